Source: an optimization exercise on an open RTL-to-GDS flow (aim: small area, a short achievable clock period and few clock cycles). Production flows keep margins and buffers that such runs may drop. Where RTL was checked, it was by simulation tests only, not by an equivalence proof against the original. Order is by start time. A run may have started before the one above it ended, and the first run may already hold edits. Some runs may be left out. An edit can pass the tests and still lose a function that they never use. Function not checked in runs 2 and 3: the RTL went through the layout flow alone. Power and IR drop assume default switching activity.

### flow/config.mk
export PLATFORM = sky130hd
export DESIGN_NAME = mvm
export DESIGN_NICKNAME = mvm
export VERILOG_FILES = /design/flow/design.v
export SDC_FILE = /design/flow/constraint.sdc
export NUM_CORES = 4
export LEC_CHECK = 0
export CAP_MARGIN = 20
export CORE_MARGIN = 2
export CORE_UTILIZATION = 40
export SLEW_MARGIN = 20
### flow/constraint.sdc
create_clock -name core_clock -period 5.5 [get_ports {clk}]
set_input_delay 1.1000 -clock core_clock [delete_from_list [all_inputs] [get_ports {clk}]]
set_output_delay 1.1000 -clock core_clock [all_outputs]
set_load 0.01 [all_outputs]
### flow/design.v
module mem # (
    parameter DATAW = 8,
    parameter DEPTH = 512,
    parameter ADDRW = $clog2(DEPTH)
)(
    input  clk,
    input  [DATAW-1:0] wdata,
    input  [ADDRW-1:0] waddr,
    input  wen,
    input  [ADDRW-1:0] raddr,
    output [DATAW-1:0] rdata
);
logic [DATAW-1:0] r_rdata;
logic [DATAW-1:0] mem_array [0:DEPTH-1];
always_ff @ (posedge clk) begin
    if (wen) begin
        mem_array[waddr] <= wdata;
    end
    r_rdata <= mem_array[raddr];
end
assign rdata = r_rdata;
endmodule
module ctrl # (
  parameter VEC_ADDRW  = 8,
  parameter MAT_ADDRW  = 9,
  parameter VEC_SIZEW  = VEC_ADDRW + 1,
  parameter MAT_SIZEW  = MAT_ADDRW + 1
)(
  input  logic                    clk,
  input  logic                    rst,
  input  logic                    start,
  input  logic [VEC_ADDRW-1:0]    vec_start_addr,
  input  logic [VEC_SIZEW-1:0]    vec_num_words,
  input  logic [MAT_ADDRW-1:0]    mat_start_addr,
  input  logic [MAT_SIZEW-1:0]    mat_num_rows_per_olane,
  output logic [VEC_ADDRW-1:0]    vec_raddr,
  output logic [MAT_ADDRW-1:0]    mat_raddr,
  output logic                    accum_first,
  output logic                    accum_last,
  output logic                    ovalid,
  output logic                    busy
);
typedef enum logic [1:0] {
 IDLE, COMPUTE 
} state_t;
state_t curr_state, next_state;
logic [VEC_SIZEW-1:0] chunk_counter;
logic [MAT_SIZEW-1:0] row_counter;
logic start_d;
    always_ff @(posedge clk) begin
        if (rst) begin                
            start_d <= 1'b0;
        end else begin                    
            start_d <= start;
        end
    end
wire start_pulse = start & ~start_d;
    logic [VEC_ADDRW-1:0]    r_vec_start_addr;
    logic [VEC_SIZEW-1:0]    r_vec_num_words;
    logic [MAT_ADDRW-1:0]    r_mat_start_addr;
    logic [MAT_SIZEW-1:0]    r_mat_num_rows_per_olane;
    always_ff @(posedge clk) begin
        if (rst) begin
            curr_state    <= IDLE;
            chunk_counter <= '0;
            row_counter   <= '0;
        end else begin
            curr_state <= next_state;            
            if (curr_state == IDLE && start_pulse) begin
                chunk_counter <= '0;
                row_counter   <= '0;                                                             
                r_vec_start_addr <= vec_start_addr;                
                r_vec_num_words <= vec_num_words;                  
                r_mat_start_addr <= mat_start_addr;                
                r_mat_num_rows_per_olane <= mat_num_rows_per_olane;
            end else if (curr_state == COMPUTE) begin
                if (chunk_counter < r_vec_num_words - 1) begin
                    chunk_counter <= chunk_counter + 1;
                end else begin
                    chunk_counter <= '0;
                    if (row_counter < r_mat_num_rows_per_olane - 1) begin
                        row_counter <= row_counter + 1;
                    end else begin
                        row_counter <= '0;
                    end
                end
            end
        end
    end
    always_comb begin
        case (curr_state)
            IDLE:
            next_state = start_pulse ? COMPUTE : IDLE;
            COMPUTE:
            next_state = (row_counter == r_mat_num_rows_per_olane - 1 && chunk_counter == r_vec_num_words   - 1) ? IDLE : COMPUTE;
            default: next_state = IDLE;
        endcase
    end
    always_comb begin
        busy        = (curr_state == COMPUTE);
        accum_first = (curr_state == COMPUTE && chunk_counter == 0);
        accum_last  = (curr_state == COMPUTE && chunk_counter == r_vec_num_words - 1);
        ovalid      = (chunk_counter == r_vec_num_words - 1 && row_counter   == r_mat_num_rows_per_olane - 1);
        vec_raddr   = (curr_state == COMPUTE) ? r_vec_start_addr + chunk_counter : '0;
        mat_raddr   = (curr_state == COMPUTE) ? r_mat_start_addr + row_counter * r_vec_num_words + chunk_counter : '0;
    end
endmodule
module dot8 # (
    parameter IWIDTH = 8,
    parameter OWIDTH = 32
)(
    input clk,
    input rst,
    input logic signed [8*IWIDTH-1:0] vec0,
    input signed [8*IWIDTH-1:0] vec1,
    input ivalid,
    output logic signed [OWIDTH-1:0] result,
    output logic ovalid
);
logic signed [IWIDTH-1:0] input_reg_a0, input_reg_a1, input_reg_a2, input_reg_a3, input_reg_a4, input_reg_a5, input_reg_a6, input_reg_a7;
logic signed [IWIDTH-1:0] input_reg_b0, input_reg_b1, input_reg_b2, input_reg_b3, input_reg_b4, input_reg_b5, input_reg_b6, input_reg_b7;
logic signed [(2*IWIDTH) - 1:0] mult_reg_0, mult_reg_1, mult_reg_2, mult_reg_3, mult_reg_4, mult_reg_5, mult_reg_6, mult_reg_7;
logic signed [(2*IWIDTH):0] add1_reg_0, add1_reg_1, add1_reg_2, add1_reg_3;
logic signed [(2*IWIDTH) + 1:0] add2_reg_0, add2_reg_1;
logic valid_0, valid_1, valid_2, valid_3;
always_ff @(posedge clk) begin
    if (rst) begin
        input_reg_a0 <= 0; input_reg_a1 <= 0; input_reg_a2 <= 0; input_reg_a3 <= 0; input_reg_a4 <= 0; input_reg_a5 <= 0; input_reg_a6 <= 0; input_reg_a7 <= 0;
        input_reg_b0 <= 0; input_reg_b1 <= 0; input_reg_b2 <= 0; input_reg_b3 <= 0; input_reg_b4 <= 0; input_reg_b5 <= 0; input_reg_b6 <= 0; input_reg_b7 <= 0;
        mult_reg_0 <= 0; mult_reg_1 <= 0; mult_reg_2 <= 0; mult_reg_3 <= 0;
        mult_reg_4 <= 0; mult_reg_5 <= 0; mult_reg_6 <= 0; mult_reg_7 <= 0;
        add1_reg_0 <= 0; add1_reg_1 <= 0; add1_reg_2 <= 0; add1_reg_3 <= 0;
        add2_reg_0 <= 0; add2_reg_1 <= 0;
        valid_0 <= 0; valid_1 <= 0; valid_2 <= 0; valid_3 <= 0;
        result <= 0;
        ovalid <= 1;
    end else begin
        input_reg_a0 <= vec0[IWIDTH-1:0]; input_reg_a1 <= vec0[(2*IWIDTH)-1:IWIDTH]; input_reg_a2 <= vec0[(3*IWIDTH)-1:2*IWIDTH]; input_reg_a3 <= vec0[(4*IWIDTH)-1:3*IWIDTH];
        input_reg_a4 <= vec0[(5*IWIDTH)-1:4*IWIDTH]; input_reg_a5 <= vec0[(6*IWIDTH)-1:5*IWIDTH]; input_reg_a6 <= vec0[(7*IWIDTH)-1:6*IWIDTH]; input_reg_a7 <= vec0[(8*IWIDTH)-1:7*IWIDTH];
        input_reg_b0 <= vec1[IWIDTH-1:0]; input_reg_b1 <= vec1[(2*IWIDTH)-1:IWIDTH]; input_reg_b2 <= vec1[(3*IWIDTH)-1:2*IWIDTH]; input_reg_b3 <= vec1[(4*IWIDTH)-1:3*IWIDTH];
        input_reg_b4 <= vec1[(5*IWIDTH)-1:4*IWIDTH]; input_reg_b5 <= vec1[(6*IWIDTH)-1:5*IWIDTH]; input_reg_b6 <= vec1[(7*IWIDTH)-1:6*IWIDTH]; input_reg_b7 <= vec1[(8*IWIDTH)-1:7*IWIDTH];
        valid_0 <= ivalid;                     
        mult_reg_0 <= input_reg_a0 * input_reg_b0; mult_reg_1 <= input_reg_a1 * input_reg_b1; mult_reg_2 <= input_reg_a2 * input_reg_b2; mult_reg_3 <= input_reg_a3 * input_reg_b3;
        mult_reg_4 <= input_reg_a4 * input_reg_b4; mult_reg_5 <= input_reg_a5 * input_reg_b5; mult_reg_6 <= input_reg_a6 * input_reg_b6; mult_reg_7 <= input_reg_a7 * input_reg_b7;        
        valid_1 <= valid_0;
        add1_reg_0 <= mult_reg_0 + mult_reg_1; add1_reg_1 <= mult_reg_2 + mult_reg_3; add1_reg_2 <= mult_reg_4 + mult_reg_5; add1_reg_3 <= mult_reg_6 + mult_reg_7;
        valid_2 <= valid_1;
        add2_reg_0 <= add1_reg_0 + add1_reg_1; add2_reg_1 <= add1_reg_2 + add1_reg_3;    
        valid_3 <= valid_2;
        result <= add2_reg_0 + add2_reg_1;
        ovalid <= valid_3;
   end
end
endmodule
module accum # (
    parameter DATAW = 32,
    parameter ACCUMW = 32
)(
    input  clk,
    input  rst,
    input  logic signed [DATAW-1:0] data,
    input  logic ivalid,
    input  logic first,
    input  logic last,
    output logic signed [ACCUMW-1:0] result,
    output logic ovalid
);
logic signed [ACCUMW-1:0] acc;
always_ff @(posedge clk) begin
    if (rst) begin
        ovalid <= 1'b0;
    end else begin
        if (ivalid) begin
            if (first) acc <= data;
            else       acc <= acc + data;
        end
        ovalid <= ivalid & last;
    end
end
assign result = acc;
endmodule
module mvm # (
    parameter IWIDTH = 8,
    parameter OWIDTH = 32,
    parameter MEM_DATAW = IWIDTH * 8,
    parameter VEC_MEM_DEPTH = 4,
    parameter VEC_ADDRW = $clog2(VEC_MEM_DEPTH),
    parameter MAT_MEM_DEPTH = 8,
    parameter MAT_ADDRW = $clog2(MAT_MEM_DEPTH),
    parameter NUM_OLANES = 4
)(
    input  logic                   clk,
    input  logic                   rst,
    input  logic [MEM_DATAW-1:0]   i_vec_wdata,
    input  logic [VEC_ADDRW-1:0]   i_vec_waddr,
    input  logic                   i_vec_wen,
    input  logic [MEM_DATAW-1:0]   i_mat_wdata,
    input  logic [MAT_ADDRW-1:0]   i_mat_waddr,
    input  logic [NUM_OLANES-1:0]  i_mat_wen,
    input  logic                   i_start,
    input  logic [VEC_ADDRW-1:0]   i_vec_start_addr,
    input  logic [VEC_ADDRW:0]     i_vec_num_words,
    input  logic [MAT_ADDRW-1:0]   i_mat_start_addr,
    input  logic [MAT_ADDRW:0]     i_mat_num_rows_per_olane,
    output logic                   o_busy,
    output logic [NUM_OLANES*OWIDTH-1:0] o_result,
    output logic                   o_valid
);
  logic [VEC_ADDRW-1:0]  cntrl_vec_raddr;
  logic [MEM_DATAW-1:0]  r_vec_data;
  mem #(
    .DATAW(MEM_DATAW),
    .DEPTH(VEC_MEM_DEPTH),
    .ADDRW(VEC_ADDRW)
  ) vec_mem_inst (
    .clk   (clk),
    .wdata (i_vec_wdata),
    .waddr (i_vec_waddr),
    .wen   (i_vec_wen),
    .raddr (cntrl_vec_raddr),
    .rdata (r_vec_data)
  );
  logic [MAT_ADDRW-1:0] cntrl_mat_raddr;
  logic                  cntrl_accum_first, cntrl_accum_last;
  logic                  cntrl_busy;
  logic                  cntrl_ovalid;
  ctrl #(
    .VEC_ADDRW(VEC_ADDRW),
    .MAT_ADDRW(MAT_ADDRW)
  ) ctrl_inst (
    .clk                    (clk),
    .rst                    (rst),
    .start                  (i_start),
    .vec_start_addr         (i_vec_start_addr),
    .vec_num_words          (i_vec_num_words),
    .mat_start_addr         (i_mat_start_addr),
    .mat_num_rows_per_olane (i_mat_num_rows_per_olane),
    .vec_raddr              (cntrl_vec_raddr),
    .mat_raddr              (cntrl_mat_raddr),
    .accum_first            (cntrl_accum_first),
    .accum_last             (cntrl_accum_last),
    .ovalid                 (cntrl_ovalid),
    .busy                   (cntrl_busy)
  );
  logic [6:1] busy_r;
  logic [6:1] first_r;
  logic [6:1] last_r;
  always_ff @(posedge clk) begin
    if (rst) begin
      busy_r <= 6'b0;
      first_r <= 6'b0;
      last_r <= 6'b0;
    end else begin
        busy_r[1]  <= cntrl_busy;
        first_r[1] <= cntrl_accum_first;
        last_r[1] <= cntrl_accum_last;
        busy_r[2]  <= busy_r[1];
        first_r[2] <= first_r[1];
        last_r [2] <= last_r [1];
        busy_r[3]  <= busy_r[2];
        first_r[3] <= first_r[2];
        last_r [3] <= last_r [2];
        busy_r[4]  <= busy_r[3];
        first_r[4] <= first_r[3];
        last_r [4] <= last_r [3];
        busy_r[5]  <= busy_r[4];
        first_r[5] <= first_r[4];
        last_r [5] <= last_r [4];
        busy_r[6]  <= busy_r[5];
        first_r[6] <= first_r[5];
        last_r [6] <= last_r [5];
    end
  end
  logic [MEM_DATAW-1:0] r_mat_data       [NUM_OLANES];
  logic [OWIDTH-1:0]    r_dot_result     [NUM_OLANES];
  logic                 r_dot_res_valid  [NUM_OLANES];
  logic [NUM_OLANES-1:0] r_accum_res_valid;
  genvar computation_num;
  generate
    for (computation_num = 0; computation_num < NUM_OLANES; computation_num = computation_num + 1) begin : OLANE
      mem #(
        .DATAW(MEM_DATAW),
        .DEPTH(MAT_MEM_DEPTH),
        .ADDRW(MAT_ADDRW)
      ) mat_mem_inst (
        .clk   (clk),
        .wdata (i_mat_wdata),
        .waddr (i_mat_waddr),
        .wen   (i_mat_wen[computation_num]),
        .raddr (cntrl_mat_raddr),
        .rdata (r_mat_data[computation_num])
      );
      dot8 #(
        .IWIDTH(IWIDTH),
        .OWIDTH(OWIDTH)
      ) dot8_inst (
        .clk    (clk),
        .rst    (rst),
        .vec0   (r_vec_data),
        .vec1   (r_mat_data[computation_num]),
        .ivalid (busy_r[1]),
        .result (r_dot_result[computation_num]),
        .ovalid (r_dot_res_valid[computation_num])
      );
      accum #(
        .DATAW(OWIDTH),
        .ACCUMW(OWIDTH)
      ) accum_inst (
        .clk    (clk),
        .rst    (rst),
        .data   (r_dot_result[computation_num]),
        .ivalid (r_dot_res_valid[computation_num]),
        .first  (first_r[6]),
        .last   (last_r[6]),
        .result (o_result[computation_num*OWIDTH +: OWIDTH]),
        .ovalid (r_accum_res_valid[computation_num])
      );
    end
  endgenerate
  assign o_busy  = cntrl_busy;
  assign o_valid  = &r_accum_res_valid;
endmodule
### flow/run.sh
#!/bin/bash
# synth_recipe.tcl (not shown) runs the flow's synth.tcl, then flattens the netlist and writes it again
# the make line also repeats each setting of config.mk as NAME=value (left out here)
make -C /OpenROAD-flow-scripts/flow DESIGN_CONFIG=/design/flow/config.mk WORK_HOME=/design/flow/orfs CLKGATE_MAP_FILE= SYNTH_SCRIPT=/design/flow/synth_recipe.tcl finish
==> qor.yml, run 1 <==
yosysWarnings: 9
synth_nets: 23411
synth-compound-area-share_pct: 8.23
ios: 283
start_kind: "register"
dp_cells: 27685
route.detailed.wl_per_inst_um: 22.1
fmax_mhz: 190
cts_resized: 0
clockBufferDepth: 4
synthCells: 19931
irDropWorstVdd_uv: 329
worst-setup-path-type: "register to register"
tritoncts: "done"
drt-pass1-iter-count: 6
grt_max_degree: 157
comb_power_share_pct: 32.6
ys_top_cells_by_area: "edfxtp_1 (31%), fa_1 (15%), dfxtp_1 (14%)"
synth_commonest_cells: "inv_1 (3012), edfxtp_1 (2444), fa_1 (1793)"
finalClockSkew_ns: 0.161
seq_area_frac_synth_pct: 45.5
final_nets: 23823
final_area_mm2: 0.265
cts-htree-levels: 5
multi_input_comb_area_mm2: 0.114
end_kind: "register"
tightest_slew_ns: 1.19
final_cells: 28540
synth_edf_count: 2444
drt-vias-per-instance: 5.18
power_density_mw_per_mm2: 398
crit_top_cell: "inv_1"
crit_path_max_fanout: 26
rows: 281
relSlewSlack_pct: 19.7
synthMuxAreaShare_pct: 3.36
initial_core_util_pct: 40.1
p_clk_share_pct: 29.2
setup_violations: 0
die_area_mm2: 0.593
yosys.area_share.simple_pct: 10.9
path_cells: "buf_12 > and2_1 > fa_1 > inv_1 > fa_1 > inv_1 > fa_1 > inv_1 > fa_1 > inv_1 > ha_1 > inv_1 > o21ai_0 > a21oi_1 > o21ai_0 > a21oi_1 > o21ai_0 > a2111oi_0 > o21ai_0 > a21oi_1"
wirelength_um: 630000
cp.arrival_ns: 6.13
cts_setup_buffers: 0
sequentialPowerShare_pct: 38.2
cts_hold_buf: 0
grt_first_pass_wirelength_um: 947000
grt_pass1_vias: 147758
synth_area_mm2: 0.235
holdCritPathClass: "register to register"
synthXorXnorAreaFrac_pct: 2.67
tns_ns: 0
critPathMaxStageDelay_ns: 0.55
cap_violations: 0
worstPathRequired_ns: 6.37
leakage_nw: 111
cp_top_family: "adder cells"
p_sw_share_pct: 34.5
synth_top_family_by_area: "adder cells"
vias: 147757
drc: 0
die_h_um: 770
path_buf_inv: 6
slowest_stage: "a2111oi_0"
numCtsBuffers: 438
synthFlopType: "edfxtp_1"
ant_nets: 0
insertion_delay_ns: 1.11
synth-async-reset-ratio_pct: 0
ys_seq_elements: 4116
cts.sinks: 4116
yosysTopAreaCellShare_pct: 31.2
synth_fa_ha_area_share_pct: 23.4
grt-ovfl-total: 0
antenna_found_initial: 99
utilization_pct: 45.2
gp_congestion: 0.877
track_usage_pct: 21.0
cts_root_buffer: "clkbuf_16"
status: "timing/DRC/antenna clean"
maxSlewViolCount: 0
power_switching_mw: 36.4
yosysUniqueCellTypes: 89
yosysMostFrequentCell: "inv_1"
dpl_cell_area_mm2: 0.250
min_period_over_period_pct: 95.7
portBuffers: 282
seq_area_mm2: 0.107
intPower_mw: 69.0
fill_cells: 53211
die_w_um: 770
postSynthAreaPerCell_um2: 11.8
areaGrowthSynthToFinish_pct: 12.7
hpwl_um: 458000
coreArea_mm2: 0.585
drt_iter0_drc: 11432
fin_crit_ns: 5.26
yosys.area.top_type: "edfxtp_1"
drive_gt1_share_pct: 7.80
path_clk_slew_ns: 0.07
finalHoldViolations: 0
==> final timing paths <==
kind | start | endpoint | slack (ns) | cells after the start
max | OLANE[3].dot8_inst.input_reg_a7[5] | OLANE[0].dot8_inst.mult_reg_7[15] | 0.24 | 20
max reg2reg | OLANE[3].dot8_inst.input_reg_a7[5] | OLANE[0].dot8_inst.mult_reg_7[15] | 0.24 | 20
min | OLANE[3].mat_mem_inst.r_rdata[4] | OLANE[3].dot8_inst.input_reg_b0[4] | 0.43 | 1
min reg2reg | OLANE[3].mat_mem_inst.r_rdata[4] | OLANE[3].dot8_inst.input_reg_b0[4] | 0.43 | 1
==> metal layers <==
metal	GRT usage [%]	wire [µm]	vias up
met5	0	297	-
met4	4.84	15400	50
met3	3.01	39300	717
met2	32.9	285000	3971
met1	30.8	290000	74909
li1	-	-	68110
==> flip-flops by register name, summed over array words and instances, names as in the netlist, 68 cells and up <==
signal / cells
OLANE.mat_mem_inst.r_rdata: 256
OLANE.dot8_inst.result: 76
OLANE.dot8_inst.add2_reg_1: 72
OLANE.dot8_inst.add1_reg_1: 68
OLANE.dot8_inst.add2_reg_0: 72
OLANE.mat_mem_inst.mem_array: 2048
OLANE.accum_inst.acc: 128
vec_mem_inst.mem_array: 256
OLANE.dot8_inst.add1_reg_0: 68
OLANE.dot8_inst.add1_reg_2: 68
OLANE.dot8_inst.add1_reg_3: 68
==> area by class of cell <==
type | count | share of cell area [%]
multi-input cells | 12118 | 43.2
flip-flops and latches | 4116 | 40.4
clock buffers | 594 | 4.64
inverters | 3012 | 4.27
well taps | 7782 | 3.68
repair buffers | 657 | 2.66
clock inverters | 231 | 1.09
diodes | 30 | 0.0284
==> cell usage in the layout, fill, tap and decap left out, types with 33 or more instances in the layout <==
cell                n
nor3_1            371
buf_2              37
nand2_1           811
clkinv_1           34
mux2_2             51
clkbuf_16         448
nand2b_1          122
clkbuf_1           93
a21o_1            407
o21bai_1           62
dfxtp_1          1651
and2_1           1375
o21ai_0           563
mux4_2            320
and3_1             75
xnor2_1           487
nor2_4             33
buf_4             248
or3_1              87
nand3_1           111
clkbuf_8           52
ha_1             1533
a21oi_1           750
clkdlybuf4s50_1   244
edfxtp_1         2444
inv_1            3011
nor3b_1            64
o21a_1             47
a2111oi_0          40
a21boi_0          147
o21ai_1            33
bufinv_16          43
nor2b_1           831
xor2_1            229
fa_1             1793
o221ai_1          513
nor2_1            796
buf_12            126
a211oi_1           45
clkinv_2           71
==> metrics by stage <==
| step | worst slack [ns] | total power, mW | hold slack [ns] |
|---|---|---|---|
| floorplan | 0.201 | 62.8 | 0.389 |
| global placement | 0.201 | 74.7 | 0.415 |
| detailed placement | 0.149 | 75.1 | 0.418 |
| CTS | 0.107 | 106 | 0.428 |
| global route | -0.0151 | 112 | 0.444 |
| finish | 0.239 | 105 | 0.427 |
==> cell families after synthesis <==
logic type,after synthesis
simple gates,4807
buf+inv,3697
fa+ha+maj,3327
mux,383
xor+xnor,716
flops,4116
compound gates,2885
==> power groups by stage <==
stage	registers, mW	clock network, mW	logic, mW
finish	40.3	30.8	34.4
global route	40.6	32.5	38.6
CTS	40.3	31.3	34.4
detailed placement	41.0	0	34.1
global placement	40.9	0	33.8
floorplan	38.9	0	24.0
Testbench counts, summed over its fixed seeds: cycles 6,463.
## Run 2: large edit since run 1, in outline
flow/design.v: 322 -> 3448 lines; modules unchanged: 0
  mem: edited, 22 -> 18 lines
  ctrl: edited, 85 -> 70 lines
  dot8: edited, 47 -> 3274 lines, shown in part
  accum: edited, 27 -> 15 lines
  mvm: edited, 141 -> 71 lines
==> module mem as of run 2 <==
module mem #(
  parameter DATAW = 64,
  parameter DEPTH = 8,
  parameter ADDRW = $clog2(DEPTH)
)(
  input  logic             clk,
  input  logic [DATAW-1:0] wdata,
  input  logic [ADDRW-1:0] waddr,
  input  logic             wen,
  input  logic [ADDRW-1:0] raddr,
  output logic [DATAW-1:0] rdata
);
  logic [DATAW-1:0] mem_array [0:DEPTH-1];
  always_ff @(posedge clk) begin
    if (wen) mem_array[waddr] <= wdata;
    rdata <= mem_array[raddr];
  end
endmodule
==> module ctrl as of run 2 <==
module ctrl (
  input  logic       clk,
  input  logic       rst,
  input  logic       start,
  input  logic [1:0] vec_start_addr,
  input  logic [2:0] vec_num_words,
  input  logic [2:0] mat_start_addr,
  input  logic [3:0] mat_num_rows_per_olane,
  output logic [1:0] vec_raddr,
  output logic [2:0] mat_raddr,
  output logic       issue,
  output logic       first,
  output logic       last,
  output logic       busy
);
  logic [1:0] vs;       
  logic [2:0] wm1;      
  logic [2:0] col;      
  logic [3:0] rows;     
  logic       act;
  wire accept  = start & ~busy;
  wire row_end = (col == wm1);
  wire job_end = row_end & (rows == 4'd0);
  logic       act_n;
  logic [2:0] col_n, wm1_n;
  logic [3:0] rows_n;
  always_comb begin
    act_n  = act;
    col_n  = col;
    rows_n = rows;
    wm1_n  = wm1;
    if (accept) begin
      act_n  = 1'b1;
      col_n  = 3'd0;
      rows_n = mat_num_rows_per_olane - 4'd1;
      wm1_n  = vec_num_words - 3'd1;
    end else if (act) begin
      if (row_end) begin
        col_n  = 3'd0;
        rows_n = rows - 4'd1;
        act_n  = ~job_end;
      end else begin
        col_n  = col + 3'd1;
      end
    end
  end
  always_ff @(posedge clk) begin
    if (rst) begin
      act  <= 1'b0;
      busy <= 1'b0;
    end else begin
      act  <= act_n;
      busy <= accept | (act_n & ~((col_n == wm1_n) & (rows_n == 4'd0)));
    end
    col  <= col_n;
    rows <= rows_n;
    wm1  <= wm1_n;
    if (accept) begin
      vs        <= vec_start_addr;
      vec_raddr <= vec_start_addr;
      mat_raddr <= mat_start_addr;
    end else if (act) begin
      mat_raddr <= mat_raddr + 3'd1;
      vec_raddr <= row_end ? vs : vec_raddr + 2'd1;
    end
  end
  assign issue = act;
  assign first = (col == 3'd0);
  assign last  = row_end;
endmodule
==> module dot8, changes in run 2, first 36 of 3320 lines <==
@@ -1,47 +1,3274 @@
-module dot8 # (
-    parameter IWIDTH = 8,
-    parameter OWIDTH = 32
-)(
-    input clk,
-    input rst,
-    input logic signed [8*IWIDTH-1:0] vec0,
-    input signed [8*IWIDTH-1:0] vec1,
-    input ivalid,
-    output logic signed [OWIDTH-1:0] result,
-    output logic ovalid
+module dot8 (
+  input  logic        clk,
+  input  logic [63:0] a,
+  input  logic [63:0] b,
+  output logic [31:0] x,
+  output logic [31:0] y
 );
-logic signed [IWIDTH-1:0] input_reg_a0, input_reg_a1, input_reg_a2, input_reg_a3, input_reg_a4, input_reg_a5, input_reg_a6, input_reg_a7;
-logic signed [IWIDTH-1:0] input_reg_b0, input_reg_b1, input_reg_b2, input_reg_b3, input_reg_b4, input_reg_b5, input_reg_b6, input_reg_b7;
-logic signed [(2*IWIDTH) - 1:0] mult_reg_0, mult_reg_1, mult_reg_2, mult_reg_3, mult_reg_4, mult_reg_5, mult_reg_6, mult_reg_7;
-logic signed [(2*IWIDTH):0] add1_reg_0, add1_reg_1, add1_reg_2, add1_reg_3;
-logic signed [(2*IWIDTH) + 1:0] add2_reg_0, add2_reg_1;
-logic valid_0, valid_1, valid_2, valid_3;
-always_ff @(posedge clk) begin
-    if (rst) begin
-        input_reg_a0 <= 0; input_reg_a1 <= 0; input_reg_a2 <= 0; input_reg_a3 <= 0; input_reg_a4 <= 0; input_reg_a5 <= 0; input_reg_a6 <= 0; input_reg_a7 <= 0;
-        input_reg_b0 <= 0; input_reg_b1 <= 0; input_reg_b2 <= 0; input_reg_b3 <= 0; input_reg_b4 <= 0; input_reg_b5 <= 0; input_reg_b6 <= 0; input_reg_b7 <= 0;
-        mult_reg_0 <= 0; mult_reg_1 <= 0; mult_reg_2 <= 0; mult_reg_3 <= 0;
-        mult_reg_4 <= 0; mult_reg_5 <= 0; mult_reg_6 <= 0; mult_reg_7 <= 0;
-        add1_reg_0 <= 0; add1_reg_1 <= 0; add1_reg_2 <= 0; add1_reg_3 <= 0;
-        add2_reg_0 <= 0; add2_reg_1 <= 0;
-        valid_0 <= 0; valid_1 <= 0; valid_2 <= 0; valid_3 <= 0;
-        result <= 0;
-        ovalid <= 1;
==> module accum as of run 2 <==
module accum (
  input  logic        clk,
  input  logic        first,
  input  logic [31:0] x,
  input  logic [31:0] y,
  output logic [31:0] result
);
  logic [31:0] acc;
  wire  [31:0] a = first ? 32'd0 : acc;
  wire  [31:0] s = a ^ x ^ y;
  wire  [31:0] c = (a & x) | (a & y) | (x & y);
  always_ff @(posedge clk)
    acc <= s + {c[30:0], 1'b0};
  assign result = acc;
endmodule
==> module mvm as of run 2 <==
module mvm #(
  parameter IWIDTH = 8,
  parameter OWIDTH = 32,
  parameter MEM_DATAW = IWIDTH * 8,
  parameter VEC_MEM_DEPTH = 4,
  parameter VEC_ADDRW = $clog2(VEC_MEM_DEPTH),
  parameter MAT_MEM_DEPTH = 8,
  parameter MAT_ADDRW = $clog2(MAT_MEM_DEPTH),
  parameter NUM_OLANES = 4
)(
  input  logic                   clk,
  input  logic                   rst,
  input  logic [MEM_DATAW-1:0]   i_vec_wdata,
  input  logic [VEC_ADDRW-1:0]   i_vec_waddr,
  input  logic                   i_vec_wen,
  input  logic [MEM_DATAW-1:0]   i_mat_wdata,
  input  logic [MAT_ADDRW-1:0]   i_mat_waddr,
  input  logic [NUM_OLANES-1:0]  i_mat_wen,
  input  logic                   i_start,
  input  logic [VEC_ADDRW-1:0]   i_vec_start_addr,
  input  logic [VEC_ADDRW:0]     i_vec_num_words,
  input  logic [MAT_ADDRW-1:0]   i_mat_start_addr,
  input  logic [MAT_ADDRW:0]     i_mat_num_rows_per_olane,
  output logic                   o_busy,
  output logic [NUM_OLANES*OWIDTH-1:0] o_result,
  output logic                   o_valid
);
  logic [VEC_ADDRW-1:0] vec_raddr;
  logic [MAT_ADDRW-1:0] mat_raddr;
  logic issue, first, last;
  ctrl ctrl_inst (
    .clk(clk), .rst(rst), .start(i_start),
    .vec_start_addr(i_vec_start_addr), .vec_num_words(i_vec_num_words),
    .mat_start_addr(i_mat_start_addr), .mat_num_rows_per_olane(i_mat_num_rows_per_olane),
    .vec_raddr(vec_raddr), .mat_raddr(mat_raddr),
    .issue(issue), .first(first), .last(last), .busy(o_busy)
  );
  logic [3:1] v_r, first_r, last_r;
  always_ff @(posedge clk) begin
    if (rst) begin
      v_r     <= '0;
      o_valid <= 1'b0;
    end else begin
      v_r     <= {v_r[2:1], issue};
      o_valid <= v_r[3] & last_r[3];
    end
    first_r <= {first_r[2:1], first};
    last_r  <= {last_r[2:1], last};
  end
  logic [MEM_DATAW-1:0] vec_data;
  mem #(.DATAW(MEM_DATAW), .DEPTH(VEC_MEM_DEPTH)) vec_mem_inst (
    .clk(clk), .wdata(i_vec_wdata), .waddr(i_vec_waddr), .wen(i_vec_wen),
    .raddr(vec_raddr), .rdata(vec_data)
  );
  genvar k;
  generate
    for (k = 0; k < NUM_OLANES; k = k + 1) begin : OLANE
      logic [MEM_DATAW-1:0] mat_data;
      logic [31:0] x, y;
      mem #(.DATAW(MEM_DATAW), .DEPTH(MAT_MEM_DEPTH)) mat_mem_inst (
        .clk(clk), .wdata(i_mat_wdata), .waddr(i_mat_waddr), .wen(i_mat_wen[k]),
        .raddr(mat_raddr), .rdata(mat_data)
      );
      dot8 dot8_inst (.clk(clk), .a(vec_data), .b(mat_data), .x(x), .y(y));
      accum accum_inst (
        .clk(clk), .first(first_r[3]), .x(x), .y(y),
        .result(o_result[k*OWIDTH +: OWIDTH])
      );
    end
  endgenerate
endmodule
==> qor.yml, run 2 <==
status: "timing/DRC/antenna clean"  # unchanged
cts_root_buffer: "clkbuf_16"  # unchanged
die_h_um: 663  # was 770 µm
synth_area_mm2: 0.174  # was 0.235 mm²
synthCells: 11875  # was 19.9k
ant_nets: 0  # unchanged
final_nets: 14654  # was 23.8k
track_usage_pct: 22.8  # was 21.0%
rows: 242  # was 281
largest_reg_flops: 2048  # unchanged
die_w_um: 663  # was 770 µm
insertion_delay_ns: 0.99  # was 1.11 ns
cts_setup_buffers: 0  # unchanged
finalHoldViolations: 0  # unchanged
setup_violations: 0  # unchanged
areaGrowthSynthToFinish_pct: 13.4  # was 12.7%
tightest_slew_ns: 1.15  # was 1.19 ns
yosys.area.top_type: "edfxtp_1"  # unchanged
crit_path_max_fanout: 37  # was 26
ios: 283  # unchanged
yosysTopAreaCellShare_pct: 39.9  # was 31.2%
min_period_over_period_pct: 78.3  # was 95.7%
synth_edf_count: 2311  # was 2444
cts-htree-levels: 5  # unchanged
drc: 0  # unchanged
synth_commonest_cells: "edfxtp_1 (2311), inv_1 (2185), fa_1 (1980)"  # was inv_1 (3012), edfxtp_1 (2444), fa_1 (1793)
fin_crit_ns: 4.31  # was 5.26 ns
drt_iter0_drc: 9519  # was 11.4k
fmax_mhz: 232  # was 190 MHz
end_kind: "register"  # unchanged
yosysWarnings: 6  # was 9
synthFlopType: "edfxtp_1"  # unchanged
yosysUniqueCellTypes: 71  # was 89
cts_hold_buf: 0  # unchanged
relSlewSlack_pct: 23.6  # was 19.7%
yosysMostFrequentCell: "edfxtp_1"  # was inv_1
cts_resized: 0  # unchanged
vias: 95505  # was 148k
holdCritPathClass: "register to register"  # unchanged
grt_pass1_vias: 99679  # was 148k
portBuffers: 282  # unchanged
route.detailed.wl_per_inst_um: 27.3  # was 22.1 µm
r2r_start: "first_r[3]"  # was OLANE[3].dot8_inst.input_reg_a7[5]
finalClockSkew_ns: 0.0774  # was 0.161 ns
path_clk_slew_ns: 0.06  # was 0.07 ns
tns_ns: 0  # unchanged
drive_gt1_share_pct: 13.3  # was 7.80%
grt_max_degree: 92  # was 157
postSynthAreaPerCell_um2: 14.6  # was 11.8 µm²
start_kind: "register"  # unchanged
grt-ovfl-total: 0  # unchanged
ys_top_cells_by_area: "edfxtp_1 (40%), fa_1 (23%), dfxtp_1 (12%)"  # was edfxtp_1 (31%), fa_1 (15%), dfxtp_1 (14%)
ys_seq_elements: 3369  # was 4116
numCtsBuffers: 358  # was 438
die_area_mm2: 0.440  # was 0.593 mm²
synth_nets: 14175  # was 23.4k
tritoncts: "done"  # unchanged
cts.sinks: 3369  # was 4116
worstPathRequired_ns: 6.31  # was 6.37 ns
reg_top3: "OLANE.mat_mem_inst.mem_array: 2048 flops, OLANE.mat_mem_inst.rdata: 256 flops, vec_mem_inst.mem_array: 256 flops"  # was OLANE.mat_mem_inst.mem_array: 2048 flops, OLANE.mat_mem_inst.r_rdata: 256 flops, vec_mem_inst.mem_array: 256 flops
min_from: "OLANE[0].dot8_inst.r1312"  # was OLANE[3].mat_mem_inst.r_rdata[4]
critPathLaunch: "first_r[3]"  # was OLANE[3].dot8_inst.input_reg_a7[5]
cp.arrival_ns: 5.12  # was 6.13 ns
initial_core_util_pct: 40.1  # about the same
clockBufferDepth: 4  # unchanged
grt_first_pass_wirelength_um: 718000  # was 947000 µm
maxSlewViolCount: 0  # unchanged
drt-vias-per-instance: 5.18  # about the same
wirelength_um: 502000  # was 630000 µm
seq_area_frac_synth_pct: 52.1  # was 45.5%
worst-setup-path-type: "register to register"  # unchanged
drt-pass1-iter-count: 5  # was 6
gp_congestion: 0.903  # was 0.877
synth-async-reset-ratio_pct: 0  # unchanged
rsz0062_at_grt: "false"
final_common_cell: "edfxtp_1"  # was inv_1
mostFrequentLayoutCells: "edfxtp_1 (2311), inv_1 (2185), fa_1 (1980)"  # was inv_1 (3011), edfxtp_1 (2444), fa_1 (1793)
coreArea_mm2: 0.433  # was 0.585 mm²
cap_violations: 0  # unchanged
hpwl_um: 356000  # was 458000 µm
regMostFlops: "OLANE.mat_mem_inst.mem_array"  # unchanged
antenna_found_initial: 83  # was 99
run 2: changes by cell type after synthesis, sizes merged, moves of 614 or more:
| cell | delta |
|---|---|
| ha | -1367 |
| inv | -827 |
| nor2b | -801 |
| nor2 | -735 |
| a21oi | -648 |
| dfxtp | -614 |
run 2: path summary, 6_finish.rpt:
check                                              endpoint  cells after the start  slack [ns]
worst max-delay path            OLANE[1].accum_inst.acc[30]                     14        1.19
worst min-delay path               OLANE[0].dot8_inst.r1600                      0        0.30
worst max register to register  OLANE[1].accum_inst.acc[30]                     14        1.19
worst min register to register     OLANE[0].dot8_inst.r1600                      0        0.30
run 2: critical path, cell delays in order, from the launching register on:
cell	delay (ns)
dfxtp_4	0.70
buf_4	0.43
nand2b_1	0.17
fa_1	0.40
inv_1	0.07
ha_1	0.30
a21o_1	0.19
a21o_1	0.18
a21oi_1	0.23
nand2b_1	0.08
o31ai_1	0.45
o21ai_0	0.25
a31oi_1	0.32
mux2i_1	0.24
nand3_1	0.09
run 2: layout make-up:
class	instances	area (µm²)
clock inverters	157	1910
flip-flops and latches	3369	90600
fillers	38068	236000
clock buffers	514	10100
well taps	5734	7170
repair buffers	513	5220
multi-input cells	5926	73700
diodes	32	80.1
inverters	2186	8210
run 2: cell families after synthesis:
family | count (synthesis) | synth area share, %
DFF | 3369 | 52.1
buffers and inverters | 2580 | 5.58
adders and majority gates | 2147 | 24.0
muxes | 834 | 9.14
AOI/OAI and AO/OA | 338 | 1.27
xor gates and xnor gates | 126 | 0.635
and+or+nand+nor | 2481 | 7.22
run 2: layer usage:
layer,track usage (%),share of wire (%),up-vias
li1,-,-,39690
met1,31.7,41,50454
met2,35.3,45,4395
met3,5.67,9.8,908
met4,7.27,3.5,58
met5,0.109,0.082,-
run 2: per-stage QoR:
step	setup slack [ns]	hold WS [ns]	utilization, %	cells	cell area [µm²]
floorplan	0.756	0.310	-	11875	174000
global placement	1.14	0.312	42.7	17728	185000
detailed placement	1.14	0.312	42.7	17728	185000
CTS	0.975	0.303	45.4	18399	197000
global route	0.760	0.322	45.4	18402	197000
finish	1.19	0.301	45.5	18431	197000
Power of run 2 is left out: the tool's default activity adds up to more than one toggle a clock period on the data nets, which glitch-free logic cannot reach.
==> run 3, diff against run 2 <==
==> flow/design.v (replaced) <==
module mem #(
  parameter DATAW = 64,
  parameter DEPTH = 8,
  parameter ADDRW = $clog2(DEPTH)
)(
  input  logic             clk,
  input  logic [DATAW-1:0] wdata,
  input  logic [ADDRW-1:0] waddr,
  input  logic             wen,
  input  logic [DEPTH-1:0] rsel,
  output logic [DATAW-1:0] rdata
);
  logic [DATAW-1:0] mem_array [0:DEPTH-1];
  always_ff @(posedge clk)
    if (wen) mem_array[waddr] <= wdata;
  always_comb begin
    rdata = '0;
    for (int i = 0; i < DEPTH; i++)
      rdata = rdata | (mem_array[i] & {DATAW{rsel[i]}});
  end
endmodule
module ctrl (
  input  logic       clk,
  input  logic       rst,
  input  logic       start,
  input  logic [1:0] vec_start_addr,
  input  logic [2:0] vec_num_words,
  input  logic [2:0] mat_start_addr,
  input  logic [3:0] mat_num_rows_per_olane,
  output logic [3:0] vec_rsel,    
  output logic [7:0] mat_rsel,    
  output logic       issue,
  output logic       first,
  output logic       last,
  output logic       busy
);
  logic [3:0] vs;       
  logic [2:0] wm1;      
  logic [2:0] col;      
  logic [3:0] rows;     
  logic       act;
  wire accept  = start & ~busy;
  wire row_end = (col == wm1);
  wire job_end = row_end & (rows == 4'd0);
  logic       act_n;
  logic [2:0] col_n, wm1_n;
  logic [3:0] rows_n;
  always_comb begin
    act_n  = act;
    col_n  = col;
    rows_n = rows;
    wm1_n  = wm1;
    if (accept) begin
      act_n  = 1'b1;
      col_n  = 3'd0;
      rows_n = mat_num_rows_per_olane - 4'd1;
      wm1_n  = vec_num_words - 3'd1;
    end else if (act) begin
      if (row_end) begin
        col_n  = 3'd0;
        rows_n = rows - 4'd1;
        act_n  = ~job_end;
      end else begin
        col_n  = col + 3'd1;
      end
    end
  end
  always_ff @(posedge clk) begin
    if (rst) begin
      act  <= 1'b0;
      busy <= 1'b0;
    end else begin
      act  <= act_n;
      busy <= accept | (act_n & ~((col_n == wm1_n) & (rows_n == 4'd0)));
    end
    col  <= col_n;
    rows <= rows_n;
    wm1  <= wm1_n;
    if (accept) begin
      vs       <= 4'd1 << vec_start_addr;
      vec_rsel <= 4'd1 << vec_start_addr;
      mat_rsel <= 8'd1 << mat_start_addr;
    end else if (act) begin
      mat_rsel <= {mat_rsel[6:0], mat_rsel[7]};
      vec_rsel <= row_end ? vs : {vec_rsel[2:0], vec_rsel[3]};
    end
  end
  assign issue = act;
  assign first = (col == 3'd0);
  assign last  = row_end;
endmodule
module dot8 (
  input  logic        clk,
  input  logic        first,    
  input  logic [95:0] a,    
  input  logic [63:0] b,
  output logic [31:0] result
);
  logic [18:0] xn, yn, dot;
  logic [31:0] acc;
  logic first_q;
  logic p1;
  logic p2;
  logic p3;
  logic p4;
  logic p5;
  logic p6;
  logic p7;
  logic p8;
  logic p9;
  logic p10;
  logic p11;
  logic p12;
  logic p13;
  logic p14;
  logic p15;
  logic p16;
  logic p17;
  logic p18;
  logic p19;
  logic p20;
  logic p21;
  logic p22;
  logic p23;
  logic p24;
  logic p25;
  logic p26;
  logic p27;
  logic p28;
  logic p29;
  logic p30;
  logic p31;
  logic p32;
  logic p33;
  logic p34;
  logic p35;
  logic p36;
  logic p37;
  logic p38;
  logic p39;
  logic p40;
  logic p41;
  logic p42;
  logic p43;
  logic p44;
  logic p45;
  logic p46;
  logic p47;
  logic p48;
  logic p49;
  logic p50;
  logic p51;
  logic p52;
  logic p53;
  logic p54;
  logic p55;
  logic p56;
  logic p57;
  logic p58;
  logic p59;
  logic p60;
  logic p61;
  logic p62;
  logic p63;
  logic p64;
  logic p65;
  logic p66;
  logic p67;
  logic p68;
  logic p69;
  logic p70;
  logic p71;
  logic p72;
  logic p73;
  logic p74;
  logic p75;
  logic p76;
  logic p77;
  logic p78;
  logic p79;
  logic p80;
  logic p81;
  logic p82;
  logic p83;
  logic p84;
  logic p85;
  logic p86;
  logic p87;
  logic p88;
  logic p89;
  logic p90;
  logic p91;
  logic p92;
  logic p93;
  logic p94;
  logic p95;
  logic p96;
  logic p97;
  logic p98;
  logic p99;
  logic p100;
  logic p101;
  logic p102;
  logic p103;
  logic p104;
  logic p105;
  logic p106;
  logic p107;
  logic p108;
  logic p109;
  logic p110;
  logic p111;
  logic p112;
  logic p113;
  logic p114;
  logic p115;
  logic p116;
  logic p117;
  logic p118;
  logic p119;
  logic p120;
  logic p121;
  logic p122;
  logic p123;
  logic p124;
  logic p125;
  logic p126;
  logic p127;
  logic p128;
  logic p129;
  logic p130;
  logic p131;
  logic p132;
  logic p133;
  logic p134;
  logic p135;
  logic p136;
  logic p137;
  logic p138;
  logic p139;
  logic p140;
  logic p141;
  logic p142;
  logic p143;
  logic p144;
  logic p145;
  logic p146;
  logic p147;
  logic p148;
  logic p149;
  logic p150;
  logic p151;
  logic p152;
  logic p153;
  logic p154;
  logic p155;
  logic p156;
  logic p157;
  logic p158;
  logic p159;
  logic p160;
  logic p161;
  logic p162;
  logic p163;
  logic p164;
  logic p165;
  logic p166;
  logic p167;
  logic p168;
  logic p169;
  logic p170;
  logic p171;
  logic p172;
  logic p173;
  logic p174;
  logic p175;
  logic p176;
  logic p177;
  logic p178;
  logic p179;
  logic p180;
  logic p181;
  logic p182;
  logic p183;
  logic p184;
  logic p185;
  logic p186;
  logic p187;
  logic p188;
  logic p189;
  logic p190;
  logic p191;
  logic p192;
  logic p193;
  logic p194;
  logic p195;
  logic p196;
  logic p197;
  logic p198;
  logic p199;
  logic p200;
  logic p201;
  logic p202;
  logic p203;
  logic p204;
  logic p205;
  logic p206;
  logic p207;
  logic p208;
  logic p209;
  logic p210;
  logic p211;
  logic p212;
  logic p213;
  logic p214;
  logic p215;
  logic p216;
  logic p217;
  logic p218;
  logic p219;
  logic p220;
  logic p221;
  logic p222;
  logic p223;
  logic p224;
  logic p225;
  logic p226;
  logic p227;
  logic p228;
  logic p229;
  logic p230;
  logic p231;
  logic p232;
  logic p233;
  logic p234;
  logic p235;
  logic p236;
  logic p237;
  logic p238;
  logic p239;
  logic p240;
  logic p241;
  logic p242;
  logic p243;
  logic p244;
  logic p245;
  logic p246;
  logic p247;
  logic p248;
  logic p249;
  logic p250;
  logic p251;
  logic p252;
  logic p253;
  logic p254;
  logic p255;
  logic p256;
  logic p257;
  logic p258;
  logic p259;
  logic p260;
  logic p261;
  logic p262;
  logic p263;
  logic p264;
  logic p265;
  logic p266;
  logic p267;
  logic p268;
  logic p269;
  logic p270;
  logic p271;
  logic p272;
  logic p273;
  logic p274;
  logic p275;
  logic p276;
  logic p277;
  logic p278;
  logic p279;
  logic p280;
  logic p281;
  logic p282;
  logic p283;
  logic p284;
  logic p285;
  logic p286;
  logic p287;
  logic p288;
  logic p289;
  logic p290;
  logic p291;
  logic p292;
  logic p293;
  logic p294;
  logic p295;
  logic p296;
  logic p297;
  logic p298;
  logic p299;
  logic p300;
  logic p301;
  logic p302;
  logic p303;
  logic p304;
  logic p305;
  logic p306;
  logic p307;
  logic p308;
  logic p309;
  logic p310;
  logic p311;
  logic p312;
  logic p313;
  logic p314;
  logic p315;
  logic p316;
  logic p317;
  logic p318;
  logic p319;
  logic p320;
  logic s321;
  logic c322;
  logic s323;
  logic c324;
  logic s325;
  logic c326;
  logic s327;
  logic c328;
  logic s329;
  logic c330;
  logic s331;
  logic c332;
  logic s333;
  logic c334;
  logic s335;
  logic c336;
  logic s337;
  logic c338;
  logic s339;
  logic c340;
  logic s341;
  logic c342;
  logic s343;
  logic c344;
  logic s345;
  logic c346;
  logic s347;
  logic c348;
  logic s349;
  logic c350;
  logic s351;
  logic c352;
  logic s353;
  logic c354;
  logic s355;
  logic c356;
  logic s357;
  logic c358;
  logic s359;
  logic c360;
  logic s361;
  logic c362;
  logic s363;
  logic c364;
  logic s365;
  logic c366;
  logic s367;
  logic c368;
  logic s369;
  logic c370;
  logic s371;
  logic c372;
  logic s373;
  logic c374;
  logic s375;
  logic c376;
  logic s377;
  logic c378;
  logic s379;
  logic c380;
  logic s381;
  logic c382;
  logic s383;
  logic c384;
  logic s385;
  logic c386;
  logic s387;
  logic c388;
  logic s389;
  logic c390;
  logic s391;
  logic c392;
  logic s393;
  logic c394;
  logic s395;
  logic c396;
  logic s397;
  logic c398;
  logic s399;
  logic c400;
  logic s401;
  logic c402;
  logic s403;
  logic c404;
  logic s405;
  logic c406;
  logic s407;
  logic c408;
  logic s409;
  logic c410;
  logic s411;
  logic c412;
  logic s413;
  logic c414;
  logic s415;
  logic c416;
  logic s417;
  logic c418;
  logic s419;
  logic c420;
  logic s421;
  logic c422;
  logic s423;
  logic c424;
  logic s425;
  logic c426;
  logic s427;
  logic c428;
  logic s429;
  logic c430;
  logic s431;
  logic c432;
  logic s433;
  logic c434;
  logic s435;
  logic c436;
  logic s437;
  logic c438;
  logic s439;
  logic c440;
  logic s441;
  logic c442;
  logic s443;
  logic c444;
  logic s445;
  logic c446;
  logic s447;
  logic c448;
  logic s449;
  logic c450;
  logic s451;
  logic c452;
  logic s453;
  logic c454;
  logic s455;
  logic c456;
  logic s457;
  logic c458;
  logic s459;
  logic c460;
  logic s461;
  logic c462;
  logic s463;
  logic c464;
  logic s465;
  logic c466;
  logic s467;
  logic c468;
  logic s469;
  logic c470;
  logic s471;
  logic c472;
  logic s473;
  logic c474;
  logic s475;
  logic c476;
  logic s477;
  logic c478;
  logic s479;
  logic c480;
  logic s481;
  logic c482;
  logic s483;
  logic c484;
  logic s485;
  logic c486;
  logic s487;
  logic c488;
  logic s489;
  logic c490;
  logic s491;
  logic c492;
  logic s493;
  logic c494;
  logic s495;
  logic c496;
  logic s497;
  logic c498;
  logic s499;
  logic c500;
  logic s501;
  logic c502;
  logic s503;
  logic c504;
  logic s505;
  logic c506;
  logic s507;
  logic c508;
  logic s509;
  logic c510;
  logic s511;
  logic c512;
  logic s513;
  logic c514;
  logic s515;
  logic c516;
  logic s517;
  logic c518;
  logic s519;
  logic c520;
  logic s521;
  logic c522;
  logic s523;
  logic c524;
  logic s525;
  logic c526;
  logic s527;
  logic c528;
  logic s529;
  logic c530;
  logic s531;
  logic c532;
  logic s533;
  logic c534;
  logic s535;
  logic c536;
  logic s537;
  logic c538;
  logic s539;
  logic c540;
  logic s541;
  logic c542;
  logic s543;
  logic c544;
  logic s545;
  logic c546;
  logic s547;
  logic c548;
  logic s549;
  logic c550;
  logic s551;
  logic c552;
  logic s553;
  logic c554;
  logic s555;
  logic c556;
  logic s557;
  logic c558;
  logic s559;
  logic c560;
  logic s561;
  logic c562;
  logic s563;
  logic c564;
  logic s565;
  logic c566;
  logic s567;
  logic c568;
  logic s569;
  logic c570;
  logic s571;
  logic c572;
  logic s573;
  logic c574;
  logic s575;
  logic c576;
  logic s577;
  logic c578;
  logic s579;
  logic c580;
  logic s581;
  logic c582;
  logic s583;
  logic c584;
  logic s585;
  logic c586;
  logic s587;
  logic c588;
  logic s589;
  logic c590;
  logic s591;
  logic c592;
  logic s593;
  logic c594;
  logic s595;
  logic c596;
  logic s597;
  logic c598;
  logic s599;
  logic c600;
  logic s601;
  logic c602;
  logic s603;
  logic c604;
  logic s605;
  logic c606;
  logic s607;
  logic c608;
  logic s609;
  logic c610;
  logic s611;
  logic c612;
  logic s613;
  logic c614;
  logic s615;
  logic c616;
  logic s617;
  logic c618;
  logic s619;
  logic c620;
  logic s621;
  logic c622;
  logic s623;
  logic c624;
  logic s625;
  logic c626;
  logic s627;
  logic c628;
  logic s629;
  logic c630;
  logic s631;
  logic c632;
  logic s633;
  logic c634;
  logic s635;
  logic c636;
  logic s637;
  logic c638;
  logic s639;
  logic c640;
  logic s641;
  logic c642;
  logic s643;
  logic c644;
  logic s645;
  logic c646;
  logic s647;
  logic c648;
  logic s649;
  logic c650;
  logic s651;
  logic c652;
  logic s653;
  logic c654;
  logic s655;
  logic c656;
  logic s657;
  logic c658;
  logic s659;
  logic c660;
  logic s661;
  logic c662;
  logic s663;
  logic c664;
  logic s665;
  logic c666;
  logic s667;
  logic c668;
  logic s669;
  logic c670;
  logic s671;
  logic c672;
  logic s673;
  logic c674;
  logic s675;
  logic c676;
  logic s677;
  logic c678;
  logic s679;
  logic c680;
  logic s681;
  logic c682;
  logic s683;
  logic c684;
  logic s685;
  logic c686;
  logic s687;
  logic c688;
  logic s689;
  logic c690;
  logic s691;
  logic c692;
  logic s693;
  logic c694;
  logic s695;
  logic c696;
  logic s697;
  logic c698;
  logic s699;
  logic c700;
  logic s701;
  logic c702;
  logic s703;
  logic c704;
  logic s705;
  logic c706;
  logic s707;
  logic c708;
  logic s709;
  logic c710;
  logic s711;
  logic c712;
  logic s713;
  logic c714;
  logic s715;
  logic c716;
  logic s717;
  logic c718;
  logic s719;
  logic c720;
  logic s721;
  logic c722;
  logic s723;
  logic c724;
  logic s725;
  logic c726;
  logic s727;
  logic c728;
  logic s729;
  logic c730;
  logic s731;
  logic c732;
  logic s733;
  logic c734;
  logic s735;
  logic c736;
  logic s737;
  logic c738;
  logic s739;
  logic c740;
  logic s741;
  logic c742;
  logic s743;
  logic c744;
  logic s745;
  logic c746;
  logic s747;
  logic c748;
  logic s749;
  logic c750;
  logic s751;
  logic c752;
  logic r753;
  logic r754;
  logic r755;
  logic r756;
  logic r757;
  logic r758;
  logic r759;
  logic r760;
  logic r761;
  logic r762;
  logic r763;
  logic r764;
  logic r765;
  logic r766;
  logic r767;
  logic r768;
  logic r769;
  logic r770;
  logic r771;
  logic r772;
  logic r773;
  logic r774;
  logic r775;
  logic r776;
  logic r777;
  logic r778;
  logic r779;
  logic r780;
  logic r781;
  logic r782;
  logic r783;
  logic r784;
  logic r785;
  logic r786;
  logic r787;
  logic r788;
  logic r789;
  logic r790;
  logic r791;
  logic r792;
  logic r793;
  logic r794;
  logic r795;
  logic r796;
  logic r797;
  logic r798;
  logic r799;
  logic r800;
  logic r801;
  logic r802;
  logic r803;
  logic r804;
  logic r805;
  logic r806;
  logic r807;
  logic r808;
  logic r809;
  logic r810;
  logic r811;
  logic r812;
  logic r813;
  logic r814;
  logic r815;
  logic r816;
  logic r817;
  logic r818;
  logic r819;
  logic r820;
  logic r821;
  logic r822;
  logic r823;
  logic r824;
  logic r825;
  logic r826;
  logic r827;
  logic r828;
  logic r829;
  logic r830;
  logic r831;
  logic r832;
  logic r833;
  logic r834;
  logic r835;
  logic r836;
  logic r837;
  logic r838;
  logic r839;
  logic r840;
  logic r841;
  logic r842;
  logic r843;
  logic r844;
  logic r845;
  logic r846;
  logic r847;
  logic r848;
  logic r849;
  logic r850;
  logic r851;
  logic r852;
  logic r853;
  logic r854;
  logic r855;
  logic r856;
  logic r857;
  logic r858;
  logic r859;
  logic s860;
  logic c861;
  logic s862;
  logic c863;
  logic s864;
  logic c865;
  logic s866;
  logic c867;
  logic s868;
  logic c869;
  logic s870;
  logic c871;
  logic s872;
  logic c873;
  logic s874;
  logic c875;
  logic s876;
  logic c877;
  logic s878;
  logic c879;
  logic s880;
  logic c881;
  logic s882;
  logic c883;
  logic s884;
  logic c885;
  logic s886;
  logic c887;
  logic s888;
  logic c889;
  logic s890;
  logic c891;
  logic s892;
  logic c893;
  logic s894;
  logic c895;
  logic s896;
  logic c897;
  logic s898;
  logic c899;
  logic s900;
  logic c901;
  logic s902;
  logic c903;
  logic s904;
  logic c905;
  logic s906;
  logic c907;
  logic s908;
  logic c909;
  logic s910;
  logic c911;
  logic s912;
  logic c913;
  logic s914;
  logic c915;
  logic s916;
  logic c917;
  logic s918;
  logic c919;
  logic s920;
  logic c921;
  logic s922;
  logic c923;
  logic s924;
  logic c925;
  logic s926;
  logic c927;
  logic s928;
  logic c929;
  logic s930;
  logic c931;
  logic s932;
  logic c933;
  logic s934;
  logic c935;
  logic s936;
  logic c937;
  logic s938;
  logic c939;
  logic s940;
  logic c941;
  logic s942;
  logic c943;
  logic s944;
  logic c945;
  logic s946;
  logic c947;
  logic s948;
  logic c949;
  logic s950;
  logic c951;
  logic s952;
  logic c953;
  logic s954;
  logic c955;
  logic s956;
  logic c957;
  logic s958;
  logic c959;
  logic s960;
  logic c961;
  logic s962;
  logic c963;
  logic s964;
  logic c965;
  logic s966;
  logic c967;
  logic s968;
  logic c969;
  logic s970;
  logic c971;
  logic s972;
  logic c973;
  logic s974;
  logic c975;
  logic s976;
  logic c977;
  logic s978;
  logic c979;
  logic s980;
  logic c981;
  logic s982;
  logic c983;
  logic s984;
  logic c985;
  logic s986;
  logic c987;
  logic s988;
  logic c989;
  logic s990;
  logic c991;
  logic s992;
  logic c993;
  logic s994;
  logic c995;
  logic s996;
  logic c997;
  logic s998;
  logic c999;
  logic s1000;
  logic c1001;
  logic r1002;
  logic r1003;
  logic r1004;
  logic r1005;
  logic r1006;
  logic r1007;
  logic r1008;
  logic r1009;
  logic r1010;
  logic r1011;
  logic r1012;
  logic r1013;
  logic r1014;
  logic r1015;
  logic r1016;
  logic r1017;
  logic r1018;
  logic r1019;
  logic r1020;
  logic r1021;
  logic r1022;
  logic r1023;
  logic r1024;
  logic r1025;
  logic r1026;
  logic r1027;
  logic r1028;
  logic r1029;
  logic r1030;
  logic r1031;
  logic r1032;
  logic r1033;
  logic r1034;
  logic r1035;
  logic r1036;
  logic r1037;
  logic r1038;
  logic r1039;
  logic r1040;
  logic r1041;
  logic r1042;
  logic r1043;
  logic r1044;
  logic r1045;
  logic r1046;
  logic r1047;
  logic s1048;
  logic c1049;
  logic s1050;
  logic c1051;
  logic s1052;
  logic c1053;
  logic s1054;
  logic c1055;
  logic s1056;
  logic c1057;
  logic s1058;
  logic c1059;
  logic s1060;
  logic c1061;
  logic s1062;
  logic c1063;
  logic s1064;
  logic c1065;
  logic s1066;
  logic c1067;
  logic s1068;
  logic c1069;
  logic s1070;
  logic c1071;
  logic s1072;
  logic c1073;
  logic s1074;
  logic c1075;
  assign p1 = ~((a[0] & b[0]) ^ a[2]);
  assign p2 = ~(((a[0] & b[1]) | (a[1] & b[0])) ^ a[2]);
  assign p3 = ~(((a[0] & b[2]) | (a[1] & b[1])) ^ a[2]);
  assign p4 = ~(((a[0] & b[3]) | (a[1] & b[2])) ^ a[2]);
  assign p5 = ~(((a[0] & b[4]) | (a[1] & b[3])) ^ a[2]);
  assign p6 = ~(((a[0] & b[5]) | (a[1] & b[4])) ^ a[2]);
  assign p7 = ~(((a[0] & b[6]) | (a[1] & b[5])) ^ a[2]);
  assign p8 = ~(((a[0] & b[7]) | (a[1] & b[6])) ^ a[2]);
  assign p9 = ((a[0] & b[7]) | (a[1] & b[7])) ^ a[2];
  assign p10 = ~a[2];
  assign p11 = ~((a[3] & b[0]) ^ a[5]);
  assign p12 = ~(((a[3] & b[1]) | (a[4] & b[0])) ^ a[5]);
  assign p13 = ~(((a[3] & b[2]) | (a[4] & b[1])) ^ a[5]);
  assign p14 = ~(((a[3] & b[3]) | (a[4] & b[2])) ^ a[5]);
  assign p15 = ~(((a[3] & b[4]) | (a[4] & b[3])) ^ a[5]);
  assign p16 = ~(((a[3] & b[5]) | (a[4] & b[4])) ^ a[5]);
  assign p17 = ~(((a[3] & b[6]) | (a[4] & b[5])) ^ a[5]);
  assign p18 = ~(((a[3] & b[7]) | (a[4] & b[6])) ^ a[5]);
  assign p19 = ((a[3] & b[7]) | (a[4] & b[7])) ^ a[5];
  assign p20 = ~a[5];
  assign p21 = ~((a[6] & b[0]) ^ a[8]);
  assign p22 = ~(((a[6] & b[1]) | (a[7] & b[0])) ^ a[8]);
  assign p23 = ~(((a[6] & b[2]) | (a[7] & b[1])) ^ a[8]);
  assign p24 = ~(((a[6] & b[3]) | (a[7] & b[2])) ^ a[8]);
  assign p25 = ~(((a[6] & b[4]) | (a[7] & b[3])) ^ a[8]);
  assign p26 = ~(((a[6] & b[5]) | (a[7] & b[4])) ^ a[8]);
  assign p27 = ~(((a[6] & b[6]) | (a[7] & b[5])) ^ a[8]);
  assign p28 = ~(((a[6] & b[7]) | (a[7] & b[6])) ^ a[8]);
  assign p29 = ((a[6] & b[7]) | (a[7] & b[7])) ^ a[8];
  assign p30 = ~a[8];
  assign p31 = ~((a[9] & b[0]) ^ a[11]);
  assign p32 = ~(((a[9] & b[1]) | (a[10] & b[0])) ^ a[11]);
  assign p33 = ~(((a[9] & b[2]) | (a[10] & b[1])) ^ a[11]);
  assign p34 = ~(((a[9] & b[3]) | (a[10] & b[2])) ^ a[11]);
  assign p35 = ~(((a[9] & b[4]) | (a[10] & b[3])) ^ a[11]);
  assign p36 = ~(((a[9] & b[5]) | (a[10] & b[4])) ^ a[11]);
  assign p37 = ~(((a[9] & b[6]) | (a[10] & b[5])) ^ a[11]);
  assign p38 = ~(((a[9] & b[7]) | (a[10] & b[6])) ^ a[11]);
  assign p39 = ((a[9] & b[7]) | (a[10] & b[7])) ^ a[11];
  assign p40 = ~a[11];
  assign p41 = ~((a[12] & b[8]) ^ a[14]);
  assign p42 = ~(((a[12] & b[9]) | (a[13] & b[8])) ^ a[14]);
  assign p43 = ~(((a[12] & b[10]) | (a[13] & b[9])) ^ a[14]);
  assign p44 = ~(((a[12] & b[11]) | (a[13] & b[10])) ^ a[14]);
  assign p45 = ~(((a[12] & b[12]) | (a[13] & b[11])) ^ a[14]);
  assign p46 = ~(((a[12] & b[13]) | (a[13] & b[12])) ^ a[14]);
  assign p47 = ~(((a[12] & b[14]) | (a[13] & b[13])) ^ a[14]);
  assign p48 = ~(((a[12] & b[15]) | (a[13] & b[14])) ^ a[14]);
  assign p49 = ((a[12] & b[15]) | (a[13] & b[15])) ^ a[14];
  assign p50 = ~a[14];
  assign p51 = ~((a[15] & b[8]) ^ a[17]);
  assign p52 = ~(((a[15] & b[9]) | (a[16] & b[8])) ^ a[17]);
  assign p53 = ~(((a[15] & b[10]) | (a[16] & b[9])) ^ a[17]);
  assign p54 = ~(((a[15] & b[11]) | (a[16] & b[10])) ^ a[17]);
  assign p55 = ~(((a[15] & b[12]) | (a[16] & b[11])) ^ a[17]);
  assign p56 = ~(((a[15] & b[13]) | (a[16] & b[12])) ^ a[17]);
  assign p57 = ~(((a[15] & b[14]) | (a[16] & b[13])) ^ a[17]);
  assign p58 = ~(((a[15] & b[15]) | (a[16] & b[14])) ^ a[17]);
  assign p59 = ((a[15] & b[15]) | (a[16] & b[15])) ^ a[17];
  assign p60 = ~a[17];
  assign p61 = ~((a[18] & b[8]) ^ a[20]);
  assign p62 = ~(((a[18] & b[9]) | (a[19] & b[8])) ^ a[20]);
  assign p63 = ~(((a[18] & b[10]) | (a[19] & b[9])) ^ a[20]);
  assign p64 = ~(((a[18] & b[11]) | (a[19] & b[10])) ^ a[20]);
  assign p65 = ~(((a[18] & b[12]) | (a[19] & b[11])) ^ a[20]);
  assign p66 = ~(((a[18] & b[13]) | (a[19] & b[12])) ^ a[20]);
  assign p67 = ~(((a[18] & b[14]) | (a[19] & b[13])) ^ a[20]);
  assign p68 = ~(((a[18] & b[15]) | (a[19] & b[14])) ^ a[20]);
  assign p69 = ((a[18] & b[15]) | (a[19] & b[15])) ^ a[20];
  assign p70 = ~a[20];
  assign p71 = ~((a[21] & b[8]) ^ a[23]);
  assign p72 = ~(((a[21] & b[9]) | (a[22] & b[8])) ^ a[23]);
  assign p73 = ~(((a[21] & b[10]) | (a[22] & b[9])) ^ a[23]);
  assign p74 = ~(((a[21] & b[11]) | (a[22] & b[10])) ^ a[23]);
  assign p75 = ~(((a[21] & b[12]) | (a[22] & b[11])) ^ a[23]);
  assign p76 = ~(((a[21] & b[13]) | (a[22] & b[12])) ^ a[23]);
  assign p77 = ~(((a[21] & b[14]) | (a[22] & b[13])) ^ a[23]);
  assign p78 = ~(((a[21] & b[15]) | (a[22] & b[14])) ^ a[23]);
  assign p79 = ((a[21] & b[15]) | (a[22] & b[15])) ^ a[23];
  assign p80 = ~a[23];
  assign p81 = ~((a[24] & b[16]) ^ a[26]);
  assign p82 = ~(((a[24] & b[17]) | (a[25] & b[16])) ^ a[26]);
  assign p83 = ~(((a[24] & b[18]) | (a[25] & b[17])) ^ a[26]);
  assign p84 = ~(((a[24] & b[19]) | (a[25] & b[18])) ^ a[26]);
  assign p85 = ~(((a[24] & b[20]) | (a[25] & b[19])) ^ a[26]);
  assign p86 = ~(((a[24] & b[21]) | (a[25] & b[20])) ^ a[26]);
  assign p87 = ~(((a[24] & b[22]) | (a[25] & b[21])) ^ a[26]);
  assign p88 = ~(((a[24] & b[23]) | (a[25] & b[22])) ^ a[26]);
  assign p89 = ((a[24] & b[23]) | (a[25] & b[23])) ^ a[26];
  assign p90 = ~a[26];
  assign p91 = ~((a[27] & b[16]) ^ a[29]);
  assign p92 = ~(((a[27] & b[17]) | (a[28] & b[16])) ^ a[29]);
  assign p93 = ~(((a[27] & b[18]) | (a[28] & b[17])) ^ a[29]);
  assign p94 = ~(((a[27] & b[19]) | (a[28] & b[18])) ^ a[29]);
  assign p95 = ~(((a[27] & b[20]) | (a[28] & b[19])) ^ a[29]);
  assign p96 = ~(((a[27] & b[21]) | (a[28] & b[20])) ^ a[29]);
  assign p97 = ~(((a[27] & b[22]) | (a[28] & b[21])) ^ a[29]);
  assign p98 = ~(((a[27] & b[23]) | (a[28] & b[22])) ^ a[29]);
  assign p99 = ((a[27] & b[23]) | (a[28] & b[23])) ^ a[29];
  assign p100 = ~a[29];
  assign p101 = ~((a[30] & b[16]) ^ a[32]);
  assign p102 = ~(((a[30] & b[17]) | (a[31] & b[16])) ^ a[32]);
  assign p103 = ~(((a[30] & b[18]) | (a[31] & b[17])) ^ a[32]);
  assign p104 = ~(((a[30] & b[19]) | (a[31] & b[18])) ^ a[32]);
  assign p105 = ~(((a[30] & b[20]) | (a[31] & b[19])) ^ a[32]);
  assign p106 = ~(((a[30] & b[21]) | (a[31] & b[20])) ^ a[32]);
  assign p107 = ~(((a[30] & b[22]) | (a[31] & b[21])) ^ a[32]);
  assign p108 = ~(((a[30] & b[23]) | (a[31] & b[22])) ^ a[32]);
  assign p109 = ((a[30] & b[23]) | (a[31] & b[23])) ^ a[32];
  assign p110 = ~a[32];
  assign p111 = ~((a[33] & b[16]) ^ a[35]);
  assign p112 = ~(((a[33] & b[17]) | (a[34] & b[16])) ^ a[35]);
  assign p113 = ~(((a[33] & b[18]) | (a[34] & b[17])) ^ a[35]);
  assign p114 = ~(((a[33] & b[19]) | (a[34] & b[18])) ^ a[35]);
  assign p115 = ~(((a[33] & b[20]) | (a[34] & b[19])) ^ a[35]);
  assign p116 = ~(((a[33] & b[21]) | (a[34] & b[20])) ^ a[35]);
  assign p117 = ~(((a[33] & b[22]) | (a[34] & b[21])) ^ a[35]);
  assign p118 = ~(((a[33] & b[23]) | (a[34] & b[22])) ^ a[35]);
  assign p119 = ((a[33] & b[23]) | (a[34] & b[23])) ^ a[35];
  assign p120 = ~a[35];
  assign p121 = ~((a[36] & b[24]) ^ a[38]);
  assign p122 = ~(((a[36] & b[25]) | (a[37] & b[24])) ^ a[38]);
  assign p123 = ~(((a[36] & b[26]) | (a[37] & b[25])) ^ a[38]);
  assign p124 = ~(((a[36] & b[27]) | (a[37] & b[26])) ^ a[38]);
  assign p125 = ~(((a[36] & b[28]) | (a[37] & b[27])) ^ a[38]);
  assign p126 = ~(((a[36] & b[29]) | (a[37] & b[28])) ^ a[38]);
  assign p127 = ~(((a[36] & b[30]) | (a[37] & b[29])) ^ a[38]);
  assign p128 = ~(((a[36] & b[31]) | (a[37] & b[30])) ^ a[38]);
  assign p129 = ((a[36] & b[31]) | (a[37] & b[31])) ^ a[38];
  assign p130 = ~a[38];
  assign p131 = ~((a[39] & b[24]) ^ a[41]);
  assign p132 = ~(((a[39] & b[25]) | (a[40] & b[24])) ^ a[41]);
  assign p133 = ~(((a[39] & b[26]) | (a[40] & b[25])) ^ a[41]);
  assign p134 = ~(((a[39] & b[27]) | (a[40] & b[26])) ^ a[41]);
  assign p135 = ~(((a[39] & b[28]) | (a[40] & b[27])) ^ a[41]);
  assign p136 = ~(((a[39] & b[29]) | (a[40] & b[28])) ^ a[41]);
  assign p137 = ~(((a[39] & b[30]) | (a[40] & b[29])) ^ a[41]);
  assign p138 = ~(((a[39] & b[31]) | (a[40] & b[30])) ^ a[41]);
  assign p139 = ((a[39] & b[31]) | (a[40] & b[31])) ^ a[41];
  assign p140 = ~a[41];
  assign p141 = ~((a[42] & b[24]) ^ a[44]);
  assign p142 = ~(((a[42] & b[25]) | (a[43] & b[24])) ^ a[44]);
  assign p143 = ~(((a[42] & b[26]) | (a[43] & b[25])) ^ a[44]);
  assign p144 = ~(((a[42] & b[27]) | (a[43] & b[26])) ^ a[44]);
  assign p145 = ~(((a[42] & b[28]) | (a[43] & b[27])) ^ a[44]);
  assign p146 = ~(((a[42] & b[29]) | (a[43] & b[28])) ^ a[44]);
  assign p147 = ~(((a[42] & b[30]) | (a[43] & b[29])) ^ a[44]);
  assign p148 = ~(((a[42] & b[31]) | (a[43] & b[30])) ^ a[44]);
  assign p149 = ((a[42] & b[31]) | (a[43] & b[31])) ^ a[44];
  assign p150 = ~a[44];
  assign p151 = ~((a[45] & b[24]) ^ a[47]);
  assign p152 = ~(((a[45] & b[25]) | (a[46] & b[24])) ^ a[47]);
  assign p153 = ~(((a[45] & b[26]) | (a[46] & b[25])) ^ a[47]);
  assign p154 = ~(((a[45] & b[27]) | (a[46] & b[26])) ^ a[47]);
  assign p155 = ~(((a[45] & b[28]) | (a[46] & b[27])) ^ a[47]);
  assign p156 = ~(((a[45] & b[29]) | (a[46] & b[28])) ^ a[47]);
  assign p157 = ~(((a[45] & b[30]) | (a[46] & b[29])) ^ a[47]);
  assign p158 = ~(((a[45] & b[31]) | (a[46] & b[30])) ^ a[47]);
  assign p159 = ((a[45] & b[31]) | (a[46] & b[31])) ^ a[47];
  assign p160 = ~a[47];
  assign p161 = ~((a[48] & b[32]) ^ a[50]);
  assign p162 = ~(((a[48] & b[33]) | (a[49] & b[32])) ^ a[50]);
  assign p163 = ~(((a[48] & b[34]) | (a[49] & b[33])) ^ a[50]);
  assign p164 = ~(((a[48] & b[35]) | (a[49] & b[34])) ^ a[50]);
  assign p165 = ~(((a[48] & b[36]) | (a[49] & b[35])) ^ a[50]);
  assign p166 = ~(((a[48] & b[37]) | (a[49] & b[36])) ^ a[50]);
  assign p167 = ~(((a[48] & b[38]) | (a[49] & b[37])) ^ a[50]);
  assign p168 = ~(((a[48] & b[39]) | (a[49] & b[38])) ^ a[50]);
  assign p169 = ((a[48] & b[39]) | (a[49] & b[39])) ^ a[50];
  assign p170 = ~a[50];
  assign p171 = ~((a[51] & b[32]) ^ a[53]);
  assign p172 = ~(((a[51] & b[33]) | (a[52] & b[32])) ^ a[53]);
  assign p173 = ~(((a[51] & b[34]) | (a[52] & b[33])) ^ a[53]);
  assign p174 = ~(((a[51] & b[35]) | (a[52] & b[34])) ^ a[53]);
  assign p175 = ~(((a[51] & b[36]) | (a[52] & b[35])) ^ a[53]);
  assign p176 = ~(((a[51] & b[37]) | (a[52] & b[36])) ^ a[53]);
  assign p177 = ~(((a[51] & b[38]) | (a[52] & b[37])) ^ a[53]);
  assign p178 = ~(((a[51] & b[39]) | (a[52] & b[38])) ^ a[53]);
  assign p179 = ((a[51] & b[39]) | (a[52] & b[39])) ^ a[53];
  assign p180 = ~a[53];
  assign p181 = ~((a[54] & b[32]) ^ a[56]);
  assign p182 = ~(((a[54] & b[33]) | (a[55] & b[32])) ^ a[56]);
  assign p183 = ~(((a[54] & b[34]) | (a[55] & b[33])) ^ a[56]);
  assign p184 = ~(((a[54] & b[35]) | (a[55] & b[34])) ^ a[56]);
  assign p185 = ~(((a[54] & b[36]) | (a[55] & b[35])) ^ a[56]);
  assign p186 = ~(((a[54] & b[37]) | (a[55] & b[36])) ^ a[56]);
  assign p187 = ~(((a[54] & b[38]) | (a[55] & b[37])) ^ a[56]);
  assign p188 = ~(((a[54] & b[39]) | (a[55] & b[38])) ^ a[56]);
  assign p189 = ((a[54] & b[39]) | (a[55] & b[39])) ^ a[56];
  assign p190 = ~a[56];
  assign p191 = ~((a[57] & b[32]) ^ a[59]);
  assign p192 = ~(((a[57] & b[33]) | (a[58] & b[32])) ^ a[59]);
  assign p193 = ~(((a[57] & b[34]) | (a[58] & b[33])) ^ a[59]);
  assign p194 = ~(((a[57] & b[35]) | (a[58] & b[34])) ^ a[59]);
  assign p195 = ~(((a[57] & b[36]) | (a[58] & b[35])) ^ a[59]);
  assign p196 = ~(((a[57] & b[37]) | (a[58] & b[36])) ^ a[59]);
  assign p197 = ~(((a[57] & b[38]) | (a[58] & b[37])) ^ a[59]);
  assign p198 = ~(((a[57] & b[39]) | (a[58] & b[38])) ^ a[59]);
  assign p199 = ((a[57] & b[39]) | (a[58] & b[39])) ^ a[59];
  assign p200 = ~a[59];
  assign p201 = ~((a[60] & b[40]) ^ a[62]);
  assign p202 = ~(((a[60] & b[41]) | (a[61] & b[40])) ^ a[62]);
  assign p203 = ~(((a[60] & b[42]) | (a[61] & b[41])) ^ a[62]);
  assign p204 = ~(((a[60] & b[43]) | (a[61] & b[42])) ^ a[62]);
  assign p205 = ~(((a[60] & b[44]) | (a[61] & b[43])) ^ a[62]);
  assign p206 = ~(((a[60] & b[45]) | (a[61] & b[44])) ^ a[62]);
  assign p207 = ~(((a[60] & b[46]) | (a[61] & b[45])) ^ a[62]);
  assign p208 = ~(((a[60] & b[47]) | (a[61] & b[46])) ^ a[62]);
  assign p209 = ((a[60] & b[47]) | (a[61] & b[47])) ^ a[62];
  assign p210 = ~a[62];
  assign p211 = ~((a[63] & b[40]) ^ a[65]);
  assign p212 = ~(((a[63] & b[41]) | (a[64] & b[40])) ^ a[65]);
  assign p213 = ~(((a[63] & b[42]) | (a[64] & b[41])) ^ a[65]);
  assign p214 = ~(((a[63] & b[43]) | (a[64] & b[42])) ^ a[65]);
  assign p215 = ~(((a[63] & b[44]) | (a[64] & b[43])) ^ a[65]);
  assign p216 = ~(((a[63] & b[45]) | (a[64] & b[44])) ^ a[65]);
  assign p217 = ~(((a[63] & b[46]) | (a[64] & b[45])) ^ a[65]);
  assign p218 = ~(((a[63] & b[47]) | (a[64] & b[46])) ^ a[65]);
  assign p219 = ((a[63] & b[47]) | (a[64] & b[47])) ^ a[65];
  assign p220 = ~a[65];
  assign p221 = ~((a[66] & b[40]) ^ a[68]);
  assign p222 = ~(((a[66] & b[41]) | (a[67] & b[40])) ^ a[68]);
  assign p223 = ~(((a[66] & b[42]) | (a[67] & b[41])) ^ a[68]);
  assign p224 = ~(((a[66] & b[43]) | (a[67] & b[42])) ^ a[68]);
  assign p225 = ~(((a[66] & b[44]) | (a[67] & b[43])) ^ a[68]);
  assign p226 = ~(((a[66] & b[45]) | (a[67] & b[44])) ^ a[68]);
  assign p227 = ~(((a[66] & b[46]) | (a[67] & b[45])) ^ a[68]);
  assign p228 = ~(((a[66] & b[47]) | (a[67] & b[46])) ^ a[68]);
  assign p229 = ((a[66] & b[47]) | (a[67] & b[47])) ^ a[68];
  assign p230 = ~a[68];
  assign p231 = ~((a[69] & b[40]) ^ a[71]);
  assign p232 = ~(((a[69] & b[41]) | (a[70] & b[40])) ^ a[71]);
  assign p233 = ~(((a[69] & b[42]) | (a[70] & b[41])) ^ a[71]);
  assign p234 = ~(((a[69] & b[43]) | (a[70] & b[42])) ^ a[71]);
  assign p235 = ~(((a[69] & b[44]) | (a[70] & b[43])) ^ a[71]);
  assign p236 = ~(((a[69] & b[45]) | (a[70] & b[44])) ^ a[71]);
  assign p237 = ~(((a[69] & b[46]) | (a[70] & b[45])) ^ a[71]);
  assign p238 = ~(((a[69] & b[47]) | (a[70] & b[46])) ^ a[71]);
  assign p239 = ((a[69] & b[47]) | (a[70] & b[47])) ^ a[71];
  assign p240 = ~a[71];
  assign p241 = ~((a[72] & b[48]) ^ a[74]);
  assign p242 = ~(((a[72] & b[49]) | (a[73] & b[48])) ^ a[74]);
  assign p243 = ~(((a[72] & b[50]) | (a[73] & b[49])) ^ a[74]);
  assign p244 = ~(((a[72] & b[51]) | (a[73] & b[50])) ^ a[74]);
  assign p245 = ~(((a[72] & b[52]) | (a[73] & b[51])) ^ a[74]);
  assign p246 = ~(((a[72] & b[53]) | (a[73] & b[52])) ^ a[74]);
  assign p247 = ~(((a[72] & b[54]) | (a[73] & b[53])) ^ a[74]);
  assign p248 = ~(((a[72] & b[55]) | (a[73] & b[54])) ^ a[74]);
  assign p249 = ((a[72] & b[55]) | (a[73] & b[55])) ^ a[74];
  assign p250 = ~a[74];
  assign p251 = ~((a[75] & b[48]) ^ a[77]);
  assign p252 = ~(((a[75] & b[49]) | (a[76] & b[48])) ^ a[77]);
  assign p253 = ~(((a[75] & b[50]) | (a[76] & b[49])) ^ a[77]);
  assign p254 = ~(((a[75] & b[51]) | (a[76] & b[50])) ^ a[77]);
  assign p255 = ~(((a[75] & b[52]) | (a[76] & b[51])) ^ a[77]);
  assign p256 = ~(((a[75] & b[53]) | (a[76] & b[52])) ^ a[77]);
  assign p257 = ~(((a[75] & b[54]) | (a[76] & b[53])) ^ a[77]);
  assign p258 = ~(((a[75] & b[55]) | (a[76] & b[54])) ^ a[77]);
  assign p259 = ((a[75] & b[55]) | (a[76] & b[55])) ^ a[77];
  assign p260 = ~a[77];
  assign p261 = ~((a[78] & b[48]) ^ a[80]);
  assign p262 = ~(((a[78] & b[49]) | (a[79] & b[48])) ^ a[80]);
  assign p263 = ~(((a[78] & b[50]) | (a[79] & b[49])) ^ a[80]);
  assign p264 = ~(((a[78] & b[51]) | (a[79] & b[50])) ^ a[80]);
  assign p265 = ~(((a[78] & b[52]) | (a[79] & b[51])) ^ a[80]);
  assign p266 = ~(((a[78] & b[53]) | (a[79] & b[52])) ^ a[80]);
  assign p267 = ~(((a[78] & b[54]) | (a[79] & b[53])) ^ a[80]);
  assign p268 = ~(((a[78] & b[55]) | (a[79] & b[54])) ^ a[80]);
  assign p269 = ((a[78] & b[55]) | (a[79] & b[55])) ^ a[80];
  assign p270 = ~a[80];
  assign p271 = ~((a[81] & b[48]) ^ a[83]);
  assign p272 = ~(((a[81] & b[49]) | (a[82] & b[48])) ^ a[83]);
  assign p273 = ~(((a[81] & b[50]) | (a[82] & b[49])) ^ a[83]);
  assign p274 = ~(((a[81] & b[51]) | (a[82] & b[50])) ^ a[83]);
  assign p275 = ~(((a[81] & b[52]) | (a[82] & b[51])) ^ a[83]);
  assign p276 = ~(((a[81] & b[53]) | (a[82] & b[52])) ^ a[83]);
  assign p277 = ~(((a[81] & b[54]) | (a[82] & b[53])) ^ a[83]);
  assign p278 = ~(((a[81] & b[55]) | (a[82] & b[54])) ^ a[83]);
  assign p279 = ((a[81] & b[55]) | (a[82] & b[55])) ^ a[83];
  assign p280 = ~a[83];
  assign p281 = ~((a[84] & b[56]) ^ a[86]);
  assign p282 = ~(((a[84] & b[57]) | (a[85] & b[56])) ^ a[86]);
  assign p283 = ~(((a[84] & b[58]) | (a[85] & b[57])) ^ a[86]);
  assign p284 = ~(((a[84] & b[59]) | (a[85] & b[58])) ^ a[86]);
  assign p285 = ~(((a[84] & b[60]) | (a[85] & b[59])) ^ a[86]);
  assign p286 = ~(((a[84] & b[61]) | (a[85] & b[60])) ^ a[86]);
  assign p287 = ~(((a[84] & b[62]) | (a[85] & b[61])) ^ a[86]);
  assign p288 = ~(((a[84] & b[63]) | (a[85] & b[62])) ^ a[86]);
  assign p289 = ((a[84] & b[63]) | (a[85] & b[63])) ^ a[86];
  assign p290 = ~a[86];
  assign p291 = ~((a[87] & b[56]) ^ a[89]);
  assign p292 = ~(((a[87] & b[57]) | (a[88] & b[56])) ^ a[89]);
  assign p293 = ~(((a[87] & b[58]) | (a[88] & b[57])) ^ a[89]);
  assign p294 = ~(((a[87] & b[59]) | (a[88] & b[58])) ^ a[89]);
  assign p295 = ~(((a[87] & b[60]) | (a[88] & b[59])) ^ a[89]);
  assign p296 = ~(((a[87] & b[61]) | (a[88] & b[60])) ^ a[89]);
  assign p297 = ~(((a[87] & b[62]) | (a[88] & b[61])) ^ a[89]);
  assign p298 = ~(((a[87] & b[63]) | (a[88] & b[62])) ^ a[89]);
  assign p299 = ((a[87] & b[63]) | (a[88] & b[63])) ^ a[89];
  assign p300 = ~a[89];
  assign p301 = ~((a[90] & b[56]) ^ a[92]);
  assign p302 = ~(((a[90] & b[57]) | (a[91] & b[56])) ^ a[92]);
  assign p303 = ~(((a[90] & b[58]) | (a[91] & b[57])) ^ a[92]);
  assign p304 = ~(((a[90] & b[59]) | (a[91] & b[58])) ^ a[92]);
  assign p305 = ~(((a[90] & b[60]) | (a[91] & b[59])) ^ a[92]);
  assign p306 = ~(((a[90] & b[61]) | (a[91] & b[60])) ^ a[92]);
  assign p307 = ~(((a[90] & b[62]) | (a[91] & b[61])) ^ a[92]);
  assign p308 = ~(((a[90] & b[63]) | (a[91] & b[62])) ^ a[92]);
  assign p309 = ((a[90] & b[63]) | (a[91] & b[63])) ^ a[92];
  assign p310 = ~a[92];
  assign p311 = ~((a[93] & b[56]) ^ a[95]);
  assign p312 = ~(((a[93] & b[57]) | (a[94] & b[56])) ^ a[95]);
  assign p313 = ~(((a[93] & b[58]) | (a[94] & b[57])) ^ a[95]);
  assign p314 = ~(((a[93] & b[59]) | (a[94] & b[58])) ^ a[95]);
  assign p315 = ~(((a[93] & b[60]) | (a[94] & b[59])) ^ a[95]);
  assign p316 = ~(((a[93] & b[61]) | (a[94] & b[60])) ^ a[95]);
  assign p317 = ~(((a[93] & b[62]) | (a[94] & b[61])) ^ a[95]);
  assign p318 = ~(((a[93] & b[63]) | (a[94] & b[62])) ^ a[95]);
  assign p319 = ((a[93] & b[63]) | (a[94] & b[63])) ^ a[95];
  assign p320 = ~a[95];
  fa u_s321 (.a(p1), .b(p10), .c(p41), .s(s321), .co(c322));
  fa u_s323 (.a(p50), .b(p81), .c(p90), .s(s323), .co(c324));
  fa u_s325 (.a(p121), .b(p130), .c(p161), .s(s325), .co(c326));
  fa u_s327 (.a(p170), .b(p201), .c(p210), .s(s327), .co(c328));
  fa u_s329 (.a(p241), .b(p250), .c(p281), .s(s329), .co(c330));
  fa u_s331 (.a(p2), .b(p42), .c(p82), .s(s331), .co(c332));
  fa u_s333 (.a(p122), .b(p162), .c(p202), .s(s333), .co(c334));
  fa u_s335 (.a(p3), .b(p11), .c(p20), .s(s335), .co(c336));
  fa u_s337 (.a(p43), .b(p51), .c(p60), .s(s337), .co(c338));
  fa u_s339 (.a(p83), .b(p91), .c(p100), .s(s339), .co(c340));
  fa u_s341 (.a(p123), .b(p131), .c(p140), .s(s341), .co(c342));
  fa u_s343 (.a(p163), .b(p171), .c(p180), .s(s343), .co(c344));
  fa u_s345 (.a(p203), .b(p211), .c(p220), .s(s345), .co(c346));
  fa u_s347 (.a(p243), .b(p251), .c(p260), .s(s347), .co(c348));
  fa u_s349 (.a(p283), .b(p291), .c(p300), .s(s349), .co(c350));
  fa u_s351 (.a(p4), .b(p12), .c(p44), .s(s351), .co(c352));
  fa u_s353 (.a(p52), .b(p84), .c(p92), .s(s353), .co(c354));
  fa u_s355 (.a(p124), .b(p132), .c(p164), .s(s355), .co(c356));
  fa u_s357 (.a(p172), .b(p204), .c(p212), .s(s357), .co(c358));
  fa u_s359 (.a(p244), .b(p252), .c(p284), .s(s359), .co(c360));
  fa u_s361 (.a(p5), .b(p13), .c(p21), .s(s361), .co(c362));
  fa u_s363 (.a(p30), .b(p45), .c(p53), .s(s363), .co(c364));
  fa u_s365 (.a(p61), .b(p70), .c(p85), .s(s365), .co(c366));
  fa u_s367 (.a(p93), .b(p101), .c(p110), .s(s367), .co(c368));
  fa u_s369 (.a(p125), .b(p133), .c(p141), .s(s369), .co(c370));
  fa u_s371 (.a(p150), .b(p165), .c(p173), .s(s371), .co(c372));
  fa u_s373 (.a(p181), .b(p190), .c(p205), .s(s373), .co(c374));
  fa u_s375 (.a(p213), .b(p221), .c(p230), .s(s375), .co(c376));
  fa u_s377 (.a(p245), .b(p253), .c(p261), .s(s377), .co(c378));
  fa u_s379 (.a(p270), .b(p285), .c(p293), .s(s379), .co(c380));
  fa u_s381 (.a(p6), .b(p14), .c(p22), .s(s381), .co(c382));
  fa u_s383 (.a(p46), .b(p54), .c(p62), .s(s383), .co(c384));
  fa u_s385 (.a(p86), .b(p94), .c(p102), .s(s385), .co(c386));
  fa u_s387 (.a(p126), .b(p134), .c(p142), .s(s387), .co(c388));
  fa u_s389 (.a(p166), .b(p174), .c(p182), .s(s389), .co(c390));
  fa u_s391 (.a(p206), .b(p214), .c(p222), .s(s391), .co(c392));
  fa u_s393 (.a(p246), .b(p254), .c(p262), .s(s393), .co(c394));
  fa u_s395 (.a(p286), .b(p294), .c(p302), .s(s395), .co(c396));
  fa u_s397 (.a(p7), .b(p15), .c(p23), .s(s397), .co(c398));
  fa u_s399 (.a(p31), .b(p40), .c(p47), .s(s399), .co(c400));
  fa u_s401 (.a(p55), .b(p63), .c(p71), .s(s401), .co(c402));
  fa u_s403 (.a(p80), .b(p87), .c(p95), .s(s403), .co(c404));
  fa u_s405 (.a(p103), .b(p111), .c(p120), .s(s405), .co(c406));
  fa u_s407 (.a(p127), .b(p135), .c(p143), .s(s407), .co(c408));
  fa u_s409 (.a(p151), .b(p160), .c(p167), .s(s409), .co(c410));
  fa u_s411 (.a(p175), .b(p183), .c(p191), .s(s411), .co(c412));
  fa u_s413 (.a(p200), .b(p207), .c(p215), .s(s413), .co(c414));
  fa u_s415 (.a(p223), .b(p231), .c(p240), .s(s415), .co(c416));
  fa u_s417 (.a(p247), .b(p255), .c(p263), .s(s417), .co(c418));
  fa u_s419 (.a(p271), .b(p280), .c(p287), .s(s419), .co(c420));
  fa u_s421 (.a(p295), .b(p303), .c(p311), .s(s421), .co(c422));
  fa u_s423 (.a(p8), .b(p16), .c(p24), .s(s423), .co(c424));
  fa u_s425 (.a(p32), .b(p48), .c(p56), .s(s425), .co(c426));
  fa u_s427 (.a(p64), .b(p72), .c(p88), .s(s427), .co(c428));
  fa u_s429 (.a(p96), .b(p104), .c(p112), .s(s429), .co(c430));
  fa u_s431 (.a(p128), .b(p136), .c(p144), .s(s431), .co(c432));
  fa u_s433 (.a(p152), .b(p168), .c(p176), .s(s433), .co(c434));
  fa u_s435 (.a(p184), .b(p192), .c(p208), .s(s435), .co(c436));
  fa u_s437 (.a(p216), .b(p224), .c(p232), .s(s437), .co(c438));
  fa u_s439 (.a(p248), .b(p256), .c(p264), .s(s439), .co(c440));
  fa u_s441 (.a(p272), .b(p288), .c(p296), .s(s441), .co(c442));
  fa u_s443 (.a(p9), .b(p17), .c(p25), .s(s443), .co(c444));
  fa u_s445 (.a(p33), .b(p49), .c(p57), .s(s445), .co(c446));
  fa u_s447 (.a(p65), .b(p73), .c(p89), .s(s447), .co(c448));
  fa u_s449 (.a(p97), .b(p105), .c(p113), .s(s449), .co(c450));
  fa u_s451 (.a(p129), .b(p137), .c(p145), .s(s451), .co(c452));
  fa u_s453 (.a(p153), .b(p169), .c(p177), .s(s453), .co(c454));
  fa u_s455 (.a(p185), .b(p193), .c(p209), .s(s455), .co(c456));
  fa u_s457 (.a(p217), .b(p225), .c(p233), .s(s457), .co(c458));
  fa u_s459 (.a(p249), .b(p257), .c(p265), .s(s459), .co(c460));
  fa u_s461 (.a(p273), .b(p289), .c(p297), .s(s461), .co(c462));
  fa u_s463 (.a(p18), .b(p26), .c(p34), .s(s463), .co(c464));
  fa u_s465 (.a(p58), .b(p66), .c(p74), .s(s465), .co(c466));
  fa u_s467 (.a(p98), .b(p106), .c(p114), .s(s467), .co(c468));
  fa u_s469 (.a(p138), .b(p146), .c(p154), .s(s469), .co(c470));
  fa u_s471 (.a(p178), .b(p186), .c(p194), .s(s471), .co(c472));
  fa u_s473 (.a(p218), .b(p226), .c(p234), .s(s473), .co(c474));
  fa u_s475 (.a(p258), .b(p266), .c(p274), .s(s475), .co(c476));
  fa u_s477 (.a(p298), .b(p306), .c(p314), .s(s477), .co(c478));
  fa u_s479 (.a(p19), .b(p27), .c(p35), .s(s479), .co(c480));
  fa u_s481 (.a(p59), .b(p67), .c(p75), .s(s481), .co(c482));
  fa u_s483 (.a(p99), .b(p107), .c(p115), .s(s483), .co(c484));
  fa u_s485 (.a(p139), .b(p147), .c(p155), .s(s485), .co(c486));
  fa u_s487 (.a(p179), .b(p187), .c(p195), .s(s487), .co(c488));
  fa u_s489 (.a(p219), .b(p227), .c(p235), .s(s489), .co(c490));
  fa u_s491 (.a(p259), .b(p267), .c(p275), .s(s491), .co(c492));
  fa u_s493 (.a(p299), .b(p307), .c(p315), .s(s493), .co(c494));
  fa u_s495 (.a(p28), .b(p36), .c(p68), .s(s495), .co(c496));
  fa u_s497 (.a(p76), .b(p108), .c(p116), .s(s497), .co(c498));
  fa u_s499 (.a(p148), .b(p156), .c(p188), .s(s499), .co(c500));
  fa u_s501 (.a(p196), .b(p228), .c(p236), .s(s501), .co(c502));
  fa u_s503 (.a(p268), .b(p276), .c(p308), .s(s503), .co(c504));
  fa u_s505 (.a(p29), .b(p37), .c(p69), .s(s505), .co(c506));
  fa u_s507 (.a(p77), .b(p109), .c(p117), .s(s507), .co(c508));
  fa u_s509 (.a(p149), .b(p157), .c(p189), .s(s509), .co(c510));
  fa u_s511 (.a(p197), .b(p229), .c(p237), .s(s511), .co(c512));
  fa u_s513 (.a(p269), .b(p277), .c(p309), .s(s513), .co(c514));
  fa u_s515 (.a(p38), .b(p78), .c(p118), .s(s515), .co(c516));
  fa u_s517 (.a(p158), .b(p198), .c(p238), .s(s517), .co(c518));
  fa u_s519 (.a(p39), .b(p79), .c(p119), .s(s519), .co(c520));
  fa u_s521 (.a(p159), .b(p199), .c(p239), .s(s521), .co(c522));
  assign s523 = p279 ^ p319 ^ 1'b0;
  assign c524 = (p279 & p319) | (p279 & 1'b0) | (p319 & 1'b0);
  fa u_s525 (.a(p290), .b(s321), .c(s323), .s(s525), .co(c526));
  fa u_s527 (.a(s325), .b(s327), .c(s329), .s(s527), .co(c528));
  fa u_s529 (.a(p242), .b(p282), .c(s331), .s(s529), .co(c530));
  fa u_s531 (.a(s333), .b(c322), .c(c324), .s(s531), .co(c532));
  fa u_s533 (.a(c326), .b(c328), .c(c330), .s(s533), .co(c534));
  fa u_s535 (.a(s335), .b(s337), .c(s339), .s(s535), .co(c536));
  fa u_s537 (.a(s341), .b(s343), .c(s345), .s(s537), .co(c538));
  fa u_s539 (.a(s347), .b(s349), .c(c332), .s(s539), .co(c540));
  fa u_s541 (.a(p292), .b(s351), .c(s353), .s(s541), .co(c542));
  fa u_s543 (.a(s355), .b(s357), .c(s359), .s(s543), .co(c544));
  fa u_s545 (.a(c336), .b(c338), .c(c340), .s(s545), .co(c546));
  fa u_s547 (.a(c342), .b(c344), .c(c346), .s(s547), .co(c548));
  fa u_s549 (.a(p301), .b(p310), .c(s361), .s(s549), .co(c550));
  fa u_s551 (.a(s363), .b(s365), .c(s367), .s(s551), .co(c552));
  fa u_s553 (.a(s369), .b(s371), .c(s373), .s(s553), .co(c554));
  fa u_s555 (.a(s375), .b(s377), .c(s379), .s(s555), .co(c556));
  fa u_s557 (.a(c352), .b(c354), .c(c356), .s(s557), .co(c558));
  fa u_s559 (.a(s381), .b(s383), .c(s385), .s(s559), .co(c560));
  fa u_s561 (.a(s387), .b(s389), .c(s391), .s(s561), .co(c562));
  fa u_s563 (.a(s393), .b(s395), .c(c362), .s(s563), .co(c564));
  fa u_s565 (.a(c364), .b(c366), .c(c368), .s(s565), .co(c566));
  fa u_s567 (.a(c370), .b(c372), .c(c374), .s(s567), .co(c568));
  fa u_s569 (.a(c376), .b(c378), .c(c380), .s(s569), .co(c570));
  fa u_s571 (.a(p320), .b(s397), .c(s399), .s(s571), .co(c572));
  fa u_s573 (.a(s401), .b(s403), .c(s405), .s(s573), .co(c574));
  fa u_s575 (.a(s407), .b(s409), .c(s411), .s(s575), .co(c576));
  fa u_s577 (.a(s413), .b(s415), .c(s417), .s(s577), .co(c578));
  fa u_s579 (.a(s419), .b(s421), .c(c382), .s(s579), .co(c580));
  fa u_s581 (.a(c384), .b(c386), .c(c388), .s(s581), .co(c582));
  fa u_s583 (.a(c390), .b(c392), .c(c394), .s(s583), .co(c584));
  fa u_s585 (.a(p304), .b(p312), .c(s423), .s(s585), .co(c586));
  fa u_s587 (.a(s425), .b(s427), .c(s429), .s(s587), .co(c588));
  fa u_s589 (.a(s431), .b(s433), .c(s435), .s(s589), .co(c590));
  fa u_s591 (.a(s437), .b(s439), .c(s441), .s(s591), .co(c592));
  fa u_s593 (.a(c398), .b(c400), .c(c402), .s(s593), .co(c594));
  fa u_s595 (.a(c404), .b(c406), .c(c408), .s(s595), .co(c596));
  fa u_s597 (.a(c410), .b(c412), .c(c414), .s(s597), .co(c598));
  fa u_s599 (.a(c416), .b(c418), .c(c420), .s(s599), .co(c600));
  fa u_s601 (.a(p305), .b(p313), .c(s443), .s(s601), .co(c602));
  fa u_s603 (.a(s445), .b(s447), .c(s449), .s(s603), .co(c604));
  fa u_s605 (.a(s451), .b(s453), .c(s455), .s(s605), .co(c606));
  fa u_s607 (.a(s457), .b(s459), .c(s461), .s(s607), .co(c608));
  fa u_s609 (.a(c424), .b(c426), .c(c428), .s(s609), .co(c610));
  fa u_s611 (.a(c430), .b(c432), .c(c434), .s(s611), .co(c612));
  fa u_s613 (.a(c436), .b(c438), .c(c440), .s(s613), .co(c614));
  fa u_s615 (.a(s463), .b(s465), .c(s467), .s(s615), .co(c616));
  fa u_s617 (.a(s469), .b(s471), .c(s473), .s(s617), .co(c618));
  fa u_s619 (.a(s475), .b(s477), .c(c444), .s(s619), .co(c620));
  fa u_s621 (.a(c446), .b(c448), .c(c450), .s(s621), .co(c622));
  fa u_s623 (.a(c452), .b(c454), .c(c456), .s(s623), .co(c624));
  fa u_s625 (.a(c458), .b(c460), .c(c462), .s(s625), .co(c626));
  fa u_s627 (.a(s479), .b(s481), .c(s483), .s(s627), .co(c628));
  fa u_s629 (.a(s485), .b(s487), .c(s489), .s(s629), .co(c630));
  fa u_s631 (.a(s491), .b(s493), .c(c464), .s(s631), .co(c632));
  fa u_s633 (.a(c466), .b(c468), .c(c470), .s(s633), .co(c634));
  fa u_s635 (.a(c472), .b(c474), .c(c476), .s(s635), .co(c636));
  assign s637 = p316 ^ 1'b0 ^ s495;
  assign c638 = (p316 & 1'b0) | (p316 & s495) | (1'b0 & s495);
  fa u_s639 (.a(s497), .b(s499), .c(s501), .s(s639), .co(c640));
  fa u_s641 (.a(s503), .b(c480), .c(c482), .s(s641), .co(c642));
  fa u_s643 (.a(c484), .b(c486), .c(c488), .s(s643), .co(c644));
  fa u_s645 (.a(c490), .b(c492), .c(c494), .s(s645), .co(c646));
  assign s647 = p317 ^ 1'b0 ^ s505;
  assign c648 = (p317 & 1'b0) | (p317 & s505) | (1'b0 & s505);
  fa u_s649 (.a(s507), .b(s509), .c(s511), .s(s649), .co(c650));
  fa u_s651 (.a(s513), .b(c496), .c(c498), .s(s651), .co(c652));
  fa u_s653 (.a(c500), .b(c502), .c(c504), .s(s653), .co(c654));
  fa u_s655 (.a(p278), .b(p318), .c(s515), .s(s655), .co(c656));
  fa u_s657 (.a(s517), .b(c506), .c(c508), .s(s657), .co(c658));
  fa u_s659 (.a(c510), .b(c512), .c(c514), .s(s659), .co(c660));
  fa u_s661 (.a(s519), .b(s521), .c(s523), .s(s661), .co(c662));
  fa u_s663 (.a(c520), .b(c522), .c(c524), .s(s663), .co(c664));
  fa u_s665 (.a(s529), .b(s531), .c(s533), .s(s665), .co(c666));
  fa u_s667 (.a(c334), .b(s535), .c(s537), .s(s667), .co(c668));
  fa u_s669 (.a(s539), .b(c530), .c(c532), .s(s669), .co(c670));
  fa u_s671 (.a(c348), .b(c350), .c(s541), .s(s671), .co(c672));
  fa u_s673 (.a(s543), .b(s545), .c(s547), .s(s673), .co(c674));
  fa u_s675 (.a(c536), .b(c538), .c(c540), .s(s675), .co(c676));
  fa u_s677 (.a(c358), .b(c360), .c(s549), .s(s677), .co(c678));
  fa u_s679 (.a(s551), .b(s553), .c(s555), .s(s679), .co(c680));
  fa u_s681 (.a(s557), .b(c542), .c(c544), .s(s681), .co(c682));
  fa u_s683 (.a(s559), .b(s561), .c(s563), .s(s683), .co(c684));
  fa u_s685 (.a(s565), .b(s567), .c(s569), .s(s685), .co(c686));
  fa u_s687 (.a(c550), .b(c552), .c(c554), .s(s687), .co(c688));
  fa u_s689 (.a(c396), .b(s571), .c(s573), .s(s689), .co(c690));
  fa u_s691 (.a(s575), .b(s577), .c(s579), .s(s691), .co(c692));
  fa u_s693 (.a(s581), .b(s583), .c(c560), .s(s693), .co(c694));
  fa u_s695 (.a(c562), .b(c564), .c(c566), .s(s695), .co(c696));
  fa u_s697 (.a(c422), .b(s585), .c(s587), .s(s697), .co(c698));
  fa u_s699 (.a(s589), .b(s591), .c(s593), .s(s699), .co(c700));
  fa u_s701 (.a(s595), .b(s597), .c(s599), .s(s701), .co(c702));
  fa u_s703 (.a(c572), .b(c574), .c(c576), .s(s703), .co(c704));
  fa u_s705 (.a(c578), .b(c580), .c(c582), .s(s705), .co(c706));
  fa u_s707 (.a(c442), .b(s601), .c(s603), .s(s707), .co(c708));
  fa u_s709 (.a(s605), .b(s607), .c(s609), .s(s709), .co(c710));
  fa u_s711 (.a(s611), .b(s613), .c(c586), .s(s711), .co(c712));
  fa u_s713 (.a(c588), .b(c590), .c(c592), .s(s713), .co(c714));
  fa u_s715 (.a(c594), .b(c596), .c(c598), .s(s715), .co(c716));
  fa u_s717 (.a(s615), .b(s617), .c(s619), .s(s717), .co(c718));
  fa u_s719 (.a(s621), .b(s623), .c(s625), .s(s719), .co(c720));
  fa u_s721 (.a(c602), .b(c604), .c(c606), .s(s721), .co(c722));
  fa u_s723 (.a(c608), .b(c610), .c(c612), .s(s723), .co(c724));
  fa u_s725 (.a(c478), .b(s627), .c(s629), .s(s725), .co(c726));
  fa u_s727 (.a(s631), .b(s633), .c(s635), .s(s727), .co(c728));
  fa u_s729 (.a(c616), .b(c618), .c(c620), .s(s729), .co(c730));
  fa u_s731 (.a(c622), .b(c624), .c(c626), .s(s731), .co(c732));
  fa u_s733 (.a(s637), .b(s639), .c(s641), .s(s733), .co(c734));
  fa u_s735 (.a(s643), .b(s645), .c(c628), .s(s735), .co(c736));
  fa u_s737 (.a(c630), .b(c632), .c(c634), .s(s737), .co(c738));
  fa u_s739 (.a(s647), .b(s649), .c(s651), .s(s739), .co(c740));
  fa u_s741 (.a(s653), .b(c638), .c(c640), .s(s741), .co(c742));
  fa u_s743 (.a(c642), .b(c644), .c(c646), .s(s743), .co(c744));
  fa u_s745 (.a(s655), .b(s657), .c(s659), .s(s745), .co(c746));
  fa u_s747 (.a(c648), .b(c650), .c(c652), .s(s747), .co(c748));
  fa u_s749 (.a(c516), .b(c518), .c(s661), .s(s749), .co(c750));
  fa u_s751 (.a(c656), .b(c658), .c(c660), .s(s751), .co(c752));
  fa u_s860 (.a(r755), .b(r756), .c(r757), .s(s860), .co(c861));
  fa u_s862 (.a(r758), .b(r759), .c(r760), .s(s862), .co(c863));
  fa u_s864 (.a(r762), .b(r763), .c(r764), .s(s864), .co(c865));
  fa u_s866 (.a(r767), .b(r768), .c(r769), .s(s866), .co(c867));
  fa u_s868 (.a(r770), .b(r771), .c(r772), .s(s868), .co(c869));
  fa u_s870 (.a(r775), .b(r776), .c(r777), .s(s870), .co(c871));
  fa u_s872 (.a(r778), .b(r779), .c(r780), .s(s872), .co(c873));
  fa u_s874 (.a(r783), .b(r784), .c(r785), .s(s874), .co(c875));
  fa u_s876 (.a(r786), .b(r787), .c(r788), .s(s876), .co(c877));
  fa u_s878 (.a(r789), .b(r790), .c(r791), .s(s878), .co(c879));
  fa u_s880 (.a(r792), .b(r793), .c(r794), .s(s880), .co(c881));
  fa u_s882 (.a(r795), .b(r796), .c(r797), .s(s882), .co(c883));
  fa u_s884 (.a(r798), .b(r799), .c(r800), .s(s884), .co(c885));
  fa u_s886 (.a(r802), .b(r803), .c(r804), .s(s886), .co(c887));
  fa u_s888 (.a(r805), .b(r806), .c(r807), .s(s888), .co(c889));
  fa u_s890 (.a(r808), .b(r809), .c(r810), .s(s890), .co(c891));
  fa u_s892 (.a(r813), .b(r814), .c(r815), .s(s892), .co(c893));
  fa u_s894 (.a(r816), .b(r817), .c(r818), .s(s894), .co(c895));
  fa u_s896 (.a(r819), .b(r820), .c(r821), .s(s896), .co(c897));
  fa u_s898 (.a(r823), .b(r824), .c(r825), .s(s898), .co(c899));
  fa u_s900 (.a(r826), .b(r827), .c(r828), .s(s900), .co(c901));
  fa u_s902 (.a(r831), .b(r832), .c(r833), .s(s902), .co(c903));
  fa u_s904 (.a(r834), .b(r835), .c(r836), .s(s904), .co(c905));
  fa u_s906 (.a(r839), .b(r840), .c(r841), .s(s906), .co(c907));
  fa u_s908 (.a(r842), .b(r843), .c(r844), .s(s908), .co(c909));
  fa u_s910 (.a(r845), .b(r846), .c(r847), .s(s910), .co(c911));
  fa u_s912 (.a(r848), .b(r849), .c(r850), .s(s912), .co(c913));
  fa u_s914 (.a(r851), .b(r852), .c(r853), .s(s914), .co(c915));
  fa u_s916 (.a(r855), .b(r856), .c(r857), .s(s916), .co(c917));
  fa u_s918 (.a(r761), .b(s862), .c(c861), .s(s918), .co(c919));
  fa u_s920 (.a(r765), .b(r766), .c(s864), .s(s920), .co(c921));
  fa u_s922 (.a(r773), .b(r774), .c(s866), .s(s922), .co(c923));
  fa u_s924 (.a(r781), .b(r782), .c(s870), .s(s924), .co(c925));
  fa u_s926 (.a(s872), .b(c867), .c(c869), .s(s926), .co(c927));
  fa u_s928 (.a(s874), .b(s876), .c(s878), .s(s928), .co(c929));
  fa u_s930 (.a(r801), .b(s880), .c(s882), .s(s930), .co(c931));
  fa u_s932 (.a(s884), .b(c875), .c(c877), .s(s932), .co(c933));
  fa u_s934 (.a(r811), .b(r812), .c(s886), .s(s934), .co(c935));
  fa u_s936 (.a(s888), .b(s890), .c(c881), .s(s936), .co(c937));
  fa u_s938 (.a(r822), .b(s892), .c(s894), .s(s938), .co(c939));
  fa u_s940 (.a(s896), .b(c887), .c(c889), .s(s940), .co(c941));
  fa u_s942 (.a(r829), .b(r830), .c(s898), .s(s942), .co(c943));
  fa u_s944 (.a(s900), .b(c893), .c(c895), .s(s944), .co(c945));
  fa u_s946 (.a(r837), .b(r838), .c(s902), .s(s946), .co(c947));
  fa u_s948 (.a(s904), .b(c899), .c(c901), .s(s948), .co(c949));
  fa u_s950 (.a(s906), .b(s908), .c(c903), .s(s950), .co(c951));
  fa u_s952 (.a(s910), .b(s912), .c(c907), .s(s952), .co(c953));
  fa u_s954 (.a(r854), .b(s914), .c(c911), .s(s954), .co(c955));
  fa u_s956 (.a(r858), .b(s916), .c(c915), .s(s956), .co(c957));
  assign s958 = 1'b0 ^ r859 ^ c917;
  assign c959 = (1'b0 & r859) | (1'b0 & c917) | (r859 & c917);
  assign s960 = ~(c871 ^ c873);
  assign c961 = c871 | c873;
  assign s962 = ~(c879 ^ s930);
  assign c963 = c879 | s930;
  fa u_s964 (.a(c883), .b(c885), .c(s934), .s(s964), .co(c965));
  assign s966 = ~(s936 ^ c931);
  assign c967 = s936 | c931;
  fa u_s968 (.a(c891), .b(s938), .c(s940), .s(s968), .co(c969));
  assign s970 = ~(c935 ^ c937);
  assign c971 = c935 | c937;
  fa u_s972 (.a(c897), .b(s942), .c(s944), .s(s972), .co(c973));
  assign s974 = ~(c939 ^ c941);
  assign c975 = c939 | c941;
  fa u_s976 (.a(s946), .b(s948), .c(c943), .s(s976), .co(c977));
  assign s978 = ~(c905 ^ s950);
  assign c979 = c905 | s950;
  assign s980 = ~(s868 ^ c865);
  assign c981 = s868 | c865;
  assign s982 = ~(s924 ^ s926);
  assign c983 = s924 | s926;
  fa u_s984 (.a(s928), .b(c925), .c(c927), .s(s984), .co(c985));
  fa u_s986 (.a(s932), .b(c929), .c(s962), .s(s986), .co(c987));
  fa u_s988 (.a(c933), .b(s964), .c(s966), .s(s988), .co(c989));
  fa u_s990 (.a(s968), .b(s970), .c(c965), .s(s990), .co(c991));
  fa u_s992 (.a(s972), .b(s974), .c(c969), .s(s992), .co(c993));
  fa u_s994 (.a(c945), .b(s976), .c(c973), .s(s994), .co(c995));
  fa u_s996 (.a(c947), .b(c949), .c(s978), .s(s996), .co(c997));
  fa u_s998 (.a(c909), .b(s952), .c(c951), .s(s998), .co(c999));
  assign s1000 = ~(c913 ^ s954);
  assign c1001 = c913 | s954;
  assign s1048 = ~(r1006 ^ r1007);
  assign c1049 = r1006 | r1007;
  fa u_s1050 (.a(r1009), .b(r1010), .c(r1011), .s(s1050), .co(c1051));
  fa u_s1052 (.a(r1012), .b(r1013), .c(r1014), .s(s1052), .co(c1053));
  fa u_s1054 (.a(r1015), .b(r1016), .c(r1017), .s(s1054), .co(c1055));
  fa u_s1056 (.a(r1018), .b(r1019), .c(r1020), .s(s1056), .co(c1057));
  fa u_s1058 (.a(r1021), .b(r1022), .c(r1023), .s(s1058), .co(c1059));
  fa u_s1060 (.a(r1024), .b(r1025), .c(r1026), .s(s1060), .co(c1061));
  fa u_s1062 (.a(r1027), .b(r1028), .c(r1029), .s(s1062), .co(c1063));
  fa u_s1064 (.a(r1030), .b(r1031), .c(r1032), .s(s1064), .co(c1065));
  fa u_s1066 (.a(r1033), .b(r1034), .c(r1035), .s(s1066), .co(c1067));
  fa u_s1068 (.a(r1036), .b(r1037), .c(r1038), .s(s1068), .co(c1069));
  fa u_s1070 (.a(r1039), .b(r1040), .c(r1041), .s(s1070), .co(c1071));
  fa u_s1072 (.a(r1042), .b(r1043), .c(r1044), .s(s1072), .co(c1073));
  assign s1074 = ~(r1045 ^ r1046);
  assign c1075 = r1045 | r1046;
  always_ff @(posedge clk) begin
    r753 <= s525;
    r754 <= s527;
    r755 <= c526;
    r756 <= c528;
    r757 <= s665;
    r758 <= c534;
    r759 <= s667;
    r760 <= s669;
    r761 <= c666;
    r762 <= s671;
    r763 <= s673;
    r764 <= s675;
    r765 <= c668;
    r766 <= c670;
    r767 <= c546;
    r768 <= c548;
    r769 <= s677;
    r770 <= s679;
    r771 <= s681;
    r772 <= c672;
    r773 <= c674;
    r774 <= c676;
    r775 <= c556;
    r776 <= c558;
    r777 <= s683;
    r778 <= s685;
    r779 <= s687;
    r780 <= c678;
    r781 <= c680;
    r782 <= c682;
    r783 <= c568;
    r784 <= c570;
    r785 <= s689;
    r786 <= s691;
    r787 <= s693;
    r788 <= s695;
    r789 <= c684;
    r790 <= c686;
    r791 <= c688;
    r792 <= c584;
    r793 <= s697;
    r794 <= s699;
    r795 <= s701;
    r796 <= s703;
    r797 <= s705;
    r798 <= c690;
    r799 <= c692;
    r800 <= c694;
    r801 <= c696;
    r802 <= c600;
    r803 <= s707;
    r804 <= s709;
    r805 <= s711;
    r806 <= s713;
    r807 <= s715;
    r808 <= c698;
    r809 <= c700;
    r810 <= c702;
    r811 <= c704;
    r812 <= c706;
    r813 <= c614;
    r814 <= s717;
    r815 <= s719;
    r816 <= s721;
    r817 <= s723;
    r818 <= c708;
    r819 <= c710;
    r820 <= c712;
    r821 <= c714;
    r822 <= c716;
    r823 <= s725;
    r824 <= s727;
    r825 <= s729;
    r826 <= s731;
    r827 <= c718;
    r828 <= c720;
    r829 <= c722;
    r830 <= c724;
    r831 <= c636;
    r832 <= s733;
    r833 <= s735;
    r834 <= s737;
    r835 <= c726;
    r836 <= c728;
    r837 <= c730;
    r838 <= c732;
    r839 <= s739;
    r840 <= s741;
    r841 <= s743;
    r842 <= c734;
    r843 <= c736;
    r844 <= c738;
    r845 <= c654;
    r846 <= s745;
    r847 <= s747;
    r848 <= c740;
    r849 <= c742;
    r850 <= c744;
    r851 <= s749;
    r852 <= s751;
    r853 <= c746;
    r854 <= c748;
    r855 <= s663;
    r856 <= c662;
    r857 <= c750;
    r858 <= c752;
    r859 <= c664;
    r1002 <= r753;
    r1003 <= r754;
    r1004 <= s860;
    r1005 <= s918;
    r1006 <= c863;
    r1007 <= s920;
    r1008 <= c919;
    r1009 <= s922;
    r1010 <= c921;
    r1011 <= s980;
    r1012 <= c923;
    r1013 <= s982;
    r1014 <= c981;
    r1015 <= s960;
    r1016 <= s984;
    r1017 <= c983;
    r1018 <= c961;
    r1019 <= s986;
    r1020 <= c985;
    r1021 <= c963;
    r1022 <= s988;
    r1023 <= c987;
    r1024 <= c967;
    r1025 <= s990;
    r1026 <= c989;
    r1027 <= c971;
    r1028 <= s992;
    r1029 <= c991;
    r1030 <= c975;
    r1031 <= s994;
    r1032 <= c993;
    r1033 <= c977;
    r1034 <= s996;
    r1035 <= c995;
    r1036 <= c979;
    r1037 <= s998;
    r1038 <= c997;
    r1039 <= c953;
    r1040 <= s1000;
    r1041 <= c999;
    r1042 <= s956;
    r1043 <= c955;
    r1044 <= c1001;
    r1045 <= s958;
    r1046 <= c957;
    r1047 <= c959;
  end
  assign xn = {1'b0, r1047, s1074, s1072, s1070, s1068, s1066, s1064, s1062, s1060, s1058, s1056, s1054, s1052, s1050, r1008, r1005, r1004, r1002};
  assign yn = {1'b1, c1075, c1073, c1071, c1069, c1067, c1065, c1063, c1061, c1059, c1057, c1055, c1053, c1051, c1049, s1048, 1'b1, 1'b1, r1003};
  always_ff @(posedge clk) begin
    dot     <= ~xn + ~yn;
    first_q <= first;
    acc     <= (first_q ? 32'd0 : acc) + {{13{dot[18]}}, dot};
  end
  assign result = acc;
endmodule
module fa (
  input  logic a,
  input  logic b,
  input  logic c,
  output logic s,
  output logic co
);
  assign s  = a ^ b ^ c;
  assign co = (a & b) | (a & c) | (b & c);
endmodule
module ha (
  input  logic a,
  input  logic b,
  output logic s,
  output logic co
);
  assign s  = a ^ b;
  assign co = a & b;
endmodule
module mvm #(
  parameter IWIDTH = 8,
  parameter OWIDTH = 32,
  parameter MEM_DATAW = IWIDTH * 8,
  parameter VEC_MEM_DEPTH = 4,
  parameter VEC_ADDRW = $clog2(VEC_MEM_DEPTH),
  parameter MAT_MEM_DEPTH = 8,
  parameter MAT_ADDRW = $clog2(MAT_MEM_DEPTH),
  parameter NUM_OLANES = 4
)(
  input  logic                   clk,
  input  logic                   rst,
  input  logic [MEM_DATAW-1:0]   i_vec_wdata,
  input  logic [VEC_ADDRW-1:0]   i_vec_waddr,
  input  logic                   i_vec_wen,
  input  logic [MEM_DATAW-1:0]   i_mat_wdata,
  input  logic [MAT_ADDRW-1:0]   i_mat_waddr,
  input  logic [NUM_OLANES-1:0]  i_mat_wen,
  input  logic                   i_start,
  input  logic [VEC_ADDRW-1:0]   i_vec_start_addr,
  input  logic [VEC_ADDRW:0]     i_vec_num_words,
  input  logic [MAT_ADDRW-1:0]   i_mat_start_addr,
  input  logic [MAT_ADDRW:0]     i_mat_num_rows_per_olane,
  output logic                   o_busy,
  output logic [NUM_OLANES*OWIDTH-1:0] o_result,
  output logic                   o_valid
);
  logic [VEC_MEM_DEPTH-1:0] vec_rsel;
  logic [MAT_MEM_DEPTH-1:0] mat_rsel;
  logic issue, first, last;
  ctrl ctrl_inst (
    .clk(clk), .rst(rst), .start(i_start),
    .vec_start_addr(i_vec_start_addr), .vec_num_words(i_vec_num_words),
    .mat_start_addr(i_mat_start_addr), .mat_num_rows_per_olane(i_mat_num_rows_per_olane),
    .vec_rsel(vec_rsel), .mat_rsel(mat_rsel),
    .issue(issue), .first(first), .last(last), .busy(o_busy)
  );
  logic [4:1] v_r, first_r, last_r;
  always_ff @(posedge clk) begin
    if (rst) begin
      v_r     <= '0;
      o_valid <= 1'b0;
    end else begin
      v_r     <= {v_r[3:1], issue};
      o_valid <= v_r[4] & last_r[4];
    end
    first_r <= {first_r[3:1], first};
    last_r  <= {last_r[3:1], last};
  end
  logic [MEM_DATAW-1:0] vec_rd;
  logic [95:0]          vec_booth;
  mem #(.DATAW(MEM_DATAW), .DEPTH(VEC_MEM_DEPTH)) vec_mem_inst (
    .clk(clk), .wdata(i_vec_wdata), .waddr(i_vec_waddr), .wen(i_vec_wen),
    .rsel(vec_rsel), .rdata(vec_rd)
  );
  always_ff @(posedge clk) begin
    for (int e = 0; e < 8; e++) begin
      for (int d = 0; d < 4; d++) begin
        logic hi, mid, lo;
        hi  = vec_rd[8*e + 2*d + 1];
        mid = vec_rd[8*e + 2*d];
        lo  = (d == 0) ? 1'b0 : vec_rd[8*e + 2*d - 1];
        vec_booth[3*(4*e+d)]     <= mid ^ lo;
        vec_booth[3*(4*e+d) + 1] <= (hi & ~mid & ~lo) | (~hi & mid & lo);
        vec_booth[3*(4*e+d) + 2] <= hi;
      end
    end
  end
  genvar k;
  generate
    for (k = 0; k < NUM_OLANES; k = k + 1) begin : OLANE
      logic [MEM_DATAW-1:0] mat_rd, mat_data;
      mem #(.DATAW(MEM_DATAW), .DEPTH(MAT_MEM_DEPTH)) mat_mem_inst (
        .clk(clk), .wdata(i_mat_wdata), .waddr(i_mat_waddr), .wen(i_mat_wen[k]),
        .rsel(mat_rsel), .rdata(mat_rd)
      );
      always_ff @(posedge clk) mat_data <= mat_rd;
      dot8 dot8_inst (
        .clk(clk), .first(first_r[3]), .a(vec_booth), .b(mat_data),
        .result(o_result[k*OWIDTH +: OWIDTH])
      );
    end
  endgenerate
endmodule
--- a/flow/config.mk
+++ b/flow/config.mk
@@ -6,6 +6,11 @@
 export NUM_CORES = 4
 export LEC_CHECK = 0
+export ABC_CLOCK_PERIOD_IN_PS = 2800
 export CAP_MARGIN = 20
 export CORE_MARGIN = 2
-export CORE_UTILIZATION = 40
+export CORE_UTILIZATION = 50
+export SETUP_SLACK_MARGIN = 2.6
 export SLEW_MARGIN = 20
+export SYNTH_HIERARCHICAL = 1
+export SYNTH_MINIMUM_KEEP_SIZE = 0
+export TNS_END_PERCENT = 10
==> qor.yml, run 3 <==
hpwl_um: 367000  # was 356000 µm
synth_commonest_cells: "edfxtp_1 (2320), a22oi_1 (2042), xnor2_1 (1263)"  # was edfxtp_1 (2311), inv_1 (2185), fa_1 (1980)
fmax_mhz: 320  # was 232 MHz
track_usage_pct: 30.9  # was 22.8%
die_h_um: 578  # was 663 µm
grt_pass1_vias: 100024  # was 99.7k
antenna_found_initial: 57  # was 83
status: "timing/DRC/antenna clean"  # unchanged
cap_violations: 0  # unchanged
maxSlewViolCount: 0  # unchanged
insertion_delay_ns: 0.97  # was 0.99 ns
vias: 101067  # was 95.5k
tns_ns: 0  # unchanged
die_w_um: 578  # was 663 µm
cts.sinks: 3516  # was 3369
synth-async-reset-ratio_pct: 0  # unchanged
drc: 0  # unchanged
cts-htree-levels: 5  # unchanged
cp.arrival_ns: 3.92  # was 5.12 ns
die_area_mm2: 0.334  # was 0.440 mm²
tightest_slew_ns: 1.34  # was 1.15 ns
synth_nets: 13058  # was 14.2k
mostFrequentLayoutCells: "edfxtp_1 (2320), a22oi_1 (2041), xnor2_1 (1257)"  # was edfxtp_1 (2311), inv_1 (2185), fa_1 (1980)
synthCells: 11499  # was 11.9k
rsz0062_at_grt: "true"  # was false
yosysMostFrequentCell: "edfxtp_1"  # unchanged
largest_reg_flops: 2048  # unchanged
final_nets: 13155  # was 14.7k
wirelength_um: 524000  # was 502000 µm
synth_area_mm2: 0.165  # was 0.174 mm²
tritoncts: "done"  # unchanged
setup_violations: 0  # unchanged
gp_congestion: 0.973  # was 0.903
postSynthAreaPerCell_um2: 14.3  # was 14.6 µm²
grt_first_pass_wirelength_um: 738000  # was 718000 µm
ys_seq_elements: 3516  # was 3369
clockBufferDepth: 4  # unchanged
yosys.area.top_type: "edfxtp_1"  # unchanged
path_clk_slew_ns: 0.06  # about the same
synth_edf_count: 2320  # was 2311
fin_crit_ns: 3.12  # was 4.31 ns
synthFlopType: "edfxtp_1"  # unchanged
ios: 283  # unchanged
areaGrowthSynthToFinish_pct: 11.2  # was 13.4%
ant_nets: 0  # unchanged
utilization_pct: 56.0  # was 45.5%
drive_gt1_share_pct: 9.69  # was 13.3%
drt-vias-per-instance: 6.21  # was 5.18
crit_path_max_fanout: 9  # was 37
seq_area_frac_synth_pct: 56.8  # was 52.1%
final_common_cell: "edfxtp_1"  # unchanged
reg_top3: "OLANE.mat_mem_inst.mem_array: 2048 flops, OLANE.mat_data: 256 flops, vec_mem_inst.mem_array: 256 flops"  # was OLANE.mat_mem_inst.mem_array: 2048 flops, OLANE.mat_mem_inst.rdata: 256 flops, vec_mem_inst.mem_array: 256 flops
finalClockSkew_ns: 0.0521  # was 0.0774 ns
route.detailed.wl_per_inst_um: 32.2  # was 27.3 µm
initial_core_util_pct: 50.3  # was 40.1%
ys_top_cells_by_area: "edfxtp_1 (42%), dfxtp_1 (15%), fa_1 (14%)"  # was edfxtp_1 (40%), fa_1 (23%), dfxtp_1 (12%)
regMostFlops: "OLANE.mat_mem_inst.mem_array"  # unchanged
worst-setup-path-type: "register to register"  # unchanged
finalHoldViolations: 0  # unchanged
min_period_over_period_pct: 56.8  # was 78.3%
rows: 210  # was 242
grt-ovfl-total: 0  # unchanged
coreArea_mm2: 0.328  # was 0.433 mm²
holdCritPathClass: "register to register"  # unchanged
worstPathRequired_ns: 6.30  # was 6.31 ns
start_kind: "register"  # unchanged
end_kind: "register"  # unchanged
yosysUniqueCellTypes: 76  # was 71
drt_iter0_drc: 13317  # was 9519
numCtsBuffers: 362  # was 358
portBuffers: 282  # unchanged
drt-pass1-iter-count: 10  # was 5
relSlewSlack_pct: 10.5  # was 23.6%
grt_max_degree: 142  # was 92
cts_root_buffer: "clkbuf_16"  # unchanged
yosysTopAreaCellShare_pct: 42.2  # was 39.9%
yosysWarnings: 11  # was 6
run 3: kinds of logic after synthesis:
group	synth area share [%]
buffers and inverters	3.90
AO/OA/AOI/OAI	12.4
multiplexers	0.0486
XOR/XNOR	7.19
AND/OR/NAND/NOR	3.75
adder cells (fa/ha/maj)	15.9
flip-flops	56.8
run 3: modules after synthesis (local to each module, per instance), a selection:
| module | flops+latches | cells inside | area (µm²) |
|---|---|---|---|
| dot8 | 205 | 1414 | 12400 |
| ctrl | 28 | 140 | 1450 |
| mvm | 364 | 474 | 8030 |
| fa | 0 | 1 | 20.0 |
run 3: worst max-delay path, stage by stage (launching register included):
cell and delay (ns):
dfxtp_1 0.31, buf_4 0.29, inv_2 0.24, xnor2_1 0.55, fa_1 0.61, fa_1 0.55
fa_1 0.41
run 3: per-stage QoR:
stage,setup WS [ns],area [µm²],hold WS [ns],cells
after floorplan,2.03,165000,0.310,11499
after global placement,1.30,170000,0.313,15550
after detailed placement,1.38,170000,0.313,15550
after CTS,2.40,183000,0.327,16232
after global routing,2.38,183000,0.333,16248
final,2.38,183000,0.326,16262
run 3: area by class of cell:
| cell class | instances | area, µm² |
|---|---|---|
| fill | 26037 | 144000 |
| sequential | 3516 | 93800 |
| multi-input combinational | 6758 | 65300 |
| clock buffer | 497 | 10200 |
| tap | 4346 | 5440 |
| timing repair buffer | 499 | 5110 |
| clock inverter | 168 | 1770 |
| inverter | 459 | 1720 |
| antenna | 19 | 47.5 |
run 3: final timing paths:
path                                 from                  endpoint  slack (ns)  cells past startpoint
setup / recovery            vec_booth[71]   OLANE[3].dot8_inst.r839        2.38                      6
hold reg to reg   OLANE[1].dot8_inst.r753  OLANE[1].dot8_inst.r1002        0.33                      0
setup reg to reg            vec_booth[71]   OLANE[3].dot8_inst.r839        2.38                      6
hold / removal    OLANE[1].dot8_inst.r753  OLANE[1].dot8_inst.r1002        0.33                      0
run 3: timing repair:
action	CTS	global route
hold buffers	0	0
buffers inserted	17	7
endpoints found under the setup margin	1065	1323
cloned	0	3
pin swaps	2	5
gates resized for setup	169	32
run 3: metal layers:
metal	vias to the layer above	part of all wire, %	GRT usage [%]
li1	42576	-	-
met1	51932	41	44.2
met2	5654	43	45.3
met3	893	12	9.08
met4	12	3.7	9.92
met5	-	0.016	0
Power of run 3 is not shown: the default activity estimate is doubtful for this run.
==> run 4, diff against run 3 <==
--- a/flow/design.v
+++ b/flow/design.v
@@ -66,4 +66,6 @@
     end
   end
+  wire next_final = row_end ? ((wm1 == 3'd0) & (rows == 4'd1))
+                            : ((col + 3'd1 == wm1) & (rows == 4'd0));
   always_ff @(posedge clk) begin
     if (rst) begin
@@ -72,5 +74,5 @@
     end else begin
       act  <= act_n;
-      busy <= accept | (act_n & ~((col_n == wm1_n) & (rows_n == 4'd0)));
+      busy <= accept | (act & ~job_end & ~next_final);
     end
     col  <= col_n;
@@ -2021,4 +2023,17 @@
   output logic                   o_valid
 );
+  logic [MEM_DATAW-1:0]  vec_wdata, mat_wdata;
+  logic [VEC_ADDRW-1:0]  vec_waddr;
+  logic [MAT_ADDRW-1:0]  mat_waddr;
+  logic                  vec_wen;
+  logic [NUM_OLANES-1:0] mat_wen;
+  always_ff @(posedge clk) begin
+    vec_wdata <= i_vec_wdata;
+    vec_waddr <= i_vec_waddr;
+    vec_wen   <= i_vec_wen;
+    mat_wdata <= i_mat_wdata;
+    mat_waddr <= i_mat_waddr;
+    mat_wen   <= i_mat_wen;
+  end
   logic [VEC_MEM_DEPTH-1:0] vec_rsel;
   logic [MAT_MEM_DEPTH-1:0] mat_rsel;
@@ -2046,5 +2061,5 @@
   logic [95:0]          vec_booth;
   mem #(.DATAW(MEM_DATAW), .DEPTH(VEC_MEM_DEPTH)) vec_mem_inst (
-    .clk(clk), .wdata(i_vec_wdata), .waddr(i_vec_waddr), .wen(i_vec_wen),
+    .clk(clk), .wdata(vec_wdata), .waddr(vec_waddr), .wen(vec_wen),
     .rsel(vec_rsel), .rdata(vec_rd)
   );
@@ -2067,5 +2082,5 @@
       logic [MEM_DATAW-1:0] mat_rd, mat_data;
       mem #(.DATAW(MEM_DATAW), .DEPTH(MAT_MEM_DEPTH)) mat_mem_inst (
-        .clk(clk), .wdata(i_mat_wdata), .waddr(i_mat_waddr), .wen(i_mat_wen[k]),
+        .clk(clk), .wdata(mat_wdata), .waddr(mat_waddr), .wen(mat_wen[k]),
         .rsel(mat_rsel), .rdata(mat_rd)
       );
--- a/flow/config.mk
+++ b/flow/config.mk
@@ -10,7 +10,7 @@
 export CORE_MARGIN = 2
 export CORE_UTILIZATION = 50
-export SETUP_SLACK_MARGIN = 2.6
+export SETUP_SLACK_MARGIN = 2.75
 export SLEW_MARGIN = 20
 export SYNTH_HIERARCHICAL = 1
 export SYNTH_MINIMUM_KEEP_SIZE = 0
-export TNS_END_PERCENT = 10
+export TNS_END_PERCENT = 100
==> qor.yml, run 4 <==
finalClockSkew_ns: 0.0829  # was 0.0521 ns
mostFrequentLayoutCells: "edfxtp_1 (2327), a22oi_1 (1770), xnor2_1 (1078)"  # was edfxtp_1 (2320), a22oi_1 (2041), xnor2_1 (1257)
final_common_cell: "edfxtp_1"  # unchanged
dpl_cell_area_mm2: 0.174  # was 0.170 mm²
drive_gt1_share_pct: 21.6  # was 9.69%
synth_area_mm2: 0.168  # was 0.165 mm²
yosys.area.top_type: "edfxtp_1"  # unchanged
coreArea_mm2: 0.334  # was 0.328 mm²
synthXorXnorAreaFrac_pct: 7.06  # was 7.19%
start_kind: "register"  # unchanged
track_usage_pct: 36.2  # was 30.9%
fill_cells: 25490  # was 26.0k
synth_top_family_by_area: "adder cells"  # unchanged
ant_nets: 0  # unchanged
areaGrowthSynthToFinish_pct: 18.8  # was 11.2%
grt_max_degree: 116  # was 142
synthCells: 11620  # was 11.5k
final_nets: 13753  # was 13.2k
synth_nets: 13179  # was 13.1k
grt_first_pass_wirelength_um: 853000  # was 738000 µm
final_area_mm2: 0.199  # was 0.183 mm²
tritoncts: "done"  # unchanged
clockBufferDepth: 4  # unchanged
ys_top_cells_by_area: "edfxtp_1 (42%), dfxtp_1 (16%), fa_1 (14%)"  # was edfxtp_1 (42%), dfxtp_1 (15%), fa_1 (14%)
gp_congestion: 1.02  # was 0.973
yosysTopAreaCellShare_pct: 41.7  # was 42.2%
ys_seq_elements: 3654  # was 3516
postSynthAreaPerCell_um2: 14.4  # was 14.3 µm²
finalHoldViolations: 0  # unchanged
yosysWarnings: 11  # unchanged
antenna_found_initial: 102  # was 57
vias: 110701  # was 101k
cts.sinks: 3654  # was 3516
worstPathRequired_ns: 6.38  # was 6.30 ns
portBuffers: 282  # unchanged
path_clk_slew_ns: 0.06  # about the same
min_period_over_period_pct: 53.9  # was 56.8%
initial_core_util_pct: 50.2  # was 50.3%
die_area_mm2: 0.340  # was 0.334 mm²
die_h_um: 583  # was 578 µm
synth-async-reset-ratio_pct: 0  # unchanged
synth_fa_ha_area_share_pct: 15.6  # was 15.9%
fin_crit_ns: 2.96  # was 3.12 ns
rsz0062_at_grt: "true"  # unchanged
drc: 0  # unchanged
grt_pass1_vias: 106807  # was 100k
status: "timing/DRC/antenna clean"  # unchanged
insertion_delay_ns: 1.05  # was 0.97 ns
maxSlewViolCount: 0  # unchanged
rows: 212  # was 210
fmax_mhz: 337  # was 320 MHz
worst-setup-path-type: "register to register"  # unchanged
cap_violations: 0  # unchanged
synth_edf_count: 2327  # was 2320
drt_iter0_drc: 14994  # was 13.3k
yosysUniqueCellTypes: 73  # was 76
synth_commonest_cells: "edfxtp_1 (2327), a22oi_1 (2042), dfxtp_1 (1327)"  # was edfxtp_1 (2320), a22oi_1 (2042), xnor2_1 (1263)
cts_root_buffer: "clkbuf_16"  # unchanged
tightest_slew_ns: 1.12  # was 1.34 ns
drt-vias-per-instance: 6.52  # was 6.21
die_w_um: 583  # was 578 µm
utilization_pct: 59.7  # was 56.0%
cts-htree-levels: 5  # unchanged
numCtsBuffers: 374  # was 362
tns_ns: 0  # unchanged
wirelength_um: 651000  # was 524000 µm
largest_reg_flops: 2048  # unchanged
yosysMostFrequentCell: "edfxtp_1"  # unchanged
route.detailed.wl_per_inst_um: 38.3  # was 32.2 µm
drt-pass1-iter-count: 10  # unchanged
seq_area_frac_synth_pct: 57.5  # was 56.8%
setup_violations: 0  # unchanged
synthFlopType: "edfxtp_1"  # unchanged
grt-ovfl-total: 0  # unchanged
end_kind: "register"  # unchanged
regMostFlops: "OLANE.mat_mem_inst.mem_array"  # unchanged
ios: 283  # unchanged
synth-compound-area-share_pct: 12.2  # was 12.4%
reg_top3: "OLANE.mat_mem_inst.mem_array: 2048 flops, OLANE.mat_data: 256 flops, vec_mem_inst.mem_array: 256 flops"  # unchanged
crit_path_max_fanout: 9  # unchanged
cp.arrival_ns: 3.85  # was 3.92 ns
relSlewSlack_pct: 25.4  # was 10.5%
hpwl_um: 399000  # was 367000 µm
synthMuxAreaShare_pct: 0.0537  # was 0.0486%
holdCritPathClass: "register to register"  # unchanged
yosys.area_share.simple_pct: 3.68  # was 3.75%
run 4: logic make-up (layout without fill, tap and decap cells):
group,count (synthesis),count (layout)
AND/OR/NAND/NOR,1165,1167
buffers and inverters,1227,2126
AO/OA/AOI/OAI,2808,2808
XOR/XNOR,1351,1351
flip-flops,3654,3654
other,0,81
multiplexers,9,9
adder cells (fa/ha/maj),1406,1406
run 4: per-stage QoR:
step | hold WS, ns | worst slack [ns] | cells
floorplan | 0.310 | 1.96 | 11620
global placement | 0.312 | 1.87 | 15745
detailed placement | 0.312 | 1.87 | 15748
CTS | 0.325 | 2.57 | 16726
global route | 0.325 | 2.53 | 16929
finish | 0.325 | 2.54 | 16989
run 4: critical path, stage by stage (launching register included):
cell and delay (ns):
dfxtp_4 0.61, inv_2 0.29, xnor2_1 0.36, fa_1 0.50, fa_2 0.61, fa_2 0.45
run 4: Yosys stat by module (local to each module, per instance), excerpt:
module,cells,cell area [µm²],flops+latches,times used
dot8,1414,12400,205,4
fa,1,20.0,0,1144
ctrl,123,1410,28,1
mvm,612,10800,502,1
run 4: routing by layer:
layer | GRT usage (%) | part of all wire (%)
met1 | 46.7 | 36
met4 | 21.2 | 8.3
met3 | 12.8 | 13
met2 | 52.8 | 42
met5 | 0.128 | 0.15
run 4: final cells by class:
class	instances	area [µm²]	area share, %
antenna	81	203	0.102
clock buffer	532	10600	5.30
clock inverter	171	2090	1.05
inverter	460	1760	0.886
multi-input combinational	6741	69300	34.8
sequential	3654	97200	48.8
tap	4387	5490	2.76
timing repair buffer	963	12500	6.27
run 4: timing repair:
action	in CTS	in global routing
setup endpoints to repair	796	503
setup buffers	233	139
gates resized for setup	932	937
pin swaps	291	605
gates cloned	42	41
hold buffers	0	0
run 4: worst paths after layout:
path	start	slack (ns)	cells after the start	end
max	vec_booth[5]	2.54	5	OLANE[0].dot8_inst.r785
min	first_r[1]	0.32	0	first_r[2]
max reg2reg	vec_booth[5]	2.54	5	OLANE[0].dot8_inst.r785
min reg2reg	first_r[1]	0.32	0	first_r[2]
Testbench counts for the RTL of run 4, summed over its fixed seeds: cycles 5,436.
Power of run 4 is not shown: the default activity estimate is doubtful for this run.
==> run 5, diff against run 4 <==
--- a/flow/design.v
+++ b/flow/design.v
@@ -2059,10 +2059,10 @@
   end
   logic [MEM_DATAW-1:0] vec_rd;
-  logic [95:0]          vec_booth;
   mem #(.DATAW(MEM_DATAW), .DEPTH(VEC_MEM_DEPTH)) vec_mem_inst (
     .clk(clk), .wdata(vec_wdata), .waddr(vec_waddr), .wen(vec_wen),
     .rsel(vec_rsel), .rdata(vec_rd)
   );
-  always_ff @(posedge clk) begin
+  logic [95:0] vec_enc;
+  always_comb begin
     for (int e = 0; e < 8; e++) begin
       for (int d = 0; d < 4; d++) begin
@@ -2071,10 +2071,17 @@
         mid = vec_rd[8*e + 2*d];
         lo  = (d == 0) ? 1'b0 : vec_rd[8*e + 2*d - 1];
-        vec_booth[3*(4*e+d)]     <= mid ^ lo;
-        vec_booth[3*(4*e+d) + 1] <= (hi & ~mid & ~lo) | (~hi & mid & lo);
-        vec_booth[3*(4*e+d) + 2] <= hi;
+        vec_enc[3*(4*e+d)]     = mid ^ lo;
+        vec_enc[3*(4*e+d) + 1] = (hi & ~mid & ~lo) | (~hi & mid & lo);
+        vec_enc[3*(4*e+d) + 2] = hi;
       end
     end
   end
+  logic [95:0] vec_booth [2];
+  genvar p;
+  generate
+    for (p = 0; p < 2; p = p + 1) begin : VPAIR
+      vreg #(.W(96)) booth_reg_inst (.clk(clk), .d(vec_enc), .q(vec_booth[p]));
+    end
+  endgenerate
   genvar k;
   generate
@@ -2087,5 +2094,5 @@
       always_ff @(posedge clk) mat_data <= mat_rd;
       dot8 dot8_inst (
-        .clk(clk), .first(first_r[3]), .a(vec_booth), .b(mat_data),
+        .clk(clk), .first(first_r[3]), .a(vec_booth[k/2]), .b(mat_data),
         .result(o_result[k*OWIDTH +: OWIDTH])
       );
@@ -2093,2 +2100,11 @@
   endgenerate
 endmodule
+module vreg #(
+  parameter W = 1
+)(
+  input  logic         clk,
+  input  logic [W-1:0] d,
+  output logic [W-1:0] q
+);
+  always_ff @(posedge clk) q <= d;
+endmodule
==> flow/flow/run.sh (new file) <==
#!/bin/bash
# The standard layout, with plain buffers (sky130_fd_sc_hd__buf_4, which the
# resizer may resize) on the ports instead of the resizer's default pick,
# a delay cell. Everything else is standard.sh unchanged.
set -euo pipefail
bash standard.sh "BUFFER_PORTS_ARGS=-buffer_cell sky130_fd_sc_hd__buf_4" finish > standard.log 2>&1
==> flow/standard.sh (new file) <==
#!/bin/bash
# synth_recipe.tcl (not shown) runs the flow's synth.tcl, then flattens the netlist and writes it again
# the make line also repeats each setting of config.mk as NAME=value (left out here)
make -C /OpenROAD-flow-scripts/flow DESIGN_CONFIG=/design/flow/config.mk WORK_HOME=/design/flow/orfs CLKGATE_MAP_FILE= SYNTH_SCRIPT=/design/flow/synth_recipe.tcl "${@:-finish}"
removed: flow/run.sh
==> qor.yml, run 5 <==
fin_crit_ns: 2.82  # was 2.96 ns
r2r_slack_ns: 2.68  # was 2.54 ns
synth_commonest_cells: "edfxtp_1 (2327), a22oi_1 (2042), dfxtp_1 (1423)"  # was edfxtp_1 (2327), a22oi_1 (2042), dfxtp_1 (1327)
end_kind: "register"  # unchanged
critPathMaxStageDelay_ns: 0.67  # was 0.61 ns
route.detailed.wl_per_inst_um: 34.0  # was 38.3 µm
rows: 213  # was 212
areaGrowthSynthToFinish_pct: 12.8  # was 18.8%
drt-pass1-iter-count: 7  # was 10
synth-async-reset-ratio_pct: 0  # unchanged
reg_top3: "OLANE.mat_mem_inst.mem_array: 2048 flops, OLANE.mat_data: 256 flops, vec_mem_inst.mem_array: 256 flops"  # unchanged
ys_top_cells_by_area: "edfxtp_1 (41%), dfxtp_1 (17%), fa_1 (14%)"  # was edfxtp_1 (42%), dfxtp_1 (16%), fa_1 (14%)
hold-path-endpoint: "mat_wdata[35]"  # was first_r[2]
largest_reg_flops: 2048  # unchanged
die_area_mm2: 0.344  # was 0.340 mm²
tightest_slew_ns: 1.17  # was 1.12 ns
grt_max_degree: 103  # was 116
gp_congestion: 1.02  # about the same
wirelength_um: 573000  # was 651000 µm
yosysWarnings: 13  # was 11
seq_area_frac_synth_pct: 58.0  # was 57.5%
path_clk_slew_ns: 0.06  # about the same
relSlewSlack_pct: 21.6  # was 25.4%
r2r_start: "VPAIR[0].booth_reg_inst.q[8]"  # was vec_booth[5]
worst-setup-path-type: "register to register"  # unchanged
grt_pass1_vias: 102313  # was 107k
holdCritPathClass: "primary input to register"  # was register to register
postSynthAreaPerCell_um2: 14.5  # was 14.4 µm²
die_h_um: 586  # was 583 µm
finalHoldViolations: 0  # unchanged
worstPathRequired_ns: 6.31  # was 6.38 ns
final_nets: 13464  # was 13.8k
tritoncts: "done"  # unchanged
yosysMostFrequentCell: "edfxtp_1"  # unchanged
crit_top_cell: "fa_1"  # was fa_2
yosysUniqueCellTypes: 73  # unchanged
cp.arrival_ns: 3.64  # was 3.85 ns
min_period_over_period_pct: 51.3  # was 53.9%
antenna_found_initial: 91  # was 102
utilization_pct: 56.7  # was 59.7%
coreArea_mm2: 0.337  # was 0.334 mm²
slowest_stage: "fa_1"  # was dfxtp_4
fmax_mhz: 354  # was 337 MHz
start_kind: "register"  # unchanged
cts_root_buffer: "clkbuf_16"  # unchanged
synth_nets: 13275  # was 13.2k
cts.sinks: 3750  # was 3654
numCtsBuffers: 390  # was 374
rr_endpoint: "OLANE[1].dot8_inst.r785"  # was OLANE[0].dot8_inst.r785
synth_edf_count: 2327  # unchanged
drt-vias-per-instance: 6.16  # was 6.52
synthCells: 11716  # was 11.6k
min_path_cells: 1  # was 0
ios: 283  # unchanged
rsz0062_at_grt: "true"  # unchanged
initial_core_util_pct: 50.3  # was 50.2%
tns_ns: 0  # unchanged
die_w_um: 586  # was 583 µm
hpwl_um: 414000  # was 399000 µm
track_usage_pct: 32.9  # was 36.2%
setup_violations: 0  # unchanged
yosysTopAreaCellShare_pct: 41.2  # was 41.7%
rr_worst_depth: 5  # unchanged
grt-ovfl-total: 0  # unchanged
maxSlewViolCount: 0  # unchanged
cts-htree-levels: 5  # unchanged
finalClockSkew_ns: 0.0715  # was 0.0829 ns
synth_area_mm2: 0.170  # was 0.168 mm²
drt_iter0_drc: 12476  # was 15.0k
vias: 103958  # was 111k
final_area_mm2: 0.191  # was 0.199 mm²
mostFrequentLayoutCells: "edfxtp_1 (2327), a22oi_1 (2036), xnor2_1 (1227)"  # was edfxtp_1 (2327), a22oi_1 (1770), xnor2_1 (1078)
crit_path_max_fanout: 9  # unchanged
path_cells: "inv_2 > xnor2_1 > fa_1 > fa_1 > fa_1"  # was inv_2 > xnor2_1 > fa_1 > fa_2 > fa_2
status: "timing/DRC/antenna clean"  # unchanged
clockBufferDepth: 4  # unchanged
portBuffers: 282  # unchanged
ant_nets: 0  # unchanged
ys_seq_elements: 3750  # was 3654
synthFlopType: "edfxtp_1"  # unchanged
min_from: "i_mat_wdata[35]"  # was first_r[1]
final_common_cell: "edfxtp_1"  # unchanged
insertion_delay_ns: 1.00  # was 1.05 ns
drc: 0  # unchanged
cap_violations: 0  # unchanged
yosys.area.top_type: "edfxtp_1"  # unchanged
dpl_cell_area_mm2: 0.175  # was 0.174 mm²
drive_gt1_share_pct: 16.4  # was 21.6%
regMostFlops: "OLANE.mat_mem_inst.mem_array"  # unchanged
grt_first_pass_wirelength_um: 791000  # was 853000 µm
## run 5: changes by cell type after synthesis
cell	change
dfxtp_1	+96
## run 5: cell type report
class | instances | area [µm²]
Sequential cell | 3750 | 99300
Fill cell | 26778 | 146000
Antenna cell | 110 | 275
Inverter | 460 | 1740
Tap cell | 4515 | 5650
Clock inverter | 207 | 2150
Timing Repair Buffer | 564 | 5030
Multi-Input combinational cell | 6739 | 66200
Clock buffer | 519 | 10900
## run 5: metrics by stage
stage                     instances  worst slack, ns  hold slack (ns)
after global placement        15928             2.00            0.313
after global routing          16814             2.56            0.175
after floorplan               11716             1.96            0.310
after detailed placement      15931             2.05            0.312
final                         16864             2.68            0.213
after CTS                     16688             2.66            0.146
## run 5: cells by family (layout without fill, tap and decap cells)
family                     Yosys count  count (layout)  synth area share, %
xor gates and xnor gates          1351            1351                 6.98
DFF                               3750            3750                 58.0
other                                0             110                    0
muxes                                9               9               0.0531
adders and majority gates         1406            1406                 15.5
AOI/OAI and AO/OA                 2808            2808                 12.1
buffers and inverters             1227            1750                 3.79
and+or+nand+nor                   1165            1165                 3.64
## run 5: per-module statistics from Yosys (local to each module, per instance), excerpt
module  copies in the design  cells inside
ctrl                       1           123
dot8                       4          1414
mvm                        1           516
fa                      1144             1
## run 5: critical path, delay by kind of cell, from the launching register on
kind       cells  cell delay, ns
xor+xnor       1            0.37
flops          1            0.44
buf+inv        1            0.21
fa+ha+maj      3            1.66
## run 5: what timing repair did
action,CTS,global route
hold buffers,0,0
gates cloned,1,1
gates resized for setup,458,355
pin swaps,16,77
endpoints found under the setup margin,832,313
buffers inserted,30,64
## run 5: worst max-delay path by stage
stage | startpoint | to | slack (ns)
6_report | VPAIR[0].booth_reg_inst.q[8] | OLANE[1].dot8_inst.r785 | 2.68
5_1_grt | OLANE[1].dot8_inst.r1030 | OLANE[1].dot8_inst.dot[17] | 2.56
4_1_cts | OLANE[1].dot8_inst.r1009 | OLANE[1].dot8_inst.dot[16] | 2.66
3_5_place_dp | VPAIR[1].booth_reg_inst.q[36] | OLANE[3].dot8_inst.r757 | 2.05
3_3_place_gp | ctrl_inst.vec_rsel[1] | VPAIR[1].booth_reg_inst.q[76] | 2.00
2_1_floorplan | mat_waddr[0] | OLANE[0].mat_mem_inst.mem_array[0][0] | 1.96
## run 5: routing by layer
layer  global-route usage (%)  vias up  wire, µm
li1                         -    43543         -
met1                     45.7    53746    230000
met2                     50.4     5592    260000
met3                     6.67     1049     55300
met4                     14.4       28     27700
met5                        0        -       190
Testbench counts for the RTL of run 5, summed over its fixed seeds: cycles 5,436.
Power of run 5 is not shown: the default activity estimate is doubtful for this run.
==> run 6, diff against run 5 <==
--- a/flow/design.v
+++ b/flow/design.v
@@ -36,4 +36,6 @@
 );
   logic [3:0] vs;       
+  logic [3:0] vsel;     
+  logic [7:0] msel;     
   logic [2:0] wm1;      
   logic [2:0] col;      
@@ -43,7 +45,28 @@
   wire row_end = (col == wm1);
   wire job_end = row_end & (rows == 4'd0);
+  wire [3:0] s_vsel = 4'd1 << vec_start_addr;
+  wire [7:0] s_msel = 8'd1 << mat_start_addr;
+  wire [2:0] s_wm1  = vec_num_words - 3'd1;
+  wire [3:0] s_rm1  = mat_num_rows_per_olane - 4'd1;
+  wire       s_rend = (s_wm1 == 3'd0);
+  always_comb begin
+    if (accept) begin
+      issue    = 1'b1;
+      vec_rsel = s_vsel;
+      mat_rsel = s_msel;
+      first    = 1'b1;
+      last     = s_rend;
+    end else begin
+      issue    = act;
+      vec_rsel = vsel;
+      mat_rsel = msel;
+      first    = (col == 3'd0);
+      last     = row_end;
+    end
+  end
   logic       act_n;
   logic [2:0] col_n, wm1_n;
-  logic [3:0] rows_n;
+  logic [3:0] rows_n, vs_n, vsel_n;
+  logic [7:0] msel_n;
   always_comb begin
     act_n  = act;
@@ -51,21 +74,35 @@
     rows_n = rows;
     wm1_n  = wm1;
+    vs_n   = vs;
+    vsel_n = vsel;
+    msel_n = msel;
     if (accept) begin
-      act_n  = 1'b1;
-      col_n  = 3'd0;
-      rows_n = mat_num_rows_per_olane - 4'd1;
-      wm1_n  = vec_num_words - 3'd1;
+      wm1_n  = s_wm1;
+      vs_n   = s_vsel;
+      msel_n = {s_msel[6:0], s_msel[7]};
+      if (s_rend) begin
+        col_n  = 3'd0;
+        rows_n = s_rm1 - 4'd1;
+        act_n  = (s_rm1 != 4'd0);
+        vsel_n = s_vsel;
+      end else begin
+        col_n  = 3'd1;
+        rows_n = s_rm1;
+        act_n  = 1'b1;
+        vsel_n = {s_vsel[2:0], s_vsel[3]};
+      end
     end else if (act) begin
+      msel_n = {msel[6:0], msel[7]};
       if (row_end) begin
         col_n  = 3'd0;
         rows_n = rows - 4'd1;
         act_n  = ~job_end;
+        vsel_n = vs;
       end else begin
         col_n  = col + 3'd1;
+        vsel_n = {vsel[2:0], vsel[3]};
       end
     end
   end
-  wire next_final = row_end ? ((wm1 == 3'd0) & (rows == 4'd1))
-                            : ((col + 3'd1 == wm1) & (rows == 4'd0));
   always_ff @(posedge clk) begin
     if (rst) begin
@@ -74,21 +111,13 @@
     end else begin
       act  <= act_n;
-      busy <= accept | (act & ~job_end & ~next_final);
+      busy <= accept | act_n;
     end
     col  <= col_n;
     rows <= rows_n;
     wm1  <= wm1_n;
-    if (accept) begin
-      vs       <= 4'd1 << vec_start_addr;
-      vec_rsel <= 4'd1 << vec_start_addr;
-      mat_rsel <= 8'd1 << mat_start_addr;
-    end else if (act) begin
-      mat_rsel <= {mat_rsel[6:0], mat_rsel[7]};
-      vec_rsel <= row_end ? vs : {vec_rsel[2:0], vec_rsel[3]};
-    end
+    vs   <= vs_n;
+    vsel <= vsel_n;
+    msel <= msel_n;
   end
-  assign issue = act;
-  assign first = (col == 3'd0);
-  assign last  = row_end;
 endmodule
 module dot8 (
@@ -2023,17 +2052,4 @@
   output logic                   o_valid
 );
-  logic [MEM_DATAW-1:0]  vec_wdata, mat_wdata;
-  logic [VEC_ADDRW-1:0]  vec_waddr;
-  logic [MAT_ADDRW-1:0]  mat_waddr;
-  logic                  vec_wen;
-  logic [NUM_OLANES-1:0] mat_wen;
-  always_ff @(posedge clk) begin
-    vec_wdata <= i_vec_wdata;
-    vec_waddr <= i_vec_waddr;
-    vec_wen   <= i_vec_wen;
-    mat_wdata <= i_mat_wdata;
-    mat_waddr <= i_mat_waddr;
-    mat_wen   <= i_mat_wen;
-  end
   logic [VEC_MEM_DEPTH-1:0] vec_rsel;
   logic [MAT_MEM_DEPTH-1:0] mat_rsel;
@@ -2060,5 +2076,5 @@
   logic [MEM_DATAW-1:0] vec_rd;
   mem #(.DATAW(MEM_DATAW), .DEPTH(VEC_MEM_DEPTH)) vec_mem_inst (
-    .clk(clk), .wdata(vec_wdata), .waddr(vec_waddr), .wen(vec_wen),
+    .clk(clk), .wdata(i_vec_wdata), .waddr(i_vec_waddr), .wen(i_vec_wen),
     .rsel(vec_rsel), .rdata(vec_rd)
   );
@@ -2089,5 +2105,5 @@
       logic [MEM_DATAW-1:0] mat_rd, mat_data;
       mem #(.DATAW(MEM_DATAW), .DEPTH(MAT_MEM_DEPTH)) mat_mem_inst (
-        .clk(clk), .wdata(mat_wdata), .waddr(mat_waddr), .wen(mat_wen[k]),
+        .clk(clk), .wdata(i_mat_wdata), .waddr(i_mat_waddr), .wen(i_mat_wen[k]),
         .rsel(mat_rsel), .rdata(mat_rd)
       );
--- a/flow/config.mk
+++ b/flow/config.mk
@@ -10,4 +10,6 @@
 export CORE_MARGIN = 2
 export CORE_UTILIZATION = 50
+export CTS_CLUSTER_DIAMETER = 60
+export CTS_CLUSTER_SIZE = 30
 export SETUP_SLACK_MARGIN = 2.75
 export SLEW_MARGIN = 20
==> qor.yml, run 6 <==
rr_endpoint: "OLANE[0].dot8_inst.r823"  # was OLANE[1].dot8_inst.r785
path_clk_slew_ns: 0.09  # was 0.06 ns
cts_hold_buf: 0  # unchanged
endpoint: "OLANE[0].dot8_inst.r823"  # was OLANE[1].dot8_inst.r785
end_kind: "register"  # unchanged
synth_commonest_cells: "edfxtp_1 (2330), a22oi_1 (2042), dfxtp_1 (1282)"  # was edfxtp_1 (2327), a22oi_1 (2042), dfxtp_1 (1423)
grt_max_degree: 87  # was 103
holdCritPathClass: "register to register"  # was primary input to register
ys_seq_elements: 3612  # was 3750
final_common_cell: "edfxtp_1"  # unchanged
largest_reg_flops: 2048  # unchanged
fmax_mhz: 342  # was 354 MHz
die_w_um: 582  # was 586 µm
ys_top_cells_by_area: "edfxtp_1 (42%), dfxtp_1 (15%), fa_1 (14%)"  # was edfxtp_1 (41%), dfxtp_1 (17%), fa_1 (14%)
yosys.area_share.simple_pct: 3.69  # was 3.64%
yosysTopAreaCellShare_pct: 41.9  # was 41.2%
yosys.area.top_type: "edfxtp_1"  # unchanged
min_period_over_period_pct: 53.1  # was 51.3%
relSlewSlack_pct: 17.7  # was 21.6%
final_area_mm2: 0.189  # was 0.191 mm²
die_h_um: 582  # was 586 µm
rows: 212  # was 213
coreArea_mm2: 0.333  # was 0.337 mm²
r2r_slack_ns: 2.58  # was 2.68 ns
drive_gt1_share_pct: 18.8  # was 16.4%
synth_edf_count: 2330  # was 2327
synth-compound-area-share_pct: 12.3  # was 12.1%
hpwl_um: 406000  # was 414000 µm
dpl_cell_area_mm2: 0.172  # was 0.175 mm²
synth_area_mm2: 0.167  # was 0.170 mm²
drt-pass1-iter-count: 10  # was 7
numCtsBuffers: 272  # was 390
areaGrowthSynthToFinish_pct: 13.4  # was 12.8%
synthCells: 11595  # was 11.7k
synthXorXnorAreaFrac_pct: 7.09  # was 6.98%
clockBufferDepth: 4  # unchanged
tns_ns: 0  # unchanged
final_nets: 13371  # was 13.5k
min_from: "last_r[1]"  # was i_mat_wdata[35]
insertion_delay_ns: 0.98  # was 1.00 ns
tightest_slew_ns: 1.23  # was 1.17 ns
synth_fa_ha_area_share_pct: 15.7  # was 15.5%
track_usage_pct: 33.9  # was 32.9%
synth_nets: 13157  # was 13.3k
mostFrequentLayoutCells: "edfxtp_1 (2330), a22oi_1 (1941), xnor2_1 (1197)"  # was edfxtp_1 (2327), a22oi_1 (2036), xnor2_1 (1227)
wirelength_um: 595000  # was 573000 µm
finalClockSkew_ns: 0.112  # was 0.0715 ns
cts_root_buffer: "clkbuf_16"  # unchanged
start_kind: "register"  # unchanged
yosysUniqueCellTypes: 76  # was 73
drt-vias-per-instance: 6.40  # was 6.16
utilization_pct: 56.9  # was 56.7%
tritoncts: "done"  # unchanged
worstPathRequired_ns: 6.25  # was 6.31 ns
r2r_start: "OLANE[0].mat_data[36]"  # was VPAIR[0].booth_reg_inst.q[8]
die_area_mm2: 0.339  # was 0.344 mm²
cp.arrival_ns: 3.67  # was 3.64 ns
drc: 0  # unchanged
rsz0062_at_grt: "true"  # unchanged
vias: 105230  # was 104k
initial_core_util_pct: 50.2  # was 50.3%
setup_violations: 0  # unchanged
route.detailed.wl_per_inst_um: 36.2  # was 34.0 µm
ios: 283  # unchanged
yosysWarnings: 13  # unchanged
maxSlewViolCount: 0  # unchanged
grt_first_pass_wirelength_um: 805000  # was 791000 µm
crit_path_max_fanout: 8  # was 9
antenna_found_initial: 33  # was 91
reg_top3: "OLANE.mat_mem_inst.mem_array: 2048 flops, OLANE.mat_data: 256 flops, vec_mem_inst.mem_array: 256 flops"  # unchanged
status: "timing/DRC/antenna clean"  # unchanged
synthFlopType: "edfxtp_1"  # unchanged
synth-async-reset-ratio_pct: 0  # unchanged
gp_congestion: 1.02  # about the same
ant_nets: 0  # unchanged
drt_iter0_drc: 14508  # was 12.5k
finalHoldViolations: 0  # unchanged
cts-htree-levels: 5  # unchanged
cts.sinks: 3612  # was 3750
fin_crit_ns: 2.92  # was 2.82 ns
cap_violations: 0  # unchanged
yosysMostFrequentCell: "edfxtp_1"  # unchanged
postSynthAreaPerCell_um2: 14.4  # was 14.5 µm²
synth_top_family_by_area: "adder cells"  # unchanged
grt-ovfl-total: 0  # unchanged
worst-setup-path-type: "register to register"  # unchanged
critPathLaunch: "OLANE[0].mat_data[36]"  # was VPAIR[0].booth_reg_inst.q[8]
grt_pass1_vias: 103345  # was 102k
synthMuxAreaShare_pct: 0.105  # was 0.0531%
seq_area_frac_synth_pct: 57.3  # was 58.0%
portBuffers: 282  # unchanged
regMostFlops: "OLANE.mat_mem_inst.mem_array"  # unchanged
rr_worst_depth: 6  # was 5
==> run 6: cell types whose count changed after synthesis, moves of 4 or more <==
cell | before | now
mux2_2 | 0 | 4
a21oi_1 | 194 | 190
nor3b_1 | 5 | 9
mux2i_1 | 9 | 13
dfxtp_1 | 1423 | 1282
==> run 6: worst max-delay path, stage by stage (launching register included) <==
cell     delay, ns
dfxtp_4       0.56
buf_4         0.17
a22oi_2       0.08
xnor2_2       0.23
fa_2          0.52
fa_2          0.68
fa_2          0.46
==> run 6: cell families after synthesis <==
logic type / Yosys count
simple gates: 1165
fa+ha+maj: 1409
mux: 17
compound gates: 2809
xor+xnor: 1352
flops: 3612
buf+inv: 1231
==> run 6: layer usage <==
metal | track usage (%) | wire length [µm]
met1 | 46.4 | 229000
met2 | 51.7 | 264000
met3 | 7.25 | 62900
met4 | 16.2 | 38600
met5 | 0 | 379
==> run 6: Yosys stat by module, one instance, submodules excluded, a selection <==
module / flip-flops and latches / cells inside / area [µm²]
ctrl: 28 / 140 / 1600
fa: 0 / 1 / 20.0
mvm: 268 / 378 / 6110
dot8: 205 / 1414 / 12400
==> run 6: how the worst min path moves through the flow <==
| stage | to | slack (ns) | depth (start not counted) |
|---|---|---|---|
| global placement | last_r[4] | 0.31 | 0 |
| CTS | vec_mem_inst.mem_array[0][60] | 0.30 | 1 |
| finish | last_r[2] | 0.33 | 0 |
| floorplan | OLANE[0].dot8_inst.r1002 | 0.31 | 0 |
| global route | vec_mem_inst.mem_array[0][60] | 0.33 | 1 |
| detailed placement | OLANE[3].dot8_inst.r1002 | 0.31 | 0 |
==> run 6: repair_timing <==
action	in CTS	in global routing
setup buffers	83	152
pin swaps	64	382
setup endpoints to repair	868	245
cloned	10	12
resized for setup	801	472
==> run 6: metrics by stage <==
stage | hold slack, ns | std cells | setup slack (ns)
final | 0.330 | 16437 | 2.58
after global routing | 0.326 | 16421 | 2.59
after CTS | 0.299 | 16255 | 2.61
after detailed placement | 0.312 | 15665 | 1.26
after global placement | 0.311 | 15665 | 1.31
after floorplan | 0.310 | 11595 | 2.11
==> run 6: area by class of cell <==
cell class,count,area [µm²]
Antenna cell,18,45.0
Clock buffer,291,7050
Clock inverter,206,2970
Fill cell,26178,144000
Inverter,463,1750
Multi-Input combinational cell,6761,67400
Sequential cell,3612,97000
Tap cell,4387,5490
Timing Repair Buffer,698,7580
Timing Repair inverter,1,5.00
Testbench counts for the RTL of run 6, summed over its fixed seeds: cycles 5,340.
Power of run 6 is not shown: the default activity estimate is doubtful for this run.
==> run 7, diff against run 6 <==
--- a/flow/config.mk
+++ b/flow/config.mk
@@ -10,6 +10,4 @@
 export CORE_MARGIN = 2
 export CORE_UTILIZATION = 50
-export CTS_CLUSTER_DIAMETER = 60
-export CTS_CLUSTER_SIZE = 30
 export SETUP_SLACK_MARGIN = 2.75
 export SLEW_MARGIN = 20
==> qor.yml, run 7 <==
endpoint: "OLANE[2].dot8_inst.dot[14]"  # was OLANE[0].dot8_inst.r823
initial_core_util_pct: 50.2  # unchanged
finalClockSkew_ns: 0.0739  # was 0.112 ns
portBuffers: 282  # unchanged
fin_crit_ns: 2.84  # was 2.92 ns
hpwl_um: 406000  # unchanged
ys_top_cells_by_area: "edfxtp_1 (42%), dfxtp_1 (15%), fa_1 (14%)"  # unchanged
vias: 104648  # about the same
drc: 0  # unchanged
cts_hold_buf: 0  # unchanged
tritoncts: "done"  # unchanged
rsz0062_at_grt: "true"  # unchanged
drt-vias-per-instance: 6.32  # was 6.40
route.detailed.wl_per_inst_um: 35.5  # was 36.2 µm
relSlewSlack_pct: 16.9  # was 17.7%
ant_nets: 0  # unchanged
synth_area_mm2: 0.167  # unchanged
met3_usage_pct: 8.25  # was 7.25%
cap_violations: 0  # unchanged
synthFlopType: "edfxtp_1"  # unchanged
ios: 283  # unchanged
crit_path_max_fanout: 4  # was 8
worstPathRequired_ns: 6.36  # was 6.25 ns
grtUsageMet1_pct: 45.9  # was 46.4%
yosys.area.top_type: "edfxtp_1"  # unchanged
wirelength_um: 587000  # was 595000 µm
rr_worst_depth: 11  # was 6
path_clk_slew_ns: 0.06  # was 0.09 ns
r2r_start: "OLANE[2].dot8_inst.r1009"  # was OLANE[0].mat_data[36]
synth_commonest_cells: "edfxtp_1 (2330), a22oi_1 (2042), dfxtp_1 (1282)"  # unchanged
drive_gt1_share_pct: 17.6  # was 18.8%
yosysUniqueCellTypes: 76  # unchanged
use_met2_pct: 51.7  # about the same
die_h_um: 582  # unchanged
critPathLaunch: "OLANE[2].dot8_inst.r1009"  # was OLANE[0].mat_data[36]
fin_ws_ns: 2.66  # was 2.58 ns
holdCritPathClass: "register to register"  # unchanged
cp.arrival_ns: 3.70  # was 3.67 ns
preCtsSetupSlack_ns: 1.26  # unchanged
areaGrowthSynthToFinish_pct: 13.7  # was 13.4%
die_area_mm2: 0.339  # unchanged
regMostFlops: "OLANE.mat_mem_inst.mem_array"  # unchanged
final_nets: 13393  # about the same
status: "timing/DRC/antenna clean"  # unchanged
rr_endpoint: "OLANE[2].dot8_inst.dot[14]"  # was OLANE[0].dot8_inst.r823
finalHoldViolations: 0  # unchanged
mostFrequentLayoutCells: "edfxtp_1 (2330), a22oi_1 (1997), xnor2_1 (1232)"  # was edfxtp_1 (2330), a22oi_1 (1941), xnor2_1 (1197)
tightest_slew_ns: 1.25  # was 1.23 ns
synth-async-reset-ratio_pct: 0  # unchanged
grt-ovfl-total: 0  # unchanged
final_common_cell: "edfxtp_1"  # unchanged
setup_violations: 0  # unchanged
r2r_slack_ns: 2.66  # was 2.58 ns
die_w_um: 582  # unchanged
seq_area_frac_synth_pct: 57.3  # unchanged
fmax_mhz: 352  # was 342 MHz
rows: 212  # unchanged
gp_congestion: 1.02  # unchanged
min_period_over_period_pct: 51.7  # was 53.1%
cts_root_buffer: "clkbuf_16"  # unchanged
cts-htree-levels: 5  # unchanged
drt_iter0_drc: 13473  # was 14.5k
start_kind: "register"  # unchanged
coreArea_mm2: 0.333  # unchanged
synth_edf_count: 2330  # unchanged
grt_first_pass_wirelength_um: 809000  # was 805000 µm
grt_max_degree: 87  # unchanged
yosysMostFrequentCell: "edfxtp_1"  # unchanged
grt_pass1_vias: 104322  # was 103k
maxSlewViolCount: 0  # unchanged
largest_reg_flops: 2048  # unchanged
yosysWarnings: 13  # unchanged
synth_nets: 13157  # unchanged
tns_ns: 0  # unchanged
clockBufferDepth: 4  # unchanged
antenna_found_initial: 26  # was 33
end_kind: "register"  # unchanged
synthCells: 11595  # unchanged
grt_busiest_layer: "met2"  # unchanged
yosysTopAreaCellShare_pct: 41.9  # unchanged
cts.sinks: 3612  # unchanged
track_usage_pct: 34.1  # was 33.9%
worst-setup-path-type: "register to register"  # unchanged
insertion_delay_ns: 1.00  # was 0.98 ns
ys_seq_elements: 3612  # unchanged
postSynthAreaPerCell_um2: 14.4  # unchanged
numCtsBuffers: 364  # was 272
reg_top3: "OLANE.mat_mem_inst.mem_array: 2048 flops, OLANE.mat_data: 256 flops, vec_mem_inst.mem_array: 256 flops"  # unchanged
drt-pass1-iter-count: 6  # was 10
run 7: cell counts after synthesis:
Identical to the previous run, type by type.
run 7: modules after synthesis, one instance, submodules excluded, excerpt:
| module | flops+latches | copies in the design | cells inside | area (µm²) |
|---|---|---|---|---|
| dot8 | 205 | 4 | 1414 | 12400 |
| mvm | 268 | 1 | 378 | 6110 |
| ctrl | 28 | 1 | 140 | 1600 |
| fa | 0 | 1144 | 1 | 20.0 |
run 7: layout make-up:
type / instances / area (µm²)
flip-flops and latches: 3612 / 96900
inverters: 463 / 1750
diodes: 12 / 30.0
well taps: 4387 / 5490
multi-input cells: 6761 / 66700
clock inverters: 191 / 2260
repair buffers: 629 / 6440
fillers: 26086 / 143000
clock buffers: 492 / 10200
run 7: cells by family after synthesis:
| logic type | count (synthesis) | synth area share, % |
|---|---|---|
| AOI/OAI and AO/OA | 2809 | 12.3 |
| muxes | 17 | 0.105 |
| and+or+nand+nor | 1165 | 3.69 |
| DFF | 3612 | 57.3 |
| buffers and inverters | 1231 | 3.86 |
| adders and majority gates | 1409 | 15.7 |
| xor gates and xnor gates | 1352 | 7.09 |
run 7: stage by stage:
stage	hold WS (ns)	utilization, %	instances	instance area [µm²]
6_report	0.326	57.0	16547	190000
4_1_cts	0.272	56.3	16424	187000
3_3_place_gp	0.311	51.8	15665	172000
5_1_grt	0.321	57.0	16539	190000
3_5_place_dp	0.312	51.8	15665	172000
2_1_floorplan	0.310	-	11595	167000
run 7: worst min-delay path by stage:
| stage | cells after the start | slack, ns | start | endpoint |
|---|---|---|---|---|
| 2_1_floorplan | 0 | 0.31 | OLANE[0].dot8_inst.r753 | OLANE[0].dot8_inst.r1002 |
| 3_3_place_gp | 0 | 0.31 | last_r[3] | last_r[4] |
| 3_5_place_dp | 0 | 0.31 | OLANE[3].dot8_inst.r753 | OLANE[3].dot8_inst.r1002 |
| 4_1_cts | 1 | 0.27 | i_vec_wdata[51] | vec_mem_inst.mem_array[0][51] |
| 5_1_grt | 1 | 0.32 | i_vec_wdata[26] | vec_mem_inst.mem_array[3][26] |
| 6_report | 0 | 0.33 | OLANE[3].dot8_inst.r753 | OLANE[3].dot8_inst.r1002 |
run 7: repair_timing:
action | CTS | global route
pin swaps | 38 | 205
gates cloned | 10 | 1
setup endpoints to repair | 865 | 227
setup buffers | 66 | 110
resized for setup | 756 | 325
run 7: worst max-delay path, stage by stage (launching register included):
cell       delay, ns
dfxtp_1         0.32
fa_1            0.56
inv_2           0.07
ha_4            0.30
nand4b_1        0.18
a21oi_2         0.28
o211ai_1        0.16
a21oi_1         0.20
o21ai_2         0.11
buf_6           0.14
or3_1           0.31
o2111ai_1       0.11
run 7: metal layers:
layer / part of all wire, % / wire length (µm) / vias up
met1: 39 / 227000 / 53946
met3: 11 / 63300 / 1212
met2: 45 / 262000 / 6296
li1: - / - / 43188
met4: 6.0 / 35000 / 6
met5: 0.0058 / 34 / -
Power of run 7 is not shown: the default activity estimate is doubtful for this run.
==> run 8, diff against run 7 <==
--- a/flow/config.mk
+++ b/flow/config.mk
@@ -9,5 +9,6 @@
 export CAP_MARGIN = 20
 export CORE_MARGIN = 2
-export CORE_UTILIZATION = 50
+export CORE_UTILIZATION = 60
+export PLACE_DENSITY = 0.7
 export SETUP_SLACK_MARGIN = 2.75
 export SLEW_MARGIN = 20
==> qor.yml, run 8 <==
status: "timing/DRC/antenna clean"  # unchanged
drive_gt1_share_pct: 18.9  # was 17.6%
synthCells: 11595  # unchanged
finalHoldViolations: 0  # unchanged
cp.arrival_ns: 3.72  # was 3.70 ns
path_clk_slew_ns: 0.06  # about the same
finalClockSkew_ns: 0.135  # was 0.0739 ns
yosysUniqueCellTypes: 76  # unchanged
coreArea_mm2: 0.277  # was 0.333 mm²
postSynthAreaPerCell_um2: 14.4  # unchanged
end_kind: "register"  # unchanged
rows: 193  # was 212
grt_max_degree: 123  # was 87
synth-async-reset-ratio_pct: 0  # unchanged
cap_violations: 0  # unchanged
reg_top3: "OLANE.mat_mem_inst.mem_array: 2048 flops, OLANE.mat_data: 256 flops, vec_mem_inst.mem_array: 256 flops"  # unchanged
final_area_mm2: 0.189  # was 0.190 mm²
die_h_um: 532  # was 582 µm
grt_pass1_vias: 103315  # was 104k
regMostFlops: "OLANE.mat_mem_inst.mem_array"  # unchanged
worstPathRequired_ns: 6.23  # was 6.36 ns
track_usage_pct: 39.0  # was 34.1%
die_area_mm2: 0.283  # was 0.339 mm²
clockBufferDepth: 4  # unchanged
hpwl_um: 390000  # was 406000 µm
tightest_slew_ns: 1.12  # was 1.25 ns
seq_area_frac_synth_pct: 57.3  # unchanged
synthFlopType: "edfxtp_1"  # unchanged
utilization_pct: 68.3  # was 57.0%
fmax_mhz: 335  # was 352 MHz
min_period_over_period_pct: 54.3  # was 51.7%
dpl_cell_area_mm2: 0.171  # was 0.172 mm²
drt-vias-per-instance: 6.63  # was 6.32
numCtsBuffers: 363  # was 364
synth_top_family_by_area: "adder cells"  # unchanged
holdCritPathClass: "register to register"  # unchanged
yosysWarnings: 13  # unchanged
r2r_start: "VPAIR[0].booth_reg_inst.q[52]"  # was OLANE[2].dot8_inst.r1009
gp_congestion: 1.02  # about the same
fill_cells: 18786  # was 26.1k
cts.sinks: 3612  # unchanged
yosys.area.top_type: "edfxtp_1"  # unchanged
grt_first_pass_wirelength_um: 779000  # was 809000 µm
areaGrowthSynthToFinish_pct: 13.2  # was 13.7%
cts-htree-levels: 5  # unchanged
ys_top_cells_by_area: "edfxtp_1 (42%), dfxtp_1 (15%), fa_1 (14%)"  # unchanged
maxSlewViolCount: 0  # unchanged
synth_commonest_cells: "edfxtp_1 (2330), a22oi_1 (2042), dfxtp_1 (1282)"  # unchanged
worst-setup-path-type: "register to register"  # unchanged
drc: 0  # unchanged
start_kind: "register"  # unchanged
tritoncts: "done"  # unchanged
synth-compound-area-share_pct: 12.3  # unchanged
grt-ovfl-total: 0  # unchanged
route.detailed.wl_per_inst_um: 35.7  # was 35.5 µm
die_w_um: 532  # was 582 µm
fin_crit_ns: 2.99  # was 2.84 ns
final_nets: 13367  # about the same
ys_seq_elements: 3612  # unchanged
tns_ns: 0  # unchanged
setup_violations: 0  # unchanged
antenna_found_initial: 47  # was 26
synth_area_mm2: 0.167  # unchanged
drt_iter0_drc: 15089  # was 13.5k
cts_root_buffer: "clkbuf_16"  # unchanged
mostFrequentLayoutCells: "edfxtp_1 (2330), a22oi_1 (1931), xnor2_1 (1183)"  # was edfxtp_1 (2330), a22oi_1 (1997), xnor2_1 (1232)
synthMuxAreaShare_pct: 0.105  # unchanged
crit_path_max_fanout: 5  # was 4
portBuffers: 282  # unchanged
relSlewSlack_pct: 25.3  # was 16.9%
vias: 105041  # about the same
final_common_cell: "edfxtp_1"  # unchanged
ant_nets: 0  # unchanged
ios: 283  # unchanged
synth_edf_count: 2330  # unchanged
yosysMostFrequentCell: "edfxtp_1"  # unchanged
synth_nets: 13157  # unchanged
wirelength_um: 565000  # was 587000 µm
rsz0062_at_grt: "true"  # unchanged
initial_core_util_pct: 60.3  # was 50.2%
largest_reg_flops: 2048  # unchanged
synthXorXnorAreaFrac_pct: 7.09  # unchanged
min_from: "OLANE[2].dot8_inst.r754"  # was OLANE[3].dot8_inst.r753
synth_fa_ha_area_share_pct: 15.7  # unchanged
insertion_delay_ns: 0.99  # was 1.00 ns
yosys.area_share.simple_pct: 3.69  # unchanged
critPathLaunch: "VPAIR[0].booth_reg_inst.q[52]"  # was OLANE[2].dot8_inst.r1009
drt-pass1-iter-count: 6  # unchanged
yosysTopAreaCellShare_pct: 41.9  # unchanged
-- run 8: cell types whose count changed in the layout (fill, tap and decap cells not counted), sizes merged --
cell      before  now
a22o          15   17
buf          627  598
bufinv        40   19
clkbuf       493  515
clkinv       125  105
clkinvlp      11   19
diode         12   20
inv          478  482
-- run 8: timing repair --
action	4_1_cts	5_1_grt
gates cloned	13	2
resized for setup	909	444
pin swaps	155	261
setup buffers	92	88
hold buffers	0	0
endpoints found under the setup margin	773	334
-- run 8: through the flow --
step	instances	hold WS [ns]	setup slack (ns)
5_1_grt	15836	0.287	2.51
4_1_cts	15728	0.264	2.64
3_5_place_dp	14949	0.312	1.67
2_1_floorplan	11595	0.310	2.11
3_3_place_gp	14948	0.310	1.68
6_report	15839	0.311	2.51
-- run 8: worst paths after layout --
| kind | end | slack [ns] | cells past startpoint |
|---|---|---|---|
| worst min-delay path | OLANE[2].dot8_inst.r1003 | 0.31 | 0 |
| worst max-delay path | OLANE[1].dot8_inst.r804 | 2.51 | 7 |
| worst min register to register | OLANE[2].dot8_inst.r1003 | 0.31 | 0 |
| worst max register to register | OLANE[1].dot8_inst.r804 | 2.51 | 7 |
-- run 8: cell type report --
class                           count  area (µm²)  area share, %
Multi-Input combinational cell   6763       67600           35.8
Clock buffer                      512       10200           5.39
Antenna cell                       20        50.0         0.0265
Timing Repair Buffer              602        5890           3.11
Clock inverter                    162        1880          0.995
Tap cell                         3705        4640           2.45
Inverter                          463        1780          0.943
Sequential cell                  3612       97000           51.3
-- run 8: worst max-delay path, cell delays in order (launching register included) --
cell and delay (ns):
dfxtp_4 0.52, buf_6 0.15, buf_6 0.12, a22oi_2 0.07, xnor2_2 0.22, fa_2 0.48
fa_2 0.66, fa_2 0.49
-- run 8: modules after synthesis, one instance, submodules excluded, a selection --
| module | cells inside | cell area [µm²] | flip-flops and latches | times used |
|---|---|---|---|---|
| fa | 1 | 20.0 | 0 | 1144 |
| ctrl | 140 | 1600 | 28 | 1 |
| mvm | 378 | 6110 | 268 | 1 |
| dot8 | 1414 | 12400 | 205 | 4 |
-- run 8: layer usage --
metal | vias up | GRT usage [%] | routed length (µm)
met2 | 7119 | 57.3 | 247000
met5 | - | 0 | 109
met1 | 53470 | 53.1 | 211000
met3 | 1337 | 12.0 | 74800
met4 | 18 | 19.2 | 33100
li1 | 43097 | - | -
-- run 8: cells by family after synthesis --
group,after synthesis
DFF,3612
AOI/OAI and AO/OA,2809
adders and majority gates,1409
xor gates and xnor gates,1352
buffers and inverters,1231
and+or+nand+nor,1165
muxes,17
Power of run 8 is not shown: default switching activity piles up to over one toggle a cycle in this logic, so the estimate is an artifact.
==> run 9, diff against run 8 <==
--- a/flow/config.mk
+++ b/flow/config.mk
@@ -9,7 +9,6 @@
 export CAP_MARGIN = 20
 export CORE_MARGIN = 2
-export CORE_UTILIZATION = 60
-export PLACE_DENSITY = 0.7
-export SETUP_SLACK_MARGIN = 2.75
+export CORE_UTILIZATION = 50
+export SETUP_SLACK_MARGIN = 2.6
 export SLEW_MARGIN = 20
 export SYNTH_HIERARCHICAL = 1
==> qor.yml, run 9 <==
status: "timing/DRC/antenna clean"  # unchanged
initial_core_util_pct: 50.2  # was 60.3%
grt-ovfl-total: 0  # unchanged
cap_violations: 0  # unchanged
die_h_um: 582  # was 532 µm
relSlewSlack_pct: 24.0  # was 25.3%
portBuffers: 282  # unchanged
cts_root_buffer: "clkbuf_16"  # unchanged
yosysUniqueCellTypes: 76  # unchanged
end_kind: "register"  # unchanged
areaGrowthSynthToFinish_pct: 11.3  # was 13.2%
mostFrequentLayoutCells: "edfxtp_1 (2330), a22oi_1 (2042), xnor2_1 (1257)"  # was edfxtp_1 (2330), a22oi_1 (1931), xnor2_1 (1183)
ant_nets: 0  # unchanged
yosys.area.top_type: "edfxtp_1"  # unchanged
cts_hold_buf: 0  # unchanged
holdCritPathClass: "register to register"  # unchanged
antenna_found_initial: 40  # was 47
path_clk_slew_ns: 0.06  # about the same
seq_area_frac_synth_pct: 57.3  # unchanged
track_usage_pct: 32.4  # was 39.0%
ios: 283  # unchanged
clockBufferDepth: 4  # unchanged
reg_top3: "OLANE.mat_mem_inst.mem_array: 2048 flops, OLANE.mat_data: 256 flops, vec_mem_inst.mem_array: 256 flops"  # unchanged
yosysMostFrequentCell: "edfxtp_1"  # unchanged
drt-vias-per-instance: 6.27  # was 6.63
min_period_over_period_pct: 53.8  # was 54.3%
fin_crit_ns: 2.96  # was 2.99 ns
tns_ns: 0  # unchanged
tightest_slew_ns: 1.14  # was 1.12 ns
route.detailed.wl_per_inst_um: 34.1  # was 35.7 µm
setup_violations: 0  # unchanged
cts-htree-levels: 5  # unchanged
grt_max_degree: 98  # was 123
insertion_delay_ns: 0.97  # was 0.99 ns
die_area_mm2: 0.339  # was 0.283 mm²
drc: 0  # unchanged
yosysWarnings: 13  # unchanged
tritoncts: "done"  # unchanged
regMostFlops: "OLANE.mat_mem_inst.mem_array"  # unchanged
ys_top_cells_by_area: "edfxtp_1 (42%), dfxtp_1 (15%), fa_1 (14%)"  # unchanged
drive_gt1_share_pct: 14.5  # was 18.9%
cp.arrival_ns: 3.75  # was 3.72 ns
crit_path_max_fanout: 8  # was 5
coreArea_mm2: 0.333  # was 0.277 mm²
vias: 102772  # was 105k
synth_nets: 13157  # unchanged
synthCells: 11595  # unchanged
start_kind: "register"  # unchanged
fill_cells: 26429  # was 18.8k
rsz0062_at_grt: "true"  # unchanged
final_common_cell: "edfxtp_1"  # unchanged
drt_iter0_drc: 13667  # was 15.1k
worst-setup-path-type: "register to register"  # unchanged
grt_first_pass_wirelength_um: 776000  # was 779000 µm
drt-pass1-iter-count: 9  # was 6
finalHoldViolations: 0  # unchanged
fmax_mhz: 338  # was 335 MHz
final_nets: 13218  # was 13.4k
yosysTopAreaCellShare_pct: 41.9  # unchanged
hpwl_um: 403000  # was 390000 µm
gp_congestion: 0.979  # was 1.02
synth_commonest_cells: "edfxtp_1 (2330), a22oi_1 (2042), dfxtp_1 (1282)"  # unchanged
maxSlewViolCount: 0  # unchanged
grt_pass1_vias: 101669  # was 103k
synth-async-reset-ratio_pct: 0  # unchanged
synth_area_mm2: 0.167  # unchanged
synth_edf_count: 2330  # unchanged
postSynthAreaPerCell_um2: 14.4  # unchanged
finalClockSkew_ns: 0.0675  # was 0.135 ns
worstPathRequired_ns: 6.29  # was 6.23 ns
rows: 212  # was 193
numCtsBuffers: 371  # was 363
cts.sinks: 3612  # unchanged
die_w_um: 582  # was 532 µm
synthFlopType: "edfxtp_1"  # unchanged
largest_reg_flops: 2048  # unchanged
ys_seq_elements: 3612  # unchanged
wirelength_um: 558000  # was 565000 µm
==> run 9: modules after synthesis, one instance, submodules excluded, excerpt <==
module,flip-flops and latches,times used
dot8,205,4
mvm,268,1
fa,0,1144
ctrl,28,1
==> run 9: layout make-up <==
cell class | count | area [µm²] | share of cell area (%)
repair buffers | 456 | 4060 | 2.18
clock buffers | 534 | 10600 | 5.71
inverters | 463 | 1740 | 0.935
well taps | 4387 | 5490 | 2.95
flip-flops and latches | 3612 | 96500 | 51.9
multi-input cells | 6752 | 65700 | 35.3
diodes | 16 | 40.0 | 0.0215
clock inverters | 159 | 1770 | 0.953
==> run 9: routing by layer <==
| layer | global-route usage, % | part of all wire, % | vias up |
|---|---|---|---|
| met2 | 48.8 | 44 | 5947 |
| met4 | 13.1 | 4.5 | 12 |
| li1 | - | - | 42814 |
| met5 | 0 | 0.066 | - |
| met3 | 7.34 | 10 | 1001 |
| met1 | 45.6 | 41 | 52998 |
==> run 9: timing repair <==
action | in CTS | in global routing
endpoints found under the setup margin | 415 | 188
setup buffers | 3 | 5
pin swaps | 8 | 14
resized for setup | 423 | 189
==> run 9: cells by family (layout without fill, tap and decap cells) <==
family / Yosys count / after routing / synth area share, %
flip-flops: 3612 / 3612 / 57.3
AO/OA/AOI/OAI: 2809 / 2809 / 12.3
adder cells (fa/ha/maj): 1409 / 1409 / 15.7
XOR/XNOR: 1352 / 1352 / 7.09
buffers and inverters: 1231 / 1612 / 3.86
AND/OR/NAND/NOR: 1165 / 1165 / 3.69
multiplexers: 17 / 17 / 0.105
other: 0 / 16 / 0
==> run 9: metrics by stage <==
| stage | cell area (µm²) | utilization, % | hold WS (ns) | std cells | setup WS [ns] |
|---|---|---|---|---|---|
| floorplan | 167000 | - | 0.310 | 11595 | 2.13 |
| finish | 186000 | 55.8 | 0.324 | 16379 | 2.54 |
| global route | 186000 | 55.8 | 0.331 | 16367 | 2.55 |
| CTS | 185000 | 55.7 | 0.295 | 16358 | 2.52 |
| global placement | 172000 | 51.7 | 0.310 | 15662 | 1.94 |
| detailed placement | 172000 | 51.7 | 0.312 | 15662 | 1.91 |
==> run 9: worst paths after layout <==
path	startpoint	end	slack, ns	depth (start not counted)
setup / recovery	OLANE[2].mat_data[31]	OLANE[2].dot8_inst.r839	2.54	5
hold / removal	OLANE[0].dot8_inst.r753	OLANE[0].dot8_inst.r1002	0.32	0
setup reg to reg	OLANE[2].mat_data[31]	OLANE[2].dot8_inst.r839	2.54	5
hold reg to reg	OLANE[0].dot8_inst.r753	OLANE[0].dot8_inst.r1002	0.32	0
==> run 9: worst max-delay path, stage by stage, from the launching register on <==
cell and delay [ns]:
dfxtp_2 0.55, o21ai_0 0.19, xnor2_1 0.19, fa_1 0.83, fa_1 0.53, fa_1 0.48
Power of run 9 is left out for the same reason.
==> run 10, diff against run 9 <==
--- a/flow/config.mk
+++ b/flow/config.mk
@@ -10,5 +10,5 @@
 export CORE_MARGIN = 2
 export CORE_UTILIZATION = 50
-export SETUP_SLACK_MARGIN = 2.6
+export SETUP_SLACK_MARGIN = 2.9
 export SLEW_MARGIN = 20
 export SYNTH_HIERARCHICAL = 1
==> qor.yml, run 10 <==
tns_ns: 0  # unchanged
min_from: "OLANE[1].dot8_inst.r754"  # was OLANE[0].dot8_inst.r753
critPathLaunch: "VPAIR[0].booth_reg_inst.q[22]"  # was OLANE[2].mat_data[31]
synth-async-reset-ratio_pct: 0  # unchanged
seq_area_frac_synth_pct: 57.3  # unchanged
holdCritPathClass: "register to register"  # unchanged
grt_max_degree: 83  # was 98
synthMuxAreaShare_pct: 0.105  # unchanged
rows: 212  # unchanged
grt_pass1_vias: 106480  # was 102k
final_cells: 16925  # was 16.4k
ys_seq_elements: 3612  # unchanged
clockBufferDepth: 4  # unchanged
synth_area_mm2: 0.167  # unchanged
crit_path_max_fanout: 6  # was 8
final_area_mm2: 0.200  # was 0.186 mm²
routed.top_layer: "met5"  # unchanged
synth_nets: 13157  # unchanged
dp_cells: 15672  # about the same
fin_crit_ns: 2.84  # was 2.96 ns
drt-vias-per-instance: 6.32  # was 6.27
die_h_um: 582  # unchanged
cts-htree-levels: 5  # unchanged
slowest_stage: "fa_1"  # unchanged
drc: 0  # unchanged
synthCells: 11595  # unchanged
synth_commonest_cells: "edfxtp_1 (2330), a22oi_1 (2042), dfxtp_1 (1282)"  # unchanged
start_kind: "register"  # unchanged
route.met3.wl_um: 66400  # was 57600 µm
drt-met1-wl_um: 226000  # was 227000 µm
yosysWarnings: 13  # unchanged
tightest_slew_ns: 1.15  # was 1.14 ns
wl_met2_um: 266000  # was 248000 µm
min_period_over_period_pct: 51.6  # was 53.8%
critPathMaxStageDelay_ns: 0.55  # was 0.83 ns
largest_reg_flops: 2048  # unchanged
regMostFlops: "OLANE.mat_mem_inst.mem_array"  # unchanged
route.detailed.wl_per_inst_um: 35.3  # was 34.1 µm
drt_iter0_drc: 13033  # was 13.7k
finalHoldViolations: 0  # unchanged
final_common_cell: "edfxtp_1"  # unchanged
ios: 283  # unchanged
drt-pass1-iter-count: 9  # unchanged
yosysTopAreaCellShare_pct: 41.9  # unchanged
coreArea_mm2: 0.333  # unchanged
initial_core_util_pct: 50.2  # unchanged
yosys.area_share.simple_pct: 3.69  # unchanged
yosys.area.top_type: "edfxtp_1"  # unchanged
r2r_start: "VPAIR[0].booth_reg_inst.q[22]"  # was OLANE[2].mat_data[31]
vias: 106894  # was 103k
cp.arrival_ns: 3.62  # was 3.75 ns
insertion_delay_ns: 1.00  # was 0.97 ns
areaGrowthSynthToFinish_pct: 20.0  # was 11.3%
portBuffers: 282  # unchanged
yosysUniqueCellTypes: 76  # unchanged
path_clk_slew_ns: 0.06  # about the same
fmax_mhz: 353  # was 338 MHz
hpwl_um: 401000  # was 403000 µm
gp_congestion: 0.996  # was 0.979
worstPathRequired_ns: 6.28  # was 6.29 ns
tritoncts: "done"  # unchanged
cp_top_family: "adder cells"  # unchanged
wirelength_um: 598000  # was 558000 µm
grt-ovfl-total: 0  # unchanged
numCtsBuffers: 370  # was 371
rsz0062_at_grt: "true"  # unchanged
synth-compound-area-share_pct: 12.3  # unchanged
relSlewSlack_pct: 23.1  # was 24.0%
synthXorXnorAreaFrac_pct: 7.09  # unchanged
mostFrequentLayoutCells: "edfxtp_1 (2330), a22oi_1 (1651), xnor2_1 (1021)"  # was edfxtp_1 (2330), a22oi_1 (2042), xnor2_1 (1257)
end_kind: "register"  # unchanged
synthFlopType: "edfxtp_1"  # unchanged
ant_nets: 0  # unchanged
synth_fa_ha_area_share_pct: 15.7  # unchanged
setup_violations: 0  # unchanged
path_buf_inv: 2  # was 0
antenna_found_initial: 27  # was 40
finalClockSkew_ns: 0.104  # was 0.0675 ns
hold-worst-slack_ns: 0.325  # was 0.324 ns
synth_edf_count: 2330  # unchanged
postSynthAreaPerCell_um2: 14.4  # unchanged
yosysMostFrequentCell: "edfxtp_1"  # unchanged
die_w_um: 582  # unchanged
fill_cells: 24989  # was 26.4k
grt_first_pass_wirelength_um: 811000  # was 776000 µm
ys_top_cells_by_area: "edfxtp_1 (42%), dfxtp_1 (15%), fa_1 (14%)"  # unchanged
maxSlewViolCount: 0  # unchanged
synth_top_family_by_area: "adder cells"  # unchanged
worst-setup-path-type: "register to register"  # unchanged
die_area_mm2: 0.339  # unchanged
final_nets: 13768  # was 13.2k
drive_gt1_share_pct: 28.9  # was 14.5%
track_usage_pct: 34.1  # was 32.4%
reg_top3: "OLANE.mat_mem_inst.mem_array: 2048 flops, OLANE.mat_data: 256 flops, vec_mem_inst.mem_array: 256 flops"  # unchanged
dpl_cell_area_mm2: 0.172  # about the same
cap_violations: 0  # unchanged
path_cells: "buf_4 > buf_4 > o21ai_2 > xnor2_2 > fa_1 > fa_1 > fa_2"  # was o21ai_0 > xnor2_1 > fa_1 > fa_1 > fa_1
status: "timing/DRC/antenna clean"  # unchanged
cts_root_buffer: "clkbuf_16"  # unchanged
cts_hold_buf: 0  # unchanged
cts.sinks: 3612  # unchanged
-- run 10: path summary, 6_finish.rpt --
| kind | slack (ns) | cells past startpoint | endpoint |
|---|---|---|---|
| worst max-delay path | 2.66 | 7 | OLANE[0].dot8_inst.r851 |
| worst min-delay path | 0.33 | 0 | OLANE[1].dot8_inst.r1003 |
| worst max register to register | 2.66 | 7 | OLANE[0].dot8_inst.r851 |
| worst min register to register | 0.33 | 0 | OLANE[1].dot8_inst.r1003 |
-- run 10: per-module statistics from Yosys, one instance, submodules excluded, a selection --
module / area, µm² / cells inside / flip-flops and latches / times used
mvm: 6110 / 378 / 268 / 1
dot8: 12400 / 1414 / 205 / 4
ctrl: 1600 / 140 / 28 / 1
fa: 20.0 / 1 / 0 / 1144
-- run 10: metal layers --
| metal | vias up | global-route usage [%] |
|---|---|---|
| met3 | 1390 | 9.53 |
| met5 | - | 0 |
| li1 | 43960 | - |
| met2 | 6416 | 51.7 |
| met4 | 10 | 17.6 |
| met1 | 55118 | 44.9 |
-- run 10: logic make-up after synthesis --
group                      after synthesis
xor gates and xnor gates              1352
adders and majority gates             1409
DFF                                   3612
muxes                                   17
buffers and inverters                 1231
AOI/OAI and AO/OA                     2809
and+or+nand+nor                       1165
-- run 10: timing repair --
item,4_1_cts,5_1_grt
endpoints found under the setup margin,864,462
setup buffers,318,206
pin swaps,601,809
gates resized for setup,1563,1078
gates cloned,17,8
-- run 10: cell type report --
cell class                      count  area [µm²]  share of cell area, %
Clock inverter                    172        1900                  0.947
Sequential cell                  3612       97300                   48.6
Inverter                          463        1820                  0.908
Timing Repair Buffer              997       11200                   5.57
Antenna cell                       16        40.0                 0.0200
Tap cell                         4387        5490                   2.74
Multi-Input combinational cell   6762       72400                   36.1
Clock buffer                      516       10300                   5.16
-- run 10: metrics by stage --
step	util [%]	setup WS (ns)
floorplan	-	2.22
global placement	51.8	1.76
detailed placement	51.8	1.74
CTS	58.1	2.74
global route	60.2	2.57
finish	60.2	2.66
Power of run 10 is not shown: the default activity estimate is doubtful for this run.
==> run 11, diff against run 10 <==
--- a/flow/config.mk
+++ b/flow/config.mk
@@ -10,5 +10,6 @@
 export CORE_MARGIN = 2
 export CORE_UTILIZATION = 50
-export SETUP_SLACK_MARGIN = 2.9
+export CTS_BUF_LIST = sky130_fd_sc_hd__clkbuf_8
+export SETUP_SLACK_MARGIN = 2.75
 export SLEW_MARGIN = 20
 export SYNTH_HIERARCHICAL = 1
==> qor.yml, run 11 <==
r2r_start: "OLANE[0].mat_data[42]"  # was VPAIR[0].booth_reg_inst.q[22]
hpwl_um: 406000  # was 401000 µm
finalHoldViolations: 0  # unchanged
route.detailed.wl_per_inst_um: 34.9  # was 35.3 µm
largest_reg_flops: 2048  # unchanged
grt_pass1_vias: 106762  # was 106k
synth_nets: 13157  # unchanged
seq_area_mm2: 0.0971  # was 0.0973 mm²
status: "timing/DRC/antenna clean"  # unchanged
grt-ovfl-total: 0  # unchanged
fill_cells: 26301  # was 25.0k
worst-setup-path-type: "register to register"  # unchanged
drive_gt1_share_pct: 20.7  # was 28.9%
coreArea_mm2: 0.333  # unchanged
cts.sinks: 3612  # unchanged
path_buf_inv: 1  # was 2
synth_commonest_cells: "edfxtp_1 (2330), a22oi_1 (2042), dfxtp_1 (1282)"  # unchanged
tns_ns: 0  # unchanged
grt_max_degree: 87  # was 83
postSynthAreaPerCell_um2: 14.4  # unchanged
ys_seq_elements: 3612  # unchanged
min_period_over_period_pct: 51.6  # about the same
initial_core_util_pct: 50.2  # unchanged
mostFrequentLayoutCells: "edfxtp_1 (2330), a22oi_1 (1983), xnor2_1 (1209)"  # was edfxtp_1 (2330), a22oi_1 (1651), xnor2_1 (1021)
yosysMostFrequentCell: "edfxtp_1"  # unchanged
ys_top_cells_by_area: "edfxtp_1 (42%), dfxtp_1 (15%), fa_1 (14%)"  # unchanged
track_usage_pct: 34.2  # was 34.1%
die_area_mm2: 0.339  # unchanged
portBuffers: 282  # unchanged
rsz0062_at_grt: "true"  # unchanged
cts-htree-levels: 6  # was 5
min_from: "i_vec_wdata[42]"  # was OLANE[1].dot8_inst.r754
finalClockSkew_ns: 0.0985  # was 0.104 ns
cp.arrival_ns: 3.84  # was 3.62 ns
wirelength_um: 593000  # was 598000 µm
yosys.area.top_type: "edfxtp_1"  # unchanged
cts_root_buffer: "clkbuf_8"  # was clkbuf_16
crit_path_max_fanout: 7  # was 6
path_clk_slew_ns: 0.07  # was 0.06 ns
gp_congestion: 1.02  # was 0.996
insertion_delay_ns: 1.22  # was 1.00 ns
rows: 212  # unchanged
synthCells: 11595  # unchanged
cap_violations: 0  # unchanged
antenna_found_initial: 27  # unchanged
regMostFlops: "OLANE.mat_mem_inst.mem_array"  # unchanged
slowest_stage: "fa_2"  # was fa_1
final_cells: 16992  # was 16.9k
drt-pass1-iter-count: 8  # was 9
cp_top_family: "adder cells"  # unchanged
drt_iter0_drc: 13752  # was 13.0k
end_kind: "register"  # unchanged
maxSlewViolCount: 0  # unchanged
ant_nets: 0  # unchanged
path_cells: "buf_4 > a22oi_1 > xnor2_1 > fa_1 > fa_2 > fa_1"  # was buf_4 > buf_4 > o21ai_2 > xnor2_2 > fa_1 > fa_1 > fa_2
drc: 0  # unchanged
worstPathRequired_ns: 6.51  # was 6.28 ns
reg_top3: "OLANE.mat_mem_inst.mem_array: 2048 flops, OLANE.mat_data: 256 flops, vec_mem_inst.mem_array: 256 flops"  # unchanged
yosysUniqueCellTypes: 76  # unchanged
yosysTopAreaCellShare_pct: 41.9  # unchanged
multi_input_comb_area_mm2: 0.0671  # was 0.0724 mm²
dp_cells: 15665  # about the same
seq_area_frac_synth_pct: 57.3  # unchanged
clockBufferDepth: 4  # unchanged
grt_first_pass_wirelength_um: 813000  # was 811000 µm
critPathLaunch: "OLANE[0].mat_data[42]"  # was VPAIR[0].booth_reg_inst.q[22]
tritoncts: "done"  # unchanged
fin_crit_ns: 2.84  # about the same
crit_top_cell: "fa_1"
holdCritPathClass: "primary input to register"  # was register to register
final_common_cell: "edfxtp_1"  # unchanged
final_nets: 13645  # was 13.8k
yosysWarnings: 13  # unchanged
synth-async-reset-ratio_pct: 0  # unchanged
relSlewSlack_pct: 12.2  # was 23.1%
synth_edf_count: 2330  # unchanged
vias: 106283  # was 107k
numCtsBuffers: 588  # was 370
die_h_um: 582  # unchanged
critPathMaxStageDelay_ns: 0.65  # was 0.55 ns
synthFlopType: "edfxtp_1"  # unchanged
fmax_mhz: 352  # was 353 MHz
setup_violations: 0  # unchanged
synth_area_mm2: 0.167  # unchanged
die_w_um: 582  # unchanged
drt-vias-per-instance: 6.25  # was 6.32
tightest_slew_ns: 1.32  # was 1.15 ns
start_kind: "register"  # unchanged
areaGrowthSynthToFinish_pct: 14.3  # was 20.0%
ios: 283  # unchanged
-- run 11: logic make-up (layout without fill, tap and decap cells) --
| kind of cell | count (synthesis) | count (layout) | synth area share (%) |
|---|---|---|---|
| other | 0 | 26 | 0 |
| AOI/OAI and AO/OA | 2809 | 2817 | 12.3 |
| and+or+nand+nor | 1165 | 1165 | 3.69 |
| xor gates and xnor gates | 1352 | 1352 | 7.09 |
| muxes | 17 | 17 | 0.105 |
| buffers and inverters | 1231 | 2207 | 3.86 |
| adders and majority gates | 1409 | 1409 | 15.7 |
| DFF | 3612 | 3612 | 57.3 |
-- run 11: repair_timing --
| action | in CTS | in global routing |
|---|---|---|
| endpoints found under the hold margin | 27 | 0 |
| buffers inserted | 61 | 135 |
| cloned | 8 | 3 |
| pin swaps | 40 | 241 |
| resized for setup | 1050 | 384 |
| hold buffers | 8 | 0 |
| endpoints found under the setup margin | 996 | 347 |
-- run 11: through the flow --
stage / hold slack (ns) / cell area [µm²] / utilization, % / setup slack, ns
2_1_floorplan: 0.310 / 167000 / - / 2.11
3_3_place_gp: 0.311 / 172000 / 51.8 / 1.31
3_5_place_dp: 0.312 / 172000 / 51.8 / 1.26
4_1_cts: 0.000669 / 188000 / 56.4 / 2.61
5_1_grt: 0.0557 / 191000 / 57.3 / 2.64
6_report: 0.0897 / 191000 / 57.3 / 2.66
-- run 11: path summary, 6_finish.rpt --
check | slack [ns] | depth (start not counted) | endpoint
max | 2.66 | 6 | OLANE[0].dot8_inst.r814
min | 0.09 | 1 | vec_mem_inst.mem_array[0][42]
max reg2reg | 2.66 | 6 | OLANE[0].dot8_inst.r814
min reg2reg | 0.33 | 0 | last_r[2]
-- run 11: worst register-to-register path, cell delays in order (launching register included) --
cell and delay (ns):
dfxtp_4 0.52, buf_4 0.22, a22oi_1 0.08, xnor2_1 0.22
fa_1 0.52, fa_2 0.65, fa_1 0.44
-- run 11: modules after synthesis (local to each module, per instance), excerpt --
module	cells inside	copies in the design	flip-flops and latches
mvm	378	1	268
ctrl	140	1	28
fa	1	1144	0
dot8	1414	4	205
-- run 11: cell type report --
cell class              count  share of cell area [%]
diodes                     26                  0.0341
clock buffers             677                    4.88
clock inverters           409                    1.41
inverters                 463                   0.924
multi-input cells        6760                    35.1
flip-flops and latches   3612                    50.9
well taps                4387                    2.88
repair buffers            658                    3.86
-- run 11: routing by layer --
| layer | global-route usage [%] | wire length [µm] |
|---|---|---|
| met1 | 45.6 | 228000 |
| met2 | 51.8 | 264000 |
| met3 | 8.71 | 64400 |
| met4 | 17.4 | 36700 |
| met5 | 0 | 28 |
Power of run 11 is not shown: the default activity estimate is doubtful for this run.
==> run 12, diff against run 11 <==
--- a/flow/config.mk
+++ b/flow/config.mk
@@ -9,6 +9,5 @@
 export CAP_MARGIN = 20
 export CORE_MARGIN = 2
-export CORE_UTILIZATION = 50
-export CTS_BUF_LIST = sky130_fd_sc_hd__clkbuf_8
+export CORE_UTILIZATION = 42
 export SETUP_SLACK_MARGIN = 2.75
 export SLEW_MARGIN = 20
==> qor.yml, run 12 <==
tritoncts: "done"  # unchanged
track_usage_pct: 28.4  # was 34.2%
drc: 0  # unchanged
cap_violations: 0  # unchanged
antenna_found_initial: 50  # was 27
end_kind: "register"  # unchanged
clockBufferDepth: 4  # unchanged
synth_edf_count: 2330  # unchanged
yosysMostFrequentCell: "edfxtp_1"  # unchanged
seq_area_mm2: 0.0970  # was 0.0971 mm²
grt_max_degree: 93  # was 87
grt_pass1_vias: 103245  # was 107k
insertion_delay_ns: 1.01  # was 1.22 ns
synth_commonest_cells: "edfxtp_1 (2330), a22oi_1 (2042), dfxtp_1 (1282)"  # unchanged
start_kind: "register"  # unchanged
regMostFlops: "OLANE.mat_mem_inst.mem_array"  # unchanged
path_clk_slew_ns: 0.06  # was 0.07 ns
hpwl_um: 414000  # was 406000 µm
die_area_mm2: 0.403  # was 0.339 mm²
drt-pass1-iter-count: 7  # was 8
die_h_um: 635  # was 582 µm
postSynthAreaPerCell_um2: 14.4  # unchanged
portBuffers: 282  # unchanged
setup_violations: 0  # unchanged
grt_first_pass_wirelength_um: 803000  # was 813000 µm
areaGrowthSynthToFinish_pct: 15.0  # was 14.3%
mostFrequentLayoutCells: "edfxtp_1 (2330), a22oi_1 (1954), xnor2_1 (1175)"  # was edfxtp_1 (2330), a22oi_1 (1983), xnor2_1 (1209)
ys_seq_elements: 3612  # unchanged
finalClockSkew_ns: 0.109  # was 0.0985 ns
holdCritPathClass: "primary input to register"  # unchanged
seq_area_frac_synth_pct: 57.3  # unchanged
hold-worst-slack_ns: 0.309  # was 0.0897 ns
rows: 231  # was 212
drive_gt1_share_pct: 19.2  # was 20.7%
finalHoldViolations: 0  # unchanged
yosysUniqueCellTypes: 76  # unchanged
die_w_um: 635  # was 582 µm
yosysTopAreaCellShare_pct: 41.9  # unchanged
relSlewSlack_pct: 27.8  # was 12.2%
yosysWarnings: 13  # unchanged
numCtsBuffers: 371  # was 588
wirelength_um: 591000  # was 593000 µm
synth-async-reset-ratio_pct: 0  # unchanged
reg_top3: "OLANE.mat_mem_inst.mem_array: 2048 flops, OLANE.mat_data: 256 flops, vec_mem_inst.mem_array: 256 flops"  # unchanged
multi_input_comb_area_mm2: 0.0674  # was 0.0671 mm²
ys_top_cells_by_area: "edfxtp_1 (42%), dfxtp_1 (15%), fa_1 (14%)"  # unchanged
crit_path_max_fanout: 6  # was 7
synthCells: 11595  # unchanged
grt-ovfl-total: 0  # unchanged
drt-vias-per-instance: 6.00  # was 6.25
yosys.area.top_type: "edfxtp_1"  # unchanged
cts.sinks: 3612  # unchanged
final_common_cell: "edfxtp_1"  # unchanged
tightest_slew_ns: 1.08  # was 1.32 ns
ios: 283  # unchanged
route.detailed.wl_per_inst_um: 33.8  # was 34.9 µm
initial_core_util_pct: 42.2  # was 50.2%
final_nets: 13435  # was 13.6k
cts_root_buffer: "clkbuf_16"  # was clkbuf_8
cp.arrival_ns: 3.69  # was 3.84 ns
ant_nets: 0  # unchanged
fin_crit_ns: 2.89  # was 2.84 ns
fill_cells: 33636  # was 26.3k
rsz0062_at_grt: "true"  # unchanged
drt_iter0_drc: 14021  # was 13.8k
tns_ns: 0  # unchanged
cts_hold_buf: 0  # was 8
cts-htree-levels: 5  # was 6
vias: 104805  # was 106k
maxSlewViolCount: 0  # unchanged
gp_congestion: 1.01  # was 1.02
coreArea_mm2: 0.396  # was 0.333 mm²
status: "timing/DRC/antenna clean"  # unchanged
worstPathRequired_ns: 6.30  # was 6.51 ns
fmax_mhz: 346  # was 352 MHz
min_period_over_period_pct: 52.5  # was 51.6%
synth_area_mm2: 0.167  # unchanged
synthFlopType: "edfxtp_1"  # unchanged
worst-setup-path-type: "register to register"  # unchanged
largest_reg_flops: 2048  # unchanged
synth_nets: 13157  # unchanged
-- run 12: critical path, cell delays in order, from the launching register on --
cell,delay [ns]
dfxtp_4,0.36
buf_12,0.15
buf_4,0.16
a22oi_2,0.20
xnor2_2,0.17
fa_2,0.49
fa_2,0.63
fa_1,0.50
-- run 12: per-stage QoR --
stage	std cells	utilization [%]	worst slack [ns]	cell area [µm²]
floorplan	11595	-	2.11	167000
global placement	16511	43.7	1.13	173000
detailed placement	16513	43.7	1.16	173000
CTS	17320	47.7	2.57	189000
global route	17457	48.5	2.65	192000
finish	17474	48.5	2.61	192000
-- run 12: kinds of logic (layout without fill, tap and decap cells) --
logic type / Yosys count / in the layout / synth area share [%]
flip-flops: 3612 / 3612 / 57.3
XOR/XNOR: 1352 / 1352 / 7.09
adder cells (fa/ha/maj): 1409 / 1409 / 15.7
buffers and inverters: 1231 / 1817 / 3.86
AND/OR/NAND/NOR: 1165 / 1165 / 3.69
other: 0 / 40 / 0
AO/OA/AOI/OAI: 2809 / 2820 / 12.3
multiplexers: 17 / 17 / 0.105
-- run 12: timing repair --
action                     in CTS  in global routing
buffers inserted              102                111
setup endpoints to repair     722                445
pin swaps                      85                227
resized for setup             845                400
cloned                         13                  3
-- run 12: area by class of cell --
cell class                 instances  share of cell area [%]
clock inverter                   212                    1.28
tap                             5242                    3.42
sequential                      3612                    50.5
multi-input combinational       6763                    35.1
inverter                         463                   0.930
clock buffer                     480                    5.29
antenna                           40                  0.0521
timing repair buffer             662                    3.45
-- run 12: worst paths after layout --
check	startpoint	end	slack (ns)	cells past startpoint
max	VPAIR[0].booth_reg_inst.q[43]	OLANE[1].dot8_inst.r794	2.61	7
min	i_vec_wdata[44]	vec_mem_inst.mem_array[0][44]	0.31	1
max reg2reg	VPAIR[0].booth_reg_inst.q[43]	OLANE[1].dot8_inst.r794	2.61	7
min reg2reg	first_r[0]	first_r[1]	0.31	0
-- run 12: modules after synthesis (local to each module, per instance), excerpt --
module | cells inside | flops+latches
ctrl | 140 | 28
dot8 | 1414 | 205
mvm | 378 | 268
fa | 1 | 0
-- run 12: layer usage --
| layer | routed length (µm) | vias to the layer above | track usage, % |
|---|---|---|---|
| li1 | - | 43301 | - |
| met1 | 234000 | 54070 | 38.7 |
| met2 | 260000 | 6290 | 43.1 |
| met3 | 64100 | 1128 | 7.02 |
| met4 | 32700 | 16 | 12.5 |
| met5 | 241 | - | 0 |
Power of run 12 is not shown: the default activity estimate is doubtful for this run.
==> run 13, diff against run 12 <==
--- a/flow/config.mk
+++ b/flow/config.mk
@@ -9,8 +9,9 @@
 export CAP_MARGIN = 20
 export CORE_MARGIN = 2
-export CORE_UTILIZATION = 42
-export SETUP_SLACK_MARGIN = 2.75
+export CORE_UTILIZATION = 50
+export CTS_BUF_LIST = sky130_fd_sc_hd__clkbuf_8
+export SETUP_SLACK_MARGIN = 2.8
 export SLEW_MARGIN = 20
 export SYNTH_HIERARCHICAL = 1
 export SYNTH_MINIMUM_KEEP_SIZE = 0
-export TNS_END_PERCENT = 100
+export TNS_END_PERCENT = 30
==> qor.yml, run 13 <==
portBuffers: 282  # unchanged
yosysTopAreaCellShare_pct: 41.9  # unchanged
postSynthAreaPerCell_um2: 14.4  # unchanged
fin_crit_ns: 2.85  # was 2.89 ns
final_nets: 13629  # was 13.4k
worst-setup-path-type: "register to register"  # unchanged
path_buf_inv: 2  # unchanged
hpwl_um: 406000  # was 414000 µm
use_met2_pct: 51.4  # was 43.1%
numCtsBuffers: 588  # was 371
antenna_found_initial: 29  # was 50
worstPathRequired_ns: 6.55  # was 6.30 ns
tritoncts: "done"  # unchanged
crit_top_cell: "fa_1"  # was fa_2
start_kind: "register"  # unchanged
synthCells: 11595  # unchanged
grt-ovfl-total: 0  # unchanged
wirelength_um: 592000  # was 591000 µm
cts.sinks: 3612  # unchanged
path_clk_slew_ns: 0.08  # was 0.06 ns
critPathMaxStageDelay_ns: 0.61  # was 0.63 ns
yosysMostFrequentCell: "edfxtp_1"  # unchanged
reg_top3: "OLANE.mat_mem_inst.mem_array: 2048 flops, OLANE.mat_data: 256 flops, vec_mem_inst.mem_array: 256 flops"  # unchanged
slowest_stage: "fa_2"  # unchanged
synth_commonest_cells: "edfxtp_1 (2330), a22oi_1 (2042), dfxtp_1 (1282)"  # unchanged
die_w_um: 582  # was 635 µm
maxSlewViolCount: 0  # unchanged
rows: 212  # was 231
grt_busiest_layer: "met2"  # unchanged
tightest_slew_ns: 1.20  # was 1.08 ns
met3_usage_pct: 8.81  # was 7.02%
synth_edf_count: 2330  # unchanged
relSlewSlack_pct: 19.7  # was 27.8%
grtUsageMet1_pct: 45.5  # was 38.7%
insertion_delay_ns: 1.22  # was 1.01 ns
areaGrowthSynthToFinish_pct: 13.6  # was 15.0%
cts_root_buffer: "clkbuf_8"  # was clkbuf_16
ant_nets: 0  # unchanged
ios: 283  # unchanged
cp_top_family: "adder cells"  # unchanged
track_usage_pct: 34.1  # was 28.4%
final_common_cell: "edfxtp_1"  # unchanged
clockBufferDepth: 4  # unchanged
gp_congestion: 1.02  # was 1.01
holdCritPathClass: "primary input to register"  # unchanged
yosys.area.top_type: "edfxtp_1"  # unchanged
yosysWarnings: 13  # unchanged
synth_area_mm2: 0.167  # unchanged
synth_nets: 13157  # unchanged
finalHoldViolations: 0  # unchanged
cp.arrival_ns: 3.91  # was 3.69 ns
route.detailed.wl_per_inst_um: 34.9  # was 33.8 µm
fmax_mhz: 350  # was 346 MHz
synth-async-reset-ratio_pct: 0  # unchanged
setup_violations: 0  # unchanged
drive_gt1_share_pct: 19.4  # was 19.2%
finalClockSkew_ns: 0.104  # was 0.109 ns
tns_ns: 0  # unchanged
mostFrequentLayoutCells: "edfxtp_1 (2330), a22oi_1 (2003), xnor2_1 (1235)"  # was edfxtp_1 (2330), a22oi_1 (1954), xnor2_1 (1175)
largest_reg_flops: 2048  # unchanged
initial_core_util_pct: 50.2  # was 42.2%
cts-htree-levels: 6  # was 5
die_area_mm2: 0.339  # was 0.403 mm²
yosysUniqueCellTypes: 76  # unchanged
fill_cells: 26345  # was 33.6k
die_h_um: 582  # was 635 µm
drt-pass1-iter-count: 7  # unchanged
synthFlopType: "edfxtp_1"  # unchanged
drt-vias-per-instance: 6.26  # was 6.00
drt_iter0_drc: 13382  # was 14.0k
end_kind: "register"  # unchanged
ys_top_cells_by_area: "edfxtp_1 (42%), dfxtp_1 (15%), fa_1 (14%)"  # unchanged
grt_pass1_vias: 106809  # was 103k
path_cells: "buf_12 > buf_6 > a22oi_1 > xnor2_1 > fa_1 > fa_2 > fa_1"  # was buf_12 > buf_4 > a22oi_2 > xnor2_2 > fa_2 > fa_2 > fa_1
ys_seq_elements: 3612  # unchanged
regMostFlops: "OLANE.mat_mem_inst.mem_array"  # unchanged
grt_first_pass_wirelength_um: 812000  # was 803000 µm
min_period_over_period_pct: 51.9  # was 52.5%
cap_violations: 0  # unchanged
vias: 106202  # was 105k
coreArea_mm2: 0.333  # was 0.396 mm²
rsz0062_at_grt: "true"  # unchanged
seq_area_frac_synth_pct: 57.3  # unchanged
utilization_pct: 57.0  # was 48.5%
drc: 0  # unchanged
crit_path_max_fanout: 10  # was 6
status: "timing/DRC/antenna clean"  # unchanged
grt_max_degree: 87  # was 93
-- run 13: worst paths after layout --
path	endpoint	slack (ns)	depth (start not counted)	start
worst max-delay path	OLANE[1].dot8_inst.r804	2.65	7	VPAIR[0].booth_reg_inst.q[87]
worst min register to register	last_r[2]	0.33	0	last_r[1]
worst max register to register	OLANE[1].dot8_inst.r804	2.65	7	VPAIR[0].booth_reg_inst.q[87]
worst min-delay path	vec_mem_inst.mem_array[3][42]	0.09	1	i_vec_wdata[42]
-- run 13: final cells by class --
type                            instances  area (µm²)  area share (%)
Sequential cell                      3612       97000            51.1
Multi-Input combinational cell       6761       66800            35.2
Clock buffer                          677        9320            4.91
Timing Repair Buffer                  641        6600            3.48
Tap cell                             4387        5490            2.89
Clock inverter                        409        2700            1.42
Inverter                              463        1760           0.929
Antenna cell                            9        22.5          0.0119
-- run 13: repair_timing --
item	in CTS	in global routing
pin swaps	128	99
hold endpoints to repair	27	0
setup endpoints to repair	1019	643
setup buffers	117	63
gates resized for setup	950	177
hold buffers	8	0
gates cloned	3	8
-- run 13: worst reg2reg max path: stages (launching register included) --
cell     delay, ns
dfxtp_2       0.39
buf_12        0.17
buf_6         0.23
a22oi_1       0.15
xnor2_1       0.25
fa_1          0.47
fa_2          0.61
fa_1          0.43
-- run 13: Yosys stat by module (local to each module, per instance), excerpt --
module,flip-flops and latches,copies in the design,cells,area (µm²)
fa,0,1144,1,20.0
ctrl,28,1,140,1600
mvm,268,1,378,6110
dot8,205,4,1414,12400
-- run 13: cell families (layout without fill, tap and decap cells) --
logic type      count (synthesis)  in the layout  synth area share [%]
compound gates               2809           2818                  12.3
other cells                     0              9                     0
simple gates                 1165           1165                  3.69
buf+inv                      1231           2190                  3.86
xor+xnor                     1352           1352                  7.09
flops                        3612           3612                  57.3
fa+ha+maj                    1409           1409                  15.7
mux                            17             17                 0.105
-- run 13: routing by layer --
layer	up-vias	share of wire, %
met5	-	0.0086
met4	8	6.1
met3	1216	11
met2	6402	45
met1	54818	39
li1	43758	-
-- run 13: stage by stage --
| step | cell area, µm² | setup WS, ns | cells | hold WS [ns] |
|---|---|---|---|---|
| after floorplan | 167000 | 2.11 | 11595 | 0.310 |
| after global placement | 172000 | 1.31 | 15665 | 0.311 |
| after detailed placement | 172000 | 1.26 | 15665 | 0.312 |
| after CTS | 188000 | 2.61 | 16879 | 0.000669 |
| after global routing | 190000 | 2.65 | 16954 | 0.0577 |
| final | 190000 | 2.65 | 16959 | 0.0939 |
Power of run 13 is not shown: the default activity estimate is doubtful for this run.
==> run 14, diff against run 13 <==
--- a/flow/config.mk
+++ b/flow/config.mk
@@ -11,7 +11,9 @@
 export CORE_UTILIZATION = 50
 export CTS_BUF_LIST = sky130_fd_sc_hd__clkbuf_8
-export SETUP_SLACK_MARGIN = 2.8
+export CTS_CLUSTER_DIAMETER = 50
+export CTS_CLUSTER_SIZE = 20
+export SETUP_SLACK_MARGIN = 2.75
 export SLEW_MARGIN = 20
 export SYNTH_HIERARCHICAL = 1
 export SYNTH_MINIMUM_KEEP_SIZE = 0
-export TNS_END_PERCENT = 30
+export TNS_END_PERCENT = 100
==> qor.yml, run 14 <==
min_from: "i_vec_wdata[28]"  # was i_vec_wdata[42]
synth_commonest_cells: "edfxtp_1 (2330), a22oi_1 (2042), dfxtp_1 (1282)"  # unchanged
cp.arrival_ns: 3.83  # was 3.91 ns
route.detailed.wl_per_inst_um: 35.6  # was 34.9 µm
seq_area_frac_synth_pct: 57.3  # unchanged
synth-compound-area-share_pct: 12.3  # unchanged
slowest_stage: "fa_1"  # was fa_2
r2r_slack_ns: 2.68  # was 2.65 ns
rsz0062_at_grt: "true"  # unchanged
cts_hold_buf: 0  # was 8
ios: 283  # unchanged
tritoncts: "done"  # unchanged
rows: 212  # unchanged
synth_top_family_by_area: "adder cells"  # unchanged
start_kind: "register"  # unchanged
path_buf_inv: 1  # was 2
holdCritPathClass: "primary input to register"  # unchanged
cp_top_family: "adder cells"  # unchanged
die_area_mm2: 0.339  # unchanged
grt_max_degree: 87  # unchanged
fin_crit_ns: 2.82  # was 2.85 ns
setup_violations: 0  # unchanged
finalHoldViolations: 0  # unchanged
numCtsBuffers: 355  # was 588
final_nets: 13399  # was 13.6k
coreArea_mm2: 0.333  # unchanged
yosys.area_share.simple_pct: 3.69  # unchanged
postSynthAreaPerCell_um2: 14.4  # unchanged
fmax_mhz: 355  # was 350 MHz
wirelength_um: 589000  # was 592000 µm
ant_nets: 0  # unchanged
maxSlewViolCount: 0  # unchanged
grt_first_pass_wirelength_um: 807000  # was 812000 µm
finalClockSkew_ns: 0.0871  # was 0.104 ns
path_cells: "buf_12 > o21ai_0 > xnor2_1 > fa_1 > fa_2 > fa_1"  # was buf_12 > buf_6 > a22oi_1 > xnor2_1 > fa_1 > fa_2 > fa_1
worstPathRequired_ns: 6.51  # was 6.55 ns
relSlewSlack_pct: 22.8  # was 19.7%
hpwl_um: 406000  # unchanged
fill_cells: 26525  # was 26.3k
mostFrequentLayoutCells: "edfxtp_1 (2330), a22oi_1 (2000), xnor2_1 (1229)"  # was edfxtp_1 (2330), a22oi_1 (2003), xnor2_1 (1235)
areaGrowthSynthToFinish_pct: 11.8  # was 13.6%
yosys.area.top_type: "edfxtp_1"  # unchanged
reg_top3: "OLANE.mat_mem_inst.mem_array: 2048 flops, OLANE.mat_data: 256 flops, vec_mem_inst.mem_array: 256 flops"  # unchanged
cap_violations: 0  # unchanged
portBuffers: 282  # unchanged
vias: 104856  # was 106k
status: "timing/DRC/antenna clean"  # unchanged
yosysMostFrequentCell: "edfxtp_1"  # unchanged
yosysUniqueCellTypes: 76  # unchanged
synth_fa_ha_area_share_pct: 15.7  # unchanged
clockBufferDepth: 4  # unchanged
insertion_delay_ns: 1.15  # was 1.22 ns
rr_worst_depth: 6  # was 7
largest_reg_flops: 2048  # unchanged
cts.sinks: 3612  # unchanged
end_kind: "register"  # unchanged
r2r_start: "VPAIR[1].booth_reg_inst.q[0]"  # was VPAIR[0].booth_reg_inst.q[87]
rr_endpoint: "OLANE[3].dot8_inst.r803"  # was OLANE[1].dot8_inst.r804
grt-ovfl-total: 0  # unchanged
min_period_over_period_pct: 51.2  # was 51.9%
cts-htree-levels: 5  # was 6
tns_ns: 0  # unchanged
yosysTopAreaCellShare_pct: 41.9  # unchanged
synth_area_mm2: 0.167  # unchanged
synth-async-reset-ratio_pct: 0  # unchanged
synthFlopType: "edfxtp_1"  # unchanged
drt_iter0_drc: 13646  # was 13.4k
worst-setup-path-type: "register to register"  # unchanged
critPathMaxStageDelay_ns: 0.60  # was 0.61 ns
min_path_cells: 1  # unchanged
synth_edf_count: 2330  # unchanged
final_common_cell: "edfxtp_1"  # unchanged
crit_path_max_fanout: 7  # was 10
ys_seq_elements: 3612  # unchanged
gp_congestion: 1.02  # unchanged
synthCells: 11595  # unchanged
drt-vias-per-instance: 6.34  # was 6.26
die_h_um: 582  # unchanged
cts_root_buffer: "clkbuf_8"  # unchanged
die_w_um: 582  # unchanged
drc: 0  # unchanged
synthMuxAreaShare_pct: 0.105  # unchanged
hold-path-endpoint: "vec_mem_inst.mem_array[1][28]"  # was vec_mem_inst.mem_array[3][42]
ys_top_cells_by_area: "edfxtp_1 (42%), dfxtp_1 (15%), fa_1 (14%)"  # unchanged
crit_top_cell: "fa_1"  # unchanged
drive_gt1_share_pct: 19.3  # was 19.4%
regMostFlops: "OLANE.mat_mem_inst.mem_array"  # unchanged
antenna_found_initial: 25  # was 29
path_clk_slew_ns: 0.11  # was 0.08 ns
track_usage_pct: 34.0  # was 34.1%
initial_core_util_pct: 50.2  # unchanged
synth_nets: 13157  # unchanged
tightest_slew_ns: 1.16  # was 1.20 ns
synthXorXnorAreaFrac_pct: 7.09  # unchanged
yosysWarnings: 13  # unchanged
drt-pass1-iter-count: 9  # was 7
grt_pass1_vias: 104340  # was 107k
[run 14: cell counts after synthesis]
No cell type changed its count.
[run 14: per-module statistics from Yosys (local to each module, per instance), a selection]
module / area (µm²) / copies in the design / cells / flops+latches
mvm: 6110 / 1 / 378 / 268
ctrl: 1600 / 1 / 140 / 28
fa: 20.0 / 1144 / 1 / 0
dot8: 12400 / 4 / 1414 / 205
[run 14: how the worst max path moves through the flow]
| stage | from | end | cells past startpoint |
|---|---|---|---|
| global route | OLANE[1].dot8_inst.first_q | OLANE[1].dot8_inst.acc[29] | 11 |
| global placement | i_start | VPAIR[1].booth_reg_inst.q[91] | 10 |
| finish | VPAIR[1].booth_reg_inst.q[0] | OLANE[3].dot8_inst.r803 | 6 |
| detailed placement | i_start | VPAIR[0].booth_reg_inst.q[91] | 10 |
| floorplan | i_mat_waddr[1] | OLANE[0].mat_mem_inst.mem_array[5][0] | 2 |
| CTS | OLANE[2].dot8_inst.acc[9] | o_result[73] | 1 |
[run 14: logic make-up after synthesis]
group                    Yosys count
XOR/XNOR                        1352
multiplexers                      17
adder cells (fa/ha/maj)         1409
AO/OA/AOI/OAI                   2809
AND/OR/NAND/NOR                 1165
flip-flops                      3612
buffers and inverters           1231
[run 14: final cells by class]
cell class,instances,area (µm²),share of cell area (%)
diodes,12,30.0,0.0161
repair buffers,644,7140,3.83
flip-flops and latches,3612,97100,52.0
multi-input cells,6761,66700,35.8
well taps,4387,5490,2.94
clock inverters,285,3170,1.70
clock buffers,376,5170,2.77
inverters,463,1760,0.941
[run 14: per-stage QoR]
| stage | util, % | instance area (µm²) | setup WS [ns] | hold WS, ns | cells |
|---|---|---|---|---|---|
| 2_1_floorplan | - | 167000 | 2.11 | 0.310 | 11595 |
| 5_1_grt | 56.1 | 187000 | 2.63 | 0.106 | 16532 |
| 3_3_place_gp | 51.8 | 172000 | 1.31 | 0.311 | 15665 |
| 3_5_place_dp | 51.8 | 172000 | 1.26 | 0.312 | 15665 |
| 6_report | 56.1 | 187000 | 2.68 | 0.158 | 16540 |
| 4_1_cts | 55.3 | 184000 | 2.64 | 0.0365 | 16413 |
[run 14: worst reg2reg max path, stage by stage, from the launching register on]
cell	delay [ns]
dfxtp_4	0.58
buf_12	0.22
o21ai_0	0.13
xnor2_1	0.19
fa_1	0.60
fa_2	0.49
fa_1	0.53
[run 14: layer usage]
| metal | global-route usage, % | part of all wire, % | wire, µm |
|---|---|---|---|
| met4 | 16.9 | 6.3 | 36900 |
| met1 | 45.9 | 39 | 227000 |
| met5 | 0 | 0.014 | 84 |
| met3 | 7.82 | 11 | 63100 |
| met2 | 51.7 | 44 | 261000 |
[run 14: timing repair]
item / in CTS / in global routing
endpoints found under the hold margin: 0 / 0
pin swaps: 35 / 191
buffers inserted: 78 / 112
endpoints found under the setup margin: 986 / 237
resized for setup: 1044 / 312
gates cloned: 9 / 3
Power of run 14 is not shown: the default activity estimate is doubtful for this run.

==> port drivers added, routing unchanged <==
No port has a modelled driver above. Below, the same layouts with a new extraction and two added sets of constraints. Step 1 sets driving cells, clkbuf_16 on the clock port and buf_2 on the other inputs (assumed; they add their load-dependent delay and slew). Step 2 also shifts input and output timing later by t, the mid clock arrival at the registers, as if the neighbouring blocks saw the same clock. Slacks: ideal / step 1 / step 2; pairs: ideal / step 1.
run	t (ns)	setup WS [ns]	worst hold slack (ns)
run 1	1.151	0.239 / 0.239 / 0.239	0.427 / 0.422 / 0.427
run 2	1.059	1.192 / 1.192 / 1.192	0.301 / 0.301 / 0.301
run 3	1.056	2.378 / 2.378 / 1.474	0.326 / 0.326 / 0.326
run 4	1.118	2.535 / 2.535 / 2.272	0.325 / 0.325 / 0.325
run 5	1.085	2.678 / 2.678 / 2.678	0.213 / 0.119 / 0.325
run 6	1.028	2.579 / 2.579 / 1.914	0.330 / 0.304 / 0.330
run 7	1.065	2.656 / 2.656 / 1.738	0.326 / 0.285 / 0.326
run 8	1.036	2.513 / 2.513 / 1.987	0.311 / 0.242 / 0.311
run 9	1.051	2.544 / 2.544 / 1.815	0.324 / 0.276 / 0.324
run 10	1.073	2.664 / 2.664 / 2.011	0.325 / 0.256 / 0.325
run 11	1.278	2.662 / 2.626 / 1.702	0.090 / 0.044 / 0.325
run 12	1.079	2.610 / 2.610 / 1.896	0.309 / 0.221 / 0.311
run 13	1.278	2.647 / 2.604 / 1.692	0.094 / 0.049 / 0.325
run 14	1.212	2.683 / 2.640 / 1.882	0.158 / 0.116 / 0.326
After both steps every run listed still meets setup and hold. For run 11, which loses most, drivers alone change the setup slack by -0.036 ns; drivers and shift together by -0.960 ns.
